From an optimization exercise on the open Yosys and OpenROAD flow, aimed at small area and a short achievable clock period; shortcuts taken in it are not production practice. Where RTL was checked, it was by simulation tests only, not by an equivalence proof against the original. The runs stand in the order in which they began. Some may have run side by side, so a run need not build on the results above it, and the first need not be the original design. Some runs may be left out. An edit can pass the tests and still lose a function that they never use. For run 1, only the layout was checked, not whether the RTL still works. Power is estimated from default activity; no workload was simulated.

==> flow/design.v <==
module core (
    input  clk_i,
    input  rst_i,
    input  [31:0] inst_i,
    input  [31:0] data_i,
    output [31:0] inst_addr_o,
    output [31:0] data_o,
    output [31:0] data_addr_o,
    output        data_rw_o,
    output [1:0]  data_width_o,
    output        fence_o
);
wire [6:0] opcode_w;
wire [4:0] rd_w;
wire [2:0] funct3_w;
wire [4:0] rs1_w;
wire [4:0] rs2_w;
wire [6:0] funct7_w;
wire [31:0] wd_w;
assign opcode_w = inst_i[6:0];
assign rd_w     = inst_i[11:7];
assign funct3_w = inst_i[14:12];
assign rs1_w    = inst_i[19:15];
assign rs2_w    = inst_i[24:20];
assign funct7_w = inst_i[31:25];
reg [1:0] PCsel;
reg       WAsel;
reg [1:0] WBsel;
reg       Op1sel;
reg       Op2sel;
reg [3:0] ALUsel;
reg [1:0] immsel;
reg [31:0] rd1_w;
reg [31:0] rd2_w;
wire [31:0] pc_next_w;
reg [31:0] result_r;
reg        data_rw_r;
reg        fence_r;
reg [31:0] pc;
wire [31:0] jalr_target_w;
assign pc_next_w = {pc[31:2], 2'b0} + 32'd4;
assign jalr_target_w = rd1_w + {{20{funct7_w[6]}}, funct7_w, rs2_w};
assign data_addr_o = result_r;
assign data_rw_o = data_rw_r & ~rst_i;
assign data_o = rd2_w;
assign inst_addr_o = pc;
assign fence_o = fence_r;
always @ (posedge clk_i) begin
    if (rst_i)
        pc <= 32'b0;
    else
    case (PCsel)
        0:
             pc <= pc_next_w;
        1:
             pc <= pc + {{12{funct7_w[6]}}, rs1_w, funct3_w, rs2_w[0], funct7_w[5:0], rs2_w[4:1], 1'b0};
        2:
             pc <= jalr_target_w & 32'hFFFFFFFE;
        3:
             pc <= pc + {{20{funct7_w[6]}}, rd_w[0], funct7_w[5:0], rd_w[4:1], 1'b0};
    endcase
end
wire [31:0] op2_w;
wire [31:0] op1_w;
wire [31:0] imm_w;
reg [31:0] mem_r;
reg [1:0]  data_width_r;
assign data_width_o = data_width_r;
assign op2_w = Op2sel ? rd2_w : imm_w;
assign op1_w = Op1sel ? pc : rd1_w;
assign imm_w = immsel[1] ? {funct7_w, rs2_w, rs1_w, funct3_w, 12'b0} : (immsel[0] ? {{20{funct7_w[6]}}, funct7_w, rd_w} : {{20{funct7_w[6]}}, funct7_w, rs2_w});
assign wd_w = WBsel[1] ? mem_r : (WBsel[0] ? result_r : pc_next_w);
always @ * begin
    mem_r = data_i;
    data_width_r = 2'b00;
    if (funct3_w == 3'b001 || funct3_w == 3'b001) begin
        mem_r = {{16{data_i[15]}}, data_i[15:0]};
        data_width_r = 2'b01;
    end
    else if (funct3_w == 3'b101) begin
        mem_r = {16'b0000000000000000, data_i[15:0]};
        data_width_r = 2'b01;
    end
    else if (funct3_w == 3'b000 || funct3_w == 3'b000) begin
        mem_r = {{24{data_i[7]}}, data_i[7:0]};
        data_width_r = 2'b11;
    end
    else if (funct3_w == 3'b100) begin
        mem_r = {24'b000000000000000000000000, data_i[7:0]};
        data_width_r = 2'b11;
    end
end
function [0:0] less_than_signed;
    input [31:0] x;
    input [31:0] y;
    reg [31:0] v;
begin
    v = (x - y);
    if (x[31] != y[31])
        less_than_signed = x[31];
    else
        less_than_signed = v[31];
end
endfunction
function [0:0] greater_than_signed;
    input [31:0] x;
    input [31:0] y;
    reg [31:0] v;
begin
    v = (y - x);
    if (x[31] != y[31])
        greater_than_signed = y[31];
    else
        greater_than_signed = v[31];
end
endfunction
reg branch_token_r;
always @ * begin
    branch_token_r = 0;
    if (funct3_w == 3'b000) begin
        branch_token_r = (rd1_w == rd2_w);
    end
    else if (funct3_w == 3'b001) begin
        branch_token_r = (rd1_w != rd2_w);
    end
    else if (funct3_w == 3'b100) begin
        branch_token_r = less_than_signed(rd1_w, rd2_w);
    end
    else if (funct3_w == 3'b101) begin
        branch_token_r = greater_than_signed(rd1_w, rd2_w) | (rd2_w == rd1_w);
    end
    else if (funct3_w == 3'b110) begin
        branch_token_r = (rd1_w < rd2_w);
    end
    else if (funct3_w == 3'b111) begin
        branch_token_r = (rd1_w >= rd2_w);
    end
end
always @ * begin
    PCsel = 0;
    WAsel = 0;
    WBsel = 2'b00;
    data_rw_r = 0;
    immsel = 2'b00;
    Op2sel = 0;
    Op1sel = 0;
    ALUsel = 4'b0000;
    fence_r = 0;
    if (opcode_w == 7'b1101111) begin
        PCsel = 1;
        WAsel = 1;
        WBsel = 2'b00;
        data_rw_r = 0;
    end
    else if (opcode_w == 7'b1100111) begin
        PCsel = 2;
        immsel = 2'b00;
        WAsel = 1;
        WBsel = 2'b00;
        data_rw_r = 0;
    end
    else if (opcode_w == 7'b1100011 && branch_token_r) begin
        PCsel = 3;
        WAsel = 0;
        WBsel = 2'b00;
        data_rw_r = 0;
    end
    else if (opcode_w == 7'b0110111) begin
        immsel = 2'b10;
        Op2sel = 0;
        ALUsel = 4'b0000;
        WAsel  = 1;
        WBsel  = 2'b01;
        data_rw_r = 0;
    end
    else if (opcode_w == 7'b0010111) begin
        immsel = 2'b10;
        Op1sel = 1;
        Op2sel = 0;
        ALUsel = 4'b0100;
        WAsel  = 1;
        WBsel  = 2'b01;
        data_rw_r = 0;
    end
    else if (opcode_w == 7'b0000011) begin
        immsel = 2'b00;
        Op1sel = 0;
        Op2sel = 0;
        ALUsel = 4'b0100;
        WAsel  = 1;
        WBsel  = 2'b10;
        data_rw_r = 0;
    end
    else if (opcode_w == 7'b0100011) begin
        immsel = 2'b01;
        Op1sel = 0;
        Op2sel = 0;
        ALUsel = 4'b0100;
        WAsel  = 0;
        data_rw_r = 1;
    end
    else if (opcode_w == 7'b0010011) begin
        immsel = 2'b00;
        Op1sel = 0;
        Op2sel = 0;
        WAsel  = 1;
        WBsel  = 2'b01;
        data_rw_r = 0;
        case (funct3_w)
            3'b000:
                 ALUsel = 4'b0100;
            3'b010:
                 ALUsel = 4'b1011;
            3'b011:
                 ALUsel = 4'b1010;
            3'b100:
                 ALUsel = 4'b1001;
            3'b110:
                 ALUsel = 4'b1000;
            3'b111:
                 ALUsel = 4'b0111;
            3'b001:
                 ALUsel = 4'b0001;
            3'b101:
                 ALUsel = (funct7_w == 7'b0000000) ?  4'b0010 : 4'b0011;
        endcase
    end
    else if (opcode_w == 7'b0110011) begin
        Op1sel = 0;
        Op2sel = 1;
        WAsel  = 1;
        WBsel  = 2'b01;
        data_rw_r = 0;
        case (funct3_w)
            3'b000:
                 ALUsel = (funct7_w == 7'b0000000) ? 4'b0100 : 4'b0110;
            3'b010:
                 ALUsel = 4'b1011;
            3'b011:
                 ALUsel = 4'b1010;
            3'b100:
                 ALUsel = 4'b1001;
            3'b110:
                 ALUsel = 4'b1000;
            3'b111:
                 ALUsel = 4'b0111;
            3'b001:
                 ALUsel = 4'b0001;
            3'b101:
                 ALUsel = (funct7_w == 7'b0000000) ? 4'b0010 : 4'b0011;
        endcase
    end
    else if (opcode_w == 7'b0001111) begin
        WAsel  = 0;
        fence_r= 1;
    end
end
reg [31:16]     shift_right_fill_r;
reg [31:0]      shift_right_1_r;
reg [31:0]      shift_right_2_r;
reg [31:0]      shift_right_4_r;
reg [31:0]      shift_right_8_r;
reg [31:0]      shift_left_1_r;
reg [31:0]      shift_left_2_r;
reg [31:0]      shift_left_4_r;
reg [31:0]      shift_left_8_r;
wire [31:0]     sub_res_w = op1_w - op2_w;
always @ *
begin
    shift_right_fill_r = 16'b0;
    shift_right_1_r = 32'b0;
    shift_right_2_r = 32'b0;
    shift_right_4_r = 32'b0;
    shift_right_8_r = 32'b0;
    shift_left_1_r = 32'b0;
    shift_left_2_r = 32'b0;
    shift_left_4_r = 32'b0;
    shift_left_8_r = 32'b0;
    case (ALUsel)
       4'b0001 :
       begin
            if (op2_w[0] == 1'b1)
                shift_left_1_r = {op1_w[30:0],1'b0};
            else
                shift_left_1_r = op1_w;
            if (op2_w[1] == 1'b1)
                shift_left_2_r = {shift_left_1_r[29:0],2'b00};
            else
                shift_left_2_r = shift_left_1_r;
            if (op2_w[2] == 1'b1)
                shift_left_4_r = {shift_left_2_r[27:0],4'b0000};
            else
                shift_left_4_r = shift_left_2_r;
            if (op2_w[3] == 1'b1)
                shift_left_8_r = {shift_left_4_r[23:0],8'b00000000};
            else
                shift_left_8_r = shift_left_4_r;
            if (op2_w[4] == 1'b1)
                result_r = {shift_left_8_r[15:0],16'b0000000000000000};
            else
                result_r = shift_left_8_r;
       end
       4'b0010, 4'b0011:
       begin
            if (op1_w[31] == 1'b1 && ALUsel == 4'b0011)
                shift_right_fill_r = 16'b1111111111111111;
            else
                shift_right_fill_r = 16'b0000000000000000;
            if (op2_w[0] == 1'b1)
                shift_right_1_r = {shift_right_fill_r[31], op1_w[31:1]};
            else
                shift_right_1_r = op1_w;
            if (op2_w[1] == 1'b1)
                shift_right_2_r = {shift_right_fill_r[31:30], shift_right_1_r[31:2]};
            else
                shift_right_2_r = shift_right_1_r;
            if (op2_w[2] == 1'b1)
                shift_right_4_r = {shift_right_fill_r[31:28], shift_right_2_r[31:4]};
            else
                shift_right_4_r = shift_right_2_r;
            if (op2_w[3] == 1'b1)
                shift_right_8_r = {shift_right_fill_r[31:24], shift_right_4_r[31:8]};
            else
                shift_right_8_r = shift_right_4_r;
            if (op2_w[4] == 1'b1)
                result_r = {shift_right_fill_r[31:16], shift_right_8_r[31:16]};
            else
                result_r = shift_right_8_r;
       end       
       4'b0100 : 
       begin
            result_r      = (op1_w + op2_w);
       end
       4'b0110 : 
       begin
            result_r      = sub_res_w;
       end
       4'b0111 : 
       begin
            result_r      = (op1_w & op2_w);
       end
       4'b1000  : 
       begin
            result_r      = (op1_w | op2_w);
       end
       4'b1001 : 
       begin
            result_r      = (op1_w ^ op2_w);
       end
       4'b1010 : 
       begin
            result_r      = (op1_w < op2_w) ? 32'h1 : 32'h0;
       end
       4'b1011 : 
       begin
            if (op1_w[31] != op2_w[31])
                result_r  = op1_w[31] ? 32'h1 : 32'h0;
            else
                result_r  = sub_res_w[31] ? 32'h1 : 32'h0;            
       end
       default  : 
       begin
            result_r      = op2_w;
       end
    endcase
end
reg [31:0] x0, x1, x2, x3, x4, x5, x6, x7, x8, x9, x10, x11, x12, x13, x14, x15, x16, x17, x18, x19, x20, x21, x22, x23, x24, x25, x26, x27, x28, x29, x30, x31;
always @ * begin
    case (rs1_w)
        5'd0: rd1_w = 32'b0;
        5'd1: rd1_w = x1;
        5'd2: rd1_w = x2;
        5'd3: rd1_w = x3;
        5'd4: rd1_w = x4;
        5'd5: rd1_w = x5;
        5'd6: rd1_w = x6;
        5'd7: rd1_w = x7;
        5'd8: rd1_w = x8;
        5'd9: rd1_w = x9;
        5'd10: rd1_w = x10;
        5'd11: rd1_w = x11;
        5'd12: rd1_w = x12;
        5'd13: rd1_w = x13;
        5'd14: rd1_w = x14;
        5'd15: rd1_w = x15;
        5'd16: rd1_w = x16;
        5'd17: rd1_w = x17;
        5'd18: rd1_w = x18;
        5'd19: rd1_w = x19;
        5'd20: rd1_w = x20;
        5'd21: rd1_w = x21;
        5'd22: rd1_w = x22;
        5'd23: rd1_w = x23;
        5'd24: rd1_w = x24;
        5'd25: rd1_w = x25;
        5'd26: rd1_w = x26;
        5'd27: rd1_w = x27;
        5'd28: rd1_w = x28;
        5'd29: rd1_w = x29;
        5'd30: rd1_w = x30;
        5'd31: rd1_w = x31;
    endcase
end
always @ * begin
    case (rs2_w)
        5'd0: rd2_w = 32'b0;
        5'd1: rd2_w = x1;
        5'd2: rd2_w = x2;
        5'd3: rd2_w = x3;
        5'd4: rd2_w = x4;
        5'd5: rd2_w = x5;
        5'd6: rd2_w = x6;
        5'd7: rd2_w = x7;
        5'd8: rd2_w = x8;
        5'd9: rd2_w = x9;
        5'd10: rd2_w = x10;
        5'd11: rd2_w = x11;
        5'd12: rd2_w = x12;
        5'd13: rd2_w = x13;
        5'd14: rd2_w = x14;
        5'd15: rd2_w = x15;
        5'd16: rd2_w = x16;
        5'd17: rd2_w = x17;
        5'd18: rd2_w = x18;
        5'd19: rd2_w = x19;
        5'd20: rd2_w = x20;
        5'd21: rd2_w = x21;
        5'd22: rd2_w = x22;
        5'd23: rd2_w = x23;
        5'd24: rd2_w = x24;
        5'd25: rd2_w = x25;
        5'd26: rd2_w = x26;
        5'd27: rd2_w = x27;
        5'd28: rd2_w = x28;
        5'd29: rd2_w = x29;
        5'd30: rd2_w = x30;
        5'd31: rd2_w = x31;
    endcase
end
always @ (posedge clk_i) begin
    if (WAsel && !rst_i) begin
    case (rd_w)
        5'd0: x0 <= 32'b0;
        5'd1: x1 <= wd_w;
        5'd2: x2 <= wd_w;
        5'd3: x3 <= wd_w;
        5'd4: x4 <= wd_w;
        5'd5: x5 <= wd_w;
        5'd6: x6 <= wd_w;
        5'd7: x7 <= wd_w;
        5'd8: x8 <= wd_w;
        5'd9: x9 <= wd_w;
        5'd10: x10 <= wd_w;
        5'd11: x11 <= wd_w;
        5'd12: x12 <= wd_w;
        5'd13: x13 <= wd_w;
        5'd14: x14 <= wd_w;
        5'd15: x15 <= wd_w;
        5'd16: x16 <= wd_w;
        5'd17: x17 <= wd_w;
        5'd18: x18 <= wd_w;
        5'd19: x19 <= wd_w;
        5'd20: x20 <= wd_w;
        5'd21: x21 <= wd_w;
        5'd22: x22 <= wd_w;
        5'd23: x23 <= wd_w;
        5'd24: x24 <= wd_w;
        5'd25: x25 <= wd_w;
        5'd26: x26 <= wd_w;
        5'd27: x27 <= wd_w;
        5'd28: x28 <= wd_w;
        5'd29: x29 <= wd_w;
        5'd30: x30 <= wd_w;
        5'd31: x31 <= wd_w;
    endcase
    end
end
endmodule
==> flow/run.sh <==
#!/bin/bash
# synth_recipe.tcl (not shown) runs the flow's synth.tcl, then flattens the netlist and writes it again
# the make line also repeats each setting of config.mk as NAME=value (left out here)
make -C /OpenROAD-flow-scripts/flow DESIGN_CONFIG=/design/flow/config.mk WORK_HOME=/design/flow/orfs CLKGATE_MAP_FILE= SYNTH_SCRIPT=/design/flow/synth_recipe.tcl finish
==> flow/config.mk <==
export PLATFORM = sky130hd
export DESIGN_NAME = core
export DESIGN_NICKNAME = core
export VERILOG_FILES = /design/flow/design.v
export SDC_FILE = /design/flow/constraint.sdc
export NUM_CORES = 4
export LEC_CHECK = 0
export CAP_MARGIN = 20
export CORE_MARGIN = 2
export CORE_UTILIZATION = 40
export SLEW_MARGIN = 20
==> flow/constraint.sdc <==
create_clock -name core_clock -period 12.0 [get_ports {clk_i}]
set_input_delay 2.4000 -clock core_clock [delete_from_list [all_inputs] [get_ports {clk_i}]]
set_output_delay 2.4000 -clock core_clock [all_outputs]
set_load 0.01 [all_outputs]
==> load_flow_metrics.sql, run 1 <==
INSERT INTO impl_metrics (metric_group, metric, value, unit) VALUES
('clock_tree', 'tritoncts.num_buffers', '108', ''),
('power', 'total_power_divided_by_cell_area', '128', 'nW/µm²'),
('setup_path', 'critPathRequiredTime', '9600', 'ps'),
('placed_design', 'post-dp-hpwl', '293000', 'µm'),
('yosys', 'mappedNetlistArea', '61700', 'µm²'),
('routing', 'initialDrtViolationCount', '11710', ''),
('final_layout', 'flow.area_growth_from_synthesis', '25.2', '%'),
('grt', 'first_global_vias', '60969', ''),
('clock_tree', 'cts-root-to-sink-buffers', '3', ''),
('routing', 'drt_wl_total', '407000', 'µm'),
('grt', 'grt.total_usage', '50.2', '%'),
('setup_path', 'crit_path_frequent_cell', 'buf_4', ''),
('placed_design', 'globalplace.congestion', '1.10', ''),
('yosys', 'synthesis.yosys.warnings', '1', ''),
('grt', 'global_route.overflow_total', '0', ''),
('routing', 'routed_wire_length_per_instance', '45.0', 'µm'),
('timing', 'worstMarginPinSlew', '1270', 'ps'),
('setup_path', 'timing.critical_path.slowest_stage_cell', 'nor4_1', ''),
('placed_design', 'placement.setup.worst_slack', '-439', 'ps'),
('setup_path', 'type_of_element_launching_the_critical_path', 'input port', ''),
('clock_tree', 'cts_tree', 'yes', ''),
('grt', 'grt_antenna_before_repair', '30', ''),
('yosys', 'yosys_most_used_dff', 'edfxtp_1', ''),
('power', 'switching_power', '3.17', 'mW'),
('grt', 'grt_pass1_wl', '538000', 'µm'),
('routing', 'final_antenna_net_count', '0', ''),
('routing', 'post_route_drc_violation_count', '0', ''),
('power', 'peakVddDrop', '0.134', 'mV'),
('routing', 'routed-via-count', '65879', ''),
('floorplan', 'die_width', '397', 'µm'),
('routing', 'dr.pass1.iters', '10', ''),
('yosys', 'synth_seq_cells', '1023', ''),
('setup_path', 'crit_path_max_incr_delay', '700', 'ps'),
('setup_path', 'critical_path_peak_fanout', '19', ''),
('status', 'status', 'finished clean', ''),
('clock_tree', 'clk_pin_slew_worst_paths', '70', 'ps'),
('yosys', 'number_of_enable_type_register_cells_in_the_synthesized_netlist', '992', ''),
('timing', 'fmax', '0.0845', 'GHz'),
('floorplan', 'placeable_area', '154000', 'µm²'),
('yosys', 'syn-mean-instance-area', '10.2', 'µm²'),
('final_layout', 'multiInputGateArea', '29400', 'µm²'),
('yosys', 'ys_seq_area_share', '49.3', '%'),
('floorplan', 'design.portCount', '166', ''),
('min_path', 'worst_hold_path_type', 'register to register', ''),
('timing', 'fin_tns_setup', '0', 'ps'),
('setup_path', 'worst-endpoint-arrival', '9440', 'ps'),
('timing', 'worst_clock_skew', '98.9', 'ps'),
('final_layout', 'finish.net_count', '7170', ''),
('clock_tree', 'insertion_delay', '790', 'ps'),
('routing', 'route.detailed.vias_per_inst', '7.29', ''),
('final_layout', 'layout.cell_area.non_filler', '77300', 'µm²'),
('placed_design', 'portBuffers', '164', ''),
('setup_path', 'category_of_the_most_critical_setup_path', 'input port to output port', ''),
('timing', 'fin_crit_sh', '98.6', '%'),
('final_layout', 'fillCellCount', '14127', ''),
('power', 'combPwrFrac', '24.8', '%'),
('floorplan', 'fp.dieArea', '157000', 'µm²'),
('final_layout', 'seqCellArea', '30400', 'µm²'),
('power', 'power_frac_clock', '35.5', '%'),
('timing', 'setup_slack', '163', 'ps'),
('floorplan', 'initial_utilization', '40.1', '%'),
('clock_tree', 'cts_hold_buf', '0', ''),
('timing', 'period_minus_ws_final', '11840', 'ps'),
('power', 'total_leakage_power', '29.0', 'nW'),
('grt', 'grt_start_max_net_pins', '61', ''),
('floorplan', 'die_y', '397', 'µm'),
('yosys', 'yosysUniqueCellTypes', '120', ''),
('floorplan', 'placement_rows', '144', ''),
('setup_path', 'crit_path_end_kind', 'output port', ''),
('timing', 'timing.slew.headroom', '15.2', '%'),
('timing', 'timing.final.max_slew_violations', '0', ''),
('clock_tree', 'cts_max_level', '3', ''),
('clock_tree', 'cts.sinks', '1023', ''),
('clock_tree', 'clock_tree.root_cell', 'clkbuf_16', ''),
('run', 'max-cap-violations', '0', ''),
('timing', 'finalHoldViolCount', '0', ''),
('power', 'power.sequential.fraction', '39.7', '%'),
('power', 'internal_power', '6.68', 'mW'),
('final_layout', 'drive_above_1_share', '20.8', '%'),
('timing', 'setup_violations', '0', ''),
('yosys', 'netlist_instances', '6055', ''),
('power', 'power.share.switching', '32.2', '%'),
('yosys', 'synthArstFlopShare', '0', '%'),
('placed_design', 'placement.cell_area', '73200', 'µm²');
[per-layer routing]
metal  track usage [%]  vias up  share of wire, %
met5                 0        -             0.068
met4              45.6       36                12
met3              17.1     2062                13
met2              74.3     6208                42
met1              57.1    31948                33
li1                  -    25625                 -
[worst paths after layout]
| path | start | to | slack, ps | cells after the start |
|---|---|---|---|---|
| max | inst_i[16] | data_addr_o[27] | 160 | 27 |
| min | pc[7]$_SDFF_PP0_ | pc[7]$_SDFF_PP0_ | 760 | 2 |
| max reg2reg | x13[1]$_DFFE_PP_ | pc[29]$_SDFF_PP0_ | 2790 | 47 |
| min reg2reg | pc[7]$_SDFF_PP0_ | pc[7]$_SDFF_PP0_ | 760 | 2 |
[cell usage after synthesis (all sizes together), types with 24 or more instances]
cell type  instances  area share, %
a21oi            259            2.1
mux2i             40           0.67
a2111oi           51           0.81
nor3             100           0.82
o211ai            58           0.71
a221o             35           0.57
edfxtp           992             48
and2              34           0.35
o21ai            223            1.8
a22o              34           0.48
o221ai            33           0.47
a21o              63           0.77
nor2b             42           0.43
dfxtp             31            1.0
xnor2             62           0.88
nor2             356            2.2
nand2            340            2.1
a31oi             59           0.60
and3             184            1.9
ha               216            4.4
o21bai            30           0.37
nand3            752            6.1
a32oi             50           0.71
clkbuf           242            1.5
inv              186            1.1
o22ai             27           0.27
xor2              31           0.44
a211oi            45           0.55
a222oi            34           0.55
buf              231            1.9
o21a              24           0.29
nor4              77           0.86
nand2b            42           0.43
a221oi            36           0.52
a22oi            436            5.3
nand4            240            2.4
[power groups by stage]
stage / combinational (mW) / sequential, mW / clock [mW]
after floorplan: 1.03 / 3.99 / 0
after global placement: 2.30 / 3.99 / 0
after detailed placement: 2.29 / 3.99 / 0
after CTS: 2.31 / 3.91 / 3.49
after global routing: 2.49 / 3.91 / 3.62
final: 2.44 / 3.91 / 3.50
[final cells by class]
class                   count  area share, %
flip-flops and latches   1023           39.4
multi-input cells        4371           38.0
repair buffers           1189           13.6
clock buffers             121           3.56
well taps                2044           3.31
clock inverters            80           1.15
inverters                 188          0.913
diodes                     20         0.0648
[timing repair]
action                                  CTS  global route
endpoints found under the setup margin    2            10
pin swaps                                 4            11
resized for setup                        14            38
gates cloned                              0             0
buffers inserted                          5             5
[worst max-delay path, delay by kind of cell]
| kind | cells | cell delay, ps |
|---|---|---|
| simple gates | 5 | 1840 |
| compound gates | 9 | 2440 |
| buf+inv | 12 | 2420 |
| fa+ha+maj | 1 | 310 |
[kinds of logic (layout without fill, tap and decap cells)]
group	after synthesis	in the layout	synth area share, %
compound gates	1681	1681	19.6
mux	68	68	1.30
buf+inv	661	1578	4.56
flops	1023	1023	49.3
xor+xnor	93	93	1.32
fa+ha+maj	225	225	4.64
simple gates	2303	2303	19.3
other cells	1	21	0.00608
[cell usage in the layout (no fill, tap or decap), types with 39 or more instances in the layout]
cell | netlist | final
buf_4 | 15 | 926
xnor2_1 | 62 | 62
clkdlybuf4s50_1 | 0 | 156
a32oi_1 | 50 | 50
nor2_1 | 351 | 287
and3_1 | 183 | 182
nor3_1 | 99 | 86
ha_1 | 216 | 216
nor2_4 | 2 | 61
a21oi_1 | 256 | 251
a211oi_1 | 45 | 44
o211ai_1 | 58 | 58
a22oi_1 | 435 | 434
nand2_1 | 340 | 338
edfxtp_1 | 992 | 992
nand3_1 | 751 | 751
nor2b_1 | 42 | 39
buf_12 | 0 | 94
nor4_1 | 71 | 57
nand4_1 | 240 | 240
inv_1 | 182 | 180
clkbuf_16 | 0 | 108
a21o_1 | 63 | 61
a31oi_1 | 59 | 58
o21ai_0 | 215 | 205
nand2b_1 | 42 | 41
[per-stage QoR]
stage / cells / power [mW] / utilization [%] / hold slack [ps]
4_1_cts: 9011 / 9.72 / 50.1 / 759
6_report: 9036 / 9.86 / 50.3 / 757
3_3_place_gp: 8805 / 6.29 / 47.7 / 734
3_5_place_dp: 8805 / 6.28 / 47.7 / 748
2_1_floorplan: 6055 / 5.02 / - / 636
5_1_grt: 9019 / 10.0 / 50.2 / 777
==> inputs of run 2 (changes only) <==
==> flow/design.v (replaced) <==
module core (
    input  clk_i,
    input  rst_i,
    input  [31:0] inst_i,
    input  [31:0] data_i,
    output [31:0] inst_addr_o,
    output [31:0] data_o,
    output [31:0] data_addr_o,
    output        data_rw_o,
    output [1:0]  data_width_o,
    output        fence_o
);
wire [6:0] op  = inst_i[6:0];
wire [4:0] rd  = inst_i[11:7];
wire [2:0] f3  = inst_i[14:12];
wire [4:0] rs1 = inst_i[19:15];
wire [4:0] rs2 = inst_i[24:20];
wire is_lui   = (op == 7'b0110111);
wire is_auipc = (op == 7'b0010111);
wire is_jal   = (op == 7'b1101111);
wire is_jalr  = (op == 7'b1100111);
wire is_br    = (op == 7'b1100011);
wire is_load  = (op == 7'b0000011);
wire is_store = (op == 7'b0100011);
wire is_alui  = (op == 7'b0010011);
wire is_alur  = (op == 7'b0110011);
wire is_fence = (op == 7'b0001111);
wire [31:0] imm_i = {{20{inst_i[31]}}, inst_i[31:20]};
wire [31:0] imm_b = {{19{inst_i[31]}}, inst_i[31], inst_i[7], inst_i[30:25], inst_i[11:8], 1'b0};
wire [31:0] imm_j = {{11{inst_i[31]}}, inst_i[31], inst_i[19:12], inst_i[20], inst_i[30:21], 1'b0};
wire [31:0] imm_u = {inst_i[31:12], 12'b0};
wire [11:0] imm_ls = is_store ? {inst_i[31:25], inst_i[11:7]} : inst_i[31:20];
reg  [31:0] regs [1:31];
wire [32*32-1:0] regs_flat;
wire [31:0] sel1, sel2;
assign regs_flat[31:0] = 32'b0;
genvar g;
generate for (g = 1; g < 32; g = g + 1) begin : rf
    assign regs_flat[g*32 +: 32] = regs[g];
end endgenerate
generate for (g = 0; g < 32; g = g + 1) begin : dec
    assign sel1[g] = (rs1 == g);
    assign sel2[g] = (rs2 == g);
end endgenerate
wire [31:0] rs1_v, rs2_v;
rf_read rp1 (.sel(sel1), .r(regs_flat), .q(rs1_v));
rf_read rp2 (.sel(sel2), .r(regs_flat), .q(rs2_v));
reg  [31:1] pc;
wire [31:0] pc_w = {pc, 1'b0};
wire [31:0] pc4 = {pc[31:2] + 30'd1, 2'b00};
wire [31:0] pc_imm = is_jal ? imm_j : (is_br ? imm_b : imm_u);
wire [31:0] pc_sum = pc_w + pc_imm;
wire [31:0] agu = rs1_v + {{20{imm_ls[11]}}, imm_ls};
wire        use_rs2 = is_alur | is_br;
wire [31:0] op2     = use_rs2 ? rs2_v : imm_i;
wire        sub     = is_br | (f3 != 3'b000) | (is_alur & inst_i[30]);
wire [31:0] op2x    = op2 ^ {32{sub}};
wire [32:0] sum     = {1'b0, rs1_v} + {1'b0, op2x} + {32'b0, sub};
wire        ltu     = ~sum[32];
wire        lt      = ltu ^ rs1_v[31] ^ op2[31];
wire        eq      = &(rs1_v ^ op2x);   
wire        shl     = ~f3[2];
wire        sra     = inst_i[30];
wire [4:0]  shamt   = op2[4:0];
reg  [31:0] sh_in, sh_rev;
integer j;
always @* begin
    for (j = 0; j < 32; j = j + 1)
        sh_in[j] = shl ? rs1_v[31-j] : rs1_v[j];
end
wire signed [32:0] sh_ext = {sra & rs1_v[31], sh_in};
wire [32:0] sh_out = sh_ext >>> shamt;
always @* begin
    for (j = 0; j < 32; j = j + 1)
        sh_rev[j] = shl ? sh_out[31-j] : sh_out[j];
end
reg [31:0] alu;
always @* begin
    case (f3)
        3'b000: alu = sum[31:0];
        3'b001: alu = sh_rev;
        3'b010: alu = {31'b0, lt};
        3'b011: alu = {31'b0, ltu};
        3'b100: alu = rs1_v ^ op2;
        3'b101: alu = sh_rev;
        3'b110: alu = rs1_v | op2;
        default: alu = rs1_v & op2;
    endcase
end
wire taken = (f3[2] ? (f3[1] ? ltu : lt) : eq) ^ f3[0];
wire [31:0] ld;
wire        ld_sign = ~f3[2] & (f3[0] ? data_i[15] : data_i[7]);
assign ld[7:0]   = data_i[7:0];
assign ld[15:8]  = (f3[1] | f3[0]) ? data_i[15:8] : {8{ld_sign}};
assign ld[31:16] = f3[1] ? data_i[31:16] : {16{ld_sign}};
wire [31:0] wd = (is_alui | is_alur) ? alu :
                 is_load             ? ld :
                 is_lui              ? imm_u :
                 is_auipc            ? pc_sum : pc4;
wire        we = ~rst_i & (is_lui | is_auipc | is_jal | is_jalr | is_load | is_alui | is_alur);
integer k;
always @(posedge clk_i) begin
    for (k = 1; k < 32; k = k + 1)
        if (we && rd == k)
            regs[k] <= wd;
end
always @(posedge clk_i) begin
    if (rst_i)
        pc <= 31'b0;
    else if (is_jalr)
        pc <= agu[31:1];
    else if (is_jal | (is_br & taken))
        pc <= pc_sum[31:1];
    else
        pc <= pc4[31:1];
end
assign inst_addr_o  = pc_w;
assign data_o       = rs2_v;
assign data_addr_o  = agu;
assign data_rw_o    = is_store & ~rst_i;
assign data_width_o = {~f3[1] & ~f3[0], ~f3[1]};
assign fence_o      = is_fence;
endmodule
module rf_read (
    input  [31:0]       sel,
    input  [32*32-1:0]  r,
    output [31:0]       q
);
genvar b, i;
generate for (b = 0; b < 32; b = b + 1) begin : bt
    wire [9:0] y;
    for (i = 0; i < 10; i = i + 1) begin : grp
        rf_aoi222 u (.a(sel[3*i+1]), .b(r[(3*i+1)*32+b]),
                     .c(sel[3*i+2]), .d(r[(3*i+2)*32+b]),
                     .e(sel[3*i+3]), .f(r[(3*i+3)*32+b]), .y(y[i]));
    end
    assign q[b] = ~&y | (sel[31] & r[31*32+b]);
end endgenerate
endmodule
module rf_aoi222 (input a, input b, input c, input d, input e, input f, output y);
assign y = ~((a & b) | (c & d) | (e & f));
endmodule
--- a/flow/config.mk
+++ b/flow/config.mk
@@ -8,4 +8,6 @@
 export CAP_MARGIN = 20
 export CORE_MARGIN = 2
 export CORE_UTILIZATION = 40
+export SETUP_SLACK_MARGIN = 4
 export SLEW_MARGIN = 20
+export SYNTH_HIERARCHICAL = 1
==> load_flow_metrics.sql, run 2 <==
INSERT INTO impl_metrics (metric_group, metric, value, unit) VALUES
('status', 'status', 'finished clean', ''),
('final_layout', 'largest_reg_flops', '992', ''),
('clock_tree', 'cts_max_level', '3', ''),
('clock_tree', 'clock_tree.root_cell', 'clkbuf_16', ''),
('setup_path', 'cp_cell_sequence', 'buf_12 -> nand3b_1 -> buf_6 -> nor2_4 -> buf_6 -> buf_4 -> a222oi_1 -> nand4_1 -> a2111o_2 -> ha_4 -> nand3_4 -> or2_4 -> inv_1 -> o211ai_1 -> a211oi_2 -> buf_4 -> o211ai_1 -> buf_4 -> buf_6 -> a21oi_2 -> xor2_1 -> buf_4 -> buf_6', ''),
('clock_tree', 'cts_hold_buf', '0', ''),
('placed_design', 'placement.setup.worst_slack', '1140', 'ps'),
('setup_path', 'critPathRequiredTime', '9600', 'ps'),
('timing', 'worstMarginPinSlew', '1220', 'ps'),
('clock_tree', 'cts_tree', 'yes', ''),
('timing', 'fmax', '0.106', 'GHz'),
('yosys', 'mappedNetlistArea', '52400', 'µm²'),
('timing', 'fin_crit_sh', '78.6', '%'),
('routing', 'post_route_drc_violation_count', '0', ''),
('final_layout', 'seqCellArea', '30400', 'µm²'),
('grt', 'grt_start_max_net_pins', '53', ''),
('yosys', 'syn-mean-instance-area', '13.1', 'µm²'),
('setup_path', 'type_of_element_launching_the_critical_path', 'input port', ''),
('final_layout', 'top_register', 'regs', ''),
('final_layout', 'layout.cell_area.non_filler', '65800', 'µm²'),
('min_path', 'worst_hold_path_type', 'register to register', ''),
('timing', 'fin_tns_setup', '0', 'ps'),
('timing', 'setup_violations', '0', ''),
('final_layout', 'multiInputGateArea', '23300', 'µm²'),
('setup_path', 'category_of_the_most_critical_setup_path', 'input port to output port', ''),
('timing', 'timing.slew.headroom', '18.6', '%'),
('power', 'peakVddDrop', '0.121', 'mV'),
('power', 'power.sequential.fraction', '43.7', '%'),
('final_layout', 'flow.area_growth_from_synthesis', '25.5', '%'),
('setup_path', 'critPathCapture', 'data_addr_o[30]', ''),
('timing', 'finalHoldViolCount', '0', ''),
('power', 'total_leakage_power', '23.7', 'nW'),
('setup_path', 'worstRegToRegCells', '18', ''),
('setup_path', 'setup.reg_to_reg.worst_slack', '6120', 'ps'),
('clock_tree', 'clk_pin_slew_worst_paths', '70', 'ps'),
('placed_design', 'post-dp-hpwl', '167000', 'µm'),
('clock_tree', 'cts.sinks', '1023', ''),
('floorplan', 'fp.dieArea', '134000', 'µm²'),
('final_layout', 'drive_above_1_share', '23.0', '%'),
('setup_path', 'cp_num_buf_inv', '10', ''),
('run', 'max-cap-violations', '0', ''),
('setup_path', 'setup.worst_path.start', 'inst_i[19]', ''),
('placed_design', 'portBuffers', '164', ''),
('timing', 'whs', '732', 'ps'),
('setup_path', 'crit_path_max_incr_delay', '570', 'ps'),
('placed_design', 'globalplace.congestion', '1.02', ''),
('clock_tree', 'cts-root-to-sink-buffers', '3', ''),
('routing', 'dr.pass1.iters', '13', ''),
('clock_tree', 'insertion_delay', '770', 'ps'),
('setup_path', 'worst-endpoint-arrival', '7030', 'ps'),
('yosys', 'netlist_instances', '4009', ''),
('clock_tree', 'tritoncts.num_buffers', '105', ''),
('timing', 'timing.final.max_slew_violations', '0', ''),
('power', 'total_power_divided_by_cell_area', '136', 'nW/µm²'),
('final_layout', 'finish.net_count', '4882', ''),
('floorplan', 'design.portCount', '166', ''),
('floorplan', 'die_width', '366', 'µm'),
('floorplan', 'placement_rows', '132', ''),
('timing', 'worst_clock_skew', '62.4', 'ps'),
('setup_path', 'worst_path_top_cell_family_by_delay', 'compound AO/OA/AOI/OAI gates', ''),
('placed_design', 'placement.cell_area', '58300', 'µm²'),
('final_layout', 'layout_common_cells', 'edfxtp_1 (992), a222oi_1 (642), buf_4 (405)', ''),
('routing', 'routed-via-count', '47884', ''),
('grt', 'first_global_vias', '44196', ''),
('timing', 'rsz0062_at_grt', 'true', ''),
('routing', 'initialDrtViolationCount', '12075', ''),
('setup_path', 'cp_num_cells', '23', ''),
('final_layout', 'fillCellCount', '11242', ''),
('power', 'internal_power', '6.38', 'mW'),
('floorplan', 'die_y', '366', 'µm'),
('grt', 'grt_antenna_before_repair', '5', ''),
('grt', 'grt_pass1_wl', '351000', 'µm'),
('setup_path', 'crit-reg2reg-launch', 'regs[19][7]$_DFFE_PP_', ''),
('power', 'switching_power', '2.59', 'mW'),
('power', 'power_frac_clock', '36.3', '%'),
('final_layout', 'layout_commonest_cell', 'edfxtp_1', ''),
('final_layout', 'finalCoreUtilization', '50.7', '%'),
('setup_path', 'critical_path_peak_fanout', '7', ''),
('power', 'power.share.switching', '28.9', '%'),
('setup_path', 'reg2reg_to', 'regs[15][26]$_DFFE_PP_', ''),
('grt', 'global_route.overflow_total', '0', ''),
('yosys', 'synthesis.yosys.warnings', '8', ''),
('final_layout', 'largest_registers', 'regs: 992 flops, pc: 31 flops', ''),
('routing', 'routed_wire_length_per_instance', '39.7', 'µm'),
('floorplan', 'initial_utilization', '40.4', '%'),
('timing', 'setup_slack', '2570', 'ps'),
('timing', 'period_minus_ws_final', '9430', 'ps'),
('routing', 'drt_wl_total', '258000', 'µm'),
('routing', 'route.detailed.vias_per_inst', '7.38', ''),
('floorplan', 'placeable_area', '130000', 'µm²'),
('grt', 'grt.total_usage', '36.8', '%'),
('power', 'combPwrFrac', '20.0', '%'),
('setup_path', 'timing.critical_path.slowest_stage_cell', 'a2111o_2', ''),
('routing', 'final_antenna_net_count', '0', ''),
('setup_path', 'crit_path_end_kind', 'output port', '');
run 2: cell count changes in the layout (fill, tap and decap cells not counted), sizes merged, moves of 61 or more:
| cell | delta |
|---|---|
| a222oi | +608 |
| a22oi | -425 |
| and3 | -164 |
| buf | -492 |
| inv | -85 |
| nand2 | -73 |
| nand3 | -700 |
| nand4 | -89 |
| nor2 | -110 |
| nor3 | -68 |
| nor4 | -70 |
| o21ai | -61 |
run 2: through the flow:
step           std cells  power (mW)
2_1_floorplan       4009        4.76
3_3_place_gp        5984        5.44
3_5_place_dp        5985        5.44
4_1_cts             6434        8.81
5_1_grt             6486        9.15
6_report            6491        8.96
run 2: worst min path at each step:
stage	endpoint	cells after the start	start	slack, ps
final	pc[30]$_SDFF_PP0_	3	pc[30]$_SDFF_PP0_	730
after global routing	pc[30]$_SDFF_PP0_	3	pc[30]$_SDFF_PP0_	780
after CTS	pc[30]$_SDFF_PP0_	3	pc[30]$_SDFF_PP0_	730
after detailed placement	pc[30]$_SDFF_PP0_	3	pc[30]$_SDFF_PP0_	710
after global placement	pc[30]$_SDFF_PP0_	3	pc[30]$_SDFF_PP0_	710
after floorplan	pc[30]$_SDFF_PP0_	3	pc[30]$_SDFF_PP0_	680
run 2: power groups by stage:
stage	registers, mW	clock network [mW]	logic, mW
finish	3.91	3.26	1.79
global route	3.91	3.41	1.82
CTS	3.91	3.28	1.63
detailed placement	3.99	0	1.45
global placement	3.99	0	1.45
floorplan	3.99	0	0.771
run 2: what timing repair did:
item | 4_1_cts | 5_1_grt
cloned | 19 | 1
endpoints found under the setup margin | 1087 | 620
pin swaps | 187 | 100
buffers inserted | 235 | 50
gates resized for setup | 397 | 126
run 2: worst min-delay path, stage by stage (launching register included):
cell     delay, ps
dfxtp_1        360
xnor2_1        180
nand3_1         80
nand3_1         70
run 2: area by class of cell:
cell class,instances,share of cell area [%]
Sequential cell,1023,46.2
Multi-Input combinational cell,2760,35.4
Timing Repair Buffer,665,9.30
Clock buffer,133,4.16
Tap cell,1742,3.31
Clock inverter,62,1.00
Inverter,101,0.586
Antenna cell,5,0.0190
run 2: per-layer routing:
metal  vias to the layer above  global-route usage, %  wire length, µm
li1                      18919                      -                -
met1                     23441                   47.5            90300
met2                      4625                   53.5           107000
met3                       893                   10.9            39200
met4                         6                   24.4            20900
met5                         -                  0.890              202
==> inputs of run 3 (changes only) <==
--- a/flow/design.v
+++ b/flow/design.v
@@ -42,20 +42,24 @@
     assign sel1[g] = (rs1 == g);
     assign sel2[g] = (rs2 == g);
 end endgenerate
-wire [31:0] rs1_v, rs2_v;
-rf_read rp1 (.sel(sel1), .r(regs_flat), .q(rs1_v));
-rf_read rp2 (.sel(sel2), .r(regs_flat), .q(rs2_v));
+wire [31:0] rs1_n, rs2_n;       
+rf_read rp1 (.sel(sel1), .r(regs_flat), .qn(rs1_n));
+rf_read rp2 (.sel(sel2), .r(regs_flat), .qn(rs2_n));
+wire [31:0] rs1_v = ~rs1_n;
+wire [31:0] rs2_v = ~rs2_n;
 reg  [31:1] pc;
 wire [31:0] pc_w = {pc, 1'b0};
 wire [31:0] pc4 = {pc[31:2] + 30'd1, 2'b00};
 wire [31:0] pc_imm = is_jal ? imm_j : (is_br ? imm_b : imm_u);
 wire [31:0] pc_sum = pc_w + pc_imm;
-wire [31:0] agu = rs1_v + {{20{imm_ls[11]}}, imm_ls};
+wire [31:0] agu;
+ks_add32 u_agu (.an(rs1_n), .bn(~{{20{imm_ls[11]}}, imm_ls}), .s(agu));
 wire        use_rs2 = is_alur | is_br;
 wire [31:0] op2     = use_rs2 ? rs2_v : imm_i;
 wire        sub     = is_br | (f3 != 3'b000) | (is_alur & inst_i[30]);
 wire [31:0] op2x    = op2 ^ {32{sub}};
-wire [32:0] sum     = {1'b0, rs1_v} + {1'b0, op2x} + {32'b0, sub};
+wire [32:0] sum;
+ks_add32c u_add (.an(rs1_n), .bn(~op2x), .cin(sub), .s(sum[31:0]), .cout(sum[32]));
 wire        ltu     = ~sum[32];
 wire        lt      = ltu ^ rs1_v[31] ^ op2[31];
 wire        eq      = &(rs1_v ^ op2x);   
@@ -124,19 +128,1513 @@
 module rf_read (
     input  [31:0]       sel,
     input  [32*32-1:0]  r,
-    output [31:0]       q
+    output [31:0]       qn
 );
 genvar b, i;
 generate for (b = 0; b < 32; b = b + 1) begin : bt
     wire [9:0] y;
+    wire [2:0] z;
+    wire       t;
     for (i = 0; i < 10; i = i + 1) begin : grp
         rf_aoi222 u (.a(sel[3*i+1]), .b(r[(3*i+1)*32+b]),
                      .c(sel[3*i+2]), .d(r[(3*i+2)*32+b]),
                      .e(sel[3*i+3]), .f(r[(3*i+3)*32+b]), .y(y[i]));
     end
-    assign q[b] = ~&y | (sel[31] & r[31*32+b]);
+    rf_nand2 u_t  (.a(sel[31]), .b(r[31*32+b]), .y(t));
+    rf_nand4 u_z0 (.a(y[0]), .b(y[1]), .c(y[2]), .d(y[3]), .y(z[0]));
+    rf_nand4 u_z1 (.a(y[4]), .b(y[5]), .c(y[6]), .d(y[7]), .y(z[1]));
+    rf_nand3 u_z2 (.a(y[8]), .b(y[9]), .c(t), .y(z[2]));
+    rf_nor3  u_q  (.a(z[0]), .b(z[1]), .c(z[2]), .y(qn[b]));
 end endgenerate
 endmodule
 module rf_aoi222 (input a, input b, input c, input d, input e, input f, output y);
 assign y = ~((a & b) | (c & d) | (e & f));
 endmodule
+module rf_nand2 (input a, input b, output y);
+assign y = ~(a & b);
+endmodule
+module rf_nand3 (input a, input b, input c, output y);
+assign y = ~(a & b & c);
+endmodule
+module rf_nand4 (input a, input b, input c, input d, output y);
+assign y = ~(a & b & c & d);
+endmodule
+module rf_nor3 (input a, input b, input c, output y);
+assign y = ~(a | b | c);
+endmodule
+module ks_nand2 (input a, input b, output y);
+assign y = ~(a & b);
+endmodule
+module ks_nor2 (input a, input b, output y);
+assign y = ~(a | b);
+endmodule
+module ks_a21oi (input a1, input a2, input b1, output y);
+assign y = ~((a1 & a2) | b1);
+endmodule
+module ks_o21ai (input a1, input a2, input b1, output y);
+assign y = ~((a1 | a2) & b1);
+endmodule
+module ks_inv (input a, output y);
+assign y = ~a;
+endmodule
+module ks_xor2 (input a, input b, output y);
+assign y = a ^ b;
+endmodule
+module ks_xnor2 (input a, input b, output y);
+assign y = ~(a ^ b);
+endmodule
+module ks_add32 (
+    input  [31:0] an,
+    input  [31:0] bn,
+    output [31:0] s
+);
+wire x0;
+ks_xor2 u1 (.a(an[0]), .b(bn[0]), .y(x0));
+wire g0_0;
+ks_nor2 u2 (.a(an[0]), .b(bn[0]), .y(g0_0));
+wire p0_0;
+ks_nand2 u3 (.a(an[0]), .b(bn[0]), .y(p0_0));
+wire x1;
+ks_xor2 u4 (.a(an[1]), .b(bn[1]), .y(x1));
+wire g0_1;
+ks_nor2 u5 (.a(an[1]), .b(bn[1]), .y(g0_1));
+wire p0_1;
+ks_nand2 u6 (.a(an[1]), .b(bn[1]), .y(p0_1));
+wire x2;
+ks_xor2 u7 (.a(an[2]), .b(bn[2]), .y(x2));
+wire g0_2;
+ks_nor2 u8 (.a(an[2]), .b(bn[2]), .y(g0_2));
+wire p0_2;
+ks_nand2 u9 (.a(an[2]), .b(bn[2]), .y(p0_2));
+wire x3;
+ks_xor2 u10 (.a(an[3]), .b(bn[3]), .y(x3));
+wire g0_3;
+ks_nor2 u11 (.a(an[3]), .b(bn[3]), .y(g0_3));
+wire p0_3;
+ks_nand2 u12 (.a(an[3]), .b(bn[3]), .y(p0_3));
+wire x4;
+ks_xor2 u13 (.a(an[4]), .b(bn[4]), .y(x4));
+wire g0_4;
+ks_nor2 u14 (.a(an[4]), .b(bn[4]), .y(g0_4));
+wire p0_4;
+ks_nand2 u15 (.a(an[4]), .b(bn[4]), .y(p0_4));
+wire x5;
+ks_xor2 u16 (.a(an[5]), .b(bn[5]), .y(x5));
+wire g0_5;
+ks_nor2 u17 (.a(an[5]), .b(bn[5]), .y(g0_5));
+wire p0_5;
+ks_nand2 u18 (.a(an[5]), .b(bn[5]), .y(p0_5));
+wire x6;
+ks_xor2 u19 (.a(an[6]), .b(bn[6]), .y(x6));
+wire g0_6;
+ks_nor2 u20 (.a(an[6]), .b(bn[6]), .y(g0_6));
+wire p0_6;
+ks_nand2 u21 (.a(an[6]), .b(bn[6]), .y(p0_6));
+wire x7;
+ks_xor2 u22 (.a(an[7]), .b(bn[7]), .y(x7));
+wire g0_7;
+ks_nor2 u23 (.a(an[7]), .b(bn[7]), .y(g0_7));
+wire p0_7;
+ks_nand2 u24 (.a(an[7]), .b(bn[7]), .y(p0_7));
+wire x8;
+ks_xor2 u25 (.a(an[8]), .b(bn[8]), .y(x8));
+wire g0_8;
+ks_nor2 u26 (.a(an[8]), .b(bn[8]), .y(g0_8));
+wire p0_8;
+ks_nand2 u27 (.a(an[8]), .b(bn[8]), .y(p0_8));
+wire x9;
+ks_xor2 u28 (.a(an[9]), .b(bn[9]), .y(x9));
+wire g0_9;
+ks_nor2 u29 (.a(an[9]), .b(bn[9]), .y(g0_9));
+wire p0_9;
+ks_nand2 u30 (.a(an[9]), .b(bn[9]), .y(p0_9));
+wire x10;
+ks_xor2 u31 (.a(an[10]), .b(bn[10]), .y(x10));
+wire g0_10;
+ks_nor2 u32 (.a(an[10]), .b(bn[10]), .y(g0_10));
+wire p0_10;
+ks_nand2 u33 (.a(an[10]), .b(bn[10]), .y(p0_10));
+wire x11;
+ks_xor2 u34 (.a(an[11]), .b(bn[11]), .y(x11));
+wire g0_11;
+ks_nor2 u35 (.a(an[11]), .b(bn[11]), .y(g0_11));
+wire p0_11;
+ks_nand2 u36 (.a(an[11]), .b(bn[11]), .y(p0_11));
+wire x12;
+ks_xor2 u37 (.a(an[12]), .b(bn[12]), .y(x12));
+wire g0_12;
+ks_nor2 u38 (.a(an[12]), .b(bn[12]), .y(g0_12));
+wire p0_12;
+ks_nand2 u39 (.a(an[12]), .b(bn[12]), .y(p0_12));
+wire x13;
+ks_xor2 u40 (.a(an[13]), .b(bn[13]), .y(x13));
+wire g0_13;
+ks_nor2 u41 (.a(an[13]), .b(bn[13]), .y(g0_13));
+wire p0_13;
+ks_nand2 u42 (.a(an[13]), .b(bn[13]), .y(p0_13));
+wire x14;
+ks_xor2 u43 (.a(an[14]), .b(bn[14]), .y(x14));
+wire g0_14;
+ks_nor2 u44 (.a(an[14]), .b(bn[14]), .y(g0_14));
+wire p0_14;
+ks_nand2 u45 (.a(an[14]), .b(bn[14]), .y(p0_14));
+wire x15;
+ks_xor2 u46 (.a(an[15]), .b(bn[15]), .y(x15));
+wire g0_15;
+ks_nor2 u47 (.a(an[15]), .b(bn[15]), .y(g0_15));
+wire p0_15;
+ks_nand2 u48 (.a(an[15]), .b(bn[15]), .y(p0_15));
+wire x16;
+ks_xor2 u49 (.a(an[16]), .b(bn[16]), .y(x16));
+wire g0_16;
+ks_nor2 u50 (.a(an[16]), .b(bn[16]), .y(g0_16));
+wire p0_16;
+ks_nand2 u51 (.a(an[16]), .b(bn[16]), .y(p0_16));
+wire x17;
+ks_xor2 u52 (.a(an[17]), .b(bn[17]), .y(x17));
+wire g0_17;
+ks_nor2 u53 (.a(an[17]), .b(bn[17]), .y(g0_17));
+wire p0_17;
+ks_nand2 u54 (.a(an[17]), .b(bn[17]), .y(p0_17));
+wire x18;
+ks_xor2 u55 (.a(an[18]), .b(bn[18]), .y(x18));
+wire g0_18;
+ks_nor2 u56 (.a(an[18]), .b(bn[18]), .y(g0_18));
+wire p0_18;
+ks_nand2 u57 (.a(an[18]), .b(bn[18]), .y(p0_18));
+wire x19;
+ks_xor2 u58 (.a(an[19]), .b(bn[19]), .y(x19));
+wire g0_19;
+ks_nor2 u59 (.a(an[19]), .b(bn[19]), .y(g0_19));
+wire p0_19;
+ks_nand2 u60 (.a(an[19]), .b(bn[19]), .y(p0_19));
+wire x20;
+ks_xor2 u61 (.a(an[20]), .b(bn[20]), .y(x20));
+wire g0_20;
+ks_nor2 u62 (.a(an[20]), .b(bn[20]), .y(g0_20));
+wire p0_20;
+ks_nand2 u63 (.a(an[20]), .b(bn[20]), .y(p0_20));
+wire x21;
+ks_xor2 u64 (.a(an[21]), .b(bn[21]), .y(x21));
+wire g0_21;
+ks_nor2 u65 (.a(an[21]), .b(bn[21]), .y(g0_21));
+wire p0_21;
+ks_nand2 u66 (.a(an[21]), .b(bn[21]), .y(p0_21));
+wire x22;
+ks_xor2 u67 (.a(an[22]), .b(bn[22]), .y(x22));
+wire g0_22;
+ks_nor2 u68 (.a(an[22]), .b(bn[22]), .y(g0_22));
+wire p0_22;
+ks_nand2 u69 (.a(an[22]), .b(bn[22]), .y(p0_22));
+wire x23;
+ks_xor2 u70 (.a(an[23]), .b(bn[23]), .y(x23));
+wire g0_23;
+ks_nor2 u71 (.a(an[23]), .b(bn[23]), .y(g0_23));
+wire p0_23;
+ks_nand2 u72 (.a(an[23]), .b(bn[23]), .y(p0_23));
+wire x24;
+ks_xor2 u73 (.a(an[24]), .b(bn[24]), .y(x24));
+wire g0_24;
+ks_nor2 u74 (.a(an[24]), .b(bn[24]), .y(g0_24));
+wire p0_24;
+ks_nand2 u75 (.a(an[24]), .b(bn[24]), .y(p0_24));
+wire x25;
+ks_xor2 u76 (.a(an[25]), .b(bn[25]), .y(x25));
+wire g0_25;
+ks_nor2 u77 (.a(an[25]), .b(bn[25]), .y(g0_25));
+wire p0_25;
+ks_nand2 u78 (.a(an[25]), .b(bn[25]), .y(p0_25));
+wire x26;
+ks_xor2 u79 (.a(an[26]), .b(bn[26]), .y(x26));
+wire g0_26;
+ks_nor2 u80 (.a(an[26]), .b(bn[26]), .y(g0_26));
+wire p0_26;
+ks_nand2 u81 (.a(an[26]), .b(bn[26]), .y(p0_26));
+wire x27;
+ks_xor2 u82 (.a(an[27]), .b(bn[27]), .y(x27));
+wire g0_27;
+ks_nor2 u83 (.a(an[27]), .b(bn[27]), .y(g0_27));
+wire p0_27;
+ks_nand2 u84 (.a(an[27]), .b(bn[27]), .y(p0_27));
+wire x28;
+ks_xor2 u85 (.a(an[28]), .b(bn[28]), .y(x28));
+wire g0_28;
+ks_nor2 u86 (.a(an[28]), .b(bn[28]), .y(g0_28));
+wire p0_28;
+ks_nand2 u87 (.a(an[28]), .b(bn[28]), .y(p0_28));
+wire x29;
+ks_xor2 u88 (.a(an[29]), .b(bn[29]), .y(x29));
+wire g0_29;
+ks_nor2 u89 (.a(an[29]), .b(bn[29]), .y(g0_29));
+wire p0_29;
+ks_nand2 u90 (.a(an[29]), .b(bn[29]), .y(p0_29));
+wire x30;
+ks_xor2 u91 (.a(an[30]), .b(bn[30]), .y(x30));
+wire g0_30;
+ks_nor2 u92 (.a(an[30]), .b(bn[30]), .y(g0_30));
+wire p0_30;
+ks_nand2 u93 (.a(an[30]), .b(bn[30]), .y(p0_30));
+wire x31;
+ks_xor2 u94 (.a(an[31]), .b(bn[31]), .y(x31));
+wire g0_31;
+ks_nor2 u95 (.a(an[31]), .b(bn[31]), .y(g0_31));
+wire p0_31;
+ks_nand2 u96 (.a(an[31]), .b(bn[31]), .y(p0_31));
+wire g1_1;
+ks_a21oi u97 (.a1(p0_1), .a2(g0_0), .b1(g0_1), .y(g1_1));
+wire g1_2;
+ks_a21oi u98 (.a1(p0_2), .a2(g0_1), .b1(g0_2), .y(g1_2));
+wire p1_2;
+ks_nand2 u99 (.a(p0_2), .b(p0_1), .y(p1_2));
+wire g1_3;
+ks_a21oi u100 (.a1(p0_3), .a2(g0_2), .b1(g0_3), .y(g1_3));
+wire p1_3;
+ks_nand2 u101 (.a(p0_3), .b(p0_2), .y(p1_3));
+wire g1_4;
+ks_a21oi u102 (.a1(p0_4), .a2(g0_3), .b1(g0_4), .y(g1_4));
+wire p1_4;
+ks_nand2 u103 (.a(p0_4), .b(p0_3), .y(p1_4));
+wire g1_5;
+ks_a21oi u104 (.a1(p0_5), .a2(g0_4), .b1(g0_5), .y(g1_5));
+wire p1_5;
+ks_nand2 u105 (.a(p0_5), .b(p0_4), .y(p1_5));
+wire g1_6;
+ks_a21oi u106 (.a1(p0_6), .a2(g0_5), .b1(g0_6), .y(g1_6));
+wire p1_6;
+ks_nand2 u107 (.a(p0_6), .b(p0_5), .y(p1_6));
+wire g1_7;
+ks_a21oi u108 (.a1(p0_7), .a2(g0_6), .b1(g0_7), .y(g1_7));
+wire p1_7;
+ks_nand2 u109 (.a(p0_7), .b(p0_6), .y(p1_7));
+wire g1_8;
+ks_a21oi u110 (.a1(p0_8), .a2(g0_7), .b1(g0_8), .y(g1_8));
+wire p1_8;
+ks_nand2 u111 (.a(p0_8), .b(p0_7), .y(p1_8));
+wire g1_9;
+ks_a21oi u112 (.a1(p0_9), .a2(g0_8), .b1(g0_9), .y(g1_9));
+wire p1_9;
+ks_nand2 u113 (.a(p0_9), .b(p0_8), .y(p1_9));
+wire g1_10;
+ks_a21oi u114 (.a1(p0_10), .a2(g0_9), .b1(g0_10), .y(g1_10));
+wire p1_10;
+ks_nand2 u115 (.a(p0_10), .b(p0_9), .y(p1_10));
+wire g1_11;
+ks_a21oi u116 (.a1(p0_11), .a2(g0_10), .b1(g0_11), .y(g1_11));
+wire p1_11;
+ks_nand2 u117 (.a(p0_11), .b(p0_10), .y(p1_11));
+wire g1_12;
+ks_a21oi u118 (.a1(p0_12), .a2(g0_11), .b1(g0_12), .y(g1_12));
+wire p1_12;
+ks_nand2 u119 (.a(p0_12), .b(p0_11), .y(p1_12));
+wire g1_13;
+ks_a21oi u120 (.a1(p0_13), .a2(g0_12), .b1(g0_13), .y(g1_13));
+wire p1_13;
+ks_nand2 u121 (.a(p0_13), .b(p0_12), .y(p1_13));
+wire g1_14;
+ks_a21oi u122 (.a1(p0_14), .a2(g0_13), .b1(g0_14), .y(g1_14));
+wire p1_14;
+ks_nand2 u123 (.a(p0_14), .b(p0_13), .y(p1_14));
+wire g1_15;
+ks_a21oi u124 (.a1(p0_15), .a2(g0_14), .b1(g0_15), .y(g1_15));
+wire p1_15;
+ks_nand2 u125 (.a(p0_15), .b(p0_14), .y(p1_15));
+wire g1_16;
+ks_a21oi u126 (.a1(p0_16), .a2(g0_15), .b1(g0_16), .y(g1_16));
+wire p1_16;
+ks_nand2 u127 (.a(p0_16), .b(p0_15), .y(p1_16));
+wire g1_17;
+ks_a21oi u128 (.a1(p0_17), .a2(g0_16), .b1(g0_17), .y(g1_17));
+wire p1_17;
+ks_nand2 u129 (.a(p0_17), .b(p0_16), .y(p1_17));
+wire g1_18;
+ks_a21oi u130 (.a1(p0_18), .a2(g0_17), .b1(g0_18), .y(g1_18));
+wire p1_18;
+ks_nand2 u131 (.a(p0_18), .b(p0_17), .y(p1_18));
+wire g1_19;
+ks_a21oi u132 (.a1(p0_19), .a2(g0_18), .b1(g0_19), .y(g1_19));
+wire p1_19;
+ks_nand2 u133 (.a(p0_19), .b(p0_18), .y(p1_19));
+wire g1_20;
+ks_a21oi u134 (.a1(p0_20), .a2(g0_19), .b1(g0_20), .y(g1_20));
+wire p1_20;
+ks_nand2 u135 (.a(p0_20), .b(p0_19), .y(p1_20));
+wire g1_21;
+ks_a21oi u136 (.a1(p0_21), .a2(g0_20), .b1(g0_21), .y(g1_21));
+wire p1_21;
+ks_nand2 u137 (.a(p0_21), .b(p0_20), .y(p1_21));
+wire g1_22;
+ks_a21oi u138 (.a1(p0_22), .a2(g0_21), .b1(g0_22), .y(g1_22));
+wire p1_22;
+ks_nand2 u139 (.a(p0_22), .b(p0_21), .y(p1_22));
+wire g1_23;
+ks_a21oi u140 (.a1(p0_23), .a2(g0_22), .b1(g0_23), .y(g1_23));
+wire p1_23;
+ks_nand2 u141 (.a(p0_23), .b(p0_22), .y(p1_23));
+wire g1_24;
+ks_a21oi u142 (.a1(p0_24), .a2(g0_23), .b1(g0_24), .y(g1_24));
+wire p1_24;
+ks_nand2 u143 (.a(p0_24), .b(p0_23), .y(p1_24));
+wire g1_25;
+ks_a21oi u144 (.a1(p0_25), .a2(g0_24), .b1(g0_25), .y(g1_25));
+wire p1_25;
+ks_nand2 u145 (.a(p0_25), .b(p0_24), .y(p1_25));
+wire g1_26;
+ks_a21oi u146 (.a1(p0_26), .a2(g0_25), .b1(g0_26), .y(g1_26));
+wire p1_26;
+ks_nand2 u147 (.a(p0_26), .b(p0_25), .y(p1_26));
+wire g1_27;
+ks_a21oi u148 (.a1(p0_27), .a2(g0_26), .b1(g0_27), .y(g1_27));
+wire p1_27;
+ks_nand2 u149 (.a(p0_27), .b(p0_26), .y(p1_27));
+wire g1_28;
+ks_a21oi u150 (.a1(p0_28), .a2(g0_27), .b1(g0_28), .y(g1_28));
+wire p1_28;
+ks_nand2 u151 (.a(p0_28), .b(p0_27), .y(p1_28));
+wire g1_29;
+ks_a21oi u152 (.a1(p0_29), .a2(g0_28), .b1(g0_29), .y(g1_29));
+wire p1_29;
+ks_nand2 u153 (.a(p0_29), .b(p0_28), .y(p1_29));
+wire g1_30;
+ks_a21oi u154 (.a1(p0_30), .a2(g0_29), .b1(g0_30), .y(g1_30));
+wire p1_30;
+ks_nand2 u155 (.a(p0_30), .b(p0_29), .y(p1_30));
+wire g1_31;
+ks_a21oi u156 (.a1(p0_31), .a2(g0_30), .b1(g0_31), .y(g1_31));
+wire p1_31;
+ks_nand2 u157 (.a(p0_31), .b(p0_30), .y(p1_31));
+wire g1_0;
+ks_inv u158 (.a(g0_0), .y(g1_0));
+wire g2_2;
+ks_o21ai u159 (.a1(p1_2), .a2(g1_0), .b1(g1_2), .y(g2_2));
+wire g2_3;
+ks_o21ai u160 (.a1(p1_3), .a2(g1_1), .b1(g1_3), .y(g2_3));
+wire g2_4;
+ks_o21ai u161 (.a1(p1_4), .a2(g1_2), .b1(g1_4), .y(g2_4));
+wire p2_4;
+ks_nor2 u162 (.a(p1_4), .b(p1_2), .y(p2_4));
+wire g2_5;
+ks_o21ai u163 (.a1(p1_5), .a2(g1_3), .b1(g1_5), .y(g2_5));
+wire p2_5;
+ks_nor2 u164 (.a(p1_5), .b(p1_3), .y(p2_5));
+wire g2_6;
+ks_o21ai u165 (.a1(p1_6), .a2(g1_4), .b1(g1_6), .y(g2_6));
+wire p2_6;
+ks_nor2 u166 (.a(p1_6), .b(p1_4), .y(p2_6));
+wire g2_7;
+ks_o21ai u167 (.a1(p1_7), .a2(g1_5), .b1(g1_7), .y(g2_7));
+wire p2_7;
+ks_nor2 u168 (.a(p1_7), .b(p1_5), .y(p2_7));
+wire g2_8;
+ks_o21ai u169 (.a1(p1_8), .a2(g1_6), .b1(g1_8), .y(g2_8));
+wire p2_8;
+ks_nor2 u170 (.a(p1_8), .b(p1_6), .y(p2_8));
+wire g2_9;
+ks_o21ai u171 (.a1(p1_9), .a2(g1_7), .b1(g1_9), .y(g2_9));
+wire p2_9;
+ks_nor2 u172 (.a(p1_9), .b(p1_7), .y(p2_9));
+wire g2_10;
+ks_o21ai u173 (.a1(p1_10), .a2(g1_8), .b1(g1_10), .y(g2_10));
+wire p2_10;
+ks_nor2 u174 (.a(p1_10), .b(p1_8), .y(p2_10));
+wire g2_11;
+ks_o21ai u175 (.a1(p1_11), .a2(g1_9), .b1(g1_11), .y(g2_11));
+wire p2_11;
+ks_nor2 u176 (.a(p1_11), .b(p1_9), .y(p2_11));
+wire g2_12;
+ks_o21ai u177 (.a1(p1_12), .a2(g1_10), .b1(g1_12), .y(g2_12));
+wire p2_12;
+ks_nor2 u178 (.a(p1_12), .b(p1_10), .y(p2_12));
+wire g2_13;
+ks_o21ai u179 (.a1(p1_13), .a2(g1_11), .b1(g1_13), .y(g2_13));
+wire p2_13;
+ks_nor2 u180 (.a(p1_13), .b(p1_11), .y(p2_13));
+wire g2_14;
+ks_o21ai u181 (.a1(p1_14), .a2(g1_12), .b1(g1_14), .y(g2_14));
+wire p2_14;
+ks_nor2 u182 (.a(p1_14), .b(p1_12), .y(p2_14));
+wire g2_15;
+ks_o21ai u183 (.a1(p1_15), .a2(g1_13), .b1(g1_15), .y(g2_15));
+wire p2_15;
+ks_nor2 u184 (.a(p1_15), .b(p1_13), .y(p2_15));
+wire g2_16;
+ks_o21ai u185 (.a1(p1_16), .a2(g1_14), .b1(g1_16), .y(g2_16));
+wire p2_16;
+ks_nor2 u186 (.a(p1_16), .b(p1_14), .y(p2_16));
+wire g2_17;
+ks_o21ai u187 (.a1(p1_17), .a2(g1_15), .b1(g1_17), .y(g2_17));
+wire p2_17;
+ks_nor2 u188 (.a(p1_17), .b(p1_15), .y(p2_17));
+wire g2_18;
+ks_o21ai u189 (.a1(p1_18), .a2(g1_16), .b1(g1_18), .y(g2_18));
+wire p2_18;
+ks_nor2 u190 (.a(p1_18), .b(p1_16), .y(p2_18));
+wire g2_19;
+ks_o21ai u191 (.a1(p1_19), .a2(g1_17), .b1(g1_19), .y(g2_19));
+wire p2_19;
+ks_nor2 u192 (.a(p1_19), .b(p1_17), .y(p2_19));
+wire g2_20;
+ks_o21ai u193 (.a1(p1_20), .a2(g1_18), .b1(g1_20), .y(g2_20));
+wire p2_20;
+ks_nor2 u194 (.a(p1_20), .b(p1_18), .y(p2_20));
+wire g2_21;
+ks_o21ai u195 (.a1(p1_21), .a2(g1_19), .b1(g1_21), .y(g2_21));
+wire p2_21;
+ks_nor2 u196 (.a(p1_21), .b(p1_19), .y(p2_21));
+wire g2_22;
+ks_o21ai u197 (.a1(p1_22), .a2(g1_20), .b1(g1_22), .y(g2_22));
+wire p2_22;
+ks_nor2 u198 (.a(p1_22), .b(p1_20), .y(p2_22));
+wire g2_23;
+ks_o21ai u199 (.a1(p1_23), .a2(g1_21), .b1(g1_23), .y(g2_23));
+wire p2_23;
+ks_nor2 u200 (.a(p1_23), .b(p1_21), .y(p2_23));
+wire g2_24;
+ks_o21ai u201 (.a1(p1_24), .a2(g1_22), .b1(g1_24), .y(g2_24));
+wire p2_24;
+ks_nor2 u202 (.a(p1_24), .b(p1_22), .y(p2_24));
+wire g2_25;
+ks_o21ai u203 (.a1(p1_25), .a2(g1_23), .b1(g1_25), .y(g2_25));
+wire p2_25;
+ks_nor2 u204 (.a(p1_25), .b(p1_23), .y(p2_25));
+wire g2_26;
+ks_o21ai u205 (.a1(p1_26), .a2(g1_24), .b1(g1_26), .y(g2_26));
+wire p2_26;
+ks_nor2 u206 (.a(p1_26), .b(p1_24), .y(p2_26));
+wire g2_27;
+ks_o21ai u207 (.a1(p1_27), .a2(g1_25), .b1(g1_27), .y(g2_27));
+wire p2_27;
+ks_nor2 u208 (.a(p1_27), .b(p1_25), .y(p2_27));
+wire g2_28;
+ks_o21ai u209 (.a1(p1_28), .a2(g1_26), .b1(g1_28), .y(g2_28));
+wire p2_28;
+ks_nor2 u210 (.a(p1_28), .b(p1_26), .y(p2_28));
+wire g2_29;
+ks_o21ai u211 (.a1(p1_29), .a2(g1_27), .b1(g1_29), .y(g2_29));
+wire p2_29;
+ks_nor2 u212 (.a(p1_29), .b(p1_27), .y(p2_29));
+wire g2_30;
+ks_o21ai u213 (.a1(p1_30), .a2(g1_28), .b1(g1_30), .y(g2_30));
+wire p2_30;
+ks_nor2 u214 (.a(p1_30), .b(p1_28), .y(p2_30));
+wire g2_31;
+ks_o21ai u215 (.a1(p1_31), .a2(g1_29), .b1(g1_31), .y(g2_31));
+wire p2_31;
+ks_nor2 u216 (.a(p1_31), .b(p1_29), .y(p2_31));
+wire g2_0;
+ks_inv u217 (.a(g1_0), .y(g2_0));
+wire g2_1;
+ks_inv u218 (.a(g1_1), .y(g2_1));
+wire g3_4;
+ks_a21oi u219 (.a1(p2_4), .a2(g2_0), .b1(g2_4), .y(g3_4));
+wire g3_5;
+ks_a21oi u220 (.a1(p2_5), .a2(g2_1), .b1(g2_5), .y(g3_5));
+wire g3_6;
+ks_a21oi u221 (.a1(p2_6), .a2(g2_2), .b1(g2_6), .y(g3_6));
+wire g3_7;
+ks_a21oi u222 (.a1(p2_7), .a2(g2_3), .b1(g2_7), .y(g3_7));
+wire g3_8;
+ks_a21oi u223 (.a1(p2_8), .a2(g2_4), .b1(g2_8), .y(g3_8));
+wire p3_8;
+ks_nand2 u224 (.a(p2_8), .b(p2_4), .y(p3_8));
+wire g3_9;
+ks_a21oi u225 (.a1(p2_9), .a2(g2_5), .b1(g2_9), .y(g3_9));
+wire p3_9;
+ks_nand2 u226 (.a(p2_9), .b(p2_5), .y(p3_9));
+wire g3_10;
+ks_a21oi u227 (.a1(p2_10), .a2(g2_6), .b1(g2_10), .y(g3_10));
+wire p3_10;
+ks_nand2 u228 (.a(p2_10), .b(p2_6), .y(p3_10));
+wire g3_11;
+ks_a21oi u229 (.a1(p2_11), .a2(g2_7), .b1(g2_11), .y(g3_11));
+wire p3_11;
+ks_nand2 u230 (.a(p2_11), .b(p2_7), .y(p3_11));
+wire g3_12;
+ks_a21oi u231 (.a1(p2_12), .a2(g2_8), .b1(g2_12), .y(g3_12));
+wire p3_12;
+ks_nand2 u232 (.a(p2_12), .b(p2_8), .y(p3_12));
+wire g3_13;
+ks_a21oi u233 (.a1(p2_13), .a2(g2_9), .b1(g2_13), .y(g3_13));
+wire p3_13;
+ks_nand2 u234 (.a(p2_13), .b(p2_9), .y(p3_13));
+wire g3_14;
+ks_a21oi u235 (.a1(p2_14), .a2(g2_10), .b1(g2_14), .y(g3_14));
+wire p3_14;
+ks_nand2 u236 (.a(p2_14), .b(p2_10), .y(p3_14));
+wire g3_15;
+ks_a21oi u237 (.a1(p2_15), .a2(g2_11), .b1(g2_15), .y(g3_15));
+wire p3_15;
+ks_nand2 u238 (.a(p2_15), .b(p2_11), .y(p3_15));
+wire g3_16;
+ks_a21oi u239 (.a1(p2_16), .a2(g2_12), .b1(g2_16), .y(g3_16));
+wire p3_16;
+ks_nand2 u240 (.a(p2_16), .b(p2_12), .y(p3_16));
+wire g3_17;
+ks_a21oi u241 (.a1(p2_17), .a2(g2_13), .b1(g2_17), .y(g3_17));
+wire p3_17;
+ks_nand2 u242 (.a(p2_17), .b(p2_13), .y(p3_17));
+wire g3_18;
+ks_a21oi u243 (.a1(p2_18), .a2(g2_14), .b1(g2_18), .y(g3_18));
+wire p3_18;
+ks_nand2 u244 (.a(p2_18), .b(p2_14), .y(p3_18));
+wire g3_19;
+ks_a21oi u245 (.a1(p2_19), .a2(g2_15), .b1(g2_19), .y(g3_19));
+wire p3_19;
+ks_nand2 u246 (.a(p2_19), .b(p2_15), .y(p3_19));
+wire g3_20;
+ks_a21oi u247 (.a1(p2_20), .a2(g2_16), .b1(g2_20), .y(g3_20));
+wire p3_20;
+ks_nand2 u248 (.a(p2_20), .b(p2_16), .y(p3_20));
+wire g3_21;
+ks_a21oi u249 (.a1(p2_21), .a2(g2_17), .b1(g2_21), .y(g3_21));
+wire p3_21;
+ks_nand2 u250 (.a(p2_21), .b(p2_17), .y(p3_21));
+wire g3_22;
+ks_a21oi u251 (.a1(p2_22), .a2(g2_18), .b1(g2_22), .y(g3_22));
+wire p3_22;
+ks_nand2 u252 (.a(p2_22), .b(p2_18), .y(p3_22));
+wire g3_23;
+ks_a21oi u253 (.a1(p2_23), .a2(g2_19), .b1(g2_23), .y(g3_23));
+wire p3_23;
+ks_nand2 u254 (.a(p2_23), .b(p2_19), .y(p3_23));
+wire g3_24;
+ks_a21oi u255 (.a1(p2_24), .a2(g2_20), .b1(g2_24), .y(g3_24));
+wire p3_24;
+ks_nand2 u256 (.a(p2_24), .b(p2_20), .y(p3_24));
+wire g3_25;
+ks_a21oi u257 (.a1(p2_25), .a2(g2_21), .b1(g2_25), .y(g3_25));
+wire p3_25;
+ks_nand2 u258 (.a(p2_25), .b(p2_21), .y(p3_25));
+wire g3_26;
+ks_a21oi u259 (.a1(p2_26), .a2(g2_22), .b1(g2_26), .y(g3_26));
+wire p3_26;
+ks_nand2 u260 (.a(p2_26), .b(p2_22), .y(p3_26));
+wire g3_27;
+ks_a21oi u261 (.a1(p2_27), .a2(g2_23), .b1(g2_27), .y(g3_27));
+wire p3_27;
+ks_nand2 u262 (.a(p2_27), .b(p2_23), .y(p3_27));
+wire g3_28;
+ks_a21oi u263 (.a1(p2_28), .a2(g2_24), .b1(g2_28), .y(g3_28));
+wire p3_28;
+ks_nand2 u264 (.a(p2_28), .b(p2_24), .y(p3_28));
+wire g3_29;
+ks_a21oi u265 (.a1(p2_29), .a2(g2_25), .b1(g2_29), .y(g3_29));
+wire p3_29;
+ks_nand2 u266 (.a(p2_29), .b(p2_25), .y(p3_29));
+wire g3_30;
+ks_a21oi u267 (.a1(p2_30), .a2(g2_26), .b1(g2_30), .y(g3_30));
+wire p3_30;
+ks_nand2 u268 (.a(p2_30), .b(p2_26), .y(p3_30));
+wire g3_31;
+ks_a21oi u269 (.a1(p2_31), .a2(g2_27), .b1(g2_31), .y(g3_31));
+wire p3_31;
+ks_nand2 u270 (.a(p2_31), .b(p2_27), .y(p3_31));
+wire g3_0;
+ks_inv u271 (.a(g2_0), .y(g3_0));
+wire g3_1;
+ks_inv u272 (.a(g2_1), .y(g3_1));
+wire g3_2;
+ks_inv u273 (.a(g2_2), .y(g3_2));
+wire g3_3;
+ks_inv u274 (.a(g2_3), .y(g3_3));
+wire g4_8;
+ks_o21ai u275 (.a1(p3_8), .a2(g3_0), .b1(g3_8), .y(g4_8));
+wire g4_9;
+ks_o21ai u276 (.a1(p3_9), .a2(g3_1), .b1(g3_9), .y(g4_9));
+wire g4_10;
+ks_o21ai u277 (.a1(p3_10), .a2(g3_2), .b1(g3_10), .y(g4_10));
+wire g4_11;
+ks_o21ai u278 (.a1(p3_11), .a2(g3_3), .b1(g3_11), .y(g4_11));
+wire g4_12;
+ks_o21ai u279 (.a1(p3_12), .a2(g3_4), .b1(g3_12), .y(g4_12));
+wire g4_13;
+ks_o21ai u280 (.a1(p3_13), .a2(g3_5), .b1(g3_13), .y(g4_13));
+wire g4_14;
+ks_o21ai u281 (.a1(p3_14), .a2(g3_6), .b1(g3_14), .y(g4_14));
+wire g4_15;
+ks_o21ai u282 (.a1(p3_15), .a2(g3_7), .b1(g3_15), .y(g4_15));
+wire g4_16;
+ks_o21ai u283 (.a1(p3_16), .a2(g3_8), .b1(g3_16), .y(g4_16));
+wire p4_16;
+ks_nor2 u284 (.a(p3_16), .b(p3_8), .y(p4_16));
+wire g4_17;
+ks_o21ai u285 (.a1(p3_17), .a2(g3_9), .b1(g3_17), .y(g4_17));
+wire p4_17;
+ks_nor2 u286 (.a(p3_17), .b(p3_9), .y(p4_17));
+wire g4_18;
+ks_o21ai u287 (.a1(p3_18), .a2(g3_10), .b1(g3_18), .y(g4_18));
+wire p4_18;
+ks_nor2 u288 (.a(p3_18), .b(p3_10), .y(p4_18));
+wire g4_19;
+ks_o21ai u289 (.a1(p3_19), .a2(g3_11), .b1(g3_19), .y(g4_19));
+wire p4_19;
+ks_nor2 u290 (.a(p3_19), .b(p3_11), .y(p4_19));
+wire g4_20;
+ks_o21ai u291 (.a1(p3_20), .a2(g3_12), .b1(g3_20), .y(g4_20));
+wire p4_20;
+ks_nor2 u292 (.a(p3_20), .b(p3_12), .y(p4_20));
+wire g4_21;
+ks_o21ai u293 (.a1(p3_21), .a2(g3_13), .b1(g3_21), .y(g4_21));
+wire p4_21;
+ks_nor2 u294 (.a(p3_21), .b(p3_13), .y(p4_21));
+wire g4_22;
+ks_o21ai u295 (.a1(p3_22), .a2(g3_14), .b1(g3_22), .y(g4_22));
+wire p4_22;
+ks_nor2 u296 (.a(p3_22), .b(p3_14), .y(p4_22));
+wire g4_23;
+ks_o21ai u297 (.a1(p3_23), .a2(g3_15), .b1(g3_23), .y(g4_23));
+wire p4_23;
+ks_nor2 u298 (.a(p3_23), .b(p3_15), .y(p4_23));
+wire g4_24;
+ks_o21ai u299 (.a1(p3_24), .a2(g3_16), .b1(g3_24), .y(g4_24));
+wire p4_24;
+ks_nor2 u300 (.a(p3_24), .b(p3_16), .y(p4_24));
+wire g4_25;
+ks_o21ai u301 (.a1(p3_25), .a2(g3_17), .b1(g3_25), .y(g4_25));
+wire p4_25;
+ks_nor2 u302 (.a(p3_25), .b(p3_17), .y(p4_25));
+wire g4_26;
+ks_o21ai u303 (.a1(p3_26), .a2(g3_18), .b1(g3_26), .y(g4_26));
+wire p4_26;
+ks_nor2 u304 (.a(p3_26), .b(p3_18), .y(p4_26));
+wire g4_27;
+ks_o21ai u305 (.a1(p3_27), .a2(g3_19), .b1(g3_27), .y(g4_27));
+wire p4_27;
+ks_nor2 u306 (.a(p3_27), .b(p3_19), .y(p4_27));
+wire g4_28;
+ks_o21ai u307 (.a1(p3_28), .a2(g3_20), .b1(g3_28), .y(g4_28));
+wire p4_28;
+ks_nor2 u308 (.a(p3_28), .b(p3_20), .y(p4_28));
+wire g4_29;
+ks_o21ai u309 (.a1(p3_29), .a2(g3_21), .b1(g3_29), .y(g4_29));
+wire p4_29;
+ks_nor2 u310 (.a(p3_29), .b(p3_21), .y(p4_29));
+wire g4_30;
+ks_o21ai u311 (.a1(p3_30), .a2(g3_22), .b1(g3_30), .y(g4_30));
+wire p4_30;
+ks_nor2 u312 (.a(p3_30), .b(p3_22), .y(p4_30));
+wire g4_31;
+ks_o21ai u313 (.a1(p3_31), .a2(g3_23), .b1(g3_31), .y(g4_31));
+wire p4_31;
+ks_nor2 u314 (.a(p3_31), .b(p3_23), .y(p4_31));
+wire g4_0;
+ks_inv u315 (.a(g3_0), .y(g4_0));
+wire g4_1;
+ks_inv u316 (.a(g3_1), .y(g4_1));
+wire g4_2;
+ks_inv u317 (.a(g3_2), .y(g4_2));
+wire g4_3;
+ks_inv u318 (.a(g3_3), .y(g4_3));
+wire g4_4;
+ks_inv u319 (.a(g3_4), .y(g4_4));
+wire g4_5;
+ks_inv u320 (.a(g3_5), .y(g4_5));
+wire g4_6;
+ks_inv u321 (.a(g3_6), .y(g4_6));
+wire g4_7;
+ks_inv u322 (.a(g3_7), .y(g4_7));
+wire g5_16;
+ks_a21oi u323 (.a1(p4_16), .a2(g4_0), .b1(g4_16), .y(g5_16));
+wire g5_17;
+ks_a21oi u324 (.a1(p4_17), .a2(g4_1), .b1(g4_17), .y(g5_17));
+wire g5_18;
+ks_a21oi u325 (.a1(p4_18), .a2(g4_2), .b1(g4_18), .y(g5_18));
+wire g5_19;
+ks_a21oi u326 (.a1(p4_19), .a2(g4_3), .b1(g4_19), .y(g5_19));
+wire g5_20;
+ks_a21oi u327 (.a1(p4_20), .a2(g4_4), .b1(g4_20), .y(g5_20));
+wire g5_21;
+ks_a21oi u328 (.a1(p4_21), .a2(g4_5), .b1(g4_21), .y(g5_21));
+wire g5_22;
+ks_a21oi u329 (.a1(p4_22), .a2(g4_6), .b1(g4_22), .y(g5_22));
+wire g5_23;
+ks_a21oi u330 (.a1(p4_23), .a2(g4_7), .b1(g4_23), .y(g5_23));
+wire g5_24;
+ks_a21oi u331 (.a1(p4_24), .a2(g4_8), .b1(g4_24), .y(g5_24));
+wire g5_25;
+ks_a21oi u332 (.a1(p4_25), .a2(g4_9), .b1(g4_25), .y(g5_25));
+wire g5_26;
+ks_a21oi u333 (.a1(p4_26), .a2(g4_10), .b1(g4_26), .y(g5_26));
+wire g5_27;
+ks_a21oi u334 (.a1(p4_27), .a2(g4_11), .b1(g4_27), .y(g5_27));
+wire g5_28;
+ks_a21oi u335 (.a1(p4_28), .a2(g4_12), .b1(g4_28), .y(g5_28));
+wire g5_29;
+ks_a21oi u336 (.a1(p4_29), .a2(g4_13), .b1(g4_29), .y(g5_29));
+wire g5_30;
+ks_a21oi u337 (.a1(p4_30), .a2(g4_14), .b1(g4_30), .y(g5_30));
+wire g5_31;
+ks_a21oi u338 (.a1(p4_31), .a2(g4_15), .b1(g4_31), .y(g5_31));
+assign s[0] = x0;
+ks_xor2 u339 (.a(x1), .b(g0_0), .y(s[1]));
+ks_xnor2 u340 (.a(x2), .b(g1_1), .y(s[2]));
+ks_xor2 u341 (.a(x3), .b(g2_2), .y(s[3]));
+ks_xor2 u342 (.a(x4), .b(g2_3), .y(s[4]));
+ks_xnor2 u343 (.a(x5), .b(g3_4), .y(s[5]));
+ks_xnor2 u344 (.a(x6), .b(g3_5), .y(s[6]));
+ks_xnor2 u345 (.a(x7), .b(g3_6), .y(s[7]));
+ks_xnor2 u346 (.a(x8), .b(g3_7), .y(s[8]));
+ks_xor2 u347 (.a(x9), .b(g4_8), .y(s[9]));
+ks_xor2 u348 (.a(x10), .b(g4_9), .y(s[10]));
+ks_xor2 u349 (.a(x11), .b(g4_10), .y(s[11]));
+ks_xor2 u350 (.a(x12), .b(g4_11), .y(s[12]));
+ks_xor2 u351 (.a(x13), .b(g4_12), .y(s[13]));
+ks_xor2 u352 (.a(x14), .b(g4_13), .y(s[14]));
+ks_xor2 u353 (.a(x15), .b(g4_14), .y(s[15]));
+ks_xor2 u354 (.a(x16), .b(g4_15), .y(s[16]));
+ks_xnor2 u355 (.a(x17), .b(g5_16), .y(s[17]));
+ks_xnor2 u356 (.a(x18), .b(g5_17), .y(s[18]));
+ks_xnor2 u357 (.a(x19), .b(g5_18), .y(s[19]));
+ks_xnor2 u358 (.a(x20), .b(g5_19), .y(s[20]));
+ks_xnor2 u359 (.a(x21), .b(g5_20), .y(s[21]));
+ks_xnor2 u360 (.a(x22), .b(g5_21), .y(s[22]));
+ks_xnor2 u361 (.a(x23), .b(g5_22), .y(s[23]));
+ks_xnor2 u362 (.a(x24), .b(g5_23), .y(s[24]));
+ks_xnor2 u363 (.a(x25), .b(g5_24), .y(s[25]));
+ks_xnor2 u364 (.a(x26), .b(g5_25), .y(s[26]));
+ks_xnor2 u365 (.a(x27), .b(g5_26), .y(s[27]));
+ks_xnor2 u366 (.a(x28), .b(g5_27), .y(s[28]));
+ks_xnor2 u367 (.a(x29), .b(g5_28), .y(s[29]));
+ks_xnor2 u368 (.a(x30), .b(g5_29), .y(s[30]));
+ks_xnor2 u369 (.a(x31), .b(g5_30), .y(s[31]));
+endmodule
+module ks_add32c (
+    input  [31:0] an,
+    input  [31:0] bn,
+    input         cin,
+    output [31:0] s,
+    output        cout
+);
+wire x0;
+ks_xor2 u1 (.a(an[0]), .b(bn[0]), .y(x0));
+wire g0_1;
+ks_nor2 u2 (.a(an[0]), .b(bn[0]), .y(g0_1));
+wire p0_1;
+ks_nand2 u3 (.a(an[0]), .b(bn[0]), .y(p0_1));
+wire x1;
+ks_xor2 u4 (.a(an[1]), .b(bn[1]), .y(x1));
+wire g0_2;
+ks_nor2 u5 (.a(an[1]), .b(bn[1]), .y(g0_2));
+wire p0_2;
+ks_nand2 u6 (.a(an[1]), .b(bn[1]), .y(p0_2));
+wire x2;
+ks_xor2 u7 (.a(an[2]), .b(bn[2]), .y(x2));
+wire g0_3;
+ks_nor2 u8 (.a(an[2]), .b(bn[2]), .y(g0_3));
+wire p0_3;
+ks_nand2 u9 (.a(an[2]), .b(bn[2]), .y(p0_3));
+wire x3;
+ks_xor2 u10 (.a(an[3]), .b(bn[3]), .y(x3));
+wire g0_4;
+ks_nor2 u11 (.a(an[3]), .b(bn[3]), .y(g0_4));
+wire p0_4;
+ks_nand2 u12 (.a(an[3]), .b(bn[3]), .y(p0_4));
+wire x4;
+ks_xor2 u13 (.a(an[4]), .b(bn[4]), .y(x4));
+wire g0_5;
+ks_nor2 u14 (.a(an[4]), .b(bn[4]), .y(g0_5));
+wire p0_5;
+ks_nand2 u15 (.a(an[4]), .b(bn[4]), .y(p0_5));
+wire x5;
+ks_xor2 u16 (.a(an[5]), .b(bn[5]), .y(x5));
+wire g0_6;
+ks_nor2 u17 (.a(an[5]), .b(bn[5]), .y(g0_6));
+wire p0_6;
+ks_nand2 u18 (.a(an[5]), .b(bn[5]), .y(p0_6));
+wire x6;
+ks_xor2 u19 (.a(an[6]), .b(bn[6]), .y(x6));
+wire g0_7;
+ks_nor2 u20 (.a(an[6]), .b(bn[6]), .y(g0_7));
+wire p0_7;
+ks_nand2 u21 (.a(an[6]), .b(bn[6]), .y(p0_7));
+wire x7;
+ks_xor2 u22 (.a(an[7]), .b(bn[7]), .y(x7));
+wire g0_8;
+ks_nor2 u23 (.a(an[7]), .b(bn[7]), .y(g0_8));
+wire p0_8;
+ks_nand2 u24 (.a(an[7]), .b(bn[7]), .y(p0_8));
+wire x8;
+ks_xor2 u25 (.a(an[8]), .b(bn[8]), .y(x8));
+wire g0_9;
+ks_nor2 u26 (.a(an[8]), .b(bn[8]), .y(g0_9));
+wire p0_9;
+ks_nand2 u27 (.a(an[8]), .b(bn[8]), .y(p0_9));
+wire x9;
+ks_xor2 u28 (.a(an[9]), .b(bn[9]), .y(x9));
+wire g0_10;
+ks_nor2 u29 (.a(an[9]), .b(bn[9]), .y(g0_10));
+wire p0_10;
+ks_nand2 u30 (.a(an[9]), .b(bn[9]), .y(p0_10));
+wire x10;
+ks_xor2 u31 (.a(an[10]), .b(bn[10]), .y(x10));
+wire g0_11;
+ks_nor2 u32 (.a(an[10]), .b(bn[10]), .y(g0_11));
+wire p0_11;
+ks_nand2 u33 (.a(an[10]), .b(bn[10]), .y(p0_11));
+wire x11;
+ks_xor2 u34 (.a(an[11]), .b(bn[11]), .y(x11));
+wire g0_12;
+ks_nor2 u35 (.a(an[11]), .b(bn[11]), .y(g0_12));
+wire p0_12;
+ks_nand2 u36 (.a(an[11]), .b(bn[11]), .y(p0_12));
+wire x12;
+ks_xor2 u37 (.a(an[12]), .b(bn[12]), .y(x12));
+wire g0_13;
+ks_nor2 u38 (.a(an[12]), .b(bn[12]), .y(g0_13));
+wire p0_13;
+ks_nand2 u39 (.a(an[12]), .b(bn[12]), .y(p0_13));
+wire x13;
+ks_xor2 u40 (.a(an[13]), .b(bn[13]), .y(x13));
+wire g0_14;
+ks_nor2 u41 (.a(an[13]), .b(bn[13]), .y(g0_14));
+wire p0_14;
+ks_nand2 u42 (.a(an[13]), .b(bn[13]), .y(p0_14));
+wire x14;
+ks_xor2 u43 (.a(an[14]), .b(bn[14]), .y(x14));
+wire g0_15;
+ks_nor2 u44 (.a(an[14]), .b(bn[14]), .y(g0_15));
+wire p0_15;
+ks_nand2 u45 (.a(an[14]), .b(bn[14]), .y(p0_15));
+wire x15;
+ks_xor2 u46 (.a(an[15]), .b(bn[15]), .y(x15));
+wire g0_16;
+ks_nor2 u47 (.a(an[15]), .b(bn[15]), .y(g0_16));
+wire p0_16;
+ks_nand2 u48 (.a(an[15]), .b(bn[15]), .y(p0_16));
+wire x16;
+ks_xor2 u49 (.a(an[16]), .b(bn[16]), .y(x16));
+wire g0_17;
+ks_nor2 u50 (.a(an[16]), .b(bn[16]), .y(g0_17));
+wire p0_17;
+ks_nand2 u51 (.a(an[16]), .b(bn[16]), .y(p0_17));
+wire x17;
+ks_xor2 u52 (.a(an[17]), .b(bn[17]), .y(x17));
+wire g0_18;
+ks_nor2 u53 (.a(an[17]), .b(bn[17]), .y(g0_18));
+wire p0_18;
+ks_nand2 u54 (.a(an[17]), .b(bn[17]), .y(p0_18));
+wire x18;
+ks_xor2 u55 (.a(an[18]), .b(bn[18]), .y(x18));
+wire g0_19;
+ks_nor2 u56 (.a(an[18]), .b(bn[18]), .y(g0_19));
+wire p0_19;
+ks_nand2 u57 (.a(an[18]), .b(bn[18]), .y(p0_19));
+wire x19;
+ks_xor2 u58 (.a(an[19]), .b(bn[19]), .y(x19));
+wire g0_20;
+ks_nor2 u59 (.a(an[19]), .b(bn[19]), .y(g0_20));
+wire p0_20;
+ks_nand2 u60 (.a(an[19]), .b(bn[19]), .y(p0_20));
+wire x20;
+ks_xor2 u61 (.a(an[20]), .b(bn[20]), .y(x20));
+wire g0_21;
+ks_nor2 u62 (.a(an[20]), .b(bn[20]), .y(g0_21));
+wire p0_21;
+ks_nand2 u63 (.a(an[20]), .b(bn[20]), .y(p0_21));
+wire x21;
+ks_xor2 u64 (.a(an[21]), .b(bn[21]), .y(x21));
+wire g0_22;
+ks_nor2 u65 (.a(an[21]), .b(bn[21]), .y(g0_22));
+wire p0_22;
+ks_nand2 u66 (.a(an[21]), .b(bn[21]), .y(p0_22));
+wire x22;
+ks_xor2 u67 (.a(an[22]), .b(bn[22]), .y(x22));
+wire g0_23;
+ks_nor2 u68 (.a(an[22]), .b(bn[22]), .y(g0_23));
+wire p0_23;
+ks_nand2 u69 (.a(an[22]), .b(bn[22]), .y(p0_23));
+wire x23;
+ks_xor2 u70 (.a(an[23]), .b(bn[23]), .y(x23));
+wire g0_24;
+ks_nor2 u71 (.a(an[23]), .b(bn[23]), .y(g0_24));
+wire p0_24;
+ks_nand2 u72 (.a(an[23]), .b(bn[23]), .y(p0_24));
+wire x24;
+ks_xor2 u73 (.a(an[24]), .b(bn[24]), .y(x24));
+wire g0_25;
+ks_nor2 u74 (.a(an[24]), .b(bn[24]), .y(g0_25));
+wire p0_25;
+ks_nand2 u75 (.a(an[24]), .b(bn[24]), .y(p0_25));
+wire x25;
+ks_xor2 u76 (.a(an[25]), .b(bn[25]), .y(x25));
+wire g0_26;
+ks_nor2 u77 (.a(an[25]), .b(bn[25]), .y(g0_26));
+wire p0_26;
+ks_nand2 u78 (.a(an[25]), .b(bn[25]), .y(p0_26));
+wire x26;
+ks_xor2 u79 (.a(an[26]), .b(bn[26]), .y(x26));
+wire g0_27;
+ks_nor2 u80 (.a(an[26]), .b(bn[26]), .y(g0_27));
+wire p0_27;
+ks_nand2 u81 (.a(an[26]), .b(bn[26]), .y(p0_27));
+wire x27;
+ks_xor2 u82 (.a(an[27]), .b(bn[27]), .y(x27));
+wire g0_28;
+ks_nor2 u83 (.a(an[27]), .b(bn[27]), .y(g0_28));
+wire p0_28;
+ks_nand2 u84 (.a(an[27]), .b(bn[27]), .y(p0_28));
+wire x28;
+ks_xor2 u85 (.a(an[28]), .b(bn[28]), .y(x28));
+wire g0_29;
+ks_nor2 u86 (.a(an[28]), .b(bn[28]), .y(g0_29));
+wire p0_29;
+ks_nand2 u87 (.a(an[28]), .b(bn[28]), .y(p0_29));
+wire x29;
+ks_xor2 u88 (.a(an[29]), .b(bn[29]), .y(x29));
+wire g0_30;
+ks_nor2 u89 (.a(an[29]), .b(bn[29]), .y(g0_30));
+wire p0_30;
+ks_nand2 u90 (.a(an[29]), .b(bn[29]), .y(p0_30));
+wire x30;
+ks_xor2 u91 (.a(an[30]), .b(bn[30]), .y(x30));
+wire g0_31;
+ks_nor2 u92 (.a(an[30]), .b(bn[30]), .y(g0_31));
+wire p0_31;
+ks_nand2 u93 (.a(an[30]), .b(bn[30]), .y(p0_31));
+wire x31;
+ks_xor2 u94 (.a(an[31]), .b(bn[31]), .y(x31));
+wire g0_32;
+ks_nor2 u95 (.a(an[31]), .b(bn[31]), .y(g0_32));
+wire p0_32;
+ks_nand2 u96 (.a(an[31]), .b(bn[31]), .y(p0_32));
+wire g1_1;
+ks_a21oi u97 (.a1(p0_1), .a2(cin), .b1(g0_1), .y(g1_1));
+wire g1_2;
+ks_a21oi u98 (.a1(p0_2), .a2(g0_1), .b1(g0_2), .y(g1_2));
+wire p1_2;
+ks_nand2 u99 (.a(p0_2), .b(p0_1), .y(p1_2));
+wire g1_3;
+ks_a21oi u100 (.a1(p0_3), .a2(g0_2), .b1(g0_3), .y(g1_3));
+wire p1_3;
+ks_nand2 u101 (.a(p0_3), .b(p0_2), .y(p1_3));
+wire g1_4;
+ks_a21oi u102 (.a1(p0_4), .a2(g0_3), .b1(g0_4), .y(g1_4));
+wire p1_4;
+ks_nand2 u103 (.a(p0_4), .b(p0_3), .y(p1_4));
+wire g1_5;
+ks_a21oi u104 (.a1(p0_5), .a2(g0_4), .b1(g0_5), .y(g1_5));
+wire p1_5;
+ks_nand2 u105 (.a(p0_5), .b(p0_4), .y(p1_5));
+wire g1_6;
+ks_a21oi u106 (.a1(p0_6), .a2(g0_5), .b1(g0_6), .y(g1_6));
+wire p1_6;
+ks_nand2 u107 (.a(p0_6), .b(p0_5), .y(p1_6));
+wire g1_7;
+ks_a21oi u108 (.a1(p0_7), .a2(g0_6), .b1(g0_7), .y(g1_7));
+wire p1_7;
+ks_nand2 u109 (.a(p0_7), .b(p0_6), .y(p1_7));
+wire g1_8;
+ks_a21oi u110 (.a1(p0_8), .a2(g0_7), .b1(g0_8), .y(g1_8));
+wire p1_8;
+ks_nand2 u111 (.a(p0_8), .b(p0_7), .y(p1_8));
+wire g1_9;
+ks_a21oi u112 (.a1(p0_9), .a2(g0_8), .b1(g0_9), .y(g1_9));
+wire p1_9;
+ks_nand2 u113 (.a(p0_9), .b(p0_8), .y(p1_9));
+wire g1_10;
+ks_a21oi u114 (.a1(p0_10), .a2(g0_9), .b1(g0_10), .y(g1_10));
+wire p1_10;
+ks_nand2 u115 (.a(p0_10), .b(p0_9), .y(p1_10));
+wire g1_11;
+ks_a21oi u116 (.a1(p0_11), .a2(g0_10), .b1(g0_11), .y(g1_11));
+wire p1_11;
+ks_nand2 u117 (.a(p0_11), .b(p0_10), .y(p1_11));
+wire g1_12;
+ks_a21oi u118 (.a1(p0_12), .a2(g0_11), .b1(g0_12), .y(g1_12));
+wire p1_12;
+ks_nand2 u119 (.a(p0_12), .b(p0_11), .y(p1_12));
+wire g1_13;
+ks_a21oi u120 (.a1(p0_13), .a2(g0_12), .b1(g0_13), .y(g1_13));
+wire p1_13;
+ks_nand2 u121 (.a(p0_13), .b(p0_12), .y(p1_13));
+wire g1_14;
+ks_a21oi u122 (.a1(p0_14), .a2(g0_13), .b1(g0_14), .y(g1_14));
+wire p1_14;
+ks_nand2 u123 (.a(p0_14), .b(p0_13), .y(p1_14));
+wire g1_15;
+ks_a21oi u124 (.a1(p0_15), .a2(g0_14), .b1(g0_15), .y(g1_15));
+wire p1_15;
+ks_nand2 u125 (.a(p0_15), .b(p0_14), .y(p1_15));
+wire g1_16;
+ks_a21oi u126 (.a1(p0_16), .a2(g0_15), .b1(g0_16), .y(g1_16));
+wire p1_16;
+ks_nand2 u127 (.a(p0_16), .b(p0_15), .y(p1_16));
+wire g1_17;
+ks_a21oi u128 (.a1(p0_17), .a2(g0_16), .b1(g0_17), .y(g1_17));
+wire p1_17;
+ks_nand2 u129 (.a(p0_17), .b(p0_16), .y(p1_17));
+wire g1_18;
+ks_a21oi u130 (.a1(p0_18), .a2(g0_17), .b1(g0_18), .y(g1_18));
+wire p1_18;
+ks_nand2 u131 (.a(p0_18), .b(p0_17), .y(p1_18));
+wire g1_19;
+ks_a21oi u132 (.a1(p0_19), .a2(g0_18), .b1(g0_19), .y(g1_19));
+wire p1_19;
+ks_nand2 u133 (.a(p0_19), .b(p0_18), .y(p1_19));
+wire g1_20;
+ks_a21oi u134 (.a1(p0_20), .a2(g0_19), .b1(g0_20), .y(g1_20));
+wire p1_20;
+ks_nand2 u135 (.a(p0_20), .b(p0_19), .y(p1_20));
+wire g1_21;
+ks_a21oi u136 (.a1(p0_21), .a2(g0_20), .b1(g0_21), .y(g1_21));
+wire p1_21;
+ks_nand2 u137 (.a(p0_21), .b(p0_20), .y(p1_21));
+wire g1_22;
+ks_a21oi u138 (.a1(p0_22), .a2(g0_21), .b1(g0_22), .y(g1_22));
+wire p1_22;
+ks_nand2 u139 (.a(p0_22), .b(p0_21), .y(p1_22));
+wire g1_23;
+ks_a21oi u140 (.a1(p0_23), .a2(g0_22), .b1(g0_23), .y(g1_23));
+wire p1_23;
+ks_nand2 u141 (.a(p0_23), .b(p0_22), .y(p1_23));
+wire g1_24;
+ks_a21oi u142 (.a1(p0_24), .a2(g0_23), .b1(g0_24), .y(g1_24));
+wire p1_24;
+ks_nand2 u143 (.a(p0_24), .b(p0_23), .y(p1_24));
+wire g1_25;
+ks_a21oi u144 (.a1(p0_25), .a2(g0_24), .b1(g0_25), .y(g1_25));
+wire p1_25;
+ks_nand2 u145 (.a(p0_25), .b(p0_24), .y(p1_25));
+wire g1_26;
+ks_a21oi u146 (.a1(p0_26), .a2(g0_25), .b1(g0_26), .y(g1_26));
+wire p1_26;
+ks_nand2 u147 (.a(p0_26), .b(p0_25), .y(p1_26));
+wire g1_27;
+ks_a21oi u148 (.a1(p0_27), .a2(g0_26), .b1(g0_27), .y(g1_27));
+wire p1_27;
+ks_nand2 u149 (.a(p0_27), .b(p0_26), .y(p1_27));
+wire g1_28;
+ks_a21oi u150 (.a1(p0_28), .a2(g0_27), .b1(g0_28), .y(g1_28));
+wire p1_28;
+ks_nand2 u151 (.a(p0_28), .b(p0_27), .y(p1_28));
+wire g1_29;
+ks_a21oi u152 (.a1(p0_29), .a2(g0_28), .b1(g0_29), .y(g1_29));
+wire p1_29;
+ks_nand2 u153 (.a(p0_29), .b(p0_28), .y(p1_29));
+wire g1_30;
+ks_a21oi u154 (.a1(p0_30), .a2(g0_29), .b1(g0_30), .y(g1_30));
+wire p1_30;
+ks_nand2 u155 (.a(p0_30), .b(p0_29), .y(p1_30));
+wire g1_31;
+ks_a21oi u156 (.a1(p0_31), .a2(g0_30), .b1(g0_31), .y(g1_31));
+wire p1_31;
+ks_nand2 u157 (.a(p0_31), .b(p0_30), .y(p1_31));
+wire g1_32;
+ks_a21oi u158 (.a1(p0_32), .a2(g0_31), .b1(g0_32), .y(g1_32));
+wire p1_32;
+ks_nand2 u159 (.a(p0_32), .b(p0_31), .y(p1_32));
+wire g1_0;
+ks_inv u160 (.a(cin), .y(g1_0));
+wire g2_2;
+ks_o21ai u161 (.a1(p1_2), .a2(g1_0), .b1(g1_2), .y(g2_2));
+wire g2_3;
+ks_o21ai u162 (.a1(p1_3), .a2(g1_1), .b1(g1_3), .y(g2_3));
+wire g2_4;
+ks_o21ai u163 (.a1(p1_4), .a2(g1_2), .b1(g1_4), .y(g2_4));
+wire p2_4;
+ks_nor2 u164 (.a(p1_4), .b(p1_2), .y(p2_4));
+wire g2_5;
+ks_o21ai u165 (.a1(p1_5), .a2(g1_3), .b1(g1_5), .y(g2_5));
+wire p2_5;
+ks_nor2 u166 (.a(p1_5), .b(p1_3), .y(p2_5));
+wire g2_6;
+ks_o21ai u167 (.a1(p1_6), .a2(g1_4), .b1(g1_6), .y(g2_6));
+wire p2_6;
+ks_nor2 u168 (.a(p1_6), .b(p1_4), .y(p2_6));
+wire g2_7;
+ks_o21ai u169 (.a1(p1_7), .a2(g1_5), .b1(g1_7), .y(g2_7));
+wire p2_7;
+ks_nor2 u170 (.a(p1_7), .b(p1_5), .y(p2_7));
+wire g2_8;
+ks_o21ai u171 (.a1(p1_8), .a2(g1_6), .b1(g1_8), .y(g2_8));
+wire p2_8;
+ks_nor2 u172 (.a(p1_8), .b(p1_6), .y(p2_8));
+wire g2_9;
+ks_o21ai u173 (.a1(p1_9), .a2(g1_7), .b1(g1_9), .y(g2_9));
+wire p2_9;
+ks_nor2 u174 (.a(p1_9), .b(p1_7), .y(p2_9));
+wire g2_10;
+ks_o21ai u175 (.a1(p1_10), .a2(g1_8), .b1(g1_10), .y(g2_10));
+wire p2_10;
+ks_nor2 u176 (.a(p1_10), .b(p1_8), .y(p2_10));
+wire g2_11;
+ks_o21ai u177 (.a1(p1_11), .a2(g1_9), .b1(g1_11), .y(g2_11));
+wire p2_11;
+ks_nor2 u178 (.a(p1_11), .b(p1_9), .y(p2_11));
+wire g2_12;
+ks_o21ai u179 (.a1(p1_12), .a2(g1_10), .b1(g1_12), .y(g2_12));
+wire p2_12;
+ks_nor2 u180 (.a(p1_12), .b(p1_10), .y(p2_12));
+wire g2_13;
+ks_o21ai u181 (.a1(p1_13), .a2(g1_11), .b1(g1_13), .y(g2_13));
+wire p2_13;
+ks_nor2 u182 (.a(p1_13), .b(p1_11), .y(p2_13));
+wire g2_14;
+ks_o21ai u183 (.a1(p1_14), .a2(g1_12), .b1(g1_14), .y(g2_14));
+wire p2_14;
+ks_nor2 u184 (.a(p1_14), .b(p1_12), .y(p2_14));
+wire g2_15;
+ks_o21ai u185 (.a1(p1_15), .a2(g1_13), .b1(g1_15), .y(g2_15));
+wire p2_15;
+ks_nor2 u186 (.a(p1_15), .b(p1_13), .y(p2_15));
+wire g2_16;
+ks_o21ai u187 (.a1(p1_16), .a2(g1_14), .b1(g1_16), .y(g2_16));
+wire p2_16;
+ks_nor2 u188 (.a(p1_16), .b(p1_14), .y(p2_16));
+wire g2_17;
+ks_o21ai u189 (.a1(p1_17), .a2(g1_15), .b1(g1_17), .y(g2_17));
+wire p2_17;
+ks_nor2 u190 (.a(p1_17), .b(p1_15), .y(p2_17));
+wire g2_18;
+ks_o21ai u191 (.a1(p1_18), .a2(g1_16), .b1(g1_18), .y(g2_18));
+wire p2_18;
+ks_nor2 u192 (.a(p1_18), .b(p1_16), .y(p2_18));
+wire g2_19;
+ks_o21ai u193 (.a1(p1_19), .a2(g1_17), .b1(g1_19), .y(g2_19));
+wire p2_19;
+ks_nor2 u194 (.a(p1_19), .b(p1_17), .y(p2_19));
+wire g2_20;
+ks_o21ai u195 (.a1(p1_20), .a2(g1_18), .b1(g1_20), .y(g2_20));
+wire p2_20;
+ks_nor2 u196 (.a(p1_20), .b(p1_18), .y(p2_20));
+wire g2_21;
+ks_o21ai u197 (.a1(p1_21), .a2(g1_19), .b1(g1_21), .y(g2_21));
+wire p2_21;
+ks_nor2 u198 (.a(p1_21), .b(p1_19), .y(p2_21));
+wire g2_22;
+ks_o21ai u199 (.a1(p1_22), .a2(g1_20), .b1(g1_22), .y(g2_22));
+wire p2_22;
+ks_nor2 u200 (.a(p1_22), .b(p1_20), .y(p2_22));
+wire g2_23;
+ks_o21ai u201 (.a1(p1_23), .a2(g1_21), .b1(g1_23), .y(g2_23));
+wire p2_23;
+ks_nor2 u202 (.a(p1_23), .b(p1_21), .y(p2_23));
+wire g2_24;
+ks_o21ai u203 (.a1(p1_24), .a2(g1_22), .b1(g1_24), .y(g2_24));
+wire p2_24;
+ks_nor2 u204 (.a(p1_24), .b(p1_22), .y(p2_24));
+wire g2_25;
+ks_o21ai u205 (.a1(p1_25), .a2(g1_23), .b1(g1_25), .y(g2_25));
+wire p2_25;
+ks_nor2 u206 (.a(p1_25), .b(p1_23), .y(p2_25));
+wire g2_26;
+ks_o21ai u207 (.a1(p1_26), .a2(g1_24), .b1(g1_26), .y(g2_26));
+wire p2_26;
+ks_nor2 u208 (.a(p1_26), .b(p1_24), .y(p2_26));
+wire g2_27;
+ks_o21ai u209 (.a1(p1_27), .a2(g1_25), .b1(g1_27), .y(g2_27));
+wire p2_27;
+ks_nor2 u210 (.a(p1_27), .b(p1_25), .y(p2_27));
+wire g2_28;
+ks_o21ai u211 (.a1(p1_28), .a2(g1_26), .b1(g1_28), .y(g2_28));
+wire p2_28;
+ks_nor2 u212 (.a(p1_28), .b(p1_26), .y(p2_28));
+wire g2_29;
+ks_o21ai u213 (.a1(p1_29), .a2(g1_27), .b1(g1_29), .y(g2_29));
+wire p2_29;
+ks_nor2 u214 (.a(p1_29), .b(p1_27), .y(p2_29));
+wire g2_30;
+ks_o21ai u215 (.a1(p1_30), .a2(g1_28), .b1(g1_30), .y(g2_30));
+wire p2_30;
+ks_nor2 u216 (.a(p1_30), .b(p1_28), .y(p2_30));
+wire g2_31;
+ks_o21ai u217 (.a1(p1_31), .a2(g1_29), .b1(g1_31), .y(g2_31));
+wire p2_31;
+ks_nor2 u218 (.a(p1_31), .b(p1_29), .y(p2_31));
+wire g2_32;
+ks_o21ai u219 (.a1(p1_32), .a2(g1_30), .b1(g1_32), .y(g2_32));
+wire p2_32;
+ks_nor2 u220 (.a(p1_32), .b(p1_30), .y(p2_32));
+wire g2_0;
+ks_inv u221 (.a(g1_0), .y(g2_0));
+wire g2_1;
+ks_inv u222 (.a(g1_1), .y(g2_1));
+wire g3_4;
+ks_a21oi u223 (.a1(p2_4), .a2(g2_0), .b1(g2_4), .y(g3_4));
+wire g3_5;
+ks_a21oi u224 (.a1(p2_5), .a2(g2_1), .b1(g2_5), .y(g3_5));
+wire g3_6;
+ks_a21oi u225 (.a1(p2_6), .a2(g2_2), .b1(g2_6), .y(g3_6));
+wire g3_7;
+ks_a21oi u226 (.a1(p2_7), .a2(g2_3), .b1(g2_7), .y(g3_7));
+wire g3_8;
+ks_a21oi u227 (.a1(p2_8), .a2(g2_4), .b1(g2_8), .y(g3_8));
+wire p3_8;
+ks_nand2 u228 (.a(p2_8), .b(p2_4), .y(p3_8));
+wire g3_9;
+ks_a21oi u229 (.a1(p2_9), .a2(g2_5), .b1(g2_9), .y(g3_9));
+wire p3_9;
+ks_nand2 u230 (.a(p2_9), .b(p2_5), .y(p3_9));
+wire g3_10;
+ks_a21oi u231 (.a1(p2_10), .a2(g2_6), .b1(g2_10), .y(g3_10));
+wire p3_10;
+ks_nand2 u232 (.a(p2_10), .b(p2_6), .y(p3_10));
+wire g3_11;
+ks_a21oi u233 (.a1(p2_11), .a2(g2_7), .b1(g2_11), .y(g3_11));
+wire p3_11;
+ks_nand2 u234 (.a(p2_11), .b(p2_7), .y(p3_11));
+wire g3_12;
+ks_a21oi u235 (.a1(p2_12), .a2(g2_8), .b1(g2_12), .y(g3_12));
+wire p3_12;
+ks_nand2 u236 (.a(p2_12), .b(p2_8), .y(p3_12));
+wire g3_13;
+ks_a21oi u237 (.a1(p2_13), .a2(g2_9), .b1(g2_13), .y(g3_13));
+wire p3_13;
+ks_nand2 u238 (.a(p2_13), .b(p2_9), .y(p3_13));
+wire g3_14;
+ks_a21oi u239 (.a1(p2_14), .a2(g2_10), .b1(g2_14), .y(g3_14));
+wire p3_14;
+ks_nand2 u240 (.a(p2_14), .b(p2_10), .y(p3_14));
+wire g3_15;
+ks_a21oi u241 (.a1(p2_15), .a2(g2_11), .b1(g2_15), .y(g3_15));
+wire p3_15;
+ks_nand2 u242 (.a(p2_15), .b(p2_11), .y(p3_15));
+wire g3_16;
+ks_a21oi u243 (.a1(p2_16), .a2(g2_12), .b1(g2_16), .y(g3_16));
+wire p3_16;
+ks_nand2 u244 (.a(p2_16), .b(p2_12), .y(p3_16));
+wire g3_17;
+ks_a21oi u245 (.a1(p2_17), .a2(g2_13), .b1(g2_17), .y(g3_17));
+wire p3_17;
+ks_nand2 u246 (.a(p2_17), .b(p2_13), .y(p3_17));
+wire g3_18;
+ks_a21oi u247 (.a1(p2_18), .a2(g2_14), .b1(g2_18), .y(g3_18));
+wire p3_18;
+ks_nand2 u248 (.a(p2_18), .b(p2_14), .y(p3_18));
+wire g3_19;
+ks_a21oi u249 (.a1(p2_19), .a2(g2_15), .b1(g2_19), .y(g3_19));
+wire p3_19;
+ks_nand2 u250 (.a(p2_19), .b(p2_15), .y(p3_19));
+wire g3_20;
+ks_a21oi u251 (.a1(p2_20), .a2(g2_16), .b1(g2_20), .y(g3_20));
+wire p3_20;
+ks_nand2 u252 (.a(p2_20), .b(p2_16), .y(p3_20));
+wire g3_21;
+ks_a21oi u253 (.a1(p2_21), .a2(g2_17), .b1(g2_21), .y(g3_21));
+wire p3_21;
+ks_nand2 u254 (.a(p2_21), .b(p2_17), .y(p3_21));
+wire g3_22;
+ks_a21oi u255 (.a1(p2_22), .a2(g2_18), .b1(g2_22), .y(g3_22));
+wire p3_22;
+ks_nand2 u256 (.a(p2_22), .b(p2_18), .y(p3_22));
+wire g3_23;
+ks_a21oi u257 (.a1(p2_23), .a2(g2_19), .b1(g2_23), .y(g3_23));
+wire p3_23;
+ks_nand2 u258 (.a(p2_23), .b(p2_19), .y(p3_23));
+wire g3_24;
+ks_a21oi u259 (.a1(p2_24), .a2(g2_20), .b1(g2_24), .y(g3_24));
+wire p3_24;
+ks_nand2 u260 (.a(p2_24), .b(p2_20), .y(p3_24));
+wire g3_25;
+ks_a21oi u261 (.a1(p2_25), .a2(g2_21), .b1(g2_25), .y(g3_25));
+wire p3_25;
+ks_nand2 u262 (.a(p2_25), .b(p2_21), .y(p3_25));
+wire g3_26;
+ks_a21oi u263 (.a1(p2_26), .a2(g2_22), .b1(g2_26), .y(g3_26));
+wire p3_26;
+ks_nand2 u264 (.a(p2_26), .b(p2_22), .y(p3_26));
+wire g3_27;
+ks_a21oi u265 (.a1(p2_27), .a2(g2_23), .b1(g2_27), .y(g3_27));
+wire p3_27;
+ks_nand2 u266 (.a(p2_27), .b(p2_23), .y(p3_27));
+wire g3_28;
+ks_a21oi u267 (.a1(p2_28), .a2(g2_24), .b1(g2_28), .y(g3_28));
+wire p3_28;
+ks_nand2 u268 (.a(p2_28), .b(p2_24), .y(p3_28));
+wire g3_29;
+ks_a21oi u269 (.a1(p2_29), .a2(g2_25), .b1(g2_29), .y(g3_29));
+wire p3_29;
+ks_nand2 u270 (.a(p2_29), .b(p2_25), .y(p3_29));
+wire g3_30;
+ks_a21oi u271 (.a1(p2_30), .a2(g2_26), .b1(g2_30), .y(g3_30));
+wire p3_30;
+ks_nand2 u272 (.a(p2_30), .b(p2_26), .y(p3_30));
+wire g3_31;
+ks_a21oi u273 (.a1(p2_31), .a2(g2_27), .b1(g2_31), .y(g3_31));
+wire p3_31;
+ks_nand2 u274 (.a(p2_31), .b(p2_27), .y(p3_31));
+wire g3_32;
+ks_a21oi u275 (.a1(p2_32), .a2(g2_28), .b1(g2_32), .y(g3_32));
+wire p3_32;
+ks_nand2 u276 (.a(p2_32), .b(p2_28), .y(p3_32));
+wire g3_0;
+ks_inv u277 (.a(g2_0), .y(g3_0));
+wire g3_1;
+ks_inv u278 (.a(g2_1), .y(g3_1));
+wire g3_2;
+ks_inv u279 (.a(g2_2), .y(g3_2));
+wire g3_3;
+ks_inv u280 (.a(g2_3), .y(g3_3));
+wire g4_8;
+ks_o21ai u281 (.a1(p3_8), .a2(g3_0), .b1(g3_8), .y(g4_8));
+wire g4_9;
+ks_o21ai u282 (.a1(p3_9), .a2(g3_1), .b1(g3_9), .y(g4_9));
+wire g4_10;
+ks_o21ai u283 (.a1(p3_10), .a2(g3_2), .b1(g3_10), .y(g4_10));
+wire g4_11;
+ks_o21ai u284 (.a1(p3_11), .a2(g3_3), .b1(g3_11), .y(g4_11));
+wire g4_12;
+ks_o21ai u285 (.a1(p3_12), .a2(g3_4), .b1(g3_12), .y(g4_12));
+wire g4_13;
+ks_o21ai u286 (.a1(p3_13), .a2(g3_5), .b1(g3_13), .y(g4_13));
+wire g4_14;
+ks_o21ai u287 (.a1(p3_14), .a2(g3_6), .b1(g3_14), .y(g4_14));
+wire g4_15;
+ks_o21ai u288 (.a1(p3_15), .a2(g3_7), .b1(g3_15), .y(g4_15));
+wire g4_16;
+ks_o21ai u289 (.a1(p3_16), .a2(g3_8), .b1(g3_16), .y(g4_16));
+wire p4_16;
+ks_nor2 u290 (.a(p3_16), .b(p3_8), .y(p4_16));
+wire g4_17;
+ks_o21ai u291 (.a1(p3_17), .a2(g3_9), .b1(g3_17), .y(g4_17));
+wire p4_17;
+ks_nor2 u292 (.a(p3_17), .b(p3_9), .y(p4_17));
+wire g4_18;
+ks_o21ai u293 (.a1(p3_18), .a2(g3_10), .b1(g3_18), .y(g4_18));
+wire p4_18;
+ks_nor2 u294 (.a(p3_18), .b(p3_10), .y(p4_18));
+wire g4_19;
+ks_o21ai u295 (.a1(p3_19), .a2(g3_11), .b1(g3_19), .y(g4_19));
+wire p4_19;
+ks_nor2 u296 (.a(p3_19), .b(p3_11), .y(p4_19));
+wire g4_20;
+ks_o21ai u297 (.a1(p3_20), .a2(g3_12), .b1(g3_20), .y(g4_20));
+wire p4_20;
+ks_nor2 u298 (.a(p3_20), .b(p3_12), .y(p4_20));
+wire g4_21;
+ks_o21ai u299 (.a1(p3_21), .a2(g3_13), .b1(g3_21), .y(g4_21));
+wire p4_21;
+ks_nor2 u300 (.a(p3_21), .b(p3_13), .y(p4_21));
+wire g4_22;
+ks_o21ai u301 (.a1(p3_22), .a2(g3_14), .b1(g3_22), .y(g4_22));
+wire p4_22;
+ks_nor2 u302 (.a(p3_22), .b(p3_14), .y(p4_22));
+wire g4_23;
+ks_o21ai u303 (.a1(p3_23), .a2(g3_15), .b1(g3_23), .y(g4_23));
+wire p4_23;
+ks_nor2 u304 (.a(p3_23), .b(p3_15), .y(p4_23));
+wire g4_24;
+ks_o21ai u305 (.a1(p3_24), .a2(g3_16), .b1(g3_24), .y(g4_24));
+wire p4_24;
+ks_nor2 u306 (.a(p3_24), .b(p3_16), .y(p4_24));
+wire g4_25;
+ks_o21ai u307 (.a1(p3_25), .a2(g3_17), .b1(g3_25), .y(g4_25));
+wire p4_25;
+ks_nor2 u308 (.a(p3_25), .b(p3_17), .y(p4_25));
+wire g4_26;
+ks_o21ai u309 (.a1(p3_26), .a2(g3_18), .b1(g3_26), .y(g4_26));
+wire p4_26;
+ks_nor2 u310 (.a(p3_26), .b(p3_18), .y(p4_26));
+wire g4_27;
+ks_o21ai u311 (.a1(p3_27), .a2(g3_19), .b1(g3_27), .y(g4_27));
+wire p4_27;
+ks_nor2 u312 (.a(p3_27), .b(p3_19), .y(p4_27));
+wire g4_28;
+ks_o21ai u313 (.a1(p3_28), .a2(g3_20), .b1(g3_28), .y(g4_28));
+wire p4_28;
+ks_nor2 u314 (.a(p3_28), .b(p3_20), .y(p4_28));
+wire g4_29;
+ks_o21ai u315 (.a1(p3_29), .a2(g3_21), .b1(g3_29), .y(g4_29));
+wire p4_29;
+ks_nor2 u316 (.a(p3_29), .b(p3_21), .y(p4_29));
+wire g4_30;
+ks_o21ai u317 (.a1(p3_30), .a2(g3_22), .b1(g3_30), .y(g4_30));
+wire p4_30;
+ks_nor2 u318 (.a(p3_30), .b(p3_22), .y(p4_30));
+wire g4_31;
+ks_o21ai u319 (.a1(p3_31), .a2(g3_23), .b1(g3_31), .y(g4_31));
+wire p4_31;
+ks_nor2 u320 (.a(p3_31), .b(p3_23), .y(p4_31));
+wire g4_32;
+ks_o21ai u321 (.a1(p3_32), .a2(g3_24), .b1(g3_32), .y(g4_32));
+wire p4_32;
+ks_nor2 u322 (.a(p3_32), .b(p3_24), .y(p4_32));
+wire g4_0;
+ks_inv u323 (.a(g3_0), .y(g4_0));
+wire g4_1;
+ks_inv u324 (.a(g3_1), .y(g4_1));
+wire g4_2;
+ks_inv u325 (.a(g3_2), .y(g4_2));
+wire g4_3;
+ks_inv u326 (.a(g3_3), .y(g4_3));
+wire g4_4;
+ks_inv u327 (.a(g3_4), .y(g4_4));
+wire g4_5;
+ks_inv u328 (.a(g3_5), .y(g4_5));
+wire g4_6;
+ks_inv u329 (.a(g3_6), .y(g4_6));
+wire g4_7;
+ks_inv u330 (.a(g3_7), .y(g4_7));
+wire g5_16;
+ks_a21oi u331 (.a1(p4_16), .a2(g4_0), .b1(g4_16), .y(g5_16));
+wire g5_17;
+ks_a21oi u332 (.a1(p4_17), .a2(g4_1), .b1(g4_17), .y(g5_17));
+wire g5_18;
+ks_a21oi u333 (.a1(p4_18), .a2(g4_2), .b1(g4_18), .y(g5_18));
+wire g5_19;
+ks_a21oi u334 (.a1(p4_19), .a2(g4_3), .b1(g4_19), .y(g5_19));
+wire g5_20;
+ks_a21oi u335 (.a1(p4_20), .a2(g4_4), .b1(g4_20), .y(g5_20));
+wire g5_21;
+ks_a21oi u336 (.a1(p4_21), .a2(g4_5), .b1(g4_21), .y(g5_21));
+wire g5_22;
+ks_a21oi u337 (.a1(p4_22), .a2(g4_6), .b1(g4_22), .y(g5_22));
+wire g5_23;
+ks_a21oi u338 (.a1(p4_23), .a2(g4_7), .b1(g4_23), .y(g5_23));
+wire g5_24;
+ks_a21oi u339 (.a1(p4_24), .a2(g4_8), .b1(g4_24), .y(g5_24));
+wire g5_25;
+ks_a21oi u340 (.a1(p4_25), .a2(g4_9), .b1(g4_25), .y(g5_25));
+wire g5_26;
+ks_a21oi u341 (.a1(p4_26), .a2(g4_10), .b1(g4_26), .y(g5_26));
+wire g5_27;
+ks_a21oi u342 (.a1(p4_27), .a2(g4_11), .b1(g4_27), .y(g5_27));
+wire g5_28;
+ks_a21oi u343 (.a1(p4_28), .a2(g4_12), .b1(g4_28), .y(g5_28));
+wire g5_29;
+ks_a21oi u344 (.a1(p4_29), .a2(g4_13), .b1(g4_29), .y(g5_29));
+wire g5_30;
+ks_a21oi u345 (.a1(p4_30), .a2(g4_14), .b1(g4_30), .y(g5_30));
+wire g5_31;
+ks_a21oi u346 (.a1(p4_31), .a2(g4_15), .b1(g4_31), .y(g5_31));
+wire g5_32;
+ks_a21oi u347 (.a1(p4_32), .a2(g4_16), .b1(g4_32), .y(g5_32));
+wire p5_32;
+ks_nand2 u348 (.a(p4_32), .b(p4_16), .y(p5_32));
+wire g5_0;
+ks_inv u349 (.a(g4_0), .y(g5_0));
+wire g6_32;
+ks_o21ai u350 (.a1(p5_32), .a2(g5_0), .b1(g5_32), .y(g6_32));
+ks_xor2 u351 (.a(x0), .b(cin), .y(s[0]));
+ks_xnor2 u352 (.a(x1), .b(g1_1), .y(s[1]));
+ks_xor2 u353 (.a(x2), .b(g2_2), .y(s[2]));
+ks_xor2 u354 (.a(x3), .b(g2_3), .y(s[3]));
+ks_xnor2 u355 (.a(x4), .b(g3_4), .y(s[4]));
+ks_xnor2 u356 (.a(x5), .b(g3_5), .y(s[5]));
+ks_xnor2 u357 (.a(x6), .b(g3_6), .y(s[6]));
+ks_xnor2 u358 (.a(x7), .b(g3_7), .y(s[7]));
+ks_xor2 u359 (.a(x8), .b(g4_8), .y(s[8]));
+ks_xor2 u360 (.a(x9), .b(g4_9), .y(s[9]));
+ks_xor2 u361 (.a(x10), .b(g4_10), .y(s[10]));
+ks_xor2 u362 (.a(x11), .b(g4_11), .y(s[11]));
+ks_xor2 u363 (.a(x12), .b(g4_12), .y(s[12]));
+ks_xor2 u364 (.a(x13), .b(g4_13), .y(s[13]));
+ks_xor2 u365 (.a(x14), .b(g4_14), .y(s[14]));
+ks_xor2 u366 (.a(x15), .b(g4_15), .y(s[15]));
+ks_xnor2 u367 (.a(x16), .b(g5_16), .y(s[16]));
+ks_xnor2 u368 (.a(x17), .b(g5_17), .y(s[17]));
+ks_xnor2 u369 (.a(x18), .b(g5_18), .y(s[18]));
+ks_xnor2 u370 (.a(x19), .b(g5_19), .y(s[19]));
+ks_xnor2 u371 (.a(x20), .b(g5_20), .y(s[20]));
+ks_xnor2 u372 (.a(x21), .b(g5_21), .y(s[21]));
+ks_xnor2 u373 (.a(x22), .b(g5_22), .y(s[22]));
+ks_xnor2 u374 (.a(x23), .b(g5_23), .y(s[23]));
+ks_xnor2 u375 (.a(x24), .b(g5_24), .y(s[24]));
+ks_xnor2 u376 (.a(x25), .b(g5_25), .y(s[25]));
+ks_xnor2 u377 (.a(x26), .b(g5_26), .y(s[26]));
+ks_xnor2 u378 (.a(x27), .b(g5_27), .y(s[27]));
+ks_xnor2 u379 (.a(x28), .b(g5_28), .y(s[28]));
+ks_xnor2 u380 (.a(x29), .b(g5_29), .y(s[29]));
+ks_xnor2 u381 (.a(x30), .b(g5_30), .y(s[30]));
+ks_xnor2 u382 (.a(x31), .b(g5_31), .y(s[31]));
+assign cout = g6_32;
+endmodule
--- a/flow/config.mk
+++ b/flow/config.mk
@@ -7,7 +7,10 @@
 export LEC_CHECK = 0
 export CAP_MARGIN = 20
 export CORE_MARGIN = 2
-export CORE_UTILIZATION = 40
+export CORE_UTILIZATION = 65
+export CTS_BUF_LIST = sky130_fd_sc_hd__clkbuf_4 sky130_fd_sc_hd__clkbuf_8
+export CTS_CLUSTER_DIAMETER = 60
+export CTS_CLUSTER_SIZE = 20
 export SETUP_SLACK_MARGIN = 4
 export SLEW_MARGIN = 20
 export SYNTH_HIERARCHICAL = 1
==> load_flow_metrics.sql, run 3 <==
INSERT INTO impl_metrics (metric_group, metric, value, unit) VALUES
('status', 'status', 'stopped before the end', ''),
('status', 'outcome.stop_stage', '5_1_grt', ''),
('status', 'error', '[ERROR GRT-0116] Global routing finished with congestion. Check the congestion regions in the DRC Viewer.', ''),
('placed_design', 'post-dp-hpwl', '181000', 'µm'),
('yosys', 'syn-mean-instance-area', '11.9', 'µm²'),
('placed_design', 'placed_cells_incl_taps', '5930', ''),
('floorplan', 'initial_utilization', '65.5', '%'),
('grt', 'global_route.overflow_total', '148', ''),
('placed_design', 'portBuffers', '164', ''),
('placed_design', 'placement.cell_area', '59800', 'µm²'),
('clock_tree', 'clock_tree.root_cell', 'clkbuf_8', ''),
('floorplan', 'design.portCount', '166', ''),
('floorplan', 'placement_rows', '106', ''),
('grt', 'grt_pass1_wl', '484000', 'µm'),
('placed_design', 'placement.setup.worst_slack', '1310', 'ps'),
('yosys', 'mappedNetlistArea', '54800', 'µm²'),
('grt', 'grt_start_max_net_pins', '58', ''),
('floorplan', 'die_y', '294', 'µm'),
('yosys', 'netlist_instances', '4606', ''),
('grt', 'first_global_vias', '62837', ''),
('clock_tree', 'cts.sinks', '1023', ''),
('yosys', 'synthesis.yosys.warnings', '8', ''),
('clock_tree', 'tritoncts.num_buffers', '69', ''),
('floorplan', 'die_width', '294', 'µm'),
('grt', 'grt.total_usage', '78.2', '%'),
('clock_tree', 'cts_max_level', '3', ''),
('clock_tree', 'cts-root-to-sink-buffers', '3', ''),
('placed_design', 'globalplace.congestion', '1.13', '');
-- run 3: worst min-delay path by stage --
stage	start	cells after the start	end
after floorplan	pc[10]$_SDFF_PP0_	3	pc[10]$_SDFF_PP0_
after global placement	pc[17]$_SDFF_PP0_	3	pc[17]$_SDFF_PP0_
after detailed placement	pc[17]$_SDFF_PP0_	3	pc[17]$_SDFF_PP0_
after CTS	pc[17]$_SDFF_PP0_	3	pc[17]$_SDFF_PP0_
-- run 3: power by group through the flow --
stage	combinational (mW)	sequential (mW)	clock, mW
4_1_cts	1.84	3.91	1.78
3_5_place_dp	1.61	3.99	0
3_3_place_gp	1.60	3.99	0
2_1_floorplan	0.872	3.99	0
-- run 3: routing by layer --
layer,GRT overflow,GRT usage (%)
met1,0,79.2
met2,71,92.5
met3,0,65.5
met4,76,75.7
met5,1,34.6
-- run 3: what timing repair did --
| action | CTS |
|---|---|
| gates cloned | 18 |
| pin swaps | 227 |
| hold buffers | 0 |
| resized for setup | 472 |
| setup buffers | 236 |
| hold endpoints to repair | 0 |
| setup endpoints to repair | 1087 |
==> inputs of run 4 (changes only) <==
--- a/flow/design.v
+++ b/flow/design.v
@@ -54,53 +54,41 @@
 wire [31:0] pc_sum = pc_w + pc_imm;
 wire [31:0] agu;
 ks_add32 u_agu (.an(rs1_n), .bn(~{{20{imm_ls[11]}}, imm_ls}), .s(agu));
-wire        use_rs2 = is_alur | is_br;
+wire        use_rs2 = op[5];
 wire [31:0] op2     = use_rs2 ? rs2_v : imm_i;
-wire        sub     = is_br | (f3 != 3'b000) | (is_alur & inst_i[30]);
+wire        sub     = op[6] | (f3[2:1] == 2'b01) | (op[5] & inst_i[30] & (f3 == 3'b000));
 wire [31:0] op2x    = op2 ^ {32{sub}};
 wire [32:0] sum;
-ks_add32c u_add (.an(rs1_n), .bn(~op2x), .cin(sub), .s(sum[31:0]), .cout(sum[32]));
+wire [31:0] bx, bg, bp;            
+ks_add32c u_add (.an(rs1_n), .bn(~op2x), .cin(sub), .s(sum[31:0]), .cout(sum[32]),
+                 .ox(bx), .og(bg), .op(bp));
 wire        ltu     = ~sum[32];
 wire        lt      = ltu ^ rs1_v[31] ^ op2[31];
-wire        eq      = &(rs1_v ^ op2x);   
-wire        shl     = ~f3[2];
-wire        sra     = inst_i[30];
-wire [4:0]  shamt   = op2[4:0];
-reg  [31:0] sh_in, sh_rev;
-integer j;
-always @* begin
-    for (j = 0; j < 32; j = j + 1)
-        sh_in[j] = shl ? rs1_v[31-j] : rs1_v[j];
-end
-wire signed [32:0] sh_ext = {sra & rs1_v[31], sh_in};
-wire [32:0] sh_out = sh_ext >>> shamt;
-always @* begin
-    for (j = 0; j < 32; j = j + 1)
-        sh_rev[j] = shl ? sh_out[31-j] : sh_out[j];
-end
-reg [31:0] alu;
-always @* begin
-    case (f3)
-        3'b000: alu = sum[31:0];
-        3'b001: alu = sh_rev;
-        3'b010: alu = {31'b0, lt};
-        3'b011: alu = {31'b0, ltu};
-        3'b100: alu = rs1_v ^ op2;
-        3'b101: alu = sh_rev;
-        3'b110: alu = rs1_v | op2;
-        default: alu = rs1_v & op2;
-    endcase
-end
+wire        eq      = &bx;           
+wire [31:0] sh_res;
+alu_shift u_sh (.a(rs1_v), .shamt(op2[4:0]), .shl(~f3[2]), .sra(inst_i[30]), .y(sh_res));
 wire taken = (f3[2] ? (f3[1] ? ltu : lt) : eq) ^ f3[0];
 wire [31:0] ld;
 wire        ld_sign = ~f3[2] & (f3[0] ? data_i[15] : data_i[7]);
 assign ld[7:0]   = data_i[7:0];
 assign ld[15:8]  = (f3[1] | f3[0]) ? data_i[15:8] : {8{ld_sign}};
 assign ld[31:16] = f3[1] ? data_i[31:16] : {16{ld_sign}};
-wire [31:0] wd = (is_alui | is_alur) ? alu :
-                 is_load             ? ld :
-                 is_lui              ? imm_u :
-                 is_auipc            ? pc_sum : pc4;
+wire is_alu = is_alui | is_alur;
+wire [31:0] wd;
+wb_mux u_wb (
+    .s_add  (is_alu & (f3 == 3'b000)),
+    .s_sh   (is_alu & (f3[1:0] == 2'b01)),
+    .s_xor  (is_alu & (f3 == 3'b100)),
+    .s_or   (is_alu & (f3 == 3'b110)),
+    .s_and  (is_alu & (f3 == 3'b111)),
+    .s_slt  (is_alu & (f3[2:1] == 2'b01)),
+    .s_ld   (is_load),
+    .s_lui  (is_lui),
+    .s_auipc(is_auipc),
+    .s_link (is_jal | is_jalr),
+    .sum(sum[31:0]), .sh(sh_res), .bx(bx), .bg(bg), .bp(bp), .slt(f3[0] ? ltu : lt),
+    .ld(ld), .lui(inst_i[31:12]), .pcs(pc_sum), .pc4(pc4[31:2]),
+    .o(wd));
 wire        we = ~rst_i & (is_lui | is_auipc | is_jal | is_jalr | is_load | is_alui | is_alur);
 integer k;
 always @(posedge clk_i) begin
@@ -108,16 +96,12 @@
         if (we && rd == k)
             regs[k] <= wd;
 end
-always @(posedge clk_i) begin
-    if (rst_i)
-        pc <= 31'b0;
-    else if (is_jalr)
-        pc <= agu[31:1];
-    else if (is_jal | (is_br & taken))
-        pc <= pc_sum[31:1];
-    else
-        pc <= pc4[31:1];
-end
+wire [31:1] pc_d;
+wire tgt = is_jal | (is_br & taken);
+pc_mux u_pcm (.s_agu(~rst_i & is_jalr), .s_pcs(~rst_i & ~is_jalr & tgt), .s_pc4(~rst_i & ~is_jalr & ~tgt),
+              .agu(agu[31:1]), .pcs(pc_sum[31:1]), .pc4(pc4[31:2]), .o(pc_d));
+always @(posedge clk_i)
+    pc <= pc_d;
 assign inst_addr_o  = pc_w;
 assign data_o       = rs2_v;
 assign data_addr_o  = agu;
@@ -902,7 +886,10 @@
     input  [31:0] bn,
     input         cin,
     output [31:0] s,
-    output        cout
+    output        cout,
+    output [31:0] ox,
+    output [31:0] og,
+    output [31:0] op
 );
 wire x0;
 ks_xor2 u1 (.a(an[0]), .b(bn[0]), .y(x0));
@@ -910,192 +897,224 @@
 ks_nor2 u2 (.a(an[0]), .b(bn[0]), .y(g0_1));
 wire p0_1;
 ks_nand2 u3 (.a(an[0]), .b(bn[0]), .y(p0_1));
+assign ox[0] = x0; assign og[0] = g0_1; assign op[0] = p0_1;
 wire x1;
 ks_xor2 u4 (.a(an[1]), .b(bn[1]), .y(x1));
 wire g0_2;
 ks_nor2 u5 (.a(an[1]), .b(bn[1]), .y(g0_2));
 wire p0_2;
 ks_nand2 u6 (.a(an[1]), .b(bn[1]), .y(p0_2));
+assign ox[1] = x1; assign og[1] = g0_2; assign op[1] = p0_2;
 wire x2;
 ks_xor2 u7 (.a(an[2]), .b(bn[2]), .y(x2));
 wire g0_3;
 ks_nor2 u8 (.a(an[2]), .b(bn[2]), .y(g0_3));
 wire p0_3;
 ks_nand2 u9 (.a(an[2]), .b(bn[2]), .y(p0_3));
+assign ox[2] = x2; assign og[2] = g0_3; assign op[2] = p0_3;
 wire x3;
 ks_xor2 u10 (.a(an[3]), .b(bn[3]), .y(x3));
 wire g0_4;
 ks_nor2 u11 (.a(an[3]), .b(bn[3]), .y(g0_4));
 wire p0_4;
 ks_nand2 u12 (.a(an[3]), .b(bn[3]), .y(p0_4));
+assign ox[3] = x3; assign og[3] = g0_4; assign op[3] = p0_4;
 wire x4;
 ks_xor2 u13 (.a(an[4]), .b(bn[4]), .y(x4));
 wire g0_5;
 ks_nor2 u14 (.a(an[4]), .b(bn[4]), .y(g0_5));
 wire p0_5;
 ks_nand2 u15 (.a(an[4]), .b(bn[4]), .y(p0_5));
+assign ox[4] = x4; assign og[4] = g0_5; assign op[4] = p0_5;
 wire x5;
 ks_xor2 u16 (.a(an[5]), .b(bn[5]), .y(x5));
 wire g0_6;
 ks_nor2 u17 (.a(an[5]), .b(bn[5]), .y(g0_6));
 wire p0_6;
 ks_nand2 u18 (.a(an[5]), .b(bn[5]), .y(p0_6));
+assign ox[5] = x5; assign og[5] = g0_6; assign op[5] = p0_6;
 wire x6;
 ks_xor2 u19 (.a(an[6]), .b(bn[6]), .y(x6));
 wire g0_7;
 ks_nor2 u20 (.a(an[6]), .b(bn[6]), .y(g0_7));
 wire p0_7;
 ks_nand2 u21 (.a(an[6]), .b(bn[6]), .y(p0_7));
+assign ox[6] = x6; assign og[6] = g0_7; assign op[6] = p0_7;
 wire x7;
 ks_xor2 u22 (.a(an[7]), .b(bn[7]), .y(x7));
 wire g0_8;
 ks_nor2 u23 (.a(an[7]), .b(bn[7]), .y(g0_8));
 wire p0_8;
 ks_nand2 u24 (.a(an[7]), .b(bn[7]), .y(p0_8));
+assign ox[7] = x7; assign og[7] = g0_8; assign op[7] = p0_8;
 wire x8;
 ks_xor2 u25 (.a(an[8]), .b(bn[8]), .y(x8));
 wire g0_9;
 ks_nor2 u26 (.a(an[8]), .b(bn[8]), .y(g0_9));
 wire p0_9;
 ks_nand2 u27 (.a(an[8]), .b(bn[8]), .y(p0_9));
+assign ox[8] = x8; assign og[8] = g0_9; assign op[8] = p0_9;
 wire x9;
 ks_xor2 u28 (.a(an[9]), .b(bn[9]), .y(x9));
 wire g0_10;
 ks_nor2 u29 (.a(an[9]), .b(bn[9]), .y(g0_10));
 wire p0_10;
 ks_nand2 u30 (.a(an[9]), .b(bn[9]), .y(p0_10));
+assign ox[9] = x9; assign og[9] = g0_10; assign op[9] = p0_10;
 wire x10;
 ks_xor2 u31 (.a(an[10]), .b(bn[10]), .y(x10));
 wire g0_11;
 ks_nor2 u32 (.a(an[10]), .b(bn[10]), .y(g0_11));
 wire p0_11;
 ks_nand2 u33 (.a(an[10]), .b(bn[10]), .y(p0_11));
+assign ox[10] = x10; assign og[10] = g0_11; assign op[10] = p0_11;
 wire x11;
 ks_xor2 u34 (.a(an[11]), .b(bn[11]), .y(x11));
 wire g0_12;
 ks_nor2 u35 (.a(an[11]), .b(bn[11]), .y(g0_12));
 wire p0_12;
 ks_nand2 u36 (.a(an[11]), .b(bn[11]), .y(p0_12));
+assign ox[11] = x11; assign og[11] = g0_12; assign op[11] = p0_12;
 wire x12;
 ks_xor2 u37 (.a(an[12]), .b(bn[12]), .y(x12));
 wire g0_13;
 ks_nor2 u38 (.a(an[12]), .b(bn[12]), .y(g0_13));
 wire p0_13;
 ks_nand2 u39 (.a(an[12]), .b(bn[12]), .y(p0_13));
+assign ox[12] = x12; assign og[12] = g0_13; assign op[12] = p0_13;
 wire x13;
 ks_xor2 u40 (.a(an[13]), .b(bn[13]), .y(x13));
 wire g0_14;
 ks_nor2 u41 (.a(an[13]), .b(bn[13]), .y(g0_14));
 wire p0_14;
 ks_nand2 u42 (.a(an[13]), .b(bn[13]), .y(p0_14));
+assign ox[13] = x13; assign og[13] = g0_14; assign op[13] = p0_14;
 wire x14;
 ks_xor2 u43 (.a(an[14]), .b(bn[14]), .y(x14));
 wire g0_15;
 ks_nor2 u44 (.a(an[14]), .b(bn[14]), .y(g0_15));
 wire p0_15;
 ks_nand2 u45 (.a(an[14]), .b(bn[14]), .y(p0_15));
+assign ox[14] = x14; assign og[14] = g0_15; assign op[14] = p0_15;
 wire x15;
 ks_xor2 u46 (.a(an[15]), .b(bn[15]), .y(x15));
 wire g0_16;
 ks_nor2 u47 (.a(an[15]), .b(bn[15]), .y(g0_16));
 wire p0_16;
 ks_nand2 u48 (.a(an[15]), .b(bn[15]), .y(p0_16));
+assign ox[15] = x15; assign og[15] = g0_16; assign op[15] = p0_16;
 wire x16;
 ks_xor2 u49 (.a(an[16]), .b(bn[16]), .y(x16));
 wire g0_17;
 ks_nor2 u50 (.a(an[16]), .b(bn[16]), .y(g0_17));
 wire p0_17;
 ks_nand2 u51 (.a(an[16]), .b(bn[16]), .y(p0_17));
+assign ox[16] = x16; assign og[16] = g0_17; assign op[16] = p0_17;
 wire x17;
 ks_xor2 u52 (.a(an[17]), .b(bn[17]), .y(x17));
 wire g0_18;
 ks_nor2 u53 (.a(an[17]), .b(bn[17]), .y(g0_18));
 wire p0_18;
 ks_nand2 u54 (.a(an[17]), .b(bn[17]), .y(p0_18));
+assign ox[17] = x17; assign og[17] = g0_18; assign op[17] = p0_18;
 wire x18;
 ks_xor2 u55 (.a(an[18]), .b(bn[18]), .y(x18));
 wire g0_19;
 ks_nor2 u56 (.a(an[18]), .b(bn[18]), .y(g0_19));
 wire p0_19;
 ks_nand2 u57 (.a(an[18]), .b(bn[18]), .y(p0_19));
+assign ox[18] = x18; assign og[18] = g0_19; assign op[18] = p0_19;
 wire x19;
 ks_xor2 u58 (.a(an[19]), .b(bn[19]), .y(x19));
 wire g0_20;
 ks_nor2 u59 (.a(an[19]), .b(bn[19]), .y(g0_20));
 wire p0_20;
 ks_nand2 u60 (.a(an[19]), .b(bn[19]), .y(p0_20));
+assign ox[19] = x19; assign og[19] = g0_20; assign op[19] = p0_20;
 wire x20;
 ks_xor2 u61 (.a(an[20]), .b(bn[20]), .y(x20));
 wire g0_21;
 ks_nor2 u62 (.a(an[20]), .b(bn[20]), .y(g0_21));
 wire p0_21;
 ks_nand2 u63 (.a(an[20]), .b(bn[20]), .y(p0_21));
+assign ox[20] = x20; assign og[20] = g0_21; assign op[20] = p0_21;
 wire x21;
 ks_xor2 u64 (.a(an[21]), .b(bn[21]), .y(x21));
 wire g0_22;
 ks_nor2 u65 (.a(an[21]), .b(bn[21]), .y(g0_22));
 wire p0_22;
 ks_nand2 u66 (.a(an[21]), .b(bn[21]), .y(p0_22));
+assign ox[21] = x21; assign og[21] = g0_22; assign op[21] = p0_22;
 wire x22;
 ks_xor2 u67 (.a(an[22]), .b(bn[22]), .y(x22));
 wire g0_23;
 ks_nor2 u68 (.a(an[22]), .b(bn[22]), .y(g0_23));
 wire p0_23;
 ks_nand2 u69 (.a(an[22]), .b(bn[22]), .y(p0_23));
+assign ox[22] = x22; assign og[22] = g0_23; assign op[22] = p0_23;
 wire x23;
 ks_xor2 u70 (.a(an[23]), .b(bn[23]), .y(x23));
 wire g0_24;
 ks_nor2 u71 (.a(an[23]), .b(bn[23]), .y(g0_24));
 wire p0_24;
 ks_nand2 u72 (.a(an[23]), .b(bn[23]), .y(p0_24));
+assign ox[23] = x23; assign og[23] = g0_24; assign op[23] = p0_24;
 wire x24;
 ks_xor2 u73 (.a(an[24]), .b(bn[24]), .y(x24));
 wire g0_25;
 ks_nor2 u74 (.a(an[24]), .b(bn[24]), .y(g0_25));
 wire p0_25;
 ks_nand2 u75 (.a(an[24]), .b(bn[24]), .y(p0_25));
+assign ox[24] = x24; assign og[24] = g0_25; assign op[24] = p0_25;
 wire x25;
 ks_xor2 u76 (.a(an[25]), .b(bn[25]), .y(x25));
 wire g0_26;
 ks_nor2 u77 (.a(an[25]), .b(bn[25]), .y(g0_26));
 wire p0_26;
 ks_nand2 u78 (.a(an[25]), .b(bn[25]), .y(p0_26));
+assign ox[25] = x25; assign og[25] = g0_26; assign op[25] = p0_26;
 wire x26;
 ks_xor2 u79 (.a(an[26]), .b(bn[26]), .y(x26));
 wire g0_27;
 ks_nor2 u80 (.a(an[26]), .b(bn[26]), .y(g0_27));
 wire p0_27;
 ks_nand2 u81 (.a(an[26]), .b(bn[26]), .y(p0_27));
+assign ox[26] = x26; assign og[26] = g0_27; assign op[26] = p0_27;
 wire x27;
 ks_xor2 u82 (.a(an[27]), .b(bn[27]), .y(x27));
 wire g0_28;
 ks_nor2 u83 (.a(an[27]), .b(bn[27]), .y(g0_28));
 wire p0_28;
 ks_nand2 u84 (.a(an[27]), .b(bn[27]), .y(p0_28));
+assign ox[27] = x27; assign og[27] = g0_28; assign op[27] = p0_28;
 wire x28;
 ks_xor2 u85 (.a(an[28]), .b(bn[28]), .y(x28));
 wire g0_29;
 ks_nor2 u86 (.a(an[28]), .b(bn[28]), .y(g0_29));
 wire p0_29;
 ks_nand2 u87 (.a(an[28]), .b(bn[28]), .y(p0_29));
+assign ox[28] = x28; assign og[28] = g0_29; assign op[28] = p0_29;
 wire x29;
 ks_xor2 u88 (.a(an[29]), .b(bn[29]), .y(x29));
 wire g0_30;
 ks_nor2 u89 (.a(an[29]), .b(bn[29]), .y(g0_30));
 wire p0_30;
 ks_nand2 u90 (.a(an[29]), .b(bn[29]), .y(p0_30));
+assign ox[29] = x29; assign og[29] = g0_30; assign op[29] = p0_30;
 wire x30;
 ks_xor2 u91 (.a(an[30]), .b(bn[30]), .y(x30));
 wire g0_31;
 ks_nor2 u92 (.a(an[30]), .b(bn[30]), .y(g0_31));
 wire p0_31;
 ks_nand2 u93 (.a(an[30]), .b(bn[30]), .y(p0_31));
+assign ox[30] = x30; assign og[30] = g0_31; assign op[30] = p0_31;
 wire x31;
 ks_xor2 u94 (.a(an[31]), .b(bn[31]), .y(x31));
 wire g0_32;
 ks_nor2 u95 (.a(an[31]), .b(bn[31]), .y(g0_32));
 wire p0_32;
 ks_nand2 u96 (.a(an[31]), .b(bn[31]), .y(p0_32));
+assign ox[31] = x31; assign og[31] = g0_32; assign op[31] = p0_32;
 wire g1_1;
 ks_a21oi u97 (.a1(p0_1), .a2(cin), .b1(g0_1), .y(g1_1));
 wire g1_2;
@@ -1638,3 +1657,590 @@
 ks_xnor2 u382 (.a(x31), .b(g5_31), .y(s[31]));
 assign cout = g6_32;
 endmodule
+module sh_mux2i (input a0, input a1, input s, output y);
+assign y = ~(s ? a1 : a0);
+endmodule
+module sh_nand2 (input a, input b, output y);
+assign y = ~(a & b);
+endmodule
+module sh_mux2 (input a0, input a1, input s, output y);
+assign y = s ? a1 : a0;
+endmodule
+module sh_inv (input a, output y);
+assign y = ~a;
+endmodule
+module alu_shift (
+    input  [31:0] a,
+    input  [4:0]  shamt,
+    input         shl,
+    input         sra,
+    output [31:0] y
+);
+wire fn, f;
+sh_nand2 u1 (.a(sra), .b(a[31]), .y(fn));
+sh_inv u2 (.a(fn), .y(f));
+wire [31:0] r0;
+sh_mux2i u3 (.a0(a[0]), .a1(a[31]), .s(shl), .y(r0[0]));
+sh_mux2i u4 (.a0(a[1]), .a1(a[30]), .s(shl), .y(r0[1]));
+sh_mux2i u5 (.a0(a[2]), .a1(a[29]), .s(shl), .y(r0[2]));
+sh_mux2i u6 (.a0(a[3]), .a1(a[28]), .s(shl), .y(r0[3]));
+sh_mux2i u7 (.a0(a[4]), .a1(a[27]), .s(shl), .y(r0[4]));
+sh_mux2i u8 (.a0(a[5]), .a1(a[26]), .s(shl), .y(r0[5]));
+sh_mux2i u9 (.a0(a[6]), .a1(a[25]), .s(shl), .y(r0[6]));
+sh_mux2i u10 (.a0(a[7]), .a1(a[24]), .s(shl), .y(r0[7]));
+sh_mux2i u11 (.a0(a[8]), .a1(a[23]), .s(shl), .y(r0[8]));
+sh_mux2i u12 (.a0(a[9]), .a1(a[22]), .s(shl), .y(r0[9]));
+sh_mux2i u13 (.a0(a[10]), .a1(a[21]), .s(shl), .y(r0[10]));
+sh_mux2i u14 (.a0(a[11]), .a1(a[20]), .s(shl), .y(r0[11]));
+sh_mux2i u15 (.a0(a[12]), .a1(a[19]), .s(shl), .y(r0[12]));
+sh_mux2i u16 (.a0(a[13]), .a1(a[18]), .s(shl), .y(r0[13]));
+sh_mux2i u17 (.a0(a[14]), .a1(a[17]), .s(shl), .y(r0[14]));
+sh_mux2i u18 (.a0(a[15]), .a1(a[16]), .s(shl), .y(r0[15]));
+sh_mux2i u19 (.a0(a[16]), .a1(a[15]), .s(shl), .y(r0[16]));
+sh_mux2i u20 (.a0(a[17]), .a1(a[14]), .s(shl), .y(r0[17]));
+sh_mux2i u21 (.a0(a[18]), .a1(a[13]), .s(shl), .y(r0[18]));
+sh_mux2i u22 (.a0(a[19]), .a1(a[12]), .s(shl), .y(r0[19]));
+sh_mux2i u23 (.a0(a[20]), .a1(a[11]), .s(shl), .y(r0[20]));
+sh_mux2i u24 (.a0(a[21]), .a1(a[10]), .s(shl), .y(r0[21]));
+sh_mux2i u25 (.a0(a[22]), .a1(a[9]), .s(shl), .y(r0[22]));
+sh_mux2i u26 (.a0(a[23]), .a1(a[8]), .s(shl), .y(r0[23]));
+sh_mux2i u27 (.a0(a[24]), .a1(a[7]), .s(shl), .y(r0[24]));
+sh_mux2i u28 (.a0(a[25]), .a1(a[6]), .s(shl), .y(r0[25]));
+sh_mux2i u29 (.a0(a[26]), .a1(a[5]), .s(shl), .y(r0[26]));
+sh_mux2i u30 (.a0(a[27]), .a1(a[4]), .s(shl), .y(r0[27]));
+sh_mux2i u31 (.a0(a[28]), .a1(a[3]), .s(shl), .y(r0[28]));
+sh_mux2i u32 (.a0(a[29]), .a1(a[2]), .s(shl), .y(r0[29]));
+sh_mux2i u33 (.a0(a[30]), .a1(a[1]), .s(shl), .y(r0[30]));
+sh_mux2i u34 (.a0(a[31]), .a1(a[0]), .s(shl), .y(r0[31]));
+wire [31:0] r1;
+sh_mux2i u35 (.a0(r0[0]), .a1(r0[1]), .s(shamt[0]), .y(r1[0]));
+sh_mux2i u36 (.a0(r0[1]), .a1(r0[2]), .s(shamt[0]), .y(r1[1]));
+sh_mux2i u37 (.a0(r0[2]), .a1(r0[3]), .s(shamt[0]), .y(r1[2]));
+sh_mux2i u38 (.a0(r0[3]), .a1(r0[4]), .s(shamt[0]), .y(r1[3]));
+sh_mux2i u39 (.a0(r0[4]), .a1(r0[5]), .s(shamt[0]), .y(r1[4]));
+sh_mux2i u40 (.a0(r0[5]), .a1(r0[6]), .s(shamt[0]), .y(r1[5]));
+sh_mux2i u41 (.a0(r0[6]), .a1(r0[7]), .s(shamt[0]), .y(r1[6]));
+sh_mux2i u42 (.a0(r0[7]), .a1(r0[8]), .s(shamt[0]), .y(r1[7]));
+sh_mux2i u43 (.a0(r0[8]), .a1(r0[9]), .s(shamt[0]), .y(r1[8]));
+sh_mux2i u44 (.a0(r0[9]), .a1(r0[10]), .s(shamt[0]), .y(r1[9]));
+sh_mux2i u45 (.a0(r0[10]), .a1(r0[11]), .s(shamt[0]), .y(r1[10]));
+sh_mux2i u46 (.a0(r0[11]), .a1(r0[12]), .s(shamt[0]), .y(r1[11]));
+sh_mux2i u47 (.a0(r0[12]), .a1(r0[13]), .s(shamt[0]), .y(r1[12]));
+sh_mux2i u48 (.a0(r0[13]), .a1(r0[14]), .s(shamt[0]), .y(r1[13]));
+sh_mux2i u49 (.a0(r0[14]), .a1(r0[15]), .s(shamt[0]), .y(r1[14]));
+sh_mux2i u50 (.a0(r0[15]), .a1(r0[16]), .s(shamt[0]), .y(r1[15]));
+sh_mux2i u51 (.a0(r0[16]), .a1(r0[17]), .s(shamt[0]), .y(r1[16]));
+sh_mux2i u52 (.a0(r0[17]), .a1(r0[18]), .s(shamt[0]), .y(r1[17]));
+sh_mux2i u53 (.a0(r0[18]), .a1(r0[19]), .s(shamt[0]), .y(r1[18]));
+sh_mux2i u54 (.a0(r0[19]), .a1(r0[20]), .s(shamt[0]), .y(r1[19]));
+sh_mux2i u55 (.a0(r0[20]), .a1(r0[21]), .s(shamt[0]), .y(r1[20]));
+sh_mux2i u56 (.a0(r0[21]), .a1(r0[22]), .s(shamt[0]), .y(r1[21]));
+sh_mux2i u57 (.a0(r0[22]), .a1(r0[23]), .s(shamt[0]), .y(r1[22]));
+sh_mux2i u58 (.a0(r0[23]), .a1(r0[24]), .s(shamt[0]), .y(r1[23]));
+sh_mux2i u59 (.a0(r0[24]), .a1(r0[25]), .s(shamt[0]), .y(r1[24]));
+sh_mux2i u60 (.a0(r0[25]), .a1(r0[26]), .s(shamt[0]), .y(r1[25]));
+sh_mux2i u61 (.a0(r0[26]), .a1(r0[27]), .s(shamt[0]), .y(r1[26]));
+sh_mux2i u62 (.a0(r0[27]), .a1(r0[28]), .s(shamt[0]), .y(r1[27]));
+sh_mux2i u63 (.a0(r0[28]), .a1(r0[29]), .s(shamt[0]), .y(r1[28]));
+sh_mux2i u64 (.a0(r0[29]), .a1(r0[30]), .s(shamt[0]), .y(r1[29]));
+sh_mux2i u65 (.a0(r0[30]), .a1(r0[31]), .s(shamt[0]), .y(r1[30]));
+sh_mux2i u66 (.a0(r0[31]), .a1(fn), .s(shamt[0]), .y(r1[31]));
+wire [31:0] r2;
+sh_mux2i u67 (.a0(r1[0]), .a1(r1[2]), .s(shamt[1]), .y(r2[0]));
+sh_mux2i u68 (.a0(r1[1]), .a1(r1[3]), .s(shamt[1]), .y(r2[1]));
+sh_mux2i u69 (.a0(r1[2]), .a1(r1[4]), .s(shamt[1]), .y(r2[2]));
+sh_mux2i u70 (.a0(r1[3]), .a1(r1[5]), .s(shamt[1]), .y(r2[3]));
+sh_mux2i u71 (.a0(r1[4]), .a1(r1[6]), .s(shamt[1]), .y(r2[4]));
+sh_mux2i u72 (.a0(r1[5]), .a1(r1[7]), .s(shamt[1]), .y(r2[5]));
+sh_mux2i u73 (.a0(r1[6]), .a1(r1[8]), .s(shamt[1]), .y(r2[6]));
+sh_mux2i u74 (.a0(r1[7]), .a1(r1[9]), .s(shamt[1]), .y(r2[7]));
+sh_mux2i u75 (.a0(r1[8]), .a1(r1[10]), .s(shamt[1]), .y(r2[8]));
+sh_mux2i u76 (.a0(r1[9]), .a1(r1[11]), .s(shamt[1]), .y(r2[9]));
+sh_mux2i u77 (.a0(r1[10]), .a1(r1[12]), .s(shamt[1]), .y(r2[10]));
+sh_mux2i u78 (.a0(r1[11]), .a1(r1[13]), .s(shamt[1]), .y(r2[11]));
+sh_mux2i u79 (.a0(r1[12]), .a1(r1[14]), .s(shamt[1]), .y(r2[12]));
+sh_mux2i u80 (.a0(r1[13]), .a1(r1[15]), .s(shamt[1]), .y(r2[13]));
+sh_mux2i u81 (.a0(r1[14]), .a1(r1[16]), .s(shamt[1]), .y(r2[14]));
+sh_mux2i u82 (.a0(r1[15]), .a1(r1[17]), .s(shamt[1]), .y(r2[15]));
+sh_mux2i u83 (.a0(r1[16]), .a1(r1[18]), .s(shamt[1]), .y(r2[16]));
+sh_mux2i u84 (.a0(r1[17]), .a1(r1[19]), .s(shamt[1]), .y(r2[17]));
+sh_mux2i u85 (.a0(r1[18]), .a1(r1[20]), .s(shamt[1]), .y(r2[18]));
+sh_mux2i u86 (.a0(r1[19]), .a1(r1[21]), .s(shamt[1]), .y(r2[19]));
+sh_mux2i u87 (.a0(r1[20]), .a1(r1[22]), .s(shamt[1]), .y(r2[20]));
+sh_mux2i u88 (.a0(r1[21]), .a1(r1[23]), .s(shamt[1]), .y(r2[21]));
+sh_mux2i u89 (.a0(r1[22]), .a1(r1[24]), .s(shamt[1]), .y(r2[22]));
+sh_mux2i u90 (.a0(r1[23]), .a1(r1[25]), .s(shamt[1]), .y(r2[23]));
+sh_mux2i u91 (.a0(r1[24]), .a1(r1[26]), .s(shamt[1]), .y(r2[24]));
+sh_mux2i u92 (.a0(r1[25]), .a1(r1[27]), .s(shamt[1]), .y(r2[25]));
+sh_mux2i u93 (.a0(r1[26]), .a1(r1[28]), .s(shamt[1]), .y(r2[26]));
+sh_mux2i u94 (.a0(r1[27]), .a1(r1[29]), .s(shamt[1]), .y(r2[27]));
+sh_mux2i u95 (.a0(r1[28]), .a1(r1[30]), .s(shamt[1]), .y(r2[28]));
+sh_mux2i u96 (.a0(r1[29]), .a1(r1[31]), .s(shamt[1]), .y(r2[29]));
+sh_mux2i u97 (.a0(r1[30]), .a1(f), .s(shamt[1]), .y(r2[30]));
+sh_mux2i u98 (.a0(r1[31]), .a1(f), .s(shamt[1]), .y(r2[31]));
+wire [31:0] r3;
+sh_mux2i u99 (.a0(r2[0]), .a1(r2[4]), .s(shamt[2]), .y(r3[0]));
+sh_mux2i u100 (.a0(r2[1]), .a1(r2[5]), .s(shamt[2]), .y(r3[1]));
+sh_mux2i u101 (.a0(r2[2]), .a1(r2[6]), .s(shamt[2]), .y(r3[2]));
+sh_mux2i u102 (.a0(r2[3]), .a1(r2[7]), .s(shamt[2]), .y(r3[3]));
+sh_mux2i u103 (.a0(r2[4]), .a1(r2[8]), .s(shamt[2]), .y(r3[4]));
+sh_mux2i u104 (.a0(r2[5]), .a1(r2[9]), .s(shamt[2]), .y(r3[5]));
+sh_mux2i u105 (.a0(r2[6]), .a1(r2[10]), .s(shamt[2]), .y(r3[6]));
+sh_mux2i u106 (.a0(r2[7]), .a1(r2[11]), .s(shamt[2]), .y(r3[7]));
+sh_mux2i u107 (.a0(r2[8]), .a1(r2[12]), .s(shamt[2]), .y(r3[8]));
+sh_mux2i u108 (.a0(r2[9]), .a1(r2[13]), .s(shamt[2]), .y(r3[9]));
+sh_mux2i u109 (.a0(r2[10]), .a1(r2[14]), .s(shamt[2]), .y(r3[10]));
+sh_mux2i u110 (.a0(r2[11]), .a1(r2[15]), .s(shamt[2]), .y(r3[11]));
+sh_mux2i u111 (.a0(r2[12]), .a1(r2[16]), .s(shamt[2]), .y(r3[12]));
+sh_mux2i u112 (.a0(r2[13]), .a1(r2[17]), .s(shamt[2]), .y(r3[13]));
+sh_mux2i u113 (.a0(r2[14]), .a1(r2[18]), .s(shamt[2]), .y(r3[14]));
+sh_mux2i u114 (.a0(r2[15]), .a1(r2[19]), .s(shamt[2]), .y(r3[15]));
+sh_mux2i u115 (.a0(r2[16]), .a1(r2[20]), .s(shamt[2]), .y(r3[16]));
+sh_mux2i u116 (.a0(r2[17]), .a1(r2[21]), .s(shamt[2]), .y(r3[17]));
+sh_mux2i u117 (.a0(r2[18]), .a1(r2[22]), .s(shamt[2]), .y(r3[18]));
+sh_mux2i u118 (.a0(r2[19]), .a1(r2[23]), .s(shamt[2]), .y(r3[19]));
+sh_mux2i u119 (.a0(r2[20]), .a1(r2[24]), .s(shamt[2]), .y(r3[20]));
+sh_mux2i u120 (.a0(r2[21]), .a1(r2[25]), .s(shamt[2]), .y(r3[21]));
+sh_mux2i u121 (.a0(r2[22]), .a1(r2[26]), .s(shamt[2]), .y(r3[22]));
+sh_mux2i u122 (.a0(r2[23]), .a1(r2[27]), .s(shamt[2]), .y(r3[23]));
+sh_mux2i u123 (.a0(r2[24]), .a1(r2[28]), .s(shamt[2]), .y(r3[24]));
+sh_mux2i u124 (.a0(r2[25]), .a1(r2[29]), .s(shamt[2]), .y(r3[25]));
+sh_mux2i u125 (.a0(r2[26]), .a1(r2[30]), .s(shamt[2]), .y(r3[26]));
+sh_mux2i u126 (.a0(r2[27]), .a1(r2[31]), .s(shamt[2]), .y(r3[27]));
+sh_mux2i u127 (.a0(r2[28]), .a1(fn), .s(shamt[2]), .y(r3[28]));
+sh_mux2i u128 (.a0(r2[29]), .a1(fn), .s(shamt[2]), .y(r3[29]));
+sh_mux2i u129 (.a0(r2[30]), .a1(fn), .s(shamt[2]), .y(r3[30]));
+sh_mux2i u130 (.a0(r2[31]), .a1(fn), .s(shamt[2]), .y(r3[31]));
+wire [31:0] r4;
+sh_mux2i u131 (.a0(r3[0]), .a1(r3[8]), .s(shamt[3]), .y(r4[0]));
+sh_mux2i u132 (.a0(r3[1]), .a1(r3[9]), .s(shamt[3]), .y(r4[1]));
+sh_mux2i u133 (.a0(r3[2]), .a1(r3[10]), .s(shamt[3]), .y(r4[2]));
+sh_mux2i u134 (.a0(r3[3]), .a1(r3[11]), .s(shamt[3]), .y(r4[3]));
+sh_mux2i u135 (.a0(r3[4]), .a1(r3[12]), .s(shamt[3]), .y(r4[4]));
+sh_mux2i u136 (.a0(r3[5]), .a1(r3[13]), .s(shamt[3]), .y(r4[5]));
+sh_mux2i u137 (.a0(r3[6]), .a1(r3[14]), .s(shamt[3]), .y(r4[6]));
+sh_mux2i u138 (.a0(r3[7]), .a1(r3[15]), .s(shamt[3]), .y(r4[7]));
+sh_mux2i u139 (.a0(r3[8]), .a1(r3[16]), .s(shamt[3]), .y(r4[8]));
+sh_mux2i u140 (.a0(r3[9]), .a1(r3[17]), .s(shamt[3]), .y(r4[9]));
+sh_mux2i u141 (.a0(r3[10]), .a1(r3[18]), .s(shamt[3]), .y(r4[10]));
+sh_mux2i u142 (.a0(r3[11]), .a1(r3[19]), .s(shamt[3]), .y(r4[11]));
+sh_mux2i u143 (.a0(r3[12]), .a1(r3[20]), .s(shamt[3]), .y(r4[12]));
+sh_mux2i u144 (.a0(r3[13]), .a1(r3[21]), .s(shamt[3]), .y(r4[13]));
+sh_mux2i u145 (.a0(r3[14]), .a1(r3[22]), .s(shamt[3]), .y(r4[14]));
+sh_mux2i u146 (.a0(r3[15]), .a1(r3[23]), .s(shamt[3]), .y(r4[15]));
+sh_mux2i u147 (.a0(r3[16]), .a1(r3[24]), .s(shamt[3]), .y(r4[16]));
+sh_mux2i u148 (.a0(r3[17]), .a1(r3[25]), .s(shamt[3]), .y(r4[17]));
+sh_mux2i u149 (.a0(r3[18]), .a1(r3[26]), .s(shamt[3]), .y(r4[18]));
+sh_mux2i u150 (.a0(r3[19]), .a1(r3[27]), .s(shamt[3]), .y(r4[19]));
+sh_mux2i u151 (.a0(r3[20]), .a1(r3[28]), .s(shamt[3]), .y(r4[20]));
+sh_mux2i u152 (.a0(r3[21]), .a1(r3[29]), .s(shamt[3]), .y(r4[21]));
+sh_mux2i u153 (.a0(r3[22]), .a1(r3[30]), .s(shamt[3]), .y(r4[22]));
+sh_mux2i u154 (.a0(r3[23]), .a1(r3[31]), .s(shamt[3]), .y(r4[23]));
+sh_mux2i u155 (.a0(r3[24]), .a1(f), .s(shamt[3]), .y(r4[24]));
+sh_mux2i u156 (.a0(r3[25]), .a1(f), .s(shamt[3]), .y(r4[25]));
+sh_mux2i u157 (.a0(r3[26]), .a1(f), .s(shamt[3]), .y(r4[26]));
+sh_mux2i u158 (.a0(r3[27]), .a1(f), .s(shamt[3]), .y(r4[27]));
+sh_mux2i u159 (.a0(r3[28]), .a1(f), .s(shamt[3]), .y(r4[28]));
+sh_mux2i u160 (.a0(r3[29]), .a1(f), .s(shamt[3]), .y(r4[29]));
+sh_mux2i u161 (.a0(r3[30]), .a1(f), .s(shamt[3]), .y(r4[30]));
+sh_mux2i u162 (.a0(r3[31]), .a1(f), .s(shamt[3]), .y(r4[31]));
+wire [31:0] r5;
+sh_mux2i u163 (.a0(r4[0]), .a1(r4[16]), .s(shamt[4]), .y(r5[0]));
+sh_mux2i u164 (.a0(r4[1]), .a1(r4[17]), .s(shamt[4]), .y(r5[1]));
+sh_mux2i u165 (.a0(r4[2]), .a1(r4[18]), .s(shamt[4]), .y(r5[2]));
+sh_mux2i u166 (.a0(r4[3]), .a1(r4[19]), .s(shamt[4]), .y(r5[3]));
+sh_mux2i u167 (.a0(r4[4]), .a1(r4[20]), .s(shamt[4]), .y(r5[4]));
+sh_mux2i u168 (.a0(r4[5]), .a1(r4[21]), .s(shamt[4]), .y(r5[5]));
+sh_mux2i u169 (.a0(r4[6]), .a1(r4[22]), .s(shamt[4]), .y(r5[6]));
+sh_mux2i u170 (.a0(r4[7]), .a1(r4[23]), .s(shamt[4]), .y(r5[7]));
+sh_mux2i u171 (.a0(r4[8]), .a1(r4[24]), .s(shamt[4]), .y(r5[8]));
+sh_mux2i u172 (.a0(r4[9]), .a1(r4[25]), .s(shamt[4]), .y(r5[9]));
+sh_mux2i u173 (.a0(r4[10]), .a1(r4[26]), .s(shamt[4]), .y(r5[10]));
+sh_mux2i u174 (.a0(r4[11]), .a1(r4[27]), .s(shamt[4]), .y(r5[11]));
+sh_mux2i u175 (.a0(r4[12]), .a1(r4[28]), .s(shamt[4]), .y(r5[12]));
+sh_mux2i u176 (.a0(r4[13]), .a1(r4[29]), .s(shamt[4]), .y(r5[13]));
+sh_mux2i u177 (.a0(r4[14]), .a1(r4[30]), .s(shamt[4]), .y(r5[14]));
+sh_mux2i u178 (.a0(r4[15]), .a1(r4[31]), .s(shamt[4]), .y(r5[15]));
+sh_mux2i u179 (.a0(r4[16]), .a1(fn), .s(shamt[4]), .y(r5[16]));
+sh_mux2i u180 (.a0(r4[17]), .a1(fn), .s(shamt[4]), .y(r5[17]));
+sh_mux2i u181 (.a0(r4[18]), .a1(fn), .s(shamt[4]), .y(r5[18]));
+sh_mux2i u182 (.a0(r4[19]), .a1(fn), .s(shamt[4]), .y(r5[19]));
+sh_mux2i u183 (.a0(r4[20]), .a1(fn), .s(shamt[4]), .y(r5[20]));
+sh_mux2i u184 (.a0(r4[21]), .a1(fn), .s(shamt[4]), .y(r5[21]));
+sh_mux2i u185 (.a0(r4[22]), .a1(fn), .s(shamt[4]), .y(r5[22]));
+sh_mux2i u186 (.a0(r4[23]), .a1(fn), .s(shamt[4]), .y(r5[23]));
+sh_mux2i u187 (.a0(r4[24]), .a1(fn), .s(shamt[4]), .y(r5[24]));
+sh_mux2i u188 (.a0(r4[25]), .a1(fn), .s(shamt[4]), .y(r5[25]));
+sh_mux2i u189 (.a0(r4[26]), .a1(fn), .s(shamt[4]), .y(r5[26]));
+sh_mux2i u190 (.a0(r4[27]), .a1(fn), .s(shamt[4]), .y(r5[27]));
+sh_mux2i u191 (.a0(r4[28]), .a1(fn), .s(shamt[4]), .y(r5[28]));
+sh_mux2i u192 (.a0(r4[29]), .a1(fn), .s(shamt[4]), .y(r5[29]));
+sh_mux2i u193 (.a0(r4[30]), .a1(fn), .s(shamt[4]), .y(r5[30]));
+sh_mux2i u194 (.a0(r4[31]), .a1(fn), .s(shamt[4]), .y(r5[31]));
+sh_mux2 u195 (.a0(r5[0]), .a1(r5[31]), .s(shl), .y(y[0]));
+sh_mux2 u196 (.a0(r5[1]), .a1(r5[30]), .s(shl), .y(y[1]));
+sh_mux2 u197 (.a0(r5[2]), .a1(r5[29]), .s(shl), .y(y[2]));
+sh_mux2 u198 (.a0(r5[3]), .a1(r5[28]), .s(shl), .y(y[3]));
+sh_mux2 u199 (.a0(r5[4]), .a1(r5[27]), .s(shl), .y(y[4]));
+sh_mux2 u200 (.a0(r5[5]), .a1(r5[26]), .s(shl), .y(y[5]));
+sh_mux2 u201 (.a0(r5[6]), .a1(r5[25]), .s(shl), .y(y[6]));
+sh_mux2 u202 (.a0(r5[7]), .a1(r5[24]), .s(shl), .y(y[7]));
+sh_mux2 u203 (.a0(r5[8]), .a1(r5[23]), .s(shl), .y(y[8]));
+sh_mux2 u204 (.a0(r5[9]), .a1(r5[22]), .s(shl), .y(y[9]));
+sh_mux2 u205 (.a0(r5[10]), .a1(r5[21]), .s(shl), .y(y[10]));
+sh_mux2 u206 (.a0(r5[11]), .a1(r5[20]), .s(shl), .y(y[11]));
+sh_mux2 u207 (.a0(r5[12]), .a1(r5[19]), .s(shl), .y(y[12]));
+sh_mux2 u208 (.a0(r5[13]), .a1(r5[18]), .s(shl), .y(y[13]));
+sh_mux2 u209 (.a0(r5[14]), .a1(r5[17]), .s(shl), .y(y[14]));
+sh_mux2 u210 (.a0(r5[15]), .a1(r5[16]), .s(shl), .y(y[15]));
+sh_mux2 u211 (.a0(r5[16]), .a1(r5[15]), .s(shl), .y(y[16]));
+sh_mux2 u212 (.a0(r5[17]), .a1(r5[14]), .s(shl), .y(y[17]));
+sh_mux2 u213 (.a0(r5[18]), .a1(r5[13]), .s(shl), .y(y[18]));
+sh_mux2 u214 (.a0(r5[19]), .a1(r5[12]), .s(shl), .y(y[19]));
+sh_mux2 u215 (.a0(r5[20]), .a1(r5[11]), .s(shl), .y(y[20]));
+sh_mux2 u216 (.a0(r5[21]), .a1(r5[10]), .s(shl), .y(y[21]));
+sh_mux2 u217 (.a0(r5[22]), .a1(r5[9]), .s(shl), .y(y[22]));
+sh_mux2 u218 (.a0(r5[23]), .a1(r5[8]), .s(shl), .y(y[23]));
+sh_mux2 u219 (.a0(r5[24]), .a1(r5[7]), .s(shl), .y(y[24]));
+sh_mux2 u220 (.a0(r5[25]), .a1(r5[6]), .s(shl), .y(y[25]));
+sh_mux2 u221 (.a0(r5[26]), .a1(r5[5]), .s(shl), .y(y[26]));
+sh_mux2 u222 (.a0(r5[27]), .a1(r5[4]), .s(shl), .y(y[27]));
+sh_mux2 u223 (.a0(r5[28]), .a1(r5[3]), .s(shl), .y(y[28]));
+sh_mux2 u224 (.a0(r5[29]), .a1(r5[2]), .s(shl), .y(y[29]));
+sh_mux2 u225 (.a0(r5[30]), .a1(r5[1]), .s(shl), .y(y[30]));
+sh_mux2 u226 (.a0(r5[31]), .a1(r5[0]), .s(shl), .y(y[31]));
+endmodule
+module mx_aoi22 (input a, input b, input c, input d, output y);
+assign y = ~((a & b) | (c & d));
+endmodule
+module wb_mux (
+    input s_add, input s_sh, input s_xor, input s_or, input s_and, input s_slt,
+    input s_ld, input s_lui, input s_auipc, input s_link,
+    input [31:0] sum, input [31:0] sh, input [31:0] bx, input [31:0] bg, input [31:0] bp,
+    input [31:0] ld, input [31:0] pcs, input slt, input [31:12] lui, input [31:2] pc4,
+    output [31:0] o
+);
+wire y0_0;
+rf_aoi222 u1 (.a(s_add), .b(sum[0]), .c(s_sh), .d(sh[0]), .e(s_xor), .f(bx[0]), .y(y0_0));
+wire y0_1;
+rf_aoi222 u2 (.a(s_or), .b(bp[0]), .c(s_and), .d(bg[0]), .e(s_ld), .f(ld[0]), .y(y0_1));
+wire y0_2;
+mx_aoi22 u3 (.a(s_auipc), .b(pcs[0]), .c(s_slt), .d(slt), .y(y0_2));
+rf_nand3 u4 (.a(y0_0), .b(y0_1), .c(y0_2), .y(o[0]));
+wire y1_0;
+rf_aoi222 u5 (.a(s_add), .b(sum[1]), .c(s_sh), .d(sh[1]), .e(s_xor), .f(bx[1]), .y(y1_0));
+wire y1_1;
+rf_aoi222 u6 (.a(s_or), .b(bp[1]), .c(s_and), .d(bg[1]), .e(s_ld), .f(ld[1]), .y(y1_1));
+wire y1_2;
+rf_nand2 u7 (.a(s_auipc), .b(pcs[1]), .y(y1_2));
+rf_nand3 u8 (.a(y1_0), .b(y1_1), .c(y1_2), .y(o[1]));
+wire y2_0;
+rf_aoi222 u9 (.a(s_add), .b(sum[2]), .c(s_sh), .d(sh[2]), .e(s_xor), .f(bx[2]), .y(y2_0));
+wire y2_1;
+rf_aoi222 u10 (.a(s_or), .b(bp[2]), .c(s_and), .d(bg[2]), .e(s_ld), .f(ld[2]), .y(y2_1));
+wire y2_2;
+mx_aoi22 u11 (.a(s_auipc), .b(pcs[2]), .c(s_link), .d(pc4[2]), .y(y2_2));
+rf_nand3 u12 (.a(y2_0), .b(y2_1), .c(y2_2), .y(o[2]));
+wire y3_0;
+rf_aoi222 u13 (.a(s_add), .b(sum[3]), .c(s_sh), .d(sh[3]), .e(s_xor), .f(bx[3]), .y(y3_0));
+wire y3_1;
+rf_aoi222 u14 (.a(s_or), .b(bp[3]), .c(s_and), .d(bg[3]), .e(s_ld), .f(ld[3]), .y(y3_1));
+wire y3_2;
+mx_aoi22 u15 (.a(s_auipc), .b(pcs[3]), .c(s_link), .d(pc4[3]), .y(y3_2));
+rf_nand3 u16 (.a(y3_0), .b(y3_1), .c(y3_2), .y(o[3]));
+wire y4_0;
+rf_aoi222 u17 (.a(s_add), .b(sum[4]), .c(s_sh), .d(sh[4]), .e(s_xor), .f(bx[4]), .y(y4_0));
+wire y4_1;
+rf_aoi222 u18 (.a(s_or), .b(bp[4]), .c(s_and), .d(bg[4]), .e(s_ld), .f(ld[4]), .y(y4_1));
+wire y4_2;
+mx_aoi22 u19 (.a(s_auipc), .b(pcs[4]), .c(s_link), .d(pc4[4]), .y(y4_2));
+rf_nand3 u20 (.a(y4_0), .b(y4_1), .c(y4_2), .y(o[4]));
+wire y5_0;
+rf_aoi222 u21 (.a(s_add), .b(sum[5]), .c(s_sh), .d(sh[5]), .e(s_xor), .f(bx[5]), .y(y5_0));
+wire y5_1;
+rf_aoi222 u22 (.a(s_or), .b(bp[5]), .c(s_and), .d(bg[5]), .e(s_ld), .f(ld[5]), .y(y5_1));
+wire y5_2;
+mx_aoi22 u23 (.a(s_auipc), .b(pcs[5]), .c(s_link), .d(pc4[5]), .y(y5_2));
+rf_nand3 u24 (.a(y5_0), .b(y5_1), .c(y5_2), .y(o[5]));
+wire y6_0;
+rf_aoi222 u25 (.a(s_add), .b(sum[6]), .c(s_sh), .d(sh[6]), .e(s_xor), .f(bx[6]), .y(y6_0));
+wire y6_1;
+rf_aoi222 u26 (.a(s_or), .b(bp[6]), .c(s_and), .d(bg[6]), .e(s_ld), .f(ld[6]), .y(y6_1));
+wire y6_2;
+mx_aoi22 u27 (.a(s_auipc), .b(pcs[6]), .c(s_link), .d(pc4[6]), .y(y6_2));
+rf_nand3 u28 (.a(y6_0), .b(y6_1), .c(y6_2), .y(o[6]));
+wire y7_0;
+rf_aoi222 u29 (.a(s_add), .b(sum[7]), .c(s_sh), .d(sh[7]), .e(s_xor), .f(bx[7]), .y(y7_0));
+wire y7_1;
+rf_aoi222 u30 (.a(s_or), .b(bp[7]), .c(s_and), .d(bg[7]), .e(s_ld), .f(ld[7]), .y(y7_1));
+wire y7_2;
+mx_aoi22 u31 (.a(s_auipc), .b(pcs[7]), .c(s_link), .d(pc4[7]), .y(y7_2));
+rf_nand3 u32 (.a(y7_0), .b(y7_1), .c(y7_2), .y(o[7]));
+wire y8_0;
+rf_aoi222 u33 (.a(s_add), .b(sum[8]), .c(s_sh), .d(sh[8]), .e(s_xor), .f(bx[8]), .y(y8_0));
+wire y8_1;
+rf_aoi222 u34 (.a(s_or), .b(bp[8]), .c(s_and), .d(bg[8]), .e(s_ld), .f(ld[8]), .y(y8_1));
+wire y8_2;
+mx_aoi22 u35 (.a(s_auipc), .b(pcs[8]), .c(s_link), .d(pc4[8]), .y(y8_2));
+rf_nand3 u36 (.a(y8_0), .b(y8_1), .c(y8_2), .y(o[8]));
+wire y9_0;
+rf_aoi222 u37 (.a(s_add), .b(sum[9]), .c(s_sh), .d(sh[9]), .e(s_xor), .f(bx[9]), .y(y9_0));
+wire y9_1;
+rf_aoi222 u38 (.a(s_or), .b(bp[9]), .c(s_and), .d(bg[9]), .e(s_ld), .f(ld[9]), .y(y9_1));
+wire y9_2;
+mx_aoi22 u39 (.a(s_auipc), .b(pcs[9]), .c(s_link), .d(pc4[9]), .y(y9_2));
+rf_nand3 u40 (.a(y9_0), .b(y9_1), .c(y9_2), .y(o[9]));
+wire y10_0;
+rf_aoi222 u41 (.a(s_add), .b(sum[10]), .c(s_sh), .d(sh[10]), .e(s_xor), .f(bx[10]), .y(y10_0));
+wire y10_1;
+rf_aoi222 u42 (.a(s_or), .b(bp[10]), .c(s_and), .d(bg[10]), .e(s_ld), .f(ld[10]), .y(y10_1));
+wire y10_2;
+mx_aoi22 u43 (.a(s_auipc), .b(pcs[10]), .c(s_link), .d(pc4[10]), .y(y10_2));
+rf_nand3 u44 (.a(y10_0), .b(y10_1), .c(y10_2), .y(o[10]));
+wire y11_0;
+rf_aoi222 u45 (.a(s_add), .b(sum[11]), .c(s_sh), .d(sh[11]), .e(s_xor), .f(bx[11]), .y(y11_0));
+wire y11_1;
+rf_aoi222 u46 (.a(s_or), .b(bp[11]), .c(s_and), .d(bg[11]), .e(s_ld), .f(ld[11]), .y(y11_1));
+wire y11_2;
+mx_aoi22 u47 (.a(s_auipc), .b(pcs[11]), .c(s_link), .d(pc4[11]), .y(y11_2));
+rf_nand3 u48 (.a(y11_0), .b(y11_1), .c(y11_2), .y(o[11]));
+wire y12_0;
+rf_aoi222 u49 (.a(s_add), .b(sum[12]), .c(s_sh), .d(sh[12]), .e(s_xor), .f(bx[12]), .y(y12_0));
+wire y12_1;
+rf_aoi222 u50 (.a(s_or), .b(bp[12]), .c(s_and), .d(bg[12]), .e(s_ld), .f(ld[12]), .y(y12_1));
+wire y12_2;
+rf_aoi222 u51 (.a(s_auipc), .b(pcs[12]), .c(s_lui), .d(lui[12]), .e(s_link), .f(pc4[12]), .y(y12_2));
+rf_nand3 u52 (.a(y12_0), .b(y12_1), .c(y12_2), .y(o[12]));
+wire y13_0;
+rf_aoi222 u53 (.a(s_add), .b(sum[13]), .c(s_sh), .d(sh[13]), .e(s_xor), .f(bx[13]), .y(y13_0));
+wire y13_1;
+rf_aoi222 u54 (.a(s_or), .b(bp[13]), .c(s_and), .d(bg[13]), .e(s_ld), .f(ld[13]), .y(y13_1));
+wire y13_2;
+rf_aoi222 u55 (.a(s_auipc), .b(pcs[13]), .c(s_lui), .d(lui[13]), .e(s_link), .f(pc4[13]), .y(y13_2));
+rf_nand3 u56 (.a(y13_0), .b(y13_1), .c(y13_2), .y(o[13]));
+wire y14_0;
+rf_aoi222 u57 (.a(s_add), .b(sum[14]), .c(s_sh), .d(sh[14]), .e(s_xor), .f(bx[14]), .y(y14_0));
+wire y14_1;
+rf_aoi222 u58 (.a(s_or), .b(bp[14]), .c(s_and), .d(bg[14]), .e(s_ld), .f(ld[14]), .y(y14_1));
+wire y14_2;
+rf_aoi222 u59 (.a(s_auipc), .b(pcs[14]), .c(s_lui), .d(lui[14]), .e(s_link), .f(pc4[14]), .y(y14_2));
+rf_nand3 u60 (.a(y14_0), .b(y14_1), .c(y14_2), .y(o[14]));
+wire y15_0;
+rf_aoi222 u61 (.a(s_add), .b(sum[15]), .c(s_sh), .d(sh[15]), .e(s_xor), .f(bx[15]), .y(y15_0));
+wire y15_1;
+rf_aoi222 u62 (.a(s_or), .b(bp[15]), .c(s_and), .d(bg[15]), .e(s_ld), .f(ld[15]), .y(y15_1));
+wire y15_2;
+rf_aoi222 u63 (.a(s_auipc), .b(pcs[15]), .c(s_lui), .d(lui[15]), .e(s_link), .f(pc4[15]), .y(y15_2));
+rf_nand3 u64 (.a(y15_0), .b(y15_1), .c(y15_2), .y(o[15]));
+wire y16_0;
+rf_aoi222 u65 (.a(s_add), .b(sum[16]), .c(s_sh), .d(sh[16]), .e(s_xor), .f(bx[16]), .y(y16_0));
+wire y16_1;
+rf_aoi222 u66 (.a(s_or), .b(bp[16]), .c(s_and), .d(bg[16]), .e(s_ld), .f(ld[16]), .y(y16_1));
+wire y16_2;
+rf_aoi222 u67 (.a(s_auipc), .b(pcs[16]), .c(s_lui), .d(lui[16]), .e(s_link), .f(pc4[16]), .y(y16_2));
+rf_nand3 u68 (.a(y16_0), .b(y16_1), .c(y16_2), .y(o[16]));
+wire y17_0;
+rf_aoi222 u69 (.a(s_add), .b(sum[17]), .c(s_sh), .d(sh[17]), .e(s_xor), .f(bx[17]), .y(y17_0));
+wire y17_1;
+rf_aoi222 u70 (.a(s_or), .b(bp[17]), .c(s_and), .d(bg[17]), .e(s_ld), .f(ld[17]), .y(y17_1));
+wire y17_2;
+rf_aoi222 u71 (.a(s_auipc), .b(pcs[17]), .c(s_lui), .d(lui[17]), .e(s_link), .f(pc4[17]), .y(y17_2));
+rf_nand3 u72 (.a(y17_0), .b(y17_1), .c(y17_2), .y(o[17]));
+wire y18_0;
+rf_aoi222 u73 (.a(s_add), .b(sum[18]), .c(s_sh), .d(sh[18]), .e(s_xor), .f(bx[18]), .y(y18_0));
+wire y18_1;
+rf_aoi222 u74 (.a(s_or), .b(bp[18]), .c(s_and), .d(bg[18]), .e(s_ld), .f(ld[18]), .y(y18_1));
+wire y18_2;
+rf_aoi222 u75 (.a(s_auipc), .b(pcs[18]), .c(s_lui), .d(lui[18]), .e(s_link), .f(pc4[18]), .y(y18_2));
+rf_nand3 u76 (.a(y18_0), .b(y18_1), .c(y18_2), .y(o[18]));
+wire y19_0;
+rf_aoi222 u77 (.a(s_add), .b(sum[19]), .c(s_sh), .d(sh[19]), .e(s_xor), .f(bx[19]), .y(y19_0));
+wire y19_1;
+rf_aoi222 u78 (.a(s_or), .b(bp[19]), .c(s_and), .d(bg[19]), .e(s_ld), .f(ld[19]), .y(y19_1));
+wire y19_2;
+rf_aoi222 u79 (.a(s_auipc), .b(pcs[19]), .c(s_lui), .d(lui[19]), .e(s_link), .f(pc4[19]), .y(y19_2));
+rf_nand3 u80 (.a(y19_0), .b(y19_1), .c(y19_2), .y(o[19]));
+wire y20_0;
+rf_aoi222 u81 (.a(s_add), .b(sum[20]), .c(s_sh), .d(sh[20]), .e(s_xor), .f(bx[20]), .y(y20_0));
+wire y20_1;
+rf_aoi222 u82 (.a(s_or), .b(bp[20]), .c(s_and), .d(bg[20]), .e(s_ld), .f(ld[20]), .y(y20_1));
+wire y20_2;
+rf_aoi222 u83 (.a(s_auipc), .b(pcs[20]), .c(s_lui), .d(lui[20]), .e(s_link), .f(pc4[20]), .y(y20_2));
+rf_nand3 u84 (.a(y20_0), .b(y20_1), .c(y20_2), .y(o[20]));
+wire y21_0;
+rf_aoi222 u85 (.a(s_add), .b(sum[21]), .c(s_sh), .d(sh[21]), .e(s_xor), .f(bx[21]), .y(y21_0));
+wire y21_1;
+rf_aoi222 u86 (.a(s_or), .b(bp[21]), .c(s_and), .d(bg[21]), .e(s_ld), .f(ld[21]), .y(y21_1));
+wire y21_2;
+rf_aoi222 u87 (.a(s_auipc), .b(pcs[21]), .c(s_lui), .d(lui[21]), .e(s_link), .f(pc4[21]), .y(y21_2));
+rf_nand3 u88 (.a(y21_0), .b(y21_1), .c(y21_2), .y(o[21]));
+wire y22_0;
+rf_aoi222 u89 (.a(s_add), .b(sum[22]), .c(s_sh), .d(sh[22]), .e(s_xor), .f(bx[22]), .y(y22_0));
+wire y22_1;
+rf_aoi222 u90 (.a(s_or), .b(bp[22]), .c(s_and), .d(bg[22]), .e(s_ld), .f(ld[22]), .y(y22_1));
+wire y22_2;
+rf_aoi222 u91 (.a(s_auipc), .b(pcs[22]), .c(s_lui), .d(lui[22]), .e(s_link), .f(pc4[22]), .y(y22_2));
+rf_nand3 u92 (.a(y22_0), .b(y22_1), .c(y22_2), .y(o[22]));
+wire y23_0;
+rf_aoi222 u93 (.a(s_add), .b(sum[23]), .c(s_sh), .d(sh[23]), .e(s_xor), .f(bx[23]), .y(y23_0));
+wire y23_1;
+rf_aoi222 u94 (.a(s_or), .b(bp[23]), .c(s_and), .d(bg[23]), .e(s_ld), .f(ld[23]), .y(y23_1));
+wire y23_2;
+rf_aoi222 u95 (.a(s_auipc), .b(pcs[23]), .c(s_lui), .d(lui[23]), .e(s_link), .f(pc4[23]), .y(y23_2));
+rf_nand3 u96 (.a(y23_0), .b(y23_1), .c(y23_2), .y(o[23]));
+wire y24_0;
+rf_aoi222 u97 (.a(s_add), .b(sum[24]), .c(s_sh), .d(sh[24]), .e(s_xor), .f(bx[24]), .y(y24_0));
+wire y24_1;
+rf_aoi222 u98 (.a(s_or), .b(bp[24]), .c(s_and), .d(bg[24]), .e(s_ld), .f(ld[24]), .y(y24_1));
+wire y24_2;
+rf_aoi222 u99 (.a(s_auipc), .b(pcs[24]), .c(s_lui), .d(lui[24]), .e(s_link), .f(pc4[24]), .y(y24_2));
+rf_nand3 u100 (.a(y24_0), .b(y24_1), .c(y24_2), .y(o[24]));
+wire y25_0;
+rf_aoi222 u101 (.a(s_add), .b(sum[25]), .c(s_sh), .d(sh[25]), .e(s_xor), .f(bx[25]), .y(y25_0));
+wire y25_1;
+rf_aoi222 u102 (.a(s_or), .b(bp[25]), .c(s_and), .d(bg[25]), .e(s_ld), .f(ld[25]), .y(y25_1));
+wire y25_2;
+rf_aoi222 u103 (.a(s_auipc), .b(pcs[25]), .c(s_lui), .d(lui[25]), .e(s_link), .f(pc4[25]), .y(y25_2));
+rf_nand3 u104 (.a(y25_0), .b(y25_1), .c(y25_2), .y(o[25]));
+wire y26_0;
+rf_aoi222 u105 (.a(s_add), .b(sum[26]), .c(s_sh), .d(sh[26]), .e(s_xor), .f(bx[26]), .y(y26_0));
+wire y26_1;
+rf_aoi222 u106 (.a(s_or), .b(bp[26]), .c(s_and), .d(bg[26]), .e(s_ld), .f(ld[26]), .y(y26_1));
+wire y26_2;
+rf_aoi222 u107 (.a(s_auipc), .b(pcs[26]), .c(s_lui), .d(lui[26]), .e(s_link), .f(pc4[26]), .y(y26_2));
+rf_nand3 u108 (.a(y26_0), .b(y26_1), .c(y26_2), .y(o[26]));
+wire y27_0;
+rf_aoi222 u109 (.a(s_add), .b(sum[27]), .c(s_sh), .d(sh[27]), .e(s_xor), .f(bx[27]), .y(y27_0));
+wire y27_1;
+rf_aoi222 u110 (.a(s_or), .b(bp[27]), .c(s_and), .d(bg[27]), .e(s_ld), .f(ld[27]), .y(y27_1));
+wire y27_2;
+rf_aoi222 u111 (.a(s_auipc), .b(pcs[27]), .c(s_lui), .d(lui[27]), .e(s_link), .f(pc4[27]), .y(y27_2));
+rf_nand3 u112 (.a(y27_0), .b(y27_1), .c(y27_2), .y(o[27]));
+wire y28_0;
+rf_aoi222 u113 (.a(s_add), .b(sum[28]), .c(s_sh), .d(sh[28]), .e(s_xor), .f(bx[28]), .y(y28_0));
+wire y28_1;
+rf_aoi222 u114 (.a(s_or), .b(bp[28]), .c(s_and), .d(bg[28]), .e(s_ld), .f(ld[28]), .y(y28_1));
+wire y28_2;
+rf_aoi222 u115 (.a(s_auipc), .b(pcs[28]), .c(s_lui), .d(lui[28]), .e(s_link), .f(pc4[28]), .y(y28_2));
+rf_nand3 u116 (.a(y28_0), .b(y28_1), .c(y28_2), .y(o[28]));
+wire y29_0;
+rf_aoi222 u117 (.a(s_add), .b(sum[29]), .c(s_sh), .d(sh[29]), .e(s_xor), .f(bx[29]), .y(y29_0));
+wire y29_1;
+rf_aoi222 u118 (.a(s_or), .b(bp[29]), .c(s_and), .d(bg[29]), .e(s_ld), .f(ld[29]), .y(y29_1));
+wire y29_2;
+rf_aoi222 u119 (.a(s_auipc), .b(pcs[29]), .c(s_lui), .d(lui[29]), .e(s_link), .f(pc4[29]), .y(y29_2));
+rf_nand3 u120 (.a(y29_0), .b(y29_1), .c(y29_2), .y(o[29]));
+wire y30_0;
+rf_aoi222 u121 (.a(s_add), .b(sum[30]), .c(s_sh), .d(sh[30]), .e(s_xor), .f(bx[30]), .y(y30_0));
+wire y30_1;
+rf_aoi222 u122 (.a(s_or), .b(bp[30]), .c(s_and), .d(bg[30]), .e(s_ld), .f(ld[30]), .y(y30_1));
+wire y30_2;
+rf_aoi222 u123 (.a(s_auipc), .b(pcs[30]), .c(s_lui), .d(lui[30]), .e(s_link), .f(pc4[30]), .y(y30_2));
+rf_nand3 u124 (.a(y30_0), .b(y30_1), .c(y30_2), .y(o[30]));
+wire y31_0;
+rf_aoi222 u125 (.a(s_add), .b(sum[31]), .c(s_sh), .d(sh[31]), .e(s_xor), .f(bx[31]), .y(y31_0));
+wire y31_1;
+rf_aoi222 u126 (.a(s_or), .b(bp[31]), .c(s_and), .d(bg[31]), .e(s_ld), .f(ld[31]), .y(y31_1));
+wire y31_2;
+rf_aoi222 u127 (.a(s_auipc), .b(pcs[31]), .c(s_lui), .d(lui[31]), .e(s_link), .f(pc4[31]), .y(y31_2));
+rf_nand3 u128 (.a(y31_0), .b(y31_1), .c(y31_2), .y(o[31]));
+endmodule
+module pc_mux (
+    input s_agu, input s_pcs, input s_pc4,
+    input [31:1] agu, input [31:1] pcs, input [31:2] pc4,
+    output [30:0] o
+);
+wire y0_0;
+mx_aoi22 u1 (.a(s_agu), .b(agu[1]), .c(s_pcs), .d(pcs[1]), .y(y0_0));
+sh_inv u2 (.a(y0_0), .y(o[0]));
+wire y1_0;
+rf_aoi222 u3 (.a(s_agu), .b(agu[2]), .c(s_pcs), .d(pcs[2]), .e(s_pc4), .f(pc4[2]), .y(y1_0));
+sh_inv u4 (.a(y1_0), .y(o[1]));
+wire y2_0;
+rf_aoi222 u5 (.a(s_agu), .b(agu[3]), .c(s_pcs), .d(pcs[3]), .e(s_pc4), .f(pc4[3]), .y(y2_0));
+sh_inv u6 (.a(y2_0), .y(o[2]));
+wire y3_0;
+rf_aoi222 u7 (.a(s_agu), .b(agu[4]), .c(s_pcs), .d(pcs[4]), .e(s_pc4), .f(pc4[4]), .y(y3_0));
+sh_inv u8 (.a(y3_0), .y(o[3]));
+wire y4_0;
+rf_aoi222 u9 (.a(s_agu), .b(agu[5]), .c(s_pcs), .d(pcs[5]), .e(s_pc4), .f(pc4[5]), .y(y4_0));
+sh_inv u10 (.a(y4_0), .y(o[4]));
+wire y5_0;
+rf_aoi222 u11 (.a(s_agu), .b(agu[6]), .c(s_pcs), .d(pcs[6]), .e(s_pc4), .f(pc4[6]), .y(y5_0));
+sh_inv u12 (.a(y5_0), .y(o[5]));
+wire y6_0;
+rf_aoi222 u13 (.a(s_agu), .b(agu[7]), .c(s_pcs), .d(pcs[7]), .e(s_pc4), .f(pc4[7]), .y(y6_0));
+sh_inv u14 (.a(y6_0), .y(o[6]));
+wire y7_0;
+rf_aoi222 u15 (.a(s_agu), .b(agu[8]), .c(s_pcs), .d(pcs[8]), .e(s_pc4), .f(pc4[8]), .y(y7_0));
+sh_inv u16 (.a(y7_0), .y(o[7]));
+wire y8_0;
+rf_aoi222 u17 (.a(s_agu), .b(agu[9]), .c(s_pcs), .d(pcs[9]), .e(s_pc4), .f(pc4[9]), .y(y8_0));
+sh_inv u18 (.a(y8_0), .y(o[8]));
+wire y9_0;
+rf_aoi222 u19 (.a(s_agu), .b(agu[10]), .c(s_pcs), .d(pcs[10]), .e(s_pc4), .f(pc4[10]), .y(y9_0));
+sh_inv u20 (.a(y9_0), .y(o[9]));
+wire y10_0;
+rf_aoi222 u21 (.a(s_agu), .b(agu[11]), .c(s_pcs), .d(pcs[11]), .e(s_pc4), .f(pc4[11]), .y(y10_0));
+sh_inv u22 (.a(y10_0), .y(o[10]));
+wire y11_0;
+rf_aoi222 u23 (.a(s_agu), .b(agu[12]), .c(s_pcs), .d(pcs[12]), .e(s_pc4), .f(pc4[12]), .y(y11_0));
+sh_inv u24 (.a(y11_0), .y(o[11]));
+wire y12_0;
+rf_aoi222 u25 (.a(s_agu), .b(agu[13]), .c(s_pcs), .d(pcs[13]), .e(s_pc4), .f(pc4[13]), .y(y12_0));
+sh_inv u26 (.a(y12_0), .y(o[12]));
+wire y13_0;
+rf_aoi222 u27 (.a(s_agu), .b(agu[14]), .c(s_pcs), .d(pcs[14]), .e(s_pc4), .f(pc4[14]), .y(y13_0));
+sh_inv u28 (.a(y13_0), .y(o[13]));
+wire y14_0;
+rf_aoi222 u29 (.a(s_agu), .b(agu[15]), .c(s_pcs), .d(pcs[15]), .e(s_pc4), .f(pc4[15]), .y(y14_0));
+sh_inv u30 (.a(y14_0), .y(o[14]));
+wire y15_0;
+rf_aoi222 u31 (.a(s_agu), .b(agu[16]), .c(s_pcs), .d(pcs[16]), .e(s_pc4), .f(pc4[16]), .y(y15_0));
+sh_inv u32 (.a(y15_0), .y(o[15]));
+wire y16_0;
+rf_aoi222 u33 (.a(s_agu), .b(agu[17]), .c(s_pcs), .d(pcs[17]), .e(s_pc4), .f(pc4[17]), .y(y16_0));
+sh_inv u34 (.a(y16_0), .y(o[16]));
+wire y17_0;
+rf_aoi222 u35 (.a(s_agu), .b(agu[18]), .c(s_pcs), .d(pcs[18]), .e(s_pc4), .f(pc4[18]), .y(y17_0));
+sh_inv u36 (.a(y17_0), .y(o[17]));
+wire y18_0;
+rf_aoi222 u37 (.a(s_agu), .b(agu[19]), .c(s_pcs), .d(pcs[19]), .e(s_pc4), .f(pc4[19]), .y(y18_0));
+sh_inv u38 (.a(y18_0), .y(o[18]));
+wire y19_0;
+rf_aoi222 u39 (.a(s_agu), .b(agu[20]), .c(s_pcs), .d(pcs[20]), .e(s_pc4), .f(pc4[20]), .y(y19_0));
+sh_inv u40 (.a(y19_0), .y(o[19]));
+wire y20_0;
+rf_aoi222 u41 (.a(s_agu), .b(agu[21]), .c(s_pcs), .d(pcs[21]), .e(s_pc4), .f(pc4[21]), .y(y20_0));
+sh_inv u42 (.a(y20_0), .y(o[20]));
+wire y21_0;
+rf_aoi222 u43 (.a(s_agu), .b(agu[22]), .c(s_pcs), .d(pcs[22]), .e(s_pc4), .f(pc4[22]), .y(y21_0));
+sh_inv u44 (.a(y21_0), .y(o[21]));
+wire y22_0;
+rf_aoi222 u45 (.a(s_agu), .b(agu[23]), .c(s_pcs), .d(pcs[23]), .e(s_pc4), .f(pc4[23]), .y(y22_0));
+sh_inv u46 (.a(y22_0), .y(o[22]));
+wire y23_0;
+rf_aoi222 u47 (.a(s_agu), .b(agu[24]), .c(s_pcs), .d(pcs[24]), .e(s_pc4), .f(pc4[24]), .y(y23_0));
+sh_inv u48 (.a(y23_0), .y(o[23]));
+wire y24_0;
+rf_aoi222 u49 (.a(s_agu), .b(agu[25]), .c(s_pcs), .d(pcs[25]), .e(s_pc4), .f(pc4[25]), .y(y24_0));
+sh_inv u50 (.a(y24_0), .y(o[24]));
+wire y25_0;
+rf_aoi222 u51 (.a(s_agu), .b(agu[26]), .c(s_pcs), .d(pcs[26]), .e(s_pc4), .f(pc4[26]), .y(y25_0));
+sh_inv u52 (.a(y25_0), .y(o[25]));
+wire y26_0;
+rf_aoi222 u53 (.a(s_agu), .b(agu[27]), .c(s_pcs), .d(pcs[27]), .e(s_pc4), .f(pc4[27]), .y(y26_0));
+sh_inv u54 (.a(y26_0), .y(o[26]));
+wire y27_0;
+rf_aoi222 u55 (.a(s_agu), .b(agu[28]), .c(s_pcs), .d(pcs[28]), .e(s_pc4), .f(pc4[28]), .y(y27_0));
+sh_inv u56 (.a(y27_0), .y(o[27]));
+wire y28_0;
+rf_aoi222 u57 (.a(s_agu), .b(agu[29]), .c(s_pcs), .d(pcs[29]), .e(s_pc4), .f(pc4[29]), .y(y28_0));
+sh_inv u58 (.a(y28_0), .y(o[28]));
+wire y29_0;
+rf_aoi222 u59 (.a(s_agu), .b(agu[30]), .c(s_pcs), .d(pcs[30]), .e(s_pc4), .f(pc4[30]), .y(y29_0));
+sh_inv u60 (.a(y29_0), .y(o[29]));
+wire y30_0;
+rf_aoi222 u61 (.a(s_agu), .b(agu[31]), .c(s_pcs), .d(pcs[31]), .e(s_pc4), .f(pc4[31]), .y(y30_0));
+sh_inv u62 (.a(y30_0), .y(o[30]));
+endmodule
==> flow/config.mk (replaced) <==
export PLATFORM = sky130hd
export DESIGN_NAME = core
export DESIGN_NICKNAME = core
export VERILOG_FILES = /design/flow/design.v
export SDC_FILE = /design/flow/constraint.sdc
export NUM_CORES = 4
export LEC_CHECK = 0
export CAP_MARGIN = 30
export CORE_MARGIN = 2
export CORE_UTILIZATION = 56
export CTS_BUF_LIST = sky130_fd_sc_hd__clkbuf_8 sky130_fd_sc_hd__clkbuf_16
export CTS_CLUSTER_DIAMETER = 60
export CTS_CLUSTER_SIZE = 20
export SETUP_SLACK_MARGIN = 4
export SLEW_MARGIN = 30
export SYNTH_HIERARCHICAL = 1
==> load_flow_metrics.sql, run 4 <==
INSERT INTO impl_metrics (metric_group, metric, value, unit) VALUES
('setup_path', 'critical_path_peak_fanout', '10', ''),
('timing', 'timing.slew.headroom', '20.4', '%'),
('setup_path', 'category_of_the_most_critical_setup_path', 'input port to output port', ''),
('floorplan', 'design.portCount', '166', ''),
('power', 'peakVddDrop', '0.148', 'mV'),
('setup_path', 'setup.reg_to_reg.worst_slack', '5840', 'ps'),
('timing', 'period_minus_ws_final', '8660', 'ps'),
('timing', 'timing.final.max_slew_violations', '0', ''),
('run', 'max-cap-violations', '0', ''),
('routing', 'routed_wire_length_per_instance', '41.6', 'µm'),
('routing', 'drt_wl_total', '251000', 'µm'),
('clock_tree', 'cts.sinks', '1023', ''),
('final_layout', 'final_cells', '6026', ''),
('placed_design', 'placement.setup.worst_slack', '1400', 'ps'),
('final_layout', 'flow.area_growth_from_synthesis', '24.5', '%'),
('setup_path', 'worst_path_top_cell_family_by_delay', 'compound AO/OA/AOI/OAI gates', ''),
('timing', 'setup_violations', '0', ''),
('final_layout', 'largest_reg_flops', '992', ''),
('grt', 'global_route.usage.met3', '21.5', '%'),
('timing', 'fin_crit_sh', '72.1', '%'),
('timing', 'fmax', '0.116', 'GHz'),
('yosys', 'mappedNetlistArea', '52300', 'µm²'),
('final_layout', 'top_register', 'regs', ''),
('routing', 'dr.pass1.iters', '15', ''),
('routing', 'post_route_drc_violation_count', '0', ''),
('setup_path', 'type_of_element_launching_the_critical_path', 'input port', ''),
('timing', 'fin_tns_setup', '0', 'ps'),
('placed_design', 'globalplace.congestion', '1.09', ''),
('clock_tree', 'cts_max_level', '3', ''),
('floorplan', 'fp.dieArea', '95900', 'µm²'),
('final_layout', 'fillCellCount', '6447', ''),
('placed_design', 'placed_cells_incl_taps', '5490', ''),
('floorplan', 'die_width', '310', 'µm'),
('timing', 'setup_slack', '3340', 'ps'),
('final_layout', 'largest_registers', 'regs: 992 flops, pc: 31 flops', ''),
('grt', 'global_route.peak_usage_layer', 'met2', ''),
('clock_tree', 'clk_pin_slew_worst_paths', '60', 'ps'),
('routing', 'route.detailed.vias_per_inst', '8.06', ''),
('grt', 'global_route.overflow_total', '0', ''),
('min_path', 'min_from', 'pc[1]$_DFF_P_', ''),
('yosys', 'netlist_instances', '4012', ''),
('floorplan', 'placement_rows', '112', ''),
('clock_tree', 'clock_tree.root_cell', 'clkbuf_16', ''),
('clock_tree', 'tritoncts.num_buffers', '81', ''),
('setup_path', 'reg2reg_to', 'pc[19]$_DFF_P_', ''),
('final_layout', 'layout_commonest_cell', 'edfxtp_1', ''),
('grt', 'grt.total_usage', '50.4', '%'),
('setup_path', 'worstRegToRegCells', '23', ''),
('min_path', 'holdPathStages', '3', ''),
('setup_path', 'crit_path_max_incr_delay', '680', 'ps'),
('timing', 'finalHoldViolCount', '0', ''),
('routing', 'routed-via-count', '48566', ''),
('grt', 'grt_pass1_wl', '336000', 'µm'),
('timing', 'rsz0062_at_grt', 'true', ''),
('setup_path', 'critPathRequiredTime', '9600', 'ps'),
('grt', 'grt_start_max_net_pins', '51', ''),
('setup_path', 'crit-reg2reg-launch', 'regs[1][12]$_DFFE_PP_', ''),
('power', 'total_leakage_power', '24.0', 'nW'),
('placed_design', 'post-dp-hpwl', '159000', 'µm'),
('placed_design', 'portBuffers', '164', ''),
('timing', 'worst_clock_skew', '59.5', 'ps'),
('status', 'status', 'finished clean', ''),
('routing', 'final_antenna_net_count', '0', ''),
('final_layout', 'finish.net_count', '4813', ''),
('floorplan', 'die_y', '310', 'µm'),
('timing', 'worstMarginPinSlew', '1190', 'ps'),
('setup_path', 'cp_num_buf_inv', '4', ''),
('min_path', 'worst_hold_path_type', 'register to register', ''),
('grt', 'grt_util_met1', '59.0', '%'),
('floorplan', 'placeable_area', '92900', 'µm²'),
('final_layout', 'drive_above_1_share', '27.5', '%'),
('min_path', 'worst_hold_path.endpoint', 'pc[1]$_DFF_P_', ''),
('floorplan', 'initial_utilization', '56.3', '%'),
('clock_tree', 'cts_tree', 'yes', ''),
('yosys', 'syn-mean-instance-area', '13.0', 'µm²'),
('setup_path', 'timing.critical_path.slowest_stage_cell', 'a222oi_1', ''),
('routing', 'initialDrtViolationCount', '13419', ''),
('clock_tree', 'cts-root-to-sink-buffers', '3', ''),
('clock_tree', 'insertion_delay', '720', 'ps'),
('grt', 'grt_antenna_before_repair', '9', ''),
('final_layout', 'layout_common_cells', 'edfxtp_1 (992), a222oi_1 (754), buf_4 (449)', ''),
('grt', 'first_global_vias', '44471', ''),
('yosys', 'synthesis.yosys.warnings', '8', ''),
('grt', 'grt.met2_usage', '74.3', '%'),
('setup_path', 'cp_cell_sequence', 'buf_6 -> nand3b_1 -> buf_4 -> nor2_4 -> a222oi_1 -> nand4_1 -> nor3_4 -> buf_6 -> nand2_4 -> a21oi_4 -> o21ai_4 -> a21oi_4 -> o21ai_2 -> a21oi_2 -> xnor2_2 -> buf_2', ''),
('setup_path', 'worst-endpoint-arrival', '6260', 'ps'),
('setup_path', 'crit_path_end_kind', 'output port', ''),
('power', 'total_power_divided_by_cell_area', '136', 'nW/µm²');
[run 4: worst register-to-register path: stages, from the launching register on]
cell	delay [ps]
edfxtp_1	450
a222oi_1	440
nand4_1	840
nor3_4	410
buf_4	190
a21oi_2	70
xor2_2	280
nor2_1	160
a21oi_2	170
o21ai_1	150
a21oi_2	190
o21ai_2	100
a21oi_2	160
o21ai_2	110
and3_1	190
or4_4	530
nor4_4	130
a31o_2	200
xnor2_4	170
a211oi_4	110
buf_12	170
buf_12	140
a222oi_1	570
inv_1	80
[run 4: worst max path at each step]
stage                     from               to  slack, ps  cells past startpoint
floorplan           inst_i[24]   pc[10]$_DFF_P_       4000                     23
global placement    inst_i[18]  data_addr_o[14]       1190                     15
detailed placement  inst_i[18]  data_addr_o[13]       1400                     14
CTS                 inst_i[18]  data_addr_o[27]       3660                     17
global route        inst_i[17]  data_addr_o[13]       3460                     18
finish              inst_i[17]  data_addr_o[25]       3340                     16
[run 4: layer usage]
layer  up-vias  routed length (µm)
met5         -                 486
met4        22               25900
met3      1459               43600
met2      5341              104000
met1     23071               76600
li1      18673                   -
[run 4: final cells by class]
| class | count | area (µm²) | share of cell area, % |
|---|---|---|---|
| Antenna cell | 3 | 7.51 | 0.0115 |
| Clock buffer | 82 | 2050 | 3.15 |
| Clock inverter | 58 | 736 | 1.13 |
| Inverter | 153 | 576 | 0.883 |
| Multi-Input combinational cell | 2720 | 23100 | 35.4 |
| Sequential cell | 1023 | 30400 | 46.6 |
| Tap cell | 1254 | 1570 | 2.41 |
| Timing Repair Buffer | 733 | 6760 | 10.4 |
[run 4: metrics by stage]
step	util [%]	power, mW	area, µm²	hold WS (ps)
final	70.2	8.86	65200	728
after global routing	70.2	9.00	65200	707
after CTS	68.5	8.61	63700	697
after detailed placement	61.4	5.60	57000	680
after global placement	61.3	5.61	56900	680
after floorplan	-	5.01	52700	646
[run 4: power by group]
| part | leakage [nW] | total (mW) | switching, mW | internal, mW |
|---|---|---|---|---|
| sequential | 10.0 | 3.88 | 0.00626 | 3.87 |
| combinational | 12.6 | 2.10 | 1.33 | 0.774 |
| clock | 1.35 | 2.88 | 1.45 | 1.43 |
| total | 24.0 | 8.86 | 2.79 | 6.08 |
[run 4: repair_timing]
item | in CTS | in global routing
hold buffers | 0 | 0
pin swaps | 234 | 133
setup buffers | 277 | 83
cloned | 26 | 7
endpoints found under the setup margin | 1087 | 227
resized for setup | 438 | 148
==> inputs of run 5 (changes only) <==
--- a/flow/config.mk
+++ b/flow/config.mk
@@ -8,9 +8,9 @@
 export CAP_MARGIN = 30
 export CORE_MARGIN = 2
 export CORE_UTILIZATION = 56
-export CTS_BUF_LIST = sky130_fd_sc_hd__clkbuf_8 sky130_fd_sc_hd__clkbuf_16
-export CTS_CLUSTER_DIAMETER = 60
-export CTS_CLUSTER_SIZE = 20
+export CTS_BUF_LIST = sky130_fd_sc_hd__clkbuf_8
+export CTS_CLUSTER_DIAMETER = 50
+export CTS_CLUSTER_SIZE = 16
 export SETUP_SLACK_MARGIN = 4
 export SLEW_MARGIN = 30
 export SYNTH_HIERARCHICAL = 1
==> load_flow_metrics.sql, run 5 <==
INSERT INTO impl_metrics (metric_group, metric, value, unit) VALUES
('status', 'status', 'finished clean', ''),
('placed_design', 'globalplace.congestion', '1.09', ''),
('yosys', 'mappedNetlistArea', '52300', 'µm²'),
('final_layout', 'largest_reg_flops', '992', ''),
('timing', 'timing.slew.headroom', '19.4', '%'),
('setup_path', 'setup.worst_path.start', 'inst_i[18]', ''),
('setup_path', 'setup.reg_to_reg.worst_slack', '5690', 'ps'),
('power', 'total_power', '8.34', 'mW'),
('setup_path', 'reg2reg_to', 'pc[23]$_DFF_P_', ''),
('clock_tree', 'cts-root-to-sink-buffers', '3', ''),
('setup_path', 'crit_path_end_kind', 'output port', ''),
('yosys', 'netlist_instances', '4012', ''),
('clock_tree', 'cts.sinks', '1023', ''),
('routing', 'drt_wl_total', '246000', 'µm'),
('floorplan', 'placement_rows', '112', ''),
('clock_tree', 'insertion_delay', '850', 'ps'),
('final_layout', 'final_cells', '5998', ''),
('final_layout', 'finish.net_count', '4764', ''),
('floorplan', 'initial_utilization', '56.3', '%'),
('floorplan', 'placeable_area', '92900', 'µm²'),
('clock_tree', 'tritoncts.num_buffers', '100', ''),
('clock_tree', 'clk_pin_slew_worst_paths', '70', 'ps'),
('final_layout', 'layout_common_cells', 'edfxtp_1 (992), a222oi_1 (754), buf_4 (417)', ''),
('min_path', 'worst_hold_path_type', 'register to register', ''),
('routing', 'routed_wire_length_per_instance', '41.0', 'µm'),
('grt', 'grt_start_max_net_pins', '51', ''),
('final_layout', 'largest_registers', 'regs: 992 flops, pc: 31 flops', ''),
('setup_path', 'critical_path_peak_fanout', '6', ''),
('timing', 'period_minus_ws_final', '8740', 'ps'),
('timing', 'finalHoldViolCount', '0', ''),
('timing', 'rsz0062_at_grt', 'true', ''),
('placed_design', 'post-dp-hpwl', '159000', 'µm'),
('timing', 'fmax', '0.114', 'GHz'),
('grt', 'grt_antenna_before_repair', '8', ''),
('floorplan', 'design.portCount', '166', ''),
('setup_path', 'category_of_the_most_critical_setup_path', 'input port to output port', ''),
('clock_tree', 'cts_max_level', '3', ''),
('grt', 'global_route.overflow_total', '0', ''),
('run', 'max-cap-violations', '0', ''),
('timing', 'timing.final.max_slew_violations', '0', ''),
('min_path', 'min_from', 'pc[1]$_DFF_P_', ''),
('timing', 'fin_tns_setup', '0', 'ps'),
('timing', 'setup_slack', '3260', 'ps'),
('final_layout', 'flow.area_growth_from_synthesis', '21.7', '%'),
('timing', 'worstMarginPinSlew', '1210', 'ps'),
('setup_path', 'crit-reg2reg-launch', 'regs[13][2]$_DFFE_PP_', ''),
('clock_tree', 'cts_hold_buf', '0', ''),
('grt', 'grt_pass1_wl', '331000', 'µm'),
('setup_path', 'type_of_element_launching_the_critical_path', 'input port', ''),
('routing', 'dr.pass1.iters', '22', ''),
('timing', 'worst_clock_skew', '105', 'ps'),
('timing', 'setup_violations', '0', ''),
('yosys', 'syn-mean-instance-area', '13.0', 'µm²'),
('grt', 'first_global_vias', '43654', ''),
('floorplan', 'die_width', '310', 'µm'),
('grt', 'grt.total_usage', '49.6', '%'),
('final_layout', 'top_register', 'regs', ''),
('clock_tree', 'cts_tree', 'yes', ''),
('setup_path', 'worst-endpoint-arrival', '6340', 'ps'),
('power', 'peakVddDrop', '0.141', 'mV'),
('placed_design', 'portBuffers', '164', ''),
('final_layout', 'drive_above_1_share', '26.3', '%'),
('routing', 'post_route_drc_violation_count', '0', ''),
('power', 'total_power_divided_by_cell_area', '131', 'nW/µm²'),
('setup_path', 'worstRegToRegCells', '32', ''),
('placed_design', 'placed_cells_incl_taps', '5490', ''),
('routing', 'initialDrtViolationCount', '14199', ''),
('timing', 'fin_crit_sh', '72.9', '%'),
('routing', 'route.detailed.vias_per_inst', '8.04', ''),
('min_path', 'worst_hold_path.endpoint', 'pc[1]$_DFF_P_', ''),
('final_layout', 'layout_commonest_cell', 'edfxtp_1', ''),
('power', 'total_leakage_power', '23.3', 'nW'),
('placed_design', 'placement.setup.worst_slack', '1400', 'ps'),
('floorplan', 'fp.dieArea', '95900', 'µm²'),
('clock_tree', 'clock_tree.root_cell', 'clkbuf_8', ''),
('routing', 'final_antenna_net_count', '0', ''),
('yosys', 'synthesis.yosys.warnings', '8', ''),
('setup_path', 'critPathRequiredTime', '9600', 'ps'),
('min_path', 'holdPathStages', '3', ''),
('floorplan', 'die_y', '310', 'µm'),
('routing', 'routed-via-count', '48242', '');
## run 5: cell types whose count changed in the layout (fill, tap and decap cells not counted), sizes merged
cell / previous run / this run
bufinv: 5 / 10
inv: 177 / 178
clkinv: 23 / 33
nor2: 318 / 317
dlygate4sd2: 1 / 2
diode: 3 / 8
dlymetal6s2s: 2 / 1
clkdlybuf4s50: 120 / 121
nand2b: 13 / 11
clkbuf: 89 / 106
buf: 602 / 538
## run 5: timing repair
item                                    4_1_cts  5_1_grt
buffers inserted                            235       63
resized for setup                           354      132
pin swaps                                   189      146
hold endpoints to repair                      0        0
endpoints found under the setup margin     1087      173
cloned                                       23        4
## run 5: where the power goes
| part | total, mW | leakage (nW) | internal [mW] | switching [mW] |
|---|---|---|---|---|
| registers | 3.88 | 10.0 | 3.87 | 0.00616 |
| clock network | 2.42 | 1.14 | 1.06 | 1.36 |
| logic | 2.05 | 12.1 | 0.743 | 1.31 |
| total | 8.34 | 23.3 | 5.67 | 2.67 |
## run 5: metrics by stage
| stage | hold WS (ps) | cell area, µm² | utilization (%) |
|---|---|---|---|
| 3_3_place_gp | 680 | 56900 | 61.3 |
| 6_report | 743 | 63700 | 68.6 |
| 5_1_grt | 719 | 63700 | 68.5 |
| 4_1_cts | 695 | 62500 | 67.3 |
| 3_5_place_dp | 680 | 57000 | 61.4 |
| 2_1_floorplan | 646 | 52700 | - |
## run 5: worst max-delay path by stage
| stage | endpoint | slack (ps) | depth (start not counted) |
|---|---|---|---|
| final | data_addr_o[27] | 3260 | 19 |
| after global placement | data_addr_o[14] | 1190 | 15 |
| after detailed placement | data_addr_o[13] | 1400 | 14 |
| after CTS | data_addr_o[27] | 3610 | 17 |
| after floorplan | pc[10]$_DFF_P_ | 4000 | 23 |
| after global routing | data_addr_o[19] | 3190 | 19 |
## run 5: critical path, cell delays in order
cell and delay, ps:
buf_6 90, buf_8 130, buf_4 150, buf_4 150, nand2b_4 130, nor2_4 90, buf_12 160, a222oi_1 350
nand4_1 700, nor3_2 370, buf_6 210, nand2_1 110, a21oi_2 260, o21ai_2 130, a21oi_2 210, o21ai_2 110
a21oi_4 220, xnor2_2 180, buf_2 180
## run 5: final cells by class
type | instances | area (µm²)
Antenna cell | 8 | 20.0
Clock buffer | 101 | 1390
Clock inverter | 74 | 837
Fill cell | 6701 | 29200
Inverter | 153 | 576
Multi-Input combinational cell | 2717 | 22800
Sequential cell | 1023 | 30400
Tap cell | 1254 | 1570
Timing Repair Buffer | 668 | 6090
## run 5: routing by layer
| layer | global-route usage, % | vias up | wire length, µm |
|---|---|---|---|
| li1 | - | 18559 | - |
| met1 | 59.7 | 22955 | 77100 |
| met2 | 73.2 | 5296 | 102000 |
| met3 | 19.2 | 1420 | 41500 |
| met4 | 35.6 | 12 | 25100 |
| met5 | 0 | - | 86 |
==> inputs of run 6 (changes only) <==
--- a/flow/design.v
+++ b/flow/design.v
@@ -32,19 +32,14 @@
 wire [11:0] imm_ls = is_store ? {inst_i[31:25], inst_i[11:7]} : inst_i[31:20];
 reg  [31:0] regs [1:31];
 wire [32*32-1:0] regs_flat;
-wire [31:0] sel1, sel2;
 assign regs_flat[31:0] = 32'b0;
 genvar g;
 generate for (g = 1; g < 32; g = g + 1) begin : rf
     assign regs_flat[g*32 +: 32] = regs[g];
 end endgenerate
-generate for (g = 0; g < 32; g = g + 1) begin : dec
-    assign sel1[g] = (rs1 == g);
-    assign sel2[g] = (rs2 == g);
-end endgenerate
 wire [31:0] rs1_n, rs2_n;       
-rf_read rp1 (.sel(sel1), .r(regs_flat), .qn(rs1_n));
-rf_read rp2 (.sel(sel2), .r(regs_flat), .qn(rs2_n));
+rf_read rp1 (.rs(rs1), .r(regs_flat), .qn(rs1_n));
+rf_read rp2 (.rs(rs2), .r(regs_flat), .qn(rs2_n));
 wire [31:0] rs1_v = ~rs1_n;
 wire [31:0] rs2_v = ~rs2_n;
 reg  [31:1] pc;
@@ -110,12 +105,16 @@
 assign fence_o      = is_fence;
 endmodule
 module rf_read (
-    input  [31:0]       sel,
+    input  [4:0]        rs,
     input  [32*32-1:0]  r,
     output [31:0]       qn
 );
+wire [31:0] sel_lo, sel_hi;
+rf_dec d_lo (.a(rs), .sel(sel_lo));
+rf_dec d_hi (.a(rs), .sel(sel_hi));
 genvar b, i;
 generate for (b = 0; b < 32; b = b + 1) begin : bt
+    wire [31:0] sel = (b < 16) ? sel_lo : sel_hi;
     wire [9:0] y;
     wire [2:0] z;
     wire       t;
@@ -131,6 +130,15 @@
     rf_nor3  u_q  (.a(z[0]), .b(z[1]), .c(z[2]), .y(qn[b]));
 end endgenerate
 endmodule
+module rf_dec (
+    input  [4:0]  a,
+    output [31:0] sel
+);
+genvar k;
+generate for (k = 0; k < 32; k = k + 1) begin : dk
+    assign sel[k] = (a == k);
+end endgenerate
+endmodule
 module rf_aoi222 (input a, input b, input c, input d, input e, input f, output y);
 assign y = ~((a & b) | (c & d) | (e & f));
 endmodule
--- a/flow/config.mk
+++ b/flow/config.mk
@@ -8,9 +8,9 @@
 export CAP_MARGIN = 30
 export CORE_MARGIN = 2
 export CORE_UTILIZATION = 56
-export CTS_BUF_LIST = sky130_fd_sc_hd__clkbuf_8
-export CTS_CLUSTER_DIAMETER = 50
-export CTS_CLUSTER_SIZE = 16
+export CTS_BUF_LIST = sky130_fd_sc_hd__clkbuf_8 sky130_fd_sc_hd__clkbuf_16
+export CTS_CLUSTER_DIAMETER = 60
+export CTS_CLUSTER_SIZE = 20
 export SETUP_SLACK_MARGIN = 4
 export SLEW_MARGIN = 30
 export SYNTH_HIERARCHICAL = 1
==> load_flow_metrics.sql, run 6 <==
INSERT INTO impl_metrics (metric_group, metric, value, unit) VALUES
('status', 'status', 'finished clean', ''),
('clock_tree', 'cts_max_level', '3', ''),
('floorplan', 'initial_utilization', '56.6', '%'),
('min_path', 'min_from', 'pc[1]$_DFF_P_', ''),
('timing', 'worstMarginPinSlew', '1240', 'ps'),
('timing', 'rsz0062_at_grt', 'true', ''),
('power', 'total_leakage_power', '23.3', 'nW'),
('power', 'total_power_divided_by_cell_area', '133', 'nW/µm²'),
('power', 'peakVddDrop', '0.149', 'mV'),
('final_layout', 'layout_common_cells', 'edfxtp_1 (992), a222oi_1 (754), buf_4 (363)', ''),
('routing', 'routed_wire_length_per_instance', '35.8', 'µm'),
('timing', 'worst_clock_skew', '45.4', 'ps'),
('yosys', 'netlist_instances', '4117', ''),
('grt', 'grt_start_max_net_pins', '64', ''),
('grt', 'grt.met2_usage', '63.6', '%'),
('final_layout', 'finish.net_count', '4787', ''),
('min_path', 'worst_hold_path_type', 'register to register', ''),
('setup_path', 'type_of_element_launching_the_critical_path', 'input port', ''),
('grt', 'global_route.usage.met3', '13.5', '%'),
('min_path', 'holdPathStages', '3', ''),
('routing', 'initialDrtViolationCount', '11055', ''),
('setup_path', 'category_of_the_most_critical_setup_path', 'input port to output port', ''),
('clock_tree', 'clk_pin_slew_worst_paths', '70', 'ps'),
('run', 'max-cap-violations', '0', ''),
('timing', 'period_minus_ws_final', '8210', 'ps'),
('grt', 'grt_pass1_wl', '294000', 'µm'),
('setup_path', 'critical_path_peak_fanout', '6', ''),
('final_layout', 'largest_reg_flops', '992', ''),
('clock_tree', 'clock_tree.root_cell', 'clkbuf_16', ''),
('timing', 'setup_violations', '0', ''),
('grt', 'first_global_vias', '41808', ''),
('final_layout', 'flow.area_growth_from_synthesis', '21.3', '%'),
('floorplan', 'placeable_area', '93500', 'µm²'),
('floorplan', 'die_width', '311', 'µm'),
('grt', 'grt_util_met1', '54.4', '%'),
('setup_path', 'reg2reg_to', 'pc[21]$_DFF_P_', ''),
('grt', 'grt.total_usage', '41.7', '%'),
('timing', 'fin_crit_sh', '68.4', '%'),
('grt', 'global_route.overflow_total', '0', ''),
('clock_tree', 'cts_tree', 'yes', ''),
('grt', 'global_route.peak_usage_layer', 'met2', ''),
('setup_path', 'critPathRequiredTime', '9600', 'ps'),
('placed_design', 'globalplace.congestion', '1.09', ''),
('clock_tree', 'tritoncts.num_buffers', '77', ''),
('floorplan', 'fp.dieArea', '96900', 'µm²'),
('setup_path', 'crit_path_end_kind', 'output port', ''),
('timing', 'timing.slew.headroom', '17.1', '%'),
('final_layout', 'drive_above_1_share', '25.2', '%'),
('routing', 'post_route_drc_violation_count', '0', ''),
('timing', 'finalHoldViolCount', '0', ''),
('routing', 'final_antenna_net_count', '0', ''),
('floorplan', 'design.portCount', '166', ''),
('timing', 'fmax', '0.122', 'GHz'),
('setup_path', 'crit-reg2reg-launch', 'regs[16][8]$_DFFE_PP_', ''),
('setup_path', 'worst-endpoint-arrival', '5810', 'ps'),
('final_layout', 'layout_commonest_cell', 'edfxtp_1', ''),
('final_layout', 'largest_registers', 'regs: 992 flops, pc: 31 flops', ''),
('yosys', 'mappedNetlistArea', '52900', 'µm²'),
('grt', 'grt_antenna_before_repair', '2', ''),
('routing', 'dr.pass1.iters', '13', ''),
('clock_tree', 'cts.sinks', '1023', ''),
('routing', 'drt_wl_total', '215000', 'µm'),
('final_layout', 'top_register', 'regs', ''),
('yosys', 'synthesis.yosys.warnings', '8', ''),
('min_path', 'worst_hold_path.endpoint', 'pc[1]$_DFF_P_', ''),
('floorplan', 'placement_rows', '112', ''),
('routing', 'routed-via-count', '45808', ''),
('timing', 'fin_tns_setup', '0', 'ps'),
('placed_design', 'post-dp-hpwl', '144000', 'µm'),
('timing', 'timing.final.max_slew_violations', '0', ''),
('floorplan', 'die_y', '311', 'µm'),
('placed_design', 'portBuffers', '164', ''),
('final_layout', 'finalCoreUtilization', '68.6', '%'),
('power', 'total_power', '8.54', 'mW'),
('routing', 'route.detailed.vias_per_inst', '7.64', ''),
('clock_tree', 'cts-root-to-sink-buffers', '3', ''),
('clock_tree', 'cts_hold_buf', '0', ''),
('setup_path', 'setup.reg_to_reg.worst_slack', '6050', 'ps'),
('setup_path', 'worstRegToRegCells', '24', ''),
('yosys', 'syn-mean-instance-area', '12.8', 'µm²'),
('clock_tree', 'insertion_delay', '680', 'ps');
-- run 6: worst max path at each step --
stage / startpoint / endpoint / slack, ps / cells past startpoint
detailed placement: inst_i[16] / data_addr_o[15] / 1670 / 14
finish: inst_i[15] / data_addr_o[28] / 3790 / 18
global placement: inst_i[18] / data_addr_o[15] / 1600 / 14
global route: inst_i[16] / data_addr_o[28] / 3780 / 18
floorplan: inst_i[23] / pc[10]$_DFF_P_ / 4000 / 22
CTS: inst_i[15] / data_addr_o[29] / 3860 / 17
-- run 6: area by class of cell --
| type | instances | area [µm²] |
|---|---|---|
| repair buffers | 631 | 5770 |
| multi-input cells | 2804 | 23100 |
| clock buffers | 79 | 1980 |
| inverters | 149 | 587 |
| clock inverters | 50 | 626 |
| fillers | 6811 | 29400 |
| flip-flops and latches | 1023 | 30400 |
| diodes | 4 | 10.0 |
| well taps | 1254 | 1570 |
-- run 6: critical path, cell delays in order --
cell and delay (ps):
buf_16 130, or3b_4 280, nor2_4 40, buf_6 140, buf_4 150, a222oi_1 310
nand4_1 470, nor3_2 350, buf_6 150, nand2_2 100, a21oi_4 280, o21ai_4 100
a21oi_2 190, buf_4 140, o21ai_2 50, a21oi_2 150, xnor2_2 160, buf_2 180
-- run 6: per-stage QoR --
| step | setup slack [ps] | instances | cell area (µm²) | hold WS (ps) |
|---|---|---|---|---|
| floorplan | 4000 | 4118 | 53000 | 646 |
| global placement | 1600 | 5599 | 57100 | 656 |
| detailed placement | 1670 | 5614 | 57300 | 652 |
| CTS | 3860 | 5881 | 62100 | 668 |
| global route | 3780 | 5990 | 64100 | 696 |
| finish | 3790 | 5994 | 64100 | 681 |
-- run 6: metal layers --
layer / up-vias / wire length (µm)
met5: - / 155
met1: 22369 / 73600
met2: 4104 / 93800
li1: 18727 / -
met4: 4 / 12700
met3: 604 / 34500
-- run 6: timing repair --
action	4_1_cts	5_1_grt
setup endpoints to repair	996	292
setup buffers	134	94
resized for setup	383	245
pin swaps	172	206
gates cloned	4	12
-- run 6: where the power goes --
part           internal (mW)  switching [mW]
Combinational          0.724            1.22
Sequential              3.87         0.00530
Clock                   1.35            1.37
Total                   5.94            2.59
==> inputs of run 7 (changes only) <==
--- a/flow/design.v
+++ b/flow/design.v
@@ -45,7 +45,7 @@
 reg  [31:1] pc;
 wire [31:0] pc_w = {pc, 1'b0};
 wire [31:0] pc4 = {pc[31:2] + 30'd1, 2'b00};
-wire [31:0] pc_imm = is_jal ? imm_j : (is_br ? imm_b : imm_u);
+wire [31:0] pc_imm = op[2] ? (op[3] ? imm_j : imm_u) : imm_b;
 wire [31:0] pc_sum = pc_w + pc_imm;
 wire [31:0] agu;
 ks_add32 u_agu (.an(rs1_n), .bn(~{{20{imm_ls[11]}}, imm_ls}), .s(agu));
@@ -58,11 +58,13 @@
 ks_add32c u_add (.an(rs1_n), .bn(~op2x), .cin(sub), .s(sum[31:0]), .cout(sum[32]),
                  .ox(bx), .og(bg), .op(bp));
 wire        ltu     = ~sum[32];
-wire        lt      = ltu ^ rs1_v[31] ^ op2[31];
+wire        sx      = rs1_v[31] ^ op2[31];
 wire        eq      = &bx;           
 wire [31:0] sh_res;
 alu_shift u_sh (.a(rs1_v), .shamt(op2[4:0]), .shl(~f3[2]), .sra(inst_i[30]), .y(sh_res));
-wire taken = (f3[2] ? (f3[1] ? ltu : lt) : eq) ^ f3[0];
+wire slt;
+tk_xnor2 u_slt (.a(sum[32]), .b(~f3[0] & sx), .y(slt));
+wire k_cmp = ~f3[0] ^ (~f3[1] & sx);
 wire [31:0] ld;
 wire        ld_sign = ~f3[2] & (f3[0] ? data_i[15] : data_i[7]);
 assign ld[7:0]   = data_i[7:0];
@@ -81,7 +83,7 @@
     .s_lui  (is_lui),
     .s_auipc(is_auipc),
     .s_link (is_jal | is_jalr),
-    .sum(sum[31:0]), .sh(sh_res), .bx(bx), .bg(bg), .bp(bp), .slt(f3[0] ? ltu : lt),
+    .sum(sum[31:0]), .sh(sh_res), .bx(bx), .bg(bg), .bp(bp), .slt(slt),
     .ld(ld), .lui(inst_i[31:12]), .pcs(pc_sum), .pc4(pc4[31:2]),
     .o(wd));
 wire        we = ~rst_i & (is_lui | is_auipc | is_jal | is_jalr | is_load | is_alui | is_alur);
@@ -92,8 +94,13 @@
             regs[k] <= wd;
 end
 wire [31:1] pc_d;
-wire tgt = is_jal | (is_br & taken);
-pc_mux u_pcm (.s_agu(~rst_i & is_jalr), .s_pcs(~rst_i & ~is_jalr & tgt), .s_pc4(~rst_i & ~is_jalr & ~tgt),
+wire tgt_a = ~rst_i & ~is_jalr & (is_jal | (is_br & ~f3[2] & (eq ^ f3[0])));
+wire tgt_b = ~rst_i & ~is_jalr & is_br & f3[2];
+wire cmp_t, s_pcs, s_pc4;
+tk_xor2 u_tk1 (.a(sum[32]), .b(k_cmp), .y(cmp_t));
+tk_a21o u_tk2 (.a1(tgt_b), .a2(cmp_t), .b1(tgt_a), .y(s_pcs));
+tk_nor2 u_tk3 (.a(s_pcs), .b(rst_i | is_jalr), .y(s_pc4));
+pc_mux u_pcm (.s_agu(~rst_i & is_jalr), .s_pcs(s_pcs), .s_pc4(s_pc4),
               .agu(agu[31:1]), .pcs(pc_sum[31:1]), .pc4(pc4[31:2]), .o(pc_d));
 always @(posedge clk_i)
     pc <= pc_d;
@@ -130,6 +137,18 @@
     rf_nor3  u_q  (.a(z[0]), .b(z[1]), .c(z[2]), .y(qn[b]));
 end endgenerate
 endmodule
+module tk_xor2 (input a, input b, output y);
+assign y = a ^ b;
+endmodule
+module tk_xnor2 (input a, input b, output y);
+assign y = ~(a ^ b);
+endmodule
+module tk_a21o (input a1, input a2, input b1, output y);
+assign y = (a1 & a2) | b1;
+endmodule
+module tk_nor2 (input a, input b, output y);
+assign y = ~(a | b);
+endmodule
 module rf_dec (
     input  [4:0]  a,
     output [31:0] sel
==> flow/flow/run.sh (new file) <==
#!/bin/bash
# Layout flow: the standard flow (standard.sh), except that the port
# buffers that global placement inserts, which are delay cells
# (clkdlybuf4s50_1), are replaced by plain buffers (buf_4 on inputs, buf_2 on
# outputs) before the placement-resizing step. Every port keeps its buffer.
set -euo pipefail
R=orfs/results/${FLOW_PLATFORM}/core/base
bash standard.sh 3_3_place_gp > standard_to_place_gp.log 2>&1
ODB_FILE=$R/3_3_place_gp.odb openroad -no_init -exit flow/swap_port_buffers.tcl > swap_port_buffers.log 2>&1
bash standard.sh > standard_finish.log 2>&1
==> flow/flow/swap_port_buffers.tcl (new file) <==
# Replace the delay-cell port buffers inserted by buffer_ports with plain
# buffers of the same function (A -> X).
set odb $::env(ODB_FILE)
read_db $odb
set db [ord::get_db]
set bin [$db findMaster sky130_fd_sc_hd__buf_4]
set bout [$db findMaster sky130_fd_sc_hd__buf_2]
set n 0
foreach inst [[ord::get_db_block] getInsts] {
  set name [$inst getName]
  if {[[$inst getMaster] getName] ne "sky130_fd_sc_hd__clkdlybuf4s50_1"} continue
  if {[regexp {^input[0-9]+$} $name]} { $inst swapMaster $bin; incr n }
  if {[regexp {^output[0-9]+$} $name]} { $inst swapMaster $bout; incr n }
}
puts "swapped $n port buffers"
write_db $odb
==> flow/standard.sh (new file) <==
#!/bin/bash
# synth_recipe.tcl (not shown) runs the flow's synth.tcl, then flattens the netlist and writes it again
# the make line also repeats each setting of config.mk as NAME=value (left out here)
make -C /OpenROAD-flow-scripts/flow DESIGN_CONFIG=/design/flow/config.mk WORK_HOME=/design/flow/orfs CLKGATE_MAP_FILE= SYNTH_SCRIPT=/design/flow/synth_recipe.tcl "${@:-finish}"
removed: flow/run.sh
==> load_flow_metrics.sql, run 7 <==
INSERT INTO impl_metrics (metric_group, metric, value, unit) VALUES
('routing', 'routed-via-count', '46043', ''),
('min_path', 'worst_hold_path_type', 'register to register', ''),
('clock_tree', 'cts_max_level', '3', ''),
('routing', 'met3WireLength', '34300', 'µm'),
('final_layout', 'layout_commonest_cell', 'edfxtp_1', ''),
('final_layout', 'largest_registers', 'regs: 992 flops, pc: 31 flops', ''),
('status', 'status', 'finished clean', ''),
('power', 'total_power_divided_by_cell_area', '136', 'nW/µm²'),
('setup_path', 'crit_path_end_kind', 'output port', ''),
('clock_tree', 'cts_tree', 'yes', ''),
('yosys', 'netlist_instances', '4125', ''),
('timing', 'period_minus_ws_final', '8200', 'ps'),
('placed_design', 'globalplace.congestion', '1.06', ''),
('timing', 'fmax', '0.122', 'GHz'),
('grt', 'global_route.overflow_total', '0', ''),
('floorplan', 'design.portCount', '166', ''),
('run', 'max-cap-violations', '0', ''),
('setup_path', 'type_of_element_launching_the_critical_path', 'input port', ''),
('timing', 'timing.slew.headroom', '25.7', '%'),
('timing', 'worst_clock_skew', '31.0', 'ps'),
('clock_tree', 'cts.sinks', '1023', ''),
('grt', 'grt_start_max_net_pins', '63', ''),
('yosys', 'syn-mean-instance-area', '12.8', 'µm²'),
('timing', 'worstMarginPinSlew', '1110', 'ps'),
('final_layout', 'finalCoreUtilization', '66.6', '%'),
('final_layout', 'finish.net_count', '4716', ''),
('final_layout', 'drive_above_1_share', '25.6', '%'),
('routing', 'dr.pass1.iters', '13', ''),
('clock_tree', 'tritoncts.num_buffers', '77', ''),
('setup_path', 'timing.critical_path.slowest_stage_cell', 'nand4_1', ''),
('setup_path', 'worst-endpoint-arrival', '5800', 'ps'),
('grt', 'grt_antenna_before_repair', '3', ''),
('final_layout', 'top_register', 'regs', ''),
('floorplan', 'initial_utilization', '56.6', '%'),
('placed_design', 'post-dp-hpwl', '146000', 'µm'),
('floorplan', 'die_width', '311', 'µm'),
('clock_tree', 'clk_pin_slew_worst_paths', '70', 'ps'),
('routing', 'final_antenna_net_count', '0', ''),
('floorplan', 'placeable_area', '93300', 'µm²'),
('floorplan', 'fp.dieArea', '96800', 'µm²'),
('setup_path', 'category_of_the_most_critical_setup_path', 'input port to output port', ''),
('grt', 'grt_pass1_wl', '296000', 'µm'),
('floorplan', 'placement_rows', '112', ''),
('timing', 'timing.final.max_slew_violations', '0', ''),
('final_layout', 'largest_reg_flops', '992', ''),
('setup_path', 'critical_path_peak_fanout', '7', ''),
('timing', 'whs', '764', 'ps'),
('routing', 'routed_wire_length_per_instance', '36.7', 'µm'),
('final_layout', 'flow.area_growth_from_synthesis', '17.7', '%'),
('power', 'total_leakage_power', '22.8', 'nW'),
('grt', 'grt.total_usage', '42.1', '%'),
('routing', 'wl_met2', '95000', 'µm'),
('grt', 'first_global_vias', '41993', ''),
('floorplan', 'die_y', '311', 'µm'),
('placed_design', 'placement.cell_area', '56700', 'µm²'),
('yosys', 'synthesis.yosys.warnings', '8', ''),
('yosys', 'mappedNetlistArea', '52800', 'µm²'),
('routing', 'route.detailed.vias_per_inst', '7.77', ''),
('routing', 'top_layer', 'met5', ''),
('power', 'peakVddDrop', '0.146', 'mV'),
('routing', 'routedLengthMet1', '74500', 'µm'),
('timing', 'rsz0062_at_grt', 'true', ''),
('setup_path', 'critPathRequiredTime', '9600', 'ps'),
('setup_path', 'cp_cell_sequence', 'buf_16 -> or3b_4 -> nor2_4 -> clkbuf_4 -> a222oi_1 -> nand4_1 -> nor3_2 -> buf_6 -> nand2_1 -> nand2_1 -> nor2_1 -> a21oi_2 -> o21ai_1 -> a21oi_2 -> xnor2_2 -> buf_2', ''),
('timing', 'fin_crit_sh', '68.3', '%'),
('routing', 'initialDrtViolationCount', '11312', ''),
('final_layout', 'layout.cell_area.non_filler', '62100', 'µm²'),
('timing', 'fin_tns_setup', '0', 'ps'),
('clock_tree', 'insertion_delay', '680', 'ps'),
('routing', 'post_route_drc_violation_count', '0', ''),
('clock_tree', 'clock_tree.root_cell', 'clkbuf_16', ''),
('placed_design', 'portBuffers', '164', ''),
('clock_tree', 'cts-root-to-sink-buffers', '3', ''),
('final_layout', 'layout_common_cells', 'edfxtp_1 (992), a222oi_1 (754), buf_4 (365)', ''),
('routing', 'drt_wl_total', '218000', 'µm'),
('setup_path', 'crit_path_max_incr_delay', '410', 'ps'),
('timing', 'setup_violations', '0', ''),
('timing', 'finalHoldViolCount', '0', '');
==> run 7: cell count changes in the layout (fill, tap and decap cells not counted), sizes merged, moves of 5 or more <==
cell / before / now
a211oi: 10 / 5
a21o: 36 / 31
buf: 494 / 542
clkdlybuf4s50: 124 / 0
inv: 169 / 175
mux2i: 197 / 192
nand2: 322 / 345
nand4: 144 / 149
nor2: 357 / 362
nor3: 90 / 81
nor4: 2 / 7
==> run 7: final cells by class <==
| class | instances | area [µm²] |
|---|---|---|
| multi-input combinational | 2810 | 22700 |
| timing repair buffer | 549 | 4390 |
| tap | 1254 | 1570 |
| inverter | 157 | 591 |
| clock buffer | 80 | 2000 |
| sequential | 1023 | 30400 |
| fill | 7008 | 31200 |
| clock inverter | 49 | 527 |
| antenna | 2 | 5.00 |
==> run 7: per-stage QoR <==
step                instances  setup slack (ps)  power, mW
floorplan                4126              4060       5.05
global placement         5614              1660       5.62
detailed placement       5633              2940       5.56
CTS                      5848              4000       8.25
global route             5922              3790       8.64
finish                   5924              3800       8.44
==> run 7: worst paths after layout <==
path                               start               endpoint  slack (ps)  cells after the start
hold reg to reg           pc[24]$_DFF_P_         pc[24]$_DFF_P_         760                      4
setup reg to reg  regs[22][31]$_DFFE_PP_  regs[30][2]$_DFFE_PP_        6210                     14
hold / removal            pc[24]$_DFF_P_         pc[24]$_DFF_P_         760                      4
setup / recovery              inst_i[15]        data_addr_o[17]        3800                     16
==> run 7: critical path: cells and delay by family <==
| family | cells | cell delay (ps) |
|---|---|---|
| compound gates | 4 | 840 |
| xor+xnor | 1 | 180 |
| buf+inv | 4 | 760 |
| simple gates | 7 | 1570 |
==> run 7: power breakdown <==
part / total (mW) / switching, mW / internal [mW] / leakage (nW)
clock: 2.67 / 1.34 / 1.32 / 1.23
combinational: 1.89 / 1.23 / 0.658 / 11.6
sequential: 3.88 / 0.00577 / 3.87 / 9.99
total: 8.44 / 2.58 / 5.85 / 22.8
==> run 7: per-layer routing <==
| metal | vias to the layer above | global-route usage, % |
|---|---|---|
| met5 | - | 0 |
| met4 | 2 | 19.0 |
| met3 | 797 | 12.8 |
| met2 | 4214 | 65.6 |
| met1 | 22422 | 54.5 |
| li1 | 18608 | - |
==> run 7: repair_timing <==
item | in CTS | in global routing
buffers inserted | 86 | 57
hold buffers | 0 | 0
gates resized for setup | 139 | 182
cloned | 0 | 15
pin swaps | 81 | 134
endpoints found under the setup margin | 61 | 301
==> inputs of run 8 (changes only) <==
==> flow/run.sh (new file) <==
#!/bin/bash
# synth_recipe.tcl (not shown) runs the flow's synth.tcl, then flattens the netlist and writes it again
# the make line also repeats each setting of config.mk as NAME=value (left out here)
make -C /OpenROAD-flow-scripts/flow DESIGN_CONFIG=/design/flow/config.mk WORK_HOME=/design/flow/orfs CLKGATE_MAP_FILE= SYNTH_SCRIPT=/design/flow/synth_recipe.tcl finish
--- a/flow/config.mk
+++ b/flow/config.mk
@@ -8,9 +8,9 @@
 export CAP_MARGIN = 30
 export CORE_MARGIN = 2
 export CORE_UTILIZATION = 56
-export CTS_BUF_LIST = sky130_fd_sc_hd__clkbuf_8 sky130_fd_sc_hd__clkbuf_16
-export CTS_CLUSTER_DIAMETER = 60
-export CTS_CLUSTER_SIZE = 20
+export CTS_BUF_LIST = sky130_fd_sc_hd__clkbuf_8
+export CTS_CLUSTER_DIAMETER = 50
+export CTS_CLUSTER_SIZE = 16
 export SETUP_SLACK_MARGIN = 4
 export SLEW_MARGIN = 30
 export SYNTH_HIERARCHICAL = 1
removed: flow/flow/run.sh
removed: flow/flow/swap_port_buffers.tcl
removed: flow/standard.sh
==> load_flow_metrics.sql, run 8 <==
INSERT INTO impl_metrics (metric_group, metric, value, unit) VALUES
('status', 'status', 'finished clean', ''),
('routing', 'dr.pass1.iters', '15', ''),
('timing', 'fmax', '0.121', 'GHz'),
('grt', 'grt_pass1_wl', '296000', 'µm'),
('final_layout', 'top_register', 'regs', ''),
('power', 'switching_power', '2.55', 'mW'),
('clock_tree', 'cts-root-to-sink-buffers', '3', ''),
('power', 'internal_power', '5.64', 'mW'),
('setup_path', 'setup.reg_to_reg.worst_slack', '6210', 'ps'),
('run', 'max-cap-violations', '0', ''),
('final_layout', 'final_cells', '5996', ''),
('setup_path', 'critical_path_peak_fanout', '9', ''),
('min_path', 'holdPathStages', '4', ''),
('power', 'total_power', '8.19', 'mW'),
('setup_path', 'worstRegToRegCells', '14', ''),
('routing', 'drt_wl_total', '217000', 'µm'),
('power', 'power.sequential.fraction', '47.3', '%'),
('floorplan', 'initial_utilization', '56.6', '%'),
('timing', 'finalHoldViolCount', '0', ''),
('clock_tree', 'cts_tree', 'yes', ''),
('power', 'total_power_divided_by_cell_area', '131', 'nW/µm²'),
('floorplan', 'design.portCount', '166', ''),
('timing', 'worstMarginPinSlew', '1130', 'ps'),
('setup_path', 'reg2reg_to', 'regs[2][2]$_DFFE_PP_', ''),
('setup_path', 'crit_path_end_kind', 'output port', ''),
('setup_path', 'crit-reg2reg-launch', 'regs[22][31]$_DFFE_PP_', ''),
('placed_design', 'placement.cell_area', '57400', 'µm²'),
('yosys', 'synthesis.yosys.warnings', '8', ''),
('floorplan', 'die_y', '311', 'µm'),
('yosys', 'netlist_instances', '4125', ''),
('grt', 'global_route.overflow_total', '0', ''),
('routing', 'post_route_drc_violation_count', '0', ''),
('power', 'total_leakage_power', '22.8', 'nW'),
('routing', 'routed_wire_length_per_instance', '36.3', 'µm'),
('setup_path', 'crit_path_max_incr_delay', '380', 'ps'),
('power', 'combPwrFrac', '23.5', '%'),
('placed_design', 'placed_cells_incl_taps', '5633', ''),
('setup_path', 'cp_cell_sequence', 'buf_16 -> nand3b_1 -> buf_4 -> nor2_1 -> buf_6 -> buf_6 -> a222oi_1 -> nand4_1 -> nor3_2 -> buf_6 -> nand2_2 -> a21oi_2 -> buf_4 -> o21ai_2 -> a21oi_2 -> o21ai_2 -> a21oi_2 -> xnor2_2 -> buf_2', ''),
('placed_design', 'globalplace.congestion', '1.06', ''),
('final_layout', 'drive_above_1_share', '24.0', '%'),
('clock_tree', 'cts_max_level', '3', ''),
('final_layout', 'multiInputGateArea', '22600', 'µm²'),
('final_layout', 'finish.net_count', '4764', ''),
('setup_path', 'category_of_the_most_critical_setup_path', 'input port to output port', ''),
('final_layout', 'layout_commonest_cell', 'edfxtp_1', ''),
('power', 'peakVddDrop', '0.125', 'mV'),
('setup_path', 'critPathRequiredTime', '9600', 'ps'),
('grt', 'grt_antenna_before_repair', '6', ''),
('placed_design', 'post-dp-hpwl', '146000', 'µm'),
('final_layout', 'largest_registers', 'regs: 992 flops, pc: 31 flops', ''),
('grt', 'grt_start_max_net_pins', '63', ''),
('final_layout', 'layout.cell_area.non_filler', '62600', 'µm²'),
('floorplan', 'placement_rows', '112', ''),
('clock_tree', 'cts.sinks', '1023', ''),
('routing', 'initialDrtViolationCount', '11638', ''),
('timing', 'worst_clock_skew', '51.7', 'ps'),
('routing', 'final_antenna_net_count', '0', ''),
('timing', 'setup_slack', '3740', 'ps'),
('floorplan', 'die_width', '311', 'µm'),
('final_layout', 'largest_reg_flops', '992', ''),
('power', 'power_frac_clock', '29.1', '%'),
('timing', 'fin_crit_sh', '68.9', '%'),
('grt', 'grt.total_usage', '42.2', '%'),
('timing', 'fin_tns_setup', '0', 'ps'),
('setup_path', 'worst_path_top_cell_family_by_delay', 'simple AND/OR/NAND/NOR gates', ''),
('yosys', 'syn-mean-instance-area', '12.8', 'µm²'),
('routing', 'routed-via-count', '46167', ''),
('clock_tree', 'clk_pin_slew_worst_paths', '100', 'ps'),
('timing', 'setup_violations', '0', ''),
('setup_path', 'timing.critical_path.slowest_stage_cell', 'nand4_1', ''),
('timing', 'rsz0062_at_grt', 'true', ''),
('placed_design', 'portBuffers', '164', ''),
('timing', 'period_minus_ws_final', '8260', 'ps'),
('timing', 'timing.slew.headroom', '25.0', '%'),
('final_layout', 'layout_common_cells', 'edfxtp_1 (992), a222oi_1 (754), buf_4 (317)', ''),
('floorplan', 'fp.dieArea', '96800', 'µm²'),
('final_layout', 'seqCellArea', '30400', 'µm²'),
('clock_tree', 'clock_tree.root_cell', 'clkbuf_8', ''),
('final_layout', 'flow.area_growth_from_synthesis', '18.6', '%'),
('routing', 'route.detailed.vias_per_inst', '7.70', ''),
('floorplan', 'placeable_area', '93300', 'µm²'),
('min_path', 'worst_hold_path_type', 'register to register', ''),
('power', 'power.share.switching', '31.1', '%'),
('placed_design', 'placement.setup.worst_slack', '1750', 'ps'),
('grt', 'first_global_vias', '42062', ''),
('final_layout', 'fillCellCount', '7041', ''),
('clock_tree', 'tritoncts.num_buffers', '96', ''),
('min_path', 'worst_hold_path.endpoint', 'pc[24]$_DFF_P_', ''),
('timing', 'timing.final.max_slew_violations', '0', ''),
('setup_path', 'cp_num_buf_inv', '7', ''),
('yosys', 'mappedNetlistArea', '52800', 'µm²'),
('setup_path', 'type_of_element_launching_the_critical_path', 'input port', ''),
('setup_path', 'worst-endpoint-arrival', '5860', 'ps'),
('setup_path', 'cp_num_cells', '19', ''),
('clock_tree', 'insertion_delay', '790', 'ps'),
('min_path', 'min_from', 'pc[24]$_DFF_P_', '');
[run 8: worst max-delay path by stage]
| stage | start | slack (ps) | to |
|---|---|---|---|
| after floorplan | inst_i[24] | 4060 | pc[10]$_DFF_P_ |
| final | inst_i[18] | 3740 | data_addr_o[18] |
| after global placement | inst_i[18] | 1660 | data_addr_o[15] |
| after detailed placement | inst_i[19] | 1750 | data_addr_o[15] |
| after global routing | inst_i[18] | 3770 | data_addr_o[18] |
| after CTS | inst_i[18] | 3960 | data_addr_o[18] |
[run 8: timing repair]
action                     4_1_cts  5_1_grt
pin swaps                      119      136
setup endpoints to repair      839      305
hold buffers                     0        0
setup buffers                  108       67
gates resized for setup        326      171
gates cloned                     1       12
[run 8: layout make-up]
cell class | instances | area share (%)
tap | 1254 | 2.51
sequential | 1023 | 48.6
timing repair buffer | 576 | 8.35
clock inverter | 69 | 1.26
inverter | 157 | 0.943
clock buffer | 100 | 2.20
antenna | 5 | 0.0200
multi-input combinational | 2812 | 36.2
[run 8: through the flow]
stage,util [%],hold slack [ps]
6_report,67.1,749
5_1_grt,67.1,773
4_1_cts,65.7,731
3_5_place_dp,61.5,704
3_3_place_gp,61.1,709
2_1_floorplan,-,646
[run 8: power by group through the flow]
stage          sequential [mW]  combinational, mW  clock [mW]
2_1_floorplan             3.96               1.09           0
6_report                  3.88               1.93        2.39
5_1_grt                   3.88               1.99        2.52
3_5_place_dp              3.96               1.66           0
3_3_place_gp              3.96               1.66           0
4_1_cts                   3.88               1.78        2.39
[run 8: per-layer routing]
metal / up-vias / global-route usage, % / part of all wire, %
met5: - / 0 / 0.014
met4: 4 / 19.0 / 6.0
met3: 731 / 11.9 / 16
met2: 4281 / 65.7 / 44
met1: 22450 / 55.2 / 34
li1: 18701 / - / -
[run 8: worst reg2reg max path: stages, from the launching register on]
cell and delay [ps]:
edfxtp_1 400, a222oi_1 430, nand4_1 390, nor3_2 260, buf_4 240, inv_1 130
nand2_1 600, inv_1 360, mux2i_1 280, mux2i_1 130, mux2i_1 220, mux2i_1 140
mux2_4 290, a222oi_1 590, nand3_2 760
==> inputs of run 9 (changes only) <==
==> flow/flow/run.sh (new file) <==
#!/bin/bash
# Layout flow: the standard flow (standard.sh), except that the port
# buffers that global placement inserts, which are delay cells
# (clkdlybuf4s50_1), are replaced by plain buffers (buf_4 on inputs, buf_2 on
# outputs) before the placement-resizing step. Every port keeps its buffer.
set -euo pipefail
R=orfs/results/${FLOW_PLATFORM}/core/base
bash standard.sh 3_3_place_gp > standard_to_place_gp.log 2>&1
ODB_FILE=$R/3_3_place_gp.odb openroad -no_init -exit flow/swap_port_buffers.tcl > swap_port_buffers.log 2>&1
bash standard.sh > standard_finish.log 2>&1
==> flow/flow/swap_port_buffers.tcl (new file) <==
# Replace the delay-cell port buffers inserted by buffer_ports with plain
# buffers of the same function (A -> X).
set odb $::env(ODB_FILE)
read_db $odb
set db [ord::get_db]
set bin [$db findMaster sky130_fd_sc_hd__buf_4]
set bout [$db findMaster sky130_fd_sc_hd__buf_2]
set n 0
foreach inst [[ord::get_db_block] getInsts] {
  set name [$inst getName]
  if {[[$inst getMaster] getName] ne "sky130_fd_sc_hd__clkdlybuf4s50_1"} continue
  if {[regexp {^input[0-9]+$} $name]} { $inst swapMaster $bin; incr n }
  if {[regexp {^output[0-9]+$} $name]} { $inst swapMaster $bout; incr n }
}
puts "swapped $n port buffers"
write_db $odb
==> flow/standard.sh (new file) <==
#!/bin/bash
# synth_recipe.tcl (not shown) runs the flow's synth.tcl, then flattens the netlist and writes it again
# the make line also repeats each setting of config.mk as NAME=value (left out here)
make -C /OpenROAD-flow-scripts/flow DESIGN_CONFIG=/design/flow/config.mk WORK_HOME=/design/flow/orfs CLKGATE_MAP_FILE= SYNTH_SCRIPT=/design/flow/synth_recipe.tcl "${@:-finish}"
removed: flow/run.sh
==> load_flow_metrics.sql, run 9 <==
INSERT INTO impl_metrics (metric_group, metric, value, unit) VALUES
('status', 'status', 'finished clean', ''),
('run', 'max-cap-violations', '0', ''),
('placed_design', 'globalplace.congestion', '1.06', ''),
('routing', 'routed-via-count', '45666', ''),
('setup_path', 'worst-endpoint-arrival', '5870', 'ps'),
('timing', 'rsz0062_at_grt', 'true', ''),
('grt', 'grt_start_max_net_pins', '63', ''),
('placed_design', 'portBuffers', '164', ''),
('min_path', 'worst_hold_path_type', 'register to register', ''),
('placed_design', 'post-dp-hpwl', '146000', 'µm'),
('routing', 'final_antenna_net_count', '0', ''),
('final_layout', 'fillCellCount', '7117', ''),
('clock_tree', 'tritoncts.num_buffers', '94', ''),
('clock_tree', 'cts-root-to-sink-buffers', '3', ''),
('grt', 'grt_antenna_before_repair', '4', ''),
('power', 'peakVddDrop', '0.121', 'mV'),
('floorplan', 'placement_rows', '112', ''),
('clock_tree', 'cts_hold_buf', '0', ''),
('timing', 'fin_crit_sh', '68.9', '%'),
('setup_path', 'type_of_element_launching_the_critical_path', 'input port', ''),
('final_layout', 'flow.area_growth_from_synthesis', '16.1', '%'),
('floorplan', 'fp.dieArea', '96800', 'µm²'),
('final_layout', 'layout_commonest_cell', 'edfxtp_1', ''),
('yosys', 'synthesis.yosys.warnings', '8', ''),
('routing', 'post_route_drc_violation_count', '0', ''),
('setup_path', 'category_of_the_most_critical_setup_path', 'input port to output port', ''),
('power', 'total_power_divided_by_cell_area', '131', 'nW/µm²'),
('final_layout', 'largest_registers', 'regs: 992 flops, pc: 31 flops', ''),
('final_layout', 'seqCellArea', '30400', 'µm²'),
('clock_tree', 'clk_pin_slew_worst_paths', '80', 'ps'),
('setup_path', 'crit_path_frequent_cell', 'a21oi_2', ''),
('clock_tree', 'cts_tree', 'yes', ''),
('floorplan', 'placeable_area', '93300', 'µm²'),
('setup_path', 'crit_path_max_incr_delay', '690', 'ps'),
('timing', 'worstMarginPinSlew', '1110', 'ps'),
('setup_path', 'cp_num_buf_inv', '4', ''),
('setup_path', 'worst_path_top_cell_family_by_delay', 'compound AO/OA/AOI/OAI gates', ''),
('setup_path', 'critPathRequiredTime', '9600', 'ps'),
('yosys', 'syn-mean-instance-area', '12.8', 'µm²'),
('floorplan', 'initial_utilization', '56.6', '%'),
('placed_design', 'placement.setup.worst_slack', '2940', 'ps'),
('floorplan', 'die_y', '311', 'µm'),
('floorplan', 'design.portCount', '166', ''),
('final_layout', 'drive_above_1_share', '24.9', '%'),
('power', 'total_leakage_power', '22.5', 'nW'),
('routing', 'drt_wl_total', '215000', 'µm'),
('timing', 'fmax', '0.121', 'GHz'),
('final_layout', 'multiInputGateArea', '22400', 'µm²'),
('yosys', 'netlist_instances', '4125', ''),
('grt', 'grt.total_usage', '41.8', '%'),
('timing', 'fin_tns_setup', '0', 'ps'),
('timing', 'timing.final.max_slew_violations', '0', ''),
('routing', 'initialDrtViolationCount', '11326', ''),
('setup_path', 'crit_path_end_kind', 'output port', ''),
('final_layout', 'finish.net_count', '4707', ''),
('grt', 'first_global_vias', '41848', ''),
('grt', 'grt_pass1_wl', '294000', 'µm'),
('final_layout', 'largest_reg_flops', '992', ''),
('final_layout', 'top_register', 'regs', ''),
('timing', 'period_minus_ws_final', '8270', 'ps'),
('timing', 'setup_slack', '3730', 'ps'),
('clock_tree', 'clock_tree.root_cell', 'clkbuf_8', ''),
('routing', 'dr.pass1.iters', '14', ''),
('final_layout', 'layout_common_cells', 'edfxtp_1 (992), a222oi_1 (754), buf_4 (346)', ''),
('routing', 'routed_wire_length_per_instance', '36.3', 'µm'),
('setup_path', 'critical_path_peak_fanout', '16', ''),
('timing', 'finalHoldViolCount', '0', ''),
('timing', 'timing.slew.headroom', '25.8', '%'),
('routing', 'route.detailed.vias_per_inst', '7.70', ''),
('final_layout', 'finalCoreUtilization', '65.7', '%'),
('clock_tree', 'cts.sinks', '1023', ''),
('setup_path', 'cp_cell_sequence', 'clkbuf_16 -> nand3b_1 -> buf_4 -> nor2_4 -> a222oi_1 -> nand4_1 -> nor3_4 -> buf_4 -> nor2_1 -> a21oi_2 -> o21ai_2 -> a21oi_2 -> o21ai_2 -> a21oi_2 -> xnor2_2 -> buf_2', ''),
('timing', 'setup_violations', '0', ''),
('clock_tree', 'cts_max_level', '3', ''),
('floorplan', 'die_width', '311', 'µm'),
('yosys', 'mappedNetlistArea', '52800', 'µm²'),
('grt', 'global_route.overflow_total', '0', ''),
('clock_tree', 'insertion_delay', '790', 'ps'),
('timing', 'worst_clock_skew', '44.4', 'ps'),
('setup_path', 'timing.critical_path.slowest_stage_cell', 'a222oi_1', '');
## run 9: final timing paths
kind | start | end | slack, ps | cells past startpoint
min reg2reg | pc[2]$_DFF_P_ | pc[2]$_DFF_P_ | 760 | 3
min | pc[2]$_DFF_P_ | pc[2]$_DFF_P_ | 760 | 3
max | inst_i[16] | data_addr_o[31] | 3730 | 16
max reg2reg | regs[19][0]$_DFFE_PP_ | regs[23][31]$_DFFE_PP_ | 6160 | 15
## run 9: per-layer routing
layer	global-route usage (%)	vias to the layer above	wire, µm
met4	18.7	2	13300
met2	65.1	4259	93700
met5	0	-	47
li1	-	18586	-
met3	12.7	745	34800
met1	54.2	22074	73500
## run 9: layout make-up
cell class,count,area share [%]
sequential,1023,49.6
timing repair buffer,524,6.91
antenna,2,0.00816
tap,1254,2.56
clock inverter,69,1.25
inverter,157,0.963
clock buffer,95,2.13
multi-input combinational,2809,36.6
## run 9: timing repair
item                       in CTS  in global routing
setup endpoints to repair      61                216
hold endpoints to repair        0                  0
gates resized for setup       137                128
setup buffers                  80                 42
pin swaps                      82                131
cloned                          0                 10
## run 9: worst min-delay path: stages, from the launching register on
cell      delay (ps)
dfxtp_1          410
inv_1            170
a222oi_1         100
inv_1             50
## run 9: power breakdown
group | internal [mW] | switching [mW]
Combinational | 0.640 | 1.22
Sequential | 3.87 | 0.00576
Clock | 1.02 | 1.29
## run 9: metrics by stage
step | hold slack [ps] | total power [mW] | area, µm² | instances
5_1_grt | 776 | 8.24 | 61300 | 5932
6_report | 763 | 8.05 | 61300 | 5933
3_5_place_dp | 712 | 5.56 | 56700 | 5633
3_3_place_gp | 709 | 5.62 | 57100 | 5614
2_1_floorplan | 646 | 5.05 | 52900 | 4126
4_1_cts | 737 | 7.89 | 60100 | 5877
==> inputs of run 10 (changes only) <==
--- a/flow/config.mk
+++ b/flow/config.mk
@@ -7,7 +7,7 @@
 export LEC_CHECK = 0
 export CAP_MARGIN = 30
 export CORE_MARGIN = 2
-export CORE_UTILIZATION = 56
+export CORE_UTILIZATION = 60
 export CTS_BUF_LIST = sky130_fd_sc_hd__clkbuf_8
 export CTS_CLUSTER_DIAMETER = 50
 export CTS_CLUSTER_SIZE = 16
==> load_flow_metrics.sql, run 10 <==
INSERT INTO impl_metrics (metric_group, metric, value, unit) VALUES
('status', 'status', 'finished clean', ''),
('clock_tree', 'tritoncts.num_buffers', '93', ''),
('timing', 'timing.slew.headroom', '20.1', '%'),
('timing', 'fin_tns_setup', '0', 'ps'),
('final_layout', 'layout_commonest_cell', 'edfxtp_1', ''),
('clock_tree', 'clock_tree.root_cell', 'clkbuf_8', ''),
('routing', 'initialDrtViolationCount', '12489', ''),
('routing', 'route.detailed.vias_per_inst', '7.99', ''),
('yosys', 'syn-mean-instance-area', '12.8', 'µm²'),
('setup_path', 'crit_path_max_incr_delay', '560', 'ps'),
('placed_design', 'placed_cells_incl_taps', '5525', ''),
('power', 'total_leakage_power', '22.3', 'nW'),
('timing', 'rsz0062_at_grt', 'true', ''),
('routing', 'routed_wire_length_per_instance', '36.9', 'µm'),
('power', 'power_frac_clock', '28.5', '%'),
('power', 'power.sequential.fraction', '48.3', '%'),
('setup_path', 'category_of_the_most_critical_setup_path', 'input port to output port', ''),
('power', 'switching_power', '2.49', 'mW'),
('routing', 'drt_wl_total', '215000', 'µm'),
('floorplan', 'initial_utilization', '60.7', '%'),
('power', 'internal_power', '5.53', 'mW'),
('yosys', 'synthesis.yosys.warnings', '8', ''),
('setup_path', 'crit_path_end_kind', 'output port', ''),
('floorplan', 'die_width', '301', 'µm'),
('final_layout', 'fillCellCount', '6127', ''),
('final_layout', 'drive_above_1_share', '25.0', '%'),
('final_layout', 'largest_reg_flops', '992', ''),
('power', 'power.share.switching', '31.1', '%'),
('timing', 'finalHoldViolCount', '0', ''),
('setup_path', 'type_of_element_launching_the_critical_path', 'input port', ''),
('timing', 'period_minus_ws_final', '8330', 'ps'),
('setup_path', 'cp_cell_sequence', 'buf_12 -> buf_12 -> or2_4 -> nor2_4 -> a222oi_1 -> nand4_1 -> nor3_4 -> buf_12 -> nand2_1 -> nand2_1 -> nor2_2 -> nand2_1 -> nor2_1 -> a21oi_4 -> xnor2_2 -> buf_2', ''),
('setup_path', 'critical_path_peak_fanout', '16', ''),
('floorplan', 'design.portCount', '166', ''),
('placed_design', 'globalplace.congestion', '1.09', ''),
('final_layout', 'finalCoreUtilization', '70.0', '%'),
('clock_tree', 'cts_tree', 'yes', ''),
('routing', 'dr.pass1.iters', '14', ''),
('yosys', 'netlist_instances', '4125', ''),
('grt', 'grt_antenna_before_repair', '6', ''),
('final_layout', 'largest_registers', 'regs: 992 flops, pc: 31 flops', ''),
('power', 'peakVddDrop', '0.142', 'mV'),
('clock_tree', 'insertion_delay', '760', 'ps'),
('final_layout', 'multiInputGateArea', '22400', 'µm²'),
('timing', 'fmax', '0.120', 'GHz'),
('timing', 'setup_violations', '0', ''),
('power', 'combPwrFrac', '23.2', '%'),
('min_path', 'worst_hold_path_type', 'register to register', ''),
('placed_design', 'portBuffers', '164', ''),
('final_layout', 'seqCellArea', '30400', 'µm²'),
('yosys', 'mappedNetlistArea', '52800', 'µm²'),
('floorplan', 'fp.dieArea', '90400', 'µm²'),
('timing', 'fin_crit_sh', '69.4', '%'),
('final_layout', 'final_cells', '5823', ''),
('final_layout', 'layout_common_cells', 'edfxtp_1 (992), a222oi_1 (754), buf_4 (352)', ''),
('grt', 'grt_pass1_wl', '299000', 'µm'),
('timing', 'timing.final.max_slew_violations', '0', ''),
('final_layout', 'finish.net_count', '4701', ''),
('clock_tree', 'cts.sinks', '1023', ''),
('routing', 'final_antenna_net_count', '0', ''),
('run', 'max-cap-violations', '0', ''),
('final_layout', 'flow.area_growth_from_synthesis', '15.3', '%'),
('floorplan', 'placement_rows', '108', ''),
('grt', 'first_global_vias', '43140', ''),
('setup_path', 'critPathRequiredTime', '9600', 'ps'),
('setup_path', 'timing.critical_path.slowest_stage_cell', 'nor2_4', ''),
('setup_path', 'worst_path_top_cell_family_by_delay', 'simple AND/OR/NAND/NOR gates', ''),
('clock_tree', 'clk_pin_slew_worst_paths', '100', 'ps'),
('clock_tree', 'cts-root-to-sink-buffers', '3', ''),
('power', 'total_power_divided_by_cell_area', '132', 'nW/µm²'),
('setup_path', 'cp_num_buf_inv', '4', ''),
('placed_design', 'post-dp-hpwl', '144000', 'µm'),
('timing', 'worstMarginPinSlew', '1200', 'ps'),
('setup_path', 'worst-endpoint-arrival', '5930', 'ps'),
('routing', 'routed-via-count', '46532', ''),
('timing', 'worst_clock_skew', '43.8', 'ps'),
('final_layout', 'top_register', 'regs', ''),
('grt', 'global_route.overflow_total', '0', ''),
('routing', 'post_route_drc_violation_count', '0', ''),
('clock_tree', 'cts_max_level', '3', ''),
('grt', 'grt.total_usage', '46.0', '%'),
('floorplan', 'die_y', '301', 'µm'),
('grt', 'grt_start_max_net_pins', '63', ''),
('floorplan', 'placeable_area', '87000', 'µm²');
## run 10: area by class of cell
cell class / instances / area share [%]
repair buffers: 519 / 6.55
inverters: 157 / 0.970
flip-flops and latches: 1023 / 49.9
diodes: 3 / 0.0123
well taps: 1155 / 2.37
clock buffers: 96 / 2.17
multi-input cells: 2809 / 36.8
clock inverters: 61 / 1.15
## run 10: power groups by stage
| stage | sequential [mW] | combinational (mW) | clock (mW) |
|---|---|---|---|
| after floorplan | 3.96 | 1.09 | 0 |
| after global placement | 3.96 | 1.65 | 0 |
| after detailed placement | 3.96 | 1.59 | 0 |
| after CTS | 3.88 | 1.70 | 2.27 |
| after global routing | 3.88 | 1.92 | 2.40 |
| final | 3.88 | 1.86 | 2.28 |
## run 10: final timing paths
kind                                              from                     to  slack, ps  cells past startpoint
worst max register to register  regs[16][31]$_DFFE_PP_  regs[24][7]$_DFFE_PP_       6170                     13
worst min register to register           pc[1]$_DFF_P_          pc[1]$_DFF_P_        710                      3
worst max-delay path                        inst_i[17]        data_addr_o[28]       3670                     16
worst min-delay path                     pc[1]$_DFF_P_          pc[1]$_DFF_P_        710                      3
## run 10: what timing repair did
action,4_1_cts,5_1_grt
buffers inserted,93,39
resized for setup,148,100
hold endpoints to repair,0,0
gates cloned,2,2
setup endpoints to repair,123,242
pin swaps,108,113
hold buffers,0,0
## run 10: metal layers
layer	routed length (µm)	global-route usage [%]	part of all wire [%]
met1	69900	58.7	33
met2	91900	69.0	43
met3	37600	16.6	17
met4	15600	24.3	7.3
met5	41	0	0.019
## run 10: worst min-delay path: stages, from the launching register on
cell,delay [ps]
dfxtp_1,380
ha_1,200
a22oi_2,60
inv_1,50
## run 10: per-stage QoR
stage / power (mW) / hold slack, ps / cell area, µm² / worst slack [ps]
2_1_floorplan: 5.05 / 646 / 52900 / 4060
3_3_place_gp: 5.61 / 669 / 57000 / 1790
3_5_place_dp: 5.55 / 676 / 56500 / 2720
4_1_cts: 7.84 / 702 / 60000 / 3970
5_1_grt: 8.20 / 744 / 60900 / 3730
6_report: 8.02 / 712 / 60900 / 3670

[afterwards: timing with drivers on the ports]
In the flow no input, the clock included, has a driving cell. The finished layouts below were timed again as built, in two steps.
Step 1: set_driving_cell puts a clkbuf_16 on clk_i and a buf_2 on each other input, an assumption about the parent block.
Step 2 times the ports against the registers' clock, not the clock port: input delays grow and output delays shrink by t, the midpoint of the rising clock arrivals with the driver on.
Three values: no drivers, after step 1, after step 2; two values: the first two.
| run | t, ns | setup slack, ns | slew at the worst register clock pin (ns) |
|---|---|---|---|
| run 1 | 0.819 | 0.163 / 0.144 / -0.194 | 0.07 / 0.07 |
| run 2 | 0.809 | 2.566 / 2.500 / 2.500 | 0.07 / 0.07 |
| run 4 | 0.762 | 3.344 / 3.302 / 2.980 | 0.09 / 0.09 |
| run 5 | 0.871 | 3.256 / 3.222 / 2.871 | 0.10 / 0.10 |
| run 6 | 0.726 | 3.793 / 3.469 / 3.256 | 0.08 / 0.08 |
| run 7 | 0.740 | 3.804 / 3.496 / 3.128 | 0.09 / 0.09 |
| run 8 | 0.841 | 3.735 / 3.417 / 2.967 | 0.11 / 0.11 |
| run 9 | 0.827 | 3.729 / 3.375 / 3.145 | 0.11 / 0.11 |
| run 10 | 0.804 | 3.667 / 3.613 / 3.143 | 0.11 / 0.11 |
With both steps, setup timing fails in run 1, where it was met with ideal ports. The setup slack of run 8, which loses most, moves by -0.318 ns with the drivers and by -0.768 ns with both steps.
